Background: an optimization exercise with open tools, aiming at small area. Do not read the settings as production practice. Only simulation tests tie the RTL to the original design; equivalence was not proved. Runs are listed by start time; runs that overlapped did not see each other's results, and the first one shown may already differ from the original design. The series may have gaps, and a smaller design here may also do less where the tests do not look. The clock port is modelled as an ideal driver, which makes a skipped or thinned clock tree look cheaper than it is; a real chip needs a root buffer or a tree. Power and IR drop assume default switching activity.

`design/flow/run.sh`:
```
#!/bin/bash
# synth_recipe.tcl (not shown) runs the flow's synth.tcl, then flattens the netlist and writes it again
# the make line also repeats each setting of config.mk as NAME=value (left out here)
make -C /OpenROAD-flow-scripts/flow DESIGN_CONFIG=/design/flow/config.mk WORK_HOME=/design/flow/orfs CLKGATE_MAP_FILE= SYNTH_SCRIPT=/design/flow/synth_recipe.tcl finish
```
`design/flow/config.mk`:
```
export PLATFORM = sky130hd
export DESIGN_NAME = rgb_fpga
export DESIGN_NICKNAME = rgb_fpga
export VERILOG_FILES = /design/flow/design.v
export SDC_FILE = /design/flow/constraint.sdc
export NUM_CORES = 4
export LEC_CHECK = 0
export CAP_MARGIN = 20
export CORE_MARGIN = 2
export CORE_UTILIZATION = 40
export SLEW_MARGIN = 20
```
`design/flow/constraint.sdc`:
```
create_clock -name core_clock -period 12.0 [get_ports {clk}]
set_input_delay 2.4000 -clock core_clock [delete_from_list [all_inputs] [get_ports {clk}]]
set_output_delay 2.4000 -clock core_clock [all_outputs]
set_load 0.01 [all_outputs]
```
`design/flow/design.v`:
```
module KeyDebounce (
    input clk,
    input rst_n,
    input key_in, 
    output reg key_pulse 
);
parameter CNT_MAX = 1_000_000;
reg [19:0] cnt_20ms ; 
always@(posedge clk or negedge rst_n)begin
    if(!rst_n)
        cnt_20ms <= 0;
    else if(key_in == 1'b1)
        cnt_20ms <= 0;
    else if(cnt_20ms == CNT_MAX && key_in == 1'b0)
        cnt_20ms <= cnt_20ms;
    else
        cnt_20ms <= cnt_20ms + 1'b1;
end
always@(posedge clk or negedge rst_n)begin
    if(!rst_n)
        key_pulse <= 0;
    else if(cnt_20ms == CNT_MAX-1 && key_in == 1'b0)
        key_pulse <= 1'b1; 
    else
        key_pulse <= 1'b0; 
end
endmodule
module LcdDriver(
    input pclk,              
    input rst_n,           
    output reg hs,          
    output reg vs,          
    output reg den,         
    output reg [23:0] rgb,   
    output pixel_request, 
    output [10:0] pixel_x,    
    output [10:0] pixel_y,     
    output [10:0] max_x,    
    output [10:0] max_y,     
    input [23:0] pixel_data 
);
    parameter H_SYNC_CYCLES     = 3;   
    parameter H_BACK_PORCH      = 3;    
    parameter H_ACTIVE_VIDEO    = 750;  
    parameter H_FRONT_PORCH     = 40;   
    parameter V_SYNC_CYCLES     = 3;    
    parameter V_BACK_PORCH      = 3;    
    parameter V_ACTIVE_VIDEO    = 1334; 
    parameter V_FRONT_PORCH     = 500;   
    reg [10:0] h_count;    
    reg [10:0] v_count;     
    wire [10:0] h_total = H_SYNC_CYCLES + H_BACK_PORCH + H_ACTIVE_VIDEO + H_FRONT_PORCH; 
    wire [10:0] v_total = V_SYNC_CYCLES + V_BACK_PORCH + V_ACTIVE_VIDEO + V_FRONT_PORCH; 
    wire [10:0] next_h_count = (h_count < (h_total - 1)) ? h_count + 1 : 0; 
    wire [10:0] next_v_count = (h_count == (h_total - 1)) ? (v_count < (v_total - 1) ? v_count + 1 : 0) : v_count; 
    always @(posedge pclk or negedge rst_n) begin
        if(!rst_n) begin
            h_count <= 0;
            v_count <= 0;
        end else begin
            h_count <= next_h_count; 
            v_count <= next_v_count; 
        end
    end
    always @(posedge pclk or negedge rst_n) begin
        if(!rst_n) begin
            hs <= 1; 
        end else begin
            if (h_count < H_SYNC_CYCLES) begin
                hs <= 0;
            end else begin
                hs <= 1;
            end
        end
    end
    always @(posedge pclk or negedge rst_n) begin
        if(!rst_n) begin
            vs <= 1; 
        end else begin
            if (v_count < V_SYNC_CYCLES) begin
                vs <= 0;
            end else begin
                vs <= 1;
            end
        end
    end
    always @(posedge pclk or negedge rst_n) begin
        if(!rst_n) begin
            den <= 0; 
        end else begin
            if (h_count >= (H_SYNC_CYCLES + H_BACK_PORCH) && h_count < (H_SYNC_CYCLES + H_BACK_PORCH + H_ACTIVE_VIDEO) && v_count >= (V_SYNC_CYCLES + V_BACK_PORCH) && v_count < (V_SYNC_CYCLES + V_BACK_PORCH + V_ACTIVE_VIDEO)) begin
                den <= 1;
            end else begin
                den <= 0;
            end
        end
    end
    wire is_next_active_video = (
        next_h_count >= (H_SYNC_CYCLES + H_BACK_PORCH) &&
        next_h_count < (H_SYNC_CYCLES + H_BACK_PORCH + H_ACTIVE_VIDEO) &&
        next_v_count >= (V_SYNC_CYCLES + V_BACK_PORCH) &&
        next_v_count < (V_SYNC_CYCLES + V_BACK_PORCH + V_ACTIVE_VIDEO)
    );
    wire [10:0] h_pos = h_count - (H_SYNC_CYCLES + H_BACK_PORCH); 
    wire [10:0] v_pos = v_count - (V_SYNC_CYCLES + V_BACK_PORCH); 
    assign pixel_request = is_next_active_video;
    assign pixel_x = next_h_count - (H_SYNC_CYCLES + H_BACK_PORCH);  
    assign pixel_y = next_v_count - (V_SYNC_CYCLES + V_BACK_PORCH);  
    assign max_x = H_ACTIVE_VIDEO;
    assign max_y = V_ACTIVE_VIDEO;
    always @(posedge pclk or negedge rst_n) begin
        if(!rst_n) begin
            rgb <= 24'b0; 
        end else begin
            rgb <= pixel_data;  
        end
    end
endmodule
module DisplaySignal(
    input pclk,              
    input rst_n,           
    input pixel_request, 
    input [10:0] pixel_x,    
    input [10:0] pixel_y,    
    input [10:0] max_x,       
    input [10:0] max_y,       
    output reg [23:0] pixel_data, 
    input btn_next_img 
);
parameter RED = 24'hFF0000;  
parameter GREEN = 24'h00FF00;  
parameter BLUE = 24'h0000FF;  
parameter WHITE = 24'hFFFFFF;  
parameter BLACK = 24'h000000;  
parameter colors = 5;
wire next_img;
KeyDebounce key_debounce (
    .clk(pclk),
    .rst_n(rst_n),
    .key_in(btn_next_img), 
    .key_pulse(next_img)
);
reg [1:0]img_id;
always @(posedge pclk or negedge rst_n)begin
    if(!rst_n)begin
        img_id <= 0;
    end else begin
        if(next_img)begin
            if(img_id == 4) begin
                img_id <= 0; 
            end else
            begin
                img_id <= img_id + 1; 
            end
        end else begin
            img_id <= img_id;
        end
    end
end
reg [23:0] grid1_color;
always @(*) begin
    if (pixel_x % 100 <= 20 || pixel_y % 100 <= 20) begin
        grid1_color = BLACK; 
    end else begin
        case( ((pixel_x / 100)+ (pixel_y / 100)) % 9)
            0: grid1_color = 24'hFF0000;
            1: grid1_color = 24'h00FF00;
            2: grid1_color = 24'h0000FF;
            3: grid1_color = 24'h00FFFF;
            4: grid1_color = 24'hFF00FF;
            5: grid1_color = 24'hFFFF00;
            6: grid1_color = 24'h7f0000;
            7: grid1_color = 24'h007f00;
            8: grid1_color = 24'h00007f;
            default: grid1_color = BLACK;  
        endcase
    end
end
always @(posedge pclk or negedge rst_n)begin
    if(!rst_n)begin
        pixel_data <= 0;
    end else begin
        if(img_id == 0)begin
            if(pixel_request)begin
                case(pixel_x / (max_x / colors))
                        0: pixel_data <= RED;
                        1: pixel_data <= GREEN;
                        2: pixel_data <= BLUE;
                        3: pixel_data <= WHITE;
                        4: pixel_data <= BLACK;
                        default: pixel_data <= BLACK;  
                endcase
            end else begin
                pixel_data <= BLACK;  
            end
        end else if(img_id == 1)begin  
            if(pixel_request)begin
                pixel_data <= RED;
            end else begin
                pixel_data <= BLACK;  
            end
        end else if(img_id == 2)begin  
            if(pixel_request)begin
                pixel_data <= GREEN;
            end else begin
                pixel_data <= BLACK;  
            end
        end else if(img_id == 3)begin  
            if(pixel_request)begin
                pixel_data <= grid1_color;
            end else begin
                pixel_data <= BLACK;  
            end
        end else if(img_id == 4)begin  
            if(pixel_request)begin
                pixel_data <= grid1_color;
            end else begin
                pixel_data <= BLACK;  
            end
        end
    end
end
endmodule
module rgb_fpga(
    input clk,               
    input rst_n,           
    output lcd_reset,     
    output lcd_bl,        
    output vs,          
    output hs,          
    output den,         
    output [23:0] rgb,   
    input btn_next_img 
);
    assign lcd_reset = 1'b0;  
    assign lcd_bl = 1'b1;  
    wire pclk = clk;
    wire pixel_request;
    wire [10:0] pixel_x;  
    wire [10:0] pixel_y;  
    wire [10:0] max_x;  
    wire [10:0] max_y;  
    wire [23:0] pixel_data; 
    LcdDriver lcd_driver(
        .pclk(pclk),
        .rst_n(rst_n),
        .hs(hs),
        .vs(vs),
        .den(den),
        .rgb(rgb),
        .pixel_request(pixel_request),
        .pixel_x(pixel_x),
        .pixel_y(pixel_y),
        .max_x(max_x),
        .max_y(max_y),
        .pixel_data(pixel_data)
    );
    DisplaySignal display_signal(
        .pclk(pclk),
        .rst_n(rst_n),
        .pixel_request(pixel_request),
        .pixel_x(pixel_x),
        .pixel_y(pixel_y),
        .max_x(max_x),
        .max_y(max_y),
        .pixel_data(pixel_data),
        .btn_next_img(btn_next_img) 
    );
endmodule
```
==> results of run 1 <==
## metal layers
layer  GRT usage, %  vias up  wire length, µm
met2          33.65      223            10380
met1          29.19     4007            10880
met5              0        -                0
met4          6.635        0              479
li1               -     4136                -
met3          2.901       27             1106
## synth_stat cells, types with 11 or more instances
cell type                  instances  area share, %
sky130_fd_sc_hd__o21ai_0          61            3.7
sky130_fd_sc_hd__nand2_1          97            4.4
sky130_fd_sc_hd__a211o_1          11            1.2
sky130_fd_sc_hd__or3_1            21            1.6
sky130_fd_sc_hd__nor3_1           29            1.8
sky130_fd_sc_hd__a21oi_1          74            4.5
sky130_fd_sc_hd__dfrtp_1          58             18
sky130_fd_sc_hd__inv_1            43            2.0
sky130_fd_sc_hd__o211ai_1         13            1.2
sky130_fd_sc_hd__nand4_1          22            1.7
sky130_fd_sc_hd__nor2_1          124            5.6
sky130_fd_sc_hd__o21a_1           15            1.4
sky130_fd_sc_hd__and2_1           13           0.99
sky130_fd_sc_hd__xor2_1           24            2.5
sky130_fd_sc_hd__nand3_1          46            2.8
sky130_fd_sc_hd__o31ai_1          16            1.5
sky130_fd_sc_hd__clkbuf_1         22            1.0
sky130_fd_sc_hd__o21ai_1          12           0.73
sky130_fd_sc_hd__buf_4            21            1.9
sky130_fd_sc_hd__ha_1             33            5.0
sky130_fd_sc_hd__a31oi_1          17            1.3
sky130_fd_sc_hd__xnor2_1          50            5.3
## sequential cells by signal, summed over array words and instances, names as in the netlist
register,cells
display_signal.img_id,2
display_signal.key_debounce.cnt_20ms,20
display_signal.key_debounce.key_pulse,1
display_signal.pixel_data,6
lcd_driver.den,1
lcd_driver.h_count,11
lcd_driver.hs,1
lcd_driver.rgb,6
lcd_driver.v_count,11
lcd_driver.vs,1
## timing repair
item	CTS	global route
gates cloned	0	0
endpoints found under the setup margin	1	6
setup buffers	0	2
resized for setup	1	34
hold buffers	0	0
pin swaps	0	3
## cell families (layout without fill, tap and decap cells)
kind of cell	count (synthesis)	in the layout	share of synthesized area [%]
xor+xnor	75	75	8.059
other cells	2	3	0.09109
fa+ha+maj	35	35	5.373
mux	16	16	2.201
buf+inv	107	133	6.496
flops	60	60	18.24
simple gates	441	441	27.56
compound gates	360	360	31.98
## final timing paths
kind                                                                        end  cells past startpoint
max reg2reg                            display_signal.pixel_data[7]$_DFFE_PN0P_                     50
max in group asynchronous             display_signal.pixel_data[14]$_DFFE_PN0P_                      2
min reg2reg                                         lcd_driver.rgb[6]$_DFF_PN0_                      0
min                                                 lcd_driver.rgb[6]$_DFF_PN0_                      0
max                                    display_signal.pixel_data[7]$_DFFE_PN0P_                     50
min in group asynchronous  display_signal.key_debounce.cnt_20ms[16]$_DFFE_PN0P_                      2
## cell type report
class / count / area [µm²] / area share (%)
Clock inverter: 7 / 55.05 / 0.5956
Tap cell: 270 / 337.8 / 3.655
Inverter: 48 / 180.2 / 1.949
Timing Repair Buffer: 69 / 585.6 / 6.335
Clock buffer: 9 / 225.2 / 2.437
Multi-Input combinational cell: 930 / 6355 / 68.76
Sequential cell: 60 / 1504 / 16.27
## per-stage QoR
| step | setup TNS (ns) | instance area (µm²) | cells | hold slack [ns] |
|---|---|---|---|---|
| 6_report | 0 | 9243 | 1393 | 0.3677 |
| 5_1_grt | -0.1016 | 9243 | 1393 | 0.3894 |
| 4_1_cts | 0 | 9087 | 1391 | 0.3725 |
| 3_5_place_dp | -0.01407 | 8807 | 1375 | 0.3653 |
| 3_3_place_gp | 0 | 8807 | 1375 | 0.3591 |
| 2_1_floorplan | 0 | 8248 | 1097 | 0.3491 |
==> run summary, run 1 <==
The setup slack after placement came out at -0.01407 ns. The setup path with the least slack is of type flip-flop to flip-flop. At the end of the flow, the number of nets in the layout was 1,155. The count of nets left with antenna violations once routing finished came out at 0.

The post-synthesis instance area is 8244 µm². The number of placed I/O pins came out at 32. The max-slew violation count was 0. The worst setup path is captured at a flip-flop. The number of distinct library cells after synthesis came out at 113.

The flow ran to the end and the layout has no timing, DRC or antenna violations. The number of antenna violations at the first check in global routing came out at 0. Measured against its own limit, the worst slew margin works out to 40.60%.

The cell type group with the largest total delay on the critical path is simple AND/OR/NAND/NOR gates. Measured along the x axis, the die boundary spans 147.6 µm. For this block, the routed nets add up to 22,850 µm of wire. The initial standard-cell utilization of the core is 40.74%.

In this run the tool buffered the top-level ports with 29 buffer cells. Across all setup checks in the final design, the least slack found is 0.8925 ns. The count of endpoints failing hold in the final timing report was 0. The full die area came out at 21,780 µm². The detail-routed via count per cell came out at 6.025. The largest fanout of any net on the critical path came out at 14. Among all flip-flop cells after synthesis, the most frequent one is sky130_fd_sc_hd__dfrtp_1. The post-synthesis sequential element count came out at 60. The number of fillers in the final layout came out at 1,999. In the final routed layout, each cell accounts on average for 16.41 µm. The floorplan row count is 52. The pin count of the biggest net entering global routing is 61.

The first global-routing pass estimated 38,140 µm of wire. The source of the worst register-to-register timing path is lcd_driver.h_count[7]$_DFF_PN0_. The measured slew at the worst slew-check pin is 0.8910 ns. The flop-to-flop setup slack is 0.89 ns. The clock buffer count from CTS came out at 9. The count of mapped cells out of synthesis came out at 1,096.

The first-pass detailed-route iteration total came out at 5. The root buffer cell is sky130_fd_sc_hd__clkbuf_16. The maximum clock insertion buffer count is 2.

Counting flops with an async set or reset pin after synthesis yields a share of 100.0%. Among all stages on the critical path, the largest delay is contributed by sky130_fd_sc_hd__or4_1. The synthesized design contains 0 enable-type register cells. The final core utilization came out at 45.68%.

The clock skew after layout is 0.01150 ns. Of the cells placed in the final design, the portion with a size suffix greater than 1 is 13.45%. The clock input transition at the sequential cells of the worst setup and hold paths came out at 0.06 ns. The CTS sink count came out at 60. The number of setup violations in the final report is 0. The detailed router placed 8,393 vias in this run. 0 antenna diodes ended up in the layout. After synthesis, flip-flops and latches occupy 18.24% of the total area. The average footprint of a synthesized cell is 7.522 µm².

The top cell types in the final layout, fill and taps aside, are sky130_fd_sc_hd__nor2_1, sky130_fd_sc_hd__nand2_1, sky130_fd_sc_hd__a21oi_1. The critical path arrival came out at 11.38 ns. The share of the clock period used by the worst path is 92.56%. The number of global-route vias before repair came out at 7,672. The placeable core region came out at 20,230 µm². For the worst-skew pair, the clock arrives at the later sink with an insertion delay of 0.34 ns. Across every metal layer, demand over resource in global routing totals 20.96%. The buffering stage count on the worst path with inverters included is 5. The delay of the slowest critical-path stage is 0.59 ns. The max-cap violation count is 0.

The violation count after the first detailed-routing iteration is 580. The global placer's final weighted congestion came out at 0.8973. The path class of the tightest hold or removal check is flip-flop to flip-flop.

The startpoint identified for the worst hold timing path is display_signal.pixel_data[6]$_DFFE_PN0P_. The maximum clock frequency is 90.03 MHz. The vertical extent of the die is 147.6 µm.

The number of synthesis warnings is 3. At the worst endpoint, the required time is 12.27 ns. TritonCTS built the clock tree. Summed over all layers, the global routing overflow is 0. The H-tree depth came out at 3. After detailed routing, the number of remaining DRC violations is 0. The clock period minus worst slack is 11.11 ns. In this run the worst setup path begins at lcd_driver.h_count[7]$_DFF_PN0_. The startpoint kind of the worst setup timing path is a flip-flop. The wire-length estimate of the detail-placed layout is 17,690 µm. The library cell used most frequently in the layout, excluding fill and tap cells, is sky130_fd_sc_hd__nor2_1.

By instance count, the cell type seen most on the critical path is sky130_fd_sc_hd__nand2_1. The layout overhead on the synthesized area came out at 12.11%.
Power of run 1 is left out: the tool's default activity adds up to more than one toggle a clock period on the data nets, which glitch-free logic cannot reach.
==> inputs of run 2 (changes only) <==
==> design/flow/design.v (replaced) <==
module KeyDebounce (
    input clk,
    input rst_n,
    input key_in,
    output key_pulse
);
localparam [19:0] S0 = 20'hC1546;   
reg [19:0] lfsr;
wire low_ones = &lfsr[18:0];
wire fb = ~(lfsr[19] ^ lfsr[16]) | low_ones;
always @(posedge clk or negedge rst_n) begin
    if (!rst_n)
        lfsr <= S0;
    else if (key_in)
        lfsr <= S0;
    else
        lfsr <= {lfsr[18:0], fb};
end
assign key_pulse = low_ones & ~lfsr[19];
endmodule
module LcdDriver(
    input pclk,
    input rst_n,
    output hs,
    output vs,
    output act,            
    output [2:0] xhi,
    output [6:0] xlo,
    output [3:0] yb,
    output [6:0] ylo
);
reg [2:0] xh;
reg [6:0] xl;
reg       yw;
reg [3:0] yh;
reg [6:0] yl;
wire blk7   = (xh == 3'd7);
wire x_wrap = blk7 ? (xl == 7'd95) : (xl == 7'd99);
wire yh_last = (yh == 4'd8);
wire y_long = yw & (yh >= 4'd4);
wire y_wrap = y_long ? (yl == 7'd107) : (yl == 7'd99);
always @(posedge pclk or negedge rst_n) begin
    if (!rst_n) begin
        xh <= 3'd7;
        xl <= 7'd89;
        yw <= 1'b1;
        yh <= 4'd8;
        yl <= 7'd101;
    end else begin
        if (x_wrap) begin
            xl <= 7'd0;
            xh <= xh + 3'd1;
            if (blk7) begin
            if (y_wrap) begin
                yl <= 7'd0;
                if (yh_last) begin
                    yh <= 4'd0;
                    yw <= ~yw;
                end else begin
                    yh <= yh + 4'd1;
                end
            end else begin
                yl <= yl + 7'd1;
            end
            end
        end else begin
            xl <= xl + 7'd1;
        end
    end
end
wire tail = blk7 & (xl >= 7'd90);
assign hs = ~(blk7 & (xl >= 7'd90) & (xl <= 7'd92));
wire last_blk = yw & yh_last;
assign vs = ~(last_blk & ((yl == 7'd102) | (yl == 7'd103) |
                          (yl == 7'd104 & ~tail) | (yl == 7'd101 & tail)));
wire x_act = ~blk7 | (xl < 7'd50);
wire y_act = ~yw | (yh < 4'd4) | (yh == 4'd4 & yl < 7'd34);
assign act = x_act & y_act;
assign xhi = xh;
assign xlo = xl;
assign yb  = yh;
assign ylo = yl;
endmodule
module DisplaySignal(
    input pclk,
    input rst_n,
    input act,
    input [2:0] xhi,
    input [6:0] xlo,
    input [3:0] yb,
    input [6:0] ylo,
    output [23:0] pixel_data,
    input btn_next_img
);
wire next_img;
KeyDebounce key_debounce (
    .clk(pclk),
    .rst_n(rst_n),
    .key_in(btn_next_img),
    .key_pulse(next_img)
);
reg d1, d2;
reg [1:0] img_id;
always @(posedge pclk or negedge rst_n) begin
    if (!rst_n) begin
        d1 <= 1'b0;
        d2 <= 1'b0;
        img_id <= 2'd0;
    end else begin
        d1 <= next_img;
        d2 <= d1;
        if (d2)
            img_id <= img_id + 2'd1;
    end
end
wire lt50 = (xlo < 7'd50);
wire bar0 = (xhi == 3'd0) | (xhi == 3'd1 & lt50);
wire bar1 = (xhi == 3'd1 & ~lt50) | (xhi == 3'd2);
wire bar2 = (xhi == 3'd3) | (xhi == 3'd4 & lt50);
wire bar3 = (xhi == 3'd4 & ~lt50) | (xhi == 3'd5);
wire line = (xlo <= 7'd20) | (ylo <= 7'd20);
wire [4:0] sum = xhi + yb;
wire [3:0] ci = (sum >= 5'd9) ? sum - 5'd9 : sum;
reg r7, rl, g7, gl, b7, bl;
always @(*) begin
    r7 = 1'b0; rl = 1'b0; g7 = 1'b0; gl = 1'b0; b7 = 1'b0; bl = 1'b0;
    case (img_id)
        2'd0: begin
            r7 = bar0 | bar3; rl = r7;
            g7 = bar1 | bar3; gl = g7;
            b7 = bar2 | bar3; bl = b7;
        end
        2'd1: begin r7 = 1'b1; rl = 1'b1; end
        2'd2: begin g7 = 1'b1; gl = 1'b1; end
        2'd3: if (!line) begin
            case (ci)
                4'd0: begin r7 = 1'b1; rl = 1'b1; end
                4'd1: begin g7 = 1'b1; gl = 1'b1; end
                4'd2: begin b7 = 1'b1; bl = 1'b1; end
                4'd3: begin g7 = 1'b1; gl = 1'b1; b7 = 1'b1; bl = 1'b1; end
                4'd4: begin r7 = 1'b1; rl = 1'b1; b7 = 1'b1; bl = 1'b1; end
                4'd5: begin r7 = 1'b1; rl = 1'b1; g7 = 1'b1; gl = 1'b1; end
                4'd6: rl = 1'b1;
                4'd7: gl = 1'b1;
                4'd8: bl = 1'b1;
                default: ;
            endcase
        end
    endcase
end
assign pixel_data = act ? {r7, {7{rl}}, g7, {7{gl}}, b7, {7{bl}}} : 24'd0;
endmodule
module rgb_fpga(
    input clk,               
    input rst_n,
    output lcd_reset,
    output lcd_bl,
    output vs,
    output hs,
    output den,
    output [23:0] rgb,
    input btn_next_img
);
    assign lcd_reset = 1'b0;  
    assign lcd_bl = 1'b1;     
    wire [2:0] xhi;
    wire [6:0] xlo;
    wire [3:0] yb;
    wire [6:0] ylo;
    LcdDriver lcd_driver(
        .pclk(clk),
        .rst_n(rst_n),
        .hs(hs),
        .vs(vs),
        .act(den),
        .xhi(xhi),
        .xlo(xlo),
        .yb(yb),
        .ylo(ylo)
    );
    DisplaySignal display_signal(
        .pclk(clk),
        .rst_n(rst_n),
        .act(den),
        .xhi(xhi),
        .xlo(xlo),
        .yb(yb),
        .ylo(ylo),
        .pixel_data(rgb),
        .btn_next_img(btn_next_img)
    );
endmodule
--- a/design/flow/config.mk
+++ b/design/flow/config.mk
@@ -6,6 +6,7 @@
 export NUM_CORES = 4
 export LEC_CHECK = 0
+export ABC_AREA = 1
 export CAP_MARGIN = 20
 export CORE_MARGIN = 2
-export CORE_UTILIZATION = 40
+export CORE_UTILIZATION = 70
 export SLEW_MARGIN = 20
==> run summary, run 2 <==
The worst setup path is launched from a flip-flop. For this run, the leading register cell type out of synthesis is sky130_fd_sc_hd__dfrtp_1. Summed over all nets, the switching power comes to 57.66 µW. The detailed placer's ending HPWL is 4220 µm. The clock input transition at the sequential cells of the worst setup and hold paths is 0.09 ns. The worst vdd rail ir drop came out at 0.09946 mV. The first-pass GRT wire length came out at 8914 µm. The routed length per placed instance came out at 12.87 µm. The pin count of the biggest net entering global routing is 47. The footprint of the multi-input gates came out at 1343 µm². The antenna diode instance count is 0. The clock latency on the worst-skew pair came out at 0.30 ns. The total setup buffers inserted after CTS is 0. The maximum clock frequency came out at 169.0 MHz. The layout overhead on the synthesized area came out at 10.24%. The number of DRC violations after detailed routing is 0. The cell with the most instances on the worst path is sky130_fd_sc_hd__nand2_1. The cell taking the most area after synthesis is sky130_fd_sc_hd__dfrtp_1. The filler cells instantiated in the layout total 280. The number of placed I/O pins came out at 32. The fraction of power consumed by sequential logic is 57.4%. The min-delay analysis places its worst path in the category flip-flop to flip-flop. The worst setup path is of the flip-flop to output port kind. The power density over the cells is 86.87 nW/µm². TritonCTS built the clock tree. Summed over all cells, the static leakage comes to 1.625 nW.

The placeable core region is 4029 µm². The run finished with no timing, DRC or antenna violations. The logic gate share of total power is 3.1%. Input and output buffers added on the ports amount to 29. The fraction of synthesis flops using an asynchronous set or reset pin came out at 100.0%. At the pin with the least slew margin, the transition time is 0.5527 ns.

STA puts the critical path data arrival time at 3.52 ns. The final routed wirelength across all metal layers came out at 5520 µm. The internal power contribution is 224.4 µW.

The signal on the critical path passes through ha_1 -> fa_1 -> inv_1 -> ha_1 -> inv_1 -> nand3_1 -> nand3_1 -> nand2_1 -> nand2_1 -> nand2_1 -> nand2_1 -> nand2_1 -> nand3_1 -> a21oi_1 -> clkdlybuf4s50_1. Timing analysis after detailed placement gives a worst setup slack of 6.368 ns. The max-cap violation count is 0. The total of hold buffers inserted after clock tree synthesis is 0.

The die covers 4742 µm². Across every metal layer, demand over resource in global routing totals 25.35%. The number of distinct library cells after synthesis is 35. The post-synthesis sequential element count is 46. Leaving out fill and tap cells, the most frequent cell in the layout is sky130_fd_sc_hd__inv_1.

The flip-flop and latch area came out at 1177 µm². CTS built an H-tree with a depth of 2. The largest fanout of any net on the critical path is 7. By area the synthesized netlist is led by sky130_fd_sc_hd__dfrtp_1, sky130_fd_sc_hd__dfstp_2, sky130_fd_sc_hd__ha_1, sky130_fd_sc_hd__inv_1, sky130_fd_sc_hd__nand2_1. The clock skew after layout is 0.005888 ns. The floorplan row count is 23. The delay of the slowest critical-path stage is 0.63 ns. At the end of routability-driven placement, the weighted congestion stood at 0.8338. The number of antenna violations at the first check in global routing came out at 0. The register with the most flip-flops is display_signal.key_debounce.lfsr. The max-slew violation count is 0. The post-synthesis instance area came out at 2945 µm². The proportion of synthesized chip area in sequential cells is 39.97%.

In the final layout, the registers with the most flip-flops are display_signal.key_debounce.lfsr (20), lcd_driver.xl (7), lcd_driver.yl (7). Measured against its own limit, the worst slew margin works out to 63.16%. The average footprint of a synthesized cell came out at 8.092 µm².

The total number of nets in the final design is 403. The clock passes through at most 2 buffers. Data on the critical path is required at its endpoint by 9.60 ns. The floorplan step set the die height to 68.87 µm. The final critical path takes up 49.32% of the cycle.

The number of setup violations in the final report came out at 0. The residual overflow from global routing is 0. The violation count after the first detailed-routing iteration came out at 119. The proportion of layout cells with a drive suffix above 1 came out at 11.87%. Setup repair after global routing left no endpoint under its margin.

The count of endpoints failing hold in the final timing report came out at 0. The number of synthesis warnings came out at 3. Detailed routing inserted a total of 2,301 vias.

The root buffer cell is sky130_fd_sc_hd__clkbuf_8. The detail-routed via count per cell is 5.364. The top cell type's share of synthesized area came out at 21.24%.

In the post-synthesis netlist, the cell with the most instances is sky130_fd_sc_hd__inv_1. The initial standard-cell utilization of the core came out at 73.11%. The flip-flop count of the largest register after layout is 20. The clock period minus worst slack is 5.918 ns. The count of mapped cells out of synthesis is 364.

The clock buffer count from CTS is 5. The count of nets left with antenna violations once routing finished came out at 0. STA classifies the critical path endpoint as an output port. The die width is 68.87 µm. The top cell types in the final layout, fill and taps aside, are sky130_fd_sc_hd__inv_1, sky130_fd_sc_hd__nand2_1, sky130_fd_sc_hd__nor2_1. The share of power burned in the clock network came out at 39.5%.

The CTS sink count came out at 46. For this run, the detailed router's first-pass iteration total came to 5. The number of enable flip-flop cells after synthesis came out at 0. The worst-case setup margin in the final layout is 6.082 ns.

The accumulated negative setup slack is 0 ns. On the critical path, the stage with the largest delay is an instance of sky130_fd_sc_hd__clkdlybuf4s50_1. Once the clock tree was built, the resizer swapped 0 gates to a different size. In the synthesized netlist, the cells that appear most often are sky130_fd_sc_hd__inv_1, sky130_fd_sc_hd__nand2_1, sky130_fd_sc_hd__nor2_1. Of the total power, the share spent switching nets is 20.44%.

The number of global-route vias before repair came out at 2,029.
==> run 2: cell types whose count changed after synthesis, moves of 27 or more <==
cell | before | now
sky130_fd_sc_hd__nor2_1 | 124 | 33
sky130_fd_sc_hd__a21oi_1 | 74 | 9
sky130_fd_sc_hd__o21ai_0 | 61 | 10
sky130_fd_sc_hd__xnor2_1 | 50 | 1
sky130_fd_sc_hd__nand2_1 | 97 | 58
sky130_fd_sc_hd__dfrtp_1 | 58 | 25
sky130_fd_sc_hd__inv_1 | 43 | 70
==> run 2: through the flow <==
stage                     total power [mW]  area [µm²]  util (%)  hold WS, ns  std cells
after global routing                0.2910        3247     80.59       0.3745        429
after detailed placement            0.1733        3134     77.80       0.3575        421
after global placement              0.1727        3134     77.80       0.3315        421
after floorplan                     0.1687        2945         -       0.3312        364
after CTS                           0.2844        3244     80.53       0.3693        429
final                               0.2821        3247     80.59       0.3750        429
==> run 2: power by group through the flow <==
stage | Sequential, mW | Clock [mW] | Combinational (mW)
finish | 0.162 | 0.111 | 0.00884
global route | 0.162 | 0.118 | 0.0106
CTS | 0.162 | 0.114 | 0.00899
detailed placement | 0.164 | 0 | 0.00894
global placement | 0.164 | 0 | 0.00856
floorplan | 0.164 | 0 | 0.00481
==> run 2: metal layers <==
layer	share of wire, %	vias to the layer above	track usage [%]	routed length (µm)
li1	-	1162	-	-
met1	48	1075	35.34	2643
met2	47	58	41.95	2619
met3	3.8	6	4.058	207
met4	0.87	0	5.882	48
met5	0	-	0	0
==> run 2: cell type report <==
cell class | count | area share, %
multi-input cells | 225 | 41.35
clock buffers | 6 | 2.235
flip-flops and latches | 46 | 36.26
inverters | 71 | 8.208
repair buffers | 29 | 8.863
clock inverters | 2 | 1.156
well taps | 50 | 1.927
==> run 2: logic make-up after synthesis <==
kind of cell / count (synthesis) / share of synthesized area [%]
simple gates: 158 / 25.53
buf+inv: 93 / 14.44
flops: 46 / 39.97
compound gates: 32 / 6.924
fa+ha+maj: 22 / 9.601
xor+xnor: 11 / 3.271
other cells: 2 / 0.2550
==> run 2: worst paths after layout <==
kind                                           endpoint                          from  slack [ns]  cells past startpoint
setup / recovery                                rgb[20]  lcd_driver.xh[0]$_DFFE_PN1N_        6.08                     15
hold / removal              display_signal.d2$_DFF_PN0_   display_signal.d1$_DFF_PN0_        0.37                      0
setup reg to reg             lcd_driver.xl[0]$_DFF_PN1_  lcd_driver.xh[1]$_DFFE_PN1N_        9.88                      7
hold reg to reg             display_signal.d2$_DFF_PN0_   display_signal.d1$_DFF_PN0_        0.37                      0
max in group asynchronous     lcd_driver.yw$_DFFE_PN1P_                         rst_n        9.52                      1
min in group asynchronous  lcd_driver.yl[3]$_DFFE_PN0P_                         rst_n        2.09                      1
==> run 2: critical path, delay by kind of cell (launching register included) <==
kind	cells	cell delay (ns)
flip-flops	1	0.56
buffers and inverters	3	0.78
AO/OA/AOI/OAI	1	0.37
AND/OR/NAND/NOR	8	0.72
adder cells (fa/ha/maj)	3	0.78
==> inputs of run 3 (changes only) <==
--- a/design/flow/design.v
+++ b/design/flow/design.v
@@ -5,17 +5,20 @@
     output key_pulse
 );
+localparam [19:0] P  = 20'h55555;
 localparam [19:0] S0 = 20'hC1546;   
-reg [19:0] lfsr;
-wire low_ones = &lfsr[18:0];
-wire fb = ~(lfsr[19] ^ lfsr[16]) | low_ones;
+localparam [19:0] T0 = S0 ^ P;
+localparam [19:0] TP = 20'h7FFFF ^ P;
+reg [19:0] t;
+wire low_ones = (t[18:0] == TP[18:0]);
+wire fb = (t[19] ^ t[16]) | low_ones;
 always @(posedge clk or negedge rst_n) begin
     if (!rst_n)
-        lfsr <= S0;
+        t <= T0;
     else if (key_in)
-        lfsr <= S0;
+        t <= T0;
     else
-        lfsr <= {lfsr[18:0], fb};
+        t <= {~t[18:0], ~fb};
 end
-assign key_pulse = low_ones & ~lfsr[19];
+assign key_pulse = low_ones & (t[19] == TP[19]);
 endmodule
 module LcdDriver(
@@ -25,31 +28,30 @@
     output vs,
     output act,            
-    output [2:0] xhi,
-    output [6:0] xlo,
+    output [3:0] xq,
+    output [5:0] xr,
     output [3:0] yb,
     output [6:0] ylo
 );
-reg [2:0] xh;
-reg [6:0] xl;
+reg [3:0] q;
+reg [5:0] r;
 reg       yw;
 reg [3:0] yh;
 reg [6:0] yl;
-wire blk7   = (xh == 3'd7);
-wire x_wrap = blk7 ? (xl == 7'd95) : (xl == 7'd99);
-wire yh_last = (yh == 4'd8);
-wire y_long = yw & (yh >= 4'd4);
-wire y_wrap = y_long ? (yl == 7'd107) : (yl == 7'd99);
+wire blk15  = &q;
+wire x_wrap = r[5] & r[0] & (blk15 ? (r[3] & r[2]) : r[4]);
+wire yh_last = yh[3];                          
+wire y_long = yw & (yh[3] | yh[2]);            
+wire y_wrap = yl[6] & yl[5] & yl[1] & yl[0] & (~y_long | yl[3]);
 always @(posedge pclk or negedge rst_n) begin
     if (!rst_n) begin
-        xh <= 3'd7;
-        xl <= 7'd89;
+        q  <= 4'd15;
+        r  <= 6'd39;
         yw <= 1'b1;
         yh <= 4'd8;
         yl <= 7'd101;
-    end else begin
-        if (x_wrap) begin
-            xl <= 7'd0;
-            xh <= xh + 3'd1;
-            if (blk7) begin
+    end else if (x_wrap) begin
+        r <= 6'd0;
+        q <= q + 4'd1;
+        if (blk15) begin
             if (y_wrap) begin
                 yl <= 7'd0;
@@ -63,20 +65,19 @@
                 yl <= yl + 7'd1;
             end
-            end
-        end else begin
-            xl <= xl + 7'd1;
         end
+    end else begin
+        r <= r + 6'd1;
     end
 end
-wire tail = blk7 & (xl >= 7'd90);
-assign hs = ~(blk7 & (xl >= 7'd90) & (xl <= 7'd92));
+wire tail = blk15 & (r >= 6'd40);
+assign hs = ~(blk15 & (r >= 6'd40) & (r <= 6'd42));
 wire last_blk = yw & yh_last;
 assign vs = ~(last_blk & ((yl == 7'd102) | (yl == 7'd103) |
                           (yl == 7'd104 & ~tail) | (yl == 7'd101 & tail)));
-wire x_act = ~blk7 | (xl < 7'd50);
-wire y_act = ~yw | (yh < 4'd4) | (yh == 4'd4 & yl < 7'd34);
+wire x_act = ~blk15;
+wire y_act = ~yw | ~(yh[3] | yh[2]) | (yh == 4'd4 & yl < 7'd34);
 assign act = x_act & y_act;
-assign xhi = xh;
-assign xlo = xl;
+assign xq  = q;
+assign xr  = r;
 assign yb  = yh;
 assign ylo = yl;
@@ -86,6 +87,6 @@
     input rst_n,
     input act,
-    input [2:0] xhi,
-    input [6:0] xlo,
+    input [3:0] xq,
+    input [5:0] xr,
     input [3:0] yb,
     input [6:0] ylo,
@@ -114,11 +115,9 @@
     end
 end
-wire lt50 = (xlo < 7'd50);
-wire bar0 = (xhi == 3'd0) | (xhi == 3'd1 & lt50);
-wire bar1 = (xhi == 3'd1 & ~lt50) | (xhi == 3'd2);
-wire bar2 = (xhi == 3'd3) | (xhi == 3'd4 & lt50);
-wire bar3 = (xhi == 3'd4 & ~lt50) | (xhi == 3'd5);
-wire line = (xlo <= 7'd20) | (ylo <= 7'd20);
-wire [4:0] sum = xhi + yb;
+wire bar_r = (xq <= 4'd2) | (xq >= 4'd9 & xq <= 4'd11);
+wire bar_g = (xq >= 4'd3 & xq <= 4'd5) | (xq >= 4'd9 & xq <= 4'd11);
+wire bar_b = (xq >= 4'd6 & xq <= 4'd11);
+wire line = (~xq[0] & (xr <= 6'd20)) | (ylo <= 7'd20);
+wire [4:0] sum = xq[3:1] + yb;
 wire [3:0] ci = (sum >= 5'd9) ? sum - 5'd9 : sum;
 reg r7, rl, g7, gl, b7, bl;
@@ -127,7 +126,7 @@
     case (img_id)
         2'd0: begin
-            r7 = bar0 | bar3; rl = r7;
-            g7 = bar1 | bar3; gl = g7;
-            b7 = bar2 | bar3; bl = b7;
+            r7 = bar_r; rl = bar_r;
+            g7 = bar_g; gl = bar_g;
+            b7 = bar_b; bl = bar_b;
         end
         2'd1: begin r7 = 1'b1; rl = 1'b1; end
@@ -164,6 +163,6 @@
     assign lcd_reset = 1'b0;  
     assign lcd_bl = 1'b1;     
-    wire [2:0] xhi;
-    wire [6:0] xlo;
+    wire [3:0] xq;
+    wire [5:0] xr;
     wire [3:0] yb;
     wire [6:0] ylo;
@@ -174,6 +173,6 @@
         .vs(vs),
         .act(den),
-        .xhi(xhi),
-        .xlo(xlo),
+        .xq(xq),
+        .xr(xr),
         .yb(yb),
         .ylo(ylo)
@@ -183,6 +182,6 @@
         .rst_n(rst_n),
         .act(den),
-        .xhi(xhi),
-        .xlo(xlo),
+        .xq(xq),
+        .xr(xr),
         .yb(yb),
         .ylo(ylo),
==> design/flow/flow/run.sh (new file) <==
#!/bin/bash
# Own layout flow: the standard ORFS flow with
#  - a stronger ABC area script for the combinational logic (registers are
#    mapped by the standard synthesis steps, unchanged),
#  - the smallest buffer on each input and output port,
#  - CTS without dummy loads and with small clock buffers.
# Each tool's output goes to the ORFS logs under orfs/logs and to the log
# files written here.
set -euo pipefail
W=$(pwd)
F=$W/flow
export MY_ABC_SCRIPT=$F/abc_area.script
make -C "$FLOW_HOME" DESIGN_CONFIG=$W/config.mk WORK_HOME=$W/orfs CLKGATE_MAP_FILE= \
  SYNTH_SCRIPT=$F/synth.tcl \
  "BUFFER_PORTS_ARGS=-buffer_cell sky130_fd_sc_hd__buf_1" \
  "CTS_ARGS=-sink_clustering_enable -repair_clock_nets -dont_use_dummy_load -buf_list sky130_fd_sc_hd__clkbuf_8" \
  finish > $W/make_finish.log 2>&1
R=$W/orfs/results/$FLOW_PLATFORM/rgb_fpga/base
: # left out here: write the final layout as DEF
==> design/flow/flow/abc_area.script (new file) <==
strash
&get -n
&fraig -x
&put
scorr
dc2
strash
&get -n
&dch -f
&nf -a -R 1000
&put
==> design/flow/flow/synth.tcl (new file) <==
# The standard synthesis script, with ABC run on a stronger area script.
proc synth {args} { yosys synth -nofsm -noshare {*}$args }
proc abc {args} {
  set i [lsearch -exact $args -script]
  if { $i >= 0 } { lset args [expr { $i + 1 }] $::env(MY_ABC_SCRIPT) }
  yosys abc {*}$args
}
source $::env(SCRIPTS_DIR)/synth.tcl
# left out here: clear keep_hierarchy, flatten, clean up, hide names made inside functions, write 1_2_yosys.v
==> design/flow/standard.sh (new file) <==
#!/bin/bash
# synth_recipe.tcl (not shown) runs the flow's synth.tcl, then flattens the netlist and writes it again
# the make line also repeats each setting of config.mk as NAME=value (left out here)
make -C /OpenROAD-flow-scripts/flow DESIGN_CONFIG=/design/flow/config.mk WORK_HOME=/design/flow/orfs CLKGATE_MAP_FILE= SYNTH_SCRIPT=/design/flow/synth_recipe.tcl "${@:-finish}"
removed: design/flow/run.sh
==> run summary, run 3 <==
The overall track demand over capacity in global routing is 23.76%. For the final routed database, the setup TNS stands at 0 ns. The worst slew margin relative to its limit is 52.07%. The setup slack after placement is 6.116 ns. In this run the top signal layer used is met4.

The leakage power came out at 1.200 nW. The proportion of synthesized chip area in sequential cells came out at 45.24%. The number of nets with antenna violations after routing is 0. display_signal.key_debounce.t holds more flip-flops than any other register.

The met3 layer wire length in the routed design is 188 µm. The synthesized netlist devotes 10.54% of its cell area to compound gates. The cell taking the most area after synthesis is sky130_fd_sc_hd__dfrtp_1. Setup repair after global routing left no endpoint under its margin. The top cell type's share of synthesized area is 25.02%. The vertical extent of the die is 64.95 µm. The number of cells after detailed placement came out at 330.

The worst vdd rail ir drop came out at 0.09685 mV. The total of hold buffers inserted after clock tree synthesis came out at 0. The required time of the critical path came out at 9.60 ns. The number of vias after detailed routing is 1,874. The number of fillers in the final layout is 277. In the final layout, the share of cells above drive strength 1 is 9.756%. The final routed wirelength across all metal layers is 4478 µm. The largest fanout of any net on the critical path is 8. The critical path class is flip-flop to output port. The worst setup path is captured at an output port. The layout overhead on the synthesized area is 3.994%. The worst-case setup margin in the final layout is 5.751 ns. Once the clock tree was built, the resizer swapped 0 gates to a different size.

After floorplanning, the core was divided into 22 placement rows. The H-tree depth is 2. The detailed placer's ending HPWL came out at 3323 µm. The non-filler instance count after layout is 335.

The routed length per placed instance is 13.37 µm. The maximum clock frequency is 160.0 MHz. Averaged over all synthesized cells, the footprint is 9.594 µm². The clock buffer count from CTS is 5. Pin placement for this block handled 32 I/O pins. The number of synthesis warnings is 3. In the layout the commonest cells are sky130_fd_sc_hd__nor2_1, sky130_fd_sc_hd__buf_1, sky130_fd_sc_hd__dfrtp_1. The cell sitting at the root of the clock tree is a sky130_fd_sc_hd__clkbuf_8. The residual overflow from global routing is 0. The adder-cell share of the synthesized area came out at 10.88%. The wire length on met1 is 2092 µm. The first-pass detailed-route iteration total is 4. The CTS tree is built.

Ranked by total cell area, the synthesized netlist is headed by sky130_fd_sc_hd__dfrtp_1, sky130_fd_sc_hd__dfstp_2, sky130_fd_sc_hd__ha_1, sky130_fd_sc_hd__buf_4, sky130_fd_sc_hd__nor2_1. The total setup buffers inserted after CTS is 0. The initial utilization of the core area, before any placement, comes to 72.10%. The post-synthesis sequential element count is 46. The worst setup path is launched from a flip-flop. The min-delay analysis places its worst path in the category flip-flop to flip-flop. The count of mapped cells out of synthesis came out at 271. Leaving out fill and tap cells, the most frequent cell in the layout is sky130_fd_sc_hd__nor2_1.

The die width came out at 64.95 µm. After synthesis, the largest family of logic cells by area is simple AND/OR/NAND/NOR gates. The count of endpoints failing hold in the final timing report came out at 0.

The share of the clock period used by the worst path came out at 52.07%. The critical path arrival is 3.85 ns. The die covers 4218 µm². The maximum clock insertion buffer count came out at 2. After synthesis, the netlist uses 39 different library cells. The clock drives 46 sinks.

The measured slew at the worst slew-check pin is 0.7190 ns. The flow ran to the end and the layout has no timing, DRC or antenna violations. The clock period minus worst slack is 6.249 ns. The fraction of synthesis flops using an asynchronous set or reset pin is 100.0%. Summing the areas of all and, or, nand and nor instances in the mapped netlist gives 19.20% of the synthesized area.

The number of DRC violations after detailed routing came out at 0. The post-synthesis instance area is 2600 µm². For this run, the leading register cell type out of synthesis is sky130_fd_sc_hd__dfrtp_1.

The global placer's final weighted congestion is 0.8355. The pin count of the biggest net entering global routing is 47. The largest registers in the layout are display_signal.key_debounce.t (20), lcd_driver.yl (7), lcd_driver.r (6).

The power density over the cells is 93.24 nW/µm². The total number of nets in the final design is 314. The placeable core region is 3606 µm².

The antenna diode instance count is 0. The routed length on met2 came out at 2103 µm. The most common cell in the synthesized netlist is sky130_fd_sc_hd__nor2_1. The max-cap violation count came out at 0. The first-pass GRT wire length is 7686 µm. The parity-gate share of the synthesized area counting xor and xnor cells is 5.390%. The clock skew after layout came out at 0.02610 ns. The violation count after the first detailed-routing iteration is 124.

After synthesis, the most frequently instantiated cells are sky130_fd_sc_hd__nor2_1, sky130_fd_sc_hd__dfrtp_1, sky130_fd_sc_hd__nand2_1. The clock reaches the later pin of the worst-skew pair after 0.30 ns. The number of setup violations in the final report came out at 0. The detail-routed via count per cell is 5.594. The max-slew violation count came out at 0. The share of synthesized area spent on multiplexers came out at 0.3850%. The number of antenna violations at the first check in global routing is 0. The number of enable flip-flop cells after synthesis is 0.

The number of global-route vias before repair came out at 1,723. The flip-flop count of the largest register after layout is 20. In this run the tool buffered the top-level ports with 29 buffer cells. The clock input transition at the sequential cells of the worst setup and hold paths came out at 0.09 ns.
## run 3: routing by layer
metal  global-route usage [%]  up-vias
met1                    31.89      890
met5                        0        -
met4                    10.11        0
li1                         -      931
met2                    37.37       41
met3                    5.208       12
## run 3: worst paths after layout
check	startpoint	endpoint	slack, ns	depth (start not counted)
max	lcd_driver.q[1]$_DFFE_PN1P_	rgb[15]	5.75	12
min	display_signal.d1$_DFF_PN0_	display_signal.d2$_DFF_PN0_	0.36	0
max reg2reg	lcd_driver.q[0]$_DFFE_PN1P_	lcd_driver.yl[6]$_DFFE_PN1P_	9.20	9
min reg2reg	display_signal.d1$_DFF_PN0_	display_signal.d2$_DFF_PN0_	0.36	0
max in group asynchronous	rst_n	lcd_driver.yh[3]$_DFFE_PN1P_	9.43	2
min in group asynchronous	rst_n	display_signal.key_debounce.t[8]$_DFF_PN0_	2.16	2
## run 3: final cells by class
type,count,area (µm²),area share (%)
clock buffer,5,68.82,2.545
timing repair buffer,31,125.1,4.627
sequential,46,1176,43.50
inverter,16,60.06,2.221
multi-input combinational,189,1214,44.89
tap,48,60.06,2.221
## run 3: power by group
part	leakage [nW]	internal [mW]	switching, mW	total, mW
Combinational	0.616	0.00209	0.00489	0.00698
Clock	0.0359	0.0376	0.0456	0.0831
Sequential	0.549	0.160	0.00226	0.162
Total	1.20	0.199	0.0527	0.252
## run 3: cell families (layout without fill, tap and decap cells)
| logic type | after synthesis | in the layout |
|---|---|---|
| other | 2 | 2 |
| multiplexers | 1 | 1 |
| XOR/XNOR | 16 | 16 |
| adder cells (fa/ha/maj) | 22 | 22 |
| buffers and inverters | 36 | 52 |
| AND/OR/NAND/NOR | 103 | 103 |
| flip-flops | 46 | 46 |
| AO/OA/AOI/OAI | 45 | 45 |
## run 3: worst max-delay path, cell delays in order, from the launching register on
cell and delay (ns):
sky130_fd_sc_hd__dfstp_2 0.58, sky130_fd_sc_hd__ha_1 0.21, sky130_fd_sc_hd__fa_1 0.45, sky130_fd_sc_hd__or3_1 0.40, sky130_fd_sc_hd__o21ai_0 0.15, sky130_fd_sc_hd__o21ai_0 0.23, sky130_fd_sc_hd__nand2_1 0.15, sky130_fd_sc_hd__xor2_1 0.23
sky130_fd_sc_hd__and2_0 0.18, sky130_fd_sc_hd__a31oi_1 0.09, sky130_fd_sc_hd__nor3_1 0.50, sky130_fd_sc_hd__o31a_1 0.24, sky130_fd_sc_hd__buf_1 0.15
## run 3: through the flow
step / power, mW / hold WS (ns) / area, µm² / util, %
detailed placement: 0.1719 / 0.3443 / 2635 / 73.07
CTS: 0.2545 / 0.3604 / 2704 / 74.98
global route: 0.2603 / 0.3631 / 2704 / 74.98
finish: 0.2521 / 0.3590 / 2704 / 74.98
floorplan: 0.1671 / 0.3312 / 2600 / -
global placement: 0.1715 / 0.3365 / 2635 / 73.07
==> inputs of run 4 (changes only) <==
--- a/design/flow/flow/run.sh
+++ b/design/flow/flow/run.sh
@@ -14,5 +14,5 @@
   SYNTH_SCRIPT=$F/synth.tcl \
   "BUFFER_PORTS_ARGS=-buffer_cell sky130_fd_sc_hd__buf_1" \
-  "CTS_ARGS=-sink_clustering_enable -repair_clock_nets -dont_use_dummy_load -buf_list sky130_fd_sc_hd__clkbuf_8" \
+  "CTS_ARGS=-sink_clustering_enable -repair_clock_nets -dont_use_dummy_load -buf_list {sky130_fd_sc_hd__clkbuf_4 sky130_fd_sc_hd__clkbuf_8}" \
   finish > $W/make_finish.log 2>&1
 R=$W/orfs/results/$FLOW_PLATFORM/rgb_fpga/base
==> run summary, run 4 <==
Yosys printed 3 warnings. The clock buffer count from CTS is 5. The tool flagged a number of max-cap violations equal to 0. The number of antenna violations at the first check in global routing is 0. The count of buffers added on input and output ports is 29.

The clock latency on the worst-skew pair came out at 0.30 ns. The setup path with the least slack is of type flip-flop to output port. The largest fanout of any net on the critical path came out at 8. The worst hold path belongs to the class flip-flop to flip-flop. The synthesized design contains 46 register bits. The share of the clock period used by the worst path is 52.07%. The worst setup path startpoint is lcd_driver.q[1]$_DFFE_PN1P_.

In the post-route analysis, the smallest setup slack over all paths is 5.751 ns. The clock skew after layout came out at 0.02610 ns. The full die area came out at 4218 µm².

STA classifies the critical path endpoint as an output port. The overall track demand over capacity in global routing came out at 23.76%. The post-synthesis instance area came out at 2600 µm². The fraction of synthesis flops using an asynchronous set or reset pin came out at 100.0%. No sink is reached through more buffers than the 2 on the longest clock path. The critical path goes through ha_1 -> fa_1 -> or3_1 -> o21ai_0 -> o21ai_0 -> nand2_1 -> xor2_1 -> and2_0 -> a31oi_1 -> nor3_1 -> o31a_1 -> buf_1.

The worst register-to-register path ends at lcd_driver.yl[6]$_DFFE_PN1P_. Dividing the detail-routed wire length by the instance count gives 13.37 µm. The number of DRC violations after detailed routing is 0. Cells with a size suffix above 1 make up 9.756% of the layout.

The antenna diode instance count is 0. The delay of the slowest critical-path stage is 0.58 ns. The number of setup violations in the final report came out at 0.

Ranked by instance count, the synthesized netlist is headed by sky130_fd_sc_hd__nor2_1, sky130_fd_sc_hd__dfrtp_1, sky130_fd_sc_hd__nand2_1. The leakage power came out at 1.200 nW. OpenSTA, run right after detailed placement, puts the worst setup slack at 6.116 ns. The slowest stage of the critical path is the sky130_fd_sc_hd__dfstp_2 cell.

More flip-flops sit in one register than any other, and that register is display_signal.key_debounce.t. Setup repair after global routing left no endpoint under its margin. Counting distinct cell types in the post-synthesis netlist gives 39. The count of endpoints failing hold in the final timing report came out at 0. The global routing met2 resource utilization came out at 37.37%. The flow ran to the end and the layout has no timing, DRC or antenna violations. The flop-to-flop setup slack came out at 9.20 ns. At the pin with the least slew margin, the transition time is 0.7190 ns. Among the stages of the critical path, the cell type that occurs most often is sky130_fd_sc_hd__o21ai_0. The vertical extent of the die came out at 64.95 µm.

The worst vdd rail ir drop is 0.09685 mV. The detail-routed via count per cell came out at 5.594. The average footprint of a synthesized cell is 9.594 µm². The floorplan row count is 22. The library cells used most frequently in the layout, excluding fill and tap cells, are sky130_fd_sc_hd__nor2_1, sky130_fd_sc_hd__buf_1, sky130_fd_sc_hd__dfrtp_1. The tree is rooted in a sky130_fd_sc_hd__clkbuf_8. The number of global-route vias before repair came out at 1,723.

The worst register-to-register path begins at lcd_driver.q[0]$_DFFE_PN1P_. The max-slew violation count came out at 0. For met3 alone, demand over resource in global routing was 5.208%.

The startpoint kind of the worst setup timing path is a flip-flop. The first-pass GRT wire length is 7686 µm. The largest total area in the synthesized netlist belongs to sky130_fd_sc_hd__dfrtp_1. The critical path arrival came out at 3.85 ns. The detailed placer's ending HPWL is 3323 µm. The initial standard-cell utilization of the core came out at 72.10%. After global routing the overflow that remains totals 0. Following the worst setup path forward leads to its endpoint at rgb[15]. The number of placed I/O pins is 32. The floorplan step defined a core boundary enclosing 3606 µm².

Among all cell types in the netlist, the one instantiated most often is sky130_fd_sc_hd__nor2_1. The post-CTS resize count came out at 0. The register with the most flip-flops in the layout has 20 of them. The layout overhead on the synthesized area is 3.994%. The largest registers in the layout are display_signal.key_debounce.t (20), lcd_driver.yl (7), lcd_driver.r (6). Summed over all failing endpoints, the final setup total negative slack is 0 ns. The H-tree depth is 2. The total number of nets in the final design is 314.

TritonCTS built the clock tree. The top cell type's share of synthesized area came out at 25.02%. The CTS sink count is 46. The predominant post-synthesis flop cell is sky130_fd_sc_hd__dfrtp_1. Derived from the worst setup path, the maximum achievable clock frequency is 160.0 MHz. After layout, the minimum clock period comes to 6.249 ns.

The leading cell type in the layout, fill and taps excluded is sky130_fd_sc_hd__nor2_1. Detailed routing inserted a total of 1,874 vias. In the global route stage, met1 resource usage came out at 31.89%. The global placer's final weighted congestion came out at 0.8355.

The detail route stage leaves a number of antenna-violating nets equal to 0. The global routing stage identified its most utilized layer as met2. The total of hold buffers inserted after clock tree synthesis came out at 0. Synthesis produced a netlist whose cell count is 271. The number of enable flip-flop cells after synthesis came out at 0. The clock input transition at the sequential cells of the worst setup and hold paths came out at 0.09 ns.

The final routed wirelength across all metal layers came out at 4478 µm. The die width came out at 64.95 µm. The proportion of synthesized chip area in sequential cells came out at 45.24%. The pin count of the biggest net entering global routing is 47.

The power density over the cells is 93.24 nW/µm². By area the synthesized netlist is led by sky130_fd_sc_hd__dfrtp_1, sky130_fd_sc_hd__dfstp_2, sky130_fd_sc_hd__ha_1, sky130_fd_sc_hd__buf_4, sky130_fd_sc_hd__nor2_1. Counting the fill cells in the layout gives 277. In this run the post-CTS setup repair buffer count came out at 0. The required time of the critical path is 9.60 ns. The worst reg-to-reg path cell count is 9.

The worst slew margin relative to its limit came out at 52.07%. The detailed router finished its first iteration with 124 violations. The first detailed-routing pass took 4 iterations.
## run 4: cell counts after synthesis
Identical to the previous run, type by type.
## run 4: layout make-up
class | instances | area, µm² | share of cell area (%)
timing repair buffer | 31 | 125.1 | 4.627
inverter | 16 | 60.06 | 2.221
tap | 48 | 60.06 | 2.221
multi-input combinational | 189 | 1214 | 44.89
sequential | 46 | 1176 | 43.50
clock buffer | 5 | 68.82 | 2.545
## run 4: worst max-delay path, delay by kind of cell (launching register included)
kind | cells | cell delay, ns
compound gates | 4 | 0.71
xor+xnor | 1 | 0.23
fa+ha+maj | 2 | 0.66
buf+inv | 1 | 0.15
flops | 1 | 0.58
simple gates | 4 | 1.23
## run 4: logic make-up after synthesis
kind of cell / count (synthesis) / synth area share, %
AO/OA/AOI/OAI: 45 / 10.54
XOR/XNOR: 16 / 5.390
adder cells (fa/ha/maj): 22 / 10.88
buffers and inverters: 36 / 8.085
flip-flops: 46 / 45.24
multiplexers: 1 / 0.3850
other: 2 / 0.2888
AND/OR/NAND/NOR: 103 / 19.20
## run 4: through the flow
stage	instances	total power, mW	utilization [%]	hold slack (ns)	instance area (µm²)
CTS	335	0.2545	74.98	0.3604	2704
global route	335	0.2603	74.98	0.3631	2704
finish	335	0.2521	74.98	0.3590	2704
detailed placement	330	0.1719	73.07	0.3443	2635
floorplan	271	0.1671	-	0.3312	2600
global placement	330	0.1715	73.07	0.3365	2635
## run 4: worst min-delay path by stage
stage / start / end / depth (start not counted)
detailed placement: display_signal.d1$_DFF_PN0_ / display_signal.d2$_DFF_PN0_ / 0
global placement: display_signal.d1$_DFF_PN0_ / display_signal.d2$_DFF_PN0_ / 0
floorplan: display_signal.d1$_DFF_PN0_ / display_signal.d2$_DFF_PN0_ / 0
finish: display_signal.d1$_DFF_PN0_ / display_signal.d2$_DFF_PN0_ / 0
global route: display_signal.d1$_DFF_PN0_ / display_signal.d2$_DFF_PN0_ / 0
CTS: display_signal.d1$_DFF_PN0_ / display_signal.d2$_DFF_PN0_ / 0
## run 4: layer usage
layer | vias to the layer above | share of wire (%) | wire, µm
met1 | 890 | 47 | 2092
li1 | 931 | - | -
met4 | 0 | 2.1 | 93
met3 | 12 | 4.2 | 188
met5 | - | 0 | 0
met2 | 41 | 47 | 2103
## run 4: report_power, final
group / internal [mW] / switching [mW]
Sequential: 0.160 / 0.00226
Combinational: 0.00209 / 0.00489
Clock: 0.0376 / 0.0456
==> inputs of run 5 (changes only) <==
--- a/design/flow/flow/run.sh
+++ b/design/flow/flow/run.sh
@@ -14,5 +14,5 @@
   SYNTH_SCRIPT=$F/synth.tcl \
   "BUFFER_PORTS_ARGS=-buffer_cell sky130_fd_sc_hd__buf_1" \
-  "CTS_ARGS=-sink_clustering_enable -repair_clock_nets -dont_use_dummy_load -buf_list {sky130_fd_sc_hd__clkbuf_4 sky130_fd_sc_hd__clkbuf_8}" \
+  "CTS_ARGS=-sink_clustering_enable -repair_clock_nets -dont_use_dummy_load -buf_list sky130_fd_sc_hd__clkbuf_16 -sink_clustering_size 50 -sink_clustering_max_diameter 1000" \
   finish > $W/make_finish.log 2>&1
 R=$W/orfs/results/$FLOW_PLATFORM/rgb_fpga/base
==> run summary, run 5 <==
The final routed wirelength across all metal layers came out at 4630 µm. More flip-flops sit in one register than any other, and that register is display_signal.key_debounce.t. In the layout the commonest cells are sky130_fd_sc_hd__nor2_1, sky130_fd_sc_hd__buf_1, sky130_fd_sc_hd__dfrtp_1.

TritonCTS built the clock tree. Clock latency on the worst-skew pair, taken at its later pin, is 0.29 ns. The worst slew margin relative to its limit came out at 52.07%. The number of distinct library cells after synthesis is 39. The overall track demand over capacity in global routing came out at 24.90%. The max-slew violation count was 0.

The number of global-route vias before repair is 1,805. The maximum clock frequency is 161.0 MHz. The post-synthesis sequential element count is 46. The number of instances on the worst hold path is 0. In the synthesized netlist the async set-or-reset flop fraction comes to 100.0%. The power density over the cells came out at 105.5 nW/µm². The share of the clock period used by the worst path came out at 51.77%. The initial utilization of the core area, before any placement, comes to 72.10%. The proportion of synthesized chip area in sequential cells is 45.24%. Setup slack on the worst reg-to-reg path comes out at 9.12 ns.

The worst register-to-register path ends at lcd_driver.yl[6]$_DFFE_PN1P_. Entering global routing, the biggest net connects 47 pins. The worst-case IR drop observed on VDD is 0.1187 mV.

The region available for standard cell placement spans 3606 µm². In the final layout, the registers with the most flip-flops are display_signal.key_debounce.t (20), lcd_driver.yl (7), lcd_driver.r (6). The proportion of layout cells with a drive suffix above 1 came out at 9.756%.

The total setup buffers inserted after CTS is 0. The flip-flop and latch area is 1176 µm². Pin placement for this block handled 32 I/O pins. The count of mapped cells out of synthesis came out at 271. Yosys printed 3 warnings. In the final timing run, aggregate negative setup slack is 0 ns.

For this design, the CTS-stage hold fixing added 0 buffers. The count of endpoints failing hold in the final timing report is 0. The routed length per placed instance is 13.82 µm. The worst reg-to-reg path cell count came out at 9. Setup repair after global routing left no endpoint under its margin. For this run, the leading register cell type out of synthesis is sky130_fd_sc_hd__dfrtp_1. The top cell type's share of synthesized area is 25.02%. The tree is rooted in a sky130_fd_sc_hd__clkbuf_16. The number of nets with antenna violations after routing is 0. The critical path in this run is classified as flip-flop to output port. The footprint of the multi-input gates is 1214 µm². The worst setup path is captured at an output port. By area the synthesized netlist is led by sky130_fd_sc_hd__dfrtp_1, sky130_fd_sc_hd__dfstp_2, sky130_fd_sc_hd__ha_1, sky130_fd_sc_hd__buf_4, sky130_fd_sc_hd__nor2_1. Counting instances in the post-synthesis netlist gives the leading cell types as sky130_fd_sc_hd__nor2_1, sky130_fd_sc_hd__dfrtp_1, sky130_fd_sc_hd__nand2_1. In this run, the number of DRC markers left after iteration 0 of detailed routing was 145.

The biggest area contributor in the post-synthesis netlist is sky130_fd_sc_hd__dfrtp_1. The clock net in this run drives a total of 46 sinks. The global placer's final weighted congestion came out at 0.8355. The average footprint of a synthesized cell came out at 9.594 µm².

The measured slew at the worst slew-check pin is 0.7190 ns. The initialized floorplan defines 22 standard-cell rows. The source of the worst register-to-register timing path is lcd_driver.q[0]$_DFFE_PN1P_. The number of antenna violations at the first check in global routing came out at 0. The clock skew after layout came out at 0.01936 ns. The clock input transition at the sequential cells of the worst setup and hold paths is 0.06 ns. Data on the critical path arrives at its endpoint at 3.81 ns. The post-synthesis instance area is 2600 µm².

The most common cell in the synthesized netlist is sky130_fd_sc_hd__nor2_1. The critical path starts at lcd_driver.q[1]$_DFFE_PN1P_. The max-cap violation count is 0.

The die width is 64.95 µm. The worst-case hold path end point is display_signal.d2$_DFF_PN0_. For this block, the via count after detailed routing is 1,882. The pre-antenna-repair detailed-routing pass consisted of 4 iterations. Once the clock tree was built, the resizer swapped 0 gates to a different size. The area growth from synthesis to layout is 6.160%. The number of antenna diodes in the final layout is 0. The register with the most flip-flops in the layout has 20 of them.

The total number of nets in the final design is 314. Detailed placement finished with a half-perimeter wire length of 3323 µm. The number of setup violations in the final report is 0. The vertical extent of the die is 64.95 µm. The count of buffers inserted at the top-level ports is 29.

STA classifies the critical path startpoint as a flip-flop. The clock buffer count from CTS is 5. The leakage power came out at 1.226 nW. The startpoint identified for the worst hold timing path is display_signal.d1$_DFF_PN0_. The design draws 291.3 µW. The number of fillers in the final layout is 270.

For this run, design rule violations remaining after detail routing come to 0. The clock period minus worst slack is 6.213 ns. The first-pass GRT wire length came out at 7990 µm. The residual overflow from global routing is 0.

The number of enable flip-flop cells after synthesis came out at 0. In this run the worst path has a maximum fanout of 8. The detail-routed via count per cell came out at 5.618. In this run the worst hold path is classified as flip-flop to flip-flop. The full die area came out at 4218 µm². The maximum clock insertion buffer count came out at 2. The required time of the critical path came out at 9.60 ns. The H-tree depth came out at 2.

The run finished with no timing, DRC or antenna violations. Leaving out fill and tap cells, the most frequent cell in the layout is sky130_fd_sc_hd__nor2_1.
run 5: cell counts after synthesis:
No cell type changed its count.
run 5: power by group:
| group | switching, mW | internal [mW] |
|---|---|---|
| Clock | 0.0488 | 0.0733 |
| Sequential | 0.00225 | 0.160 |
| Combinational | 0.00491 | 0.00209 |
run 5: worst max path at each step:
stage	endpoint	slack [ns]	cells after the start
after floorplan	rgb[15]	6.27	11
after global placement	rgb[15]	6.28	13
after detailed placement	rgb[15]	6.12	12
after CTS	rgb[15]	5.79	12
after global routing	rgb[15]	5.51	12
final	rgb[15]	5.79	12
run 5: stage by stage:
stage	area [µm²]	utilization (%)	hold slack [ns]	cells	worst slack, ns
after floorplan	2600	-	0.3312	271	6.272
after global placement	2635	73.07	0.3365	330	6.285
after global routing	2760	76.54	0.3585	335	5.511
after CTS	2760	76.54	0.3566	335	5.791
after detailed placement	2635	73.07	0.3443	330	6.116
final	2760	76.54	0.3537	335	5.787
run 5: logic make-up (layout without fill, tap and decap cells):
| kind of cell | after synthesis | after routing | synth area share (%) |
|---|---|---|---|
| AOI/OAI and AO/OA | 45 | 45 | 10.54 |
| other | 2 | 2 | 0.2888 |
| and+or+nand+nor | 103 | 103 | 19.20 |
| xor gates and xnor gates | 16 | 16 | 5.390 |
| buffers and inverters | 36 | 52 | 8.085 |
| adders and majority gates | 22 | 22 | 10.88 |
| DFF | 46 | 46 | 45.24 |
| muxes | 1 | 1 | 0.3850 |
run 5: worst max-delay path: stages, from the launching register on:
cell                      delay [ns]
sky130_fd_sc_hd__dfstp_2        0.57
sky130_fd_sc_hd__ha_1           0.20
sky130_fd_sc_hd__fa_1           0.45
sky130_fd_sc_hd__or3_1          0.40
sky130_fd_sc_hd__o21ai_0        0.15
sky130_fd_sc_hd__o21ai_0        0.22
sky130_fd_sc_hd__nand2_1        0.15
sky130_fd_sc_hd__xor2_1         0.23
sky130_fd_sc_hd__and2_0         0.18
sky130_fd_sc_hd__a31oi_1        0.09
sky130_fd_sc_hd__nor3_1         0.50
sky130_fd_sc_hd__o31a_1         0.24
sky130_fd_sc_hd__buf_1          0.15
run 5: final cells by class:
cell class,instances,area share [%]
multi-input cells,189,43.97
flip-flops and latches,46,42.61
clock buffers,5,4.533
repair buffers,31,4.533
inverters,16,2.176
well taps,48,2.176
run 5: routing by layer:
| metal | routed length [µm] | vias to the layer above | global-route usage (%) |
|---|---|---|---|
| met2 | 2198 | 52 | 38.79 |
| met4 | 131 | 0 | 11.44 |
| li1 | - | 931 | - |
| met1 | 2087 | 883 | 32.51 |
| met3 | 212 | 16 | 6.771 |
| met5 | 0 | - | 0 |
==> inputs of run 6 (changes only) <==
--- a/design/flow/flow/run.sh
+++ b/design/flow/flow/run.sh
@@ -14,5 +14,5 @@
   SYNTH_SCRIPT=$F/synth.tcl \
   "BUFFER_PORTS_ARGS=-buffer_cell sky130_fd_sc_hd__buf_1" \
-  "CTS_ARGS=-sink_clustering_enable -repair_clock_nets -dont_use_dummy_load -buf_list sky130_fd_sc_hd__clkbuf_16 -sink_clustering_size 50 -sink_clustering_max_diameter 1000" \
+  "CTS_ARGS=-sink_clustering_enable -repair_clock_nets -dont_use_dummy_load -buf_list sky130_fd_sc_hd__clkbuf_8 -sink_clustering_size 50 -sink_clustering_max_diameter 1000" \
   finish > $W/make_finish.log 2>&1
 R=$W/orfs/results/$FLOW_PLATFORM/rgb_fpga/base
==> run summary, run 6 <==
The clock latency on the worst-skew pair is 0.30 ns. The CTS sink count came out at 46. The layer flagged by global routing as most heavily used is met2. For the pin with the worst max-slew slack, the measured transition is 0.7190 ns. The cell taking the most area after synthesis is sky130_fd_sc_hd__dfrtp_1. The initial standard-cell utilization of the core is 72.10%.

The root buffer cell is sky130_fd_sc_hd__clkbuf_8. The startpoint kind of the worst setup timing path is a flip-flop. Setup repair after global routing left no endpoint under its margin. After synthesis, the cell types taking the most area are sky130_fd_sc_hd__dfrtp_1, sky130_fd_sc_hd__dfstp_2, sky130_fd_sc_hd__ha_1, sky130_fd_sc_hd__buf_4, sky130_fd_sc_hd__nor2_1.

The first-pass detailed-route iteration total is 4. Post-CTS repair changed the size of 0 cells. In the final routed layout, each cell accounts on average for 13.37 µm. Of all nets on the critical path, the largest fanout is 8. The die width is 64.95 µm.

The count of endpoints failing hold in the final timing report is 0. The number of enable flip-flop cells after synthesis came out at 0. The number of DRC violations after detailed routing came out at 0. The number of global-route vias before repair came out at 1,723. The clock period minus worst slack is 6.249 ns.

The total setup buffers inserted after CTS is 0. In this run the most critical hold path is launched from display_signal.d1$_DFF_PN0_. The worst pin sits at a relative slew slack of 52.07%. The post-synthesis instance area came out at 2600 µm².

The antenna diode instance count is 0. The detailed placer's ending HPWL is 3323 µm. The maximum clock insertion buffer count is 2. In this run the worst hold path is classified as flip-flop to flip-flop. The critical path arrival is 3.85 ns.

The floorplan row count came out at 22. The maximum clock frequency is 160.0 MHz. For met1 alone, demand over resource in global routing was 31.89%.

The register with the most flip-flops is display_signal.key_debounce.t. The violation count after the first detailed-routing iteration is 124. The final core utilization came out at 74.98%. The total number of nets in the final design is 314. For met2 alone, demand over resource in global routing was 37.37%. The most common cell in the synthesized netlist is sky130_fd_sc_hd__nor2_1. The number of vias after detailed routing came out at 1,874.

Across the run, the number of max-cap violations was 0. Setup violations remaining at the end of the flow were counted as 0. The total placed instance area is 2635 µm². In this run the worst setup path begins at lcd_driver.q[1]$_DFFE_PN1P_.

The synthesized design contains 46 register bits. The placeable core region is 3606 µm². The flip-flop count of the largest register after layout is 20. The count of buffers inserted at the top-level ports is 29. The summed area of non-filler cells in the final layout came out at 2704 µm².

The fraction of synthesis flops using an asynchronous set or reset pin came out at 100.0%. The flow ran to the end and the layout has no timing, DRC or antenna violations. The share of the clock period used by the worst path came out at 52.07%. The overall track demand over capacity in global routing is 23.76%. The full die area is 4218 µm². The vertical extent of the die came out at 64.95 µm. The clock skew after layout is 0.02610 ns. The layout overhead on the synthesized area is 3.994%. Leaving out fill and tap cells, the most frequent cells in the layout are sky130_fd_sc_hd__nor2_1, sky130_fd_sc_hd__buf_1, sky130_fd_sc_hd__dfrtp_1.

The proportion of synthesized chip area in sequential cells is 45.24%. The number of clock buffers added by TritonCTS is 5. The accumulated negative setup slack is 0 ns. The number of placed I/O pins came out at 32. Entering global routing, the biggest net connects 47 pins. The detail-routed via count per cell came out at 5.594. TritonCTS built the clock tree.

The count of mapped cells out of synthesis came out at 271. The proportion of layout cells with a drive suffix above 1 came out at 9.756%. The leakage power is 1.200 nW. The global placer's final weighted congestion came out at 0.8355. After global routing the overflow that remains totals 0. The startpoint identified for the worst register-to-register timing path is lcd_driver.q[0]$_DFFE_PN1P_. At the worst endpoint, the required time is 9.60 ns.

The first-pass GRT wire length came out at 7686 µm. The clock input transition at the sequential cells of the worst setup and hold paths came out at 0.09 ns. The number of antenna violations at the first check in global routing was 0.

Of the post-synthesis cell area, the dominant cell type holds 25.02%. In the synthesized netlist the dominant register cell turns out to be sky130_fd_sc_hd__dfrtp_1. IR analysis of the VDD net gives a maximum drop of 0.09685 mV. Across all hold checks on the routed design, the worst slack comes to 0.3590 ns.

The worst setup path is of the flip-flop to output port kind. The power density over the cells came out at 93.24 nW/µm². The max-slew violation count came to 0. The leading cell type in the layout, fill and taps excluded is sky130_fd_sc_hd__nor2_1. The largest registers in the layout are display_signal.key_debounce.t (20), lcd_driver.yl (7), lcd_driver.r (6). The global-route track usage on met3 is 5.208%. The number of synthesis warnings came out at 3. The H-tree depth came out at 2.

After synthesis, the netlist uses 39 different library cells. By count the netlist is led by sky130_fd_sc_hd__nor2_1, sky130_fd_sc_hd__dfrtp_1, sky130_fd_sc_hd__nand2_1. The number of nets with antenna violations after routing came out at 0. The final routed wirelength across all metal layers is 4478 µm. The average footprint of a synthesized cell came out at 9.594 µm².

After clock tree synthesis, the flow added hold-fix buffers numbering 0. The worst setup path is captured at an output port.
## run 6: final timing paths
kind / depth (start not counted) / slack [ns] / endpoint
max in group asynchronous: 2 / 9.43 / lcd_driver.yh[3]$_DFFE_PN1P_
min in group asynchronous: 2 / 2.16 / display_signal.key_debounce.t[8]$_DFF_PN0_
worst min register to register: 0 / 0.36 / display_signal.d2$_DFF_PN0_
worst max register to register: 9 / 9.20 / lcd_driver.yl[6]$_DFFE_PN1P_
worst max-delay path: 12 / 5.75 / rgb[15]
worst min-delay path: 0 / 0.36 / display_signal.d2$_DFF_PN0_
## run 6: where the power goes
| part | switching [mW] | internal [mW] | leakage [nW] | total, mW |
|---|---|---|---|---|
| Combinational | 0.00489 | 0.00209 | 0.616 | 0.00698 |
| Clock | 0.0456 | 0.0376 | 0.0359 | 0.0831 |
| Sequential | 0.00226 | 0.160 | 0.549 | 0.162 |
## run 6: cell families (layout without fill, tap and decap cells)
family | count (synthesis) | count (layout) | share of synthesized area [%]
flip-flops | 46 | 46 | 45.24
multiplexers | 1 | 1 | 0.3850
AND/OR/NAND/NOR | 103 | 103 | 19.20
buffers and inverters | 36 | 52 | 8.085
other | 2 | 2 | 0.2888
adder cells (fa/ha/maj) | 22 | 22 | 10.88
AO/OA/AOI/OAI | 45 | 45 | 10.54
XOR/XNOR | 16 | 16 | 5.390
## run 6: layer usage
metal | vias up | wire (µm)
li1 | 931 | -
met1 | 890 | 2092
met2 | 41 | 2103
met3 | 12 | 188
met4 | 0 | 93
met5 | - | 0
## run 6: final cells by class
| cell class | instances | area, µm² |
|---|---|---|
| clock buffer | 5 | 68.82 |
| fill | 277 | 902.1 |
| inverter | 16 | 60.06 |
| multi-input combinational | 189 | 1214 |
| sequential | 46 | 1176 |
| tap | 48 | 60.06 |
| timing repair buffer | 31 | 125.1 |
## run 6: critical path, cell delays in order, from the launching register on
cell	delay (ns)
sky130_fd_sc_hd__dfstp_2	0.58
sky130_fd_sc_hd__ha_1	0.21
sky130_fd_sc_hd__fa_1	0.45
sky130_fd_sc_hd__or3_1	0.40
sky130_fd_sc_hd__o21ai_0	0.15
sky130_fd_sc_hd__o21ai_0	0.23
sky130_fd_sc_hd__nand2_1	0.15
sky130_fd_sc_hd__xor2_1	0.23
sky130_fd_sc_hd__and2_0	0.18
sky130_fd_sc_hd__a31oi_1	0.09
sky130_fd_sc_hd__nor3_1	0.50
sky130_fd_sc_hd__o31a_1	0.24
sky130_fd_sc_hd__buf_1	0.15
## run 6: per-stage QoR
stage / total power, mW / cells / worst slack, ns
finish: 0.2521 / 335 / 5.751
global route: 0.2603 / 335 / 5.484
CTS: 0.2545 / 335 / 5.760
detailed placement: 0.1719 / 330 / 6.116
global placement: 0.1715 / 330 / 6.285
floorplan: 0.1671 / 271 / 6.272
==> inputs of run 7 (changes only) <==
--- a/design/flow/flow/run.sh
+++ b/design/flow/flow/run.sh
@@ -14,5 +14,5 @@
   SYNTH_SCRIPT=$F/synth.tcl \
   "BUFFER_PORTS_ARGS=-buffer_cell sky130_fd_sc_hd__buf_1" \
-  "CTS_ARGS=-sink_clustering_enable -repair_clock_nets -dont_use_dummy_load -buf_list sky130_fd_sc_hd__clkbuf_8 -sink_clustering_size 50 -sink_clustering_max_diameter 1000" \
+  "CTS_ARGS=-sink_clustering_enable -repair_clock_nets -dont_use_dummy_load -buf_list sky130_fd_sc_hd__clkbuf_8" \
   finish > $W/make_finish.log 2>&1
 R=$W/orfs/results/$FLOW_PLATFORM/rgb_fpga/base
==> design/flow/flow/abc_area.script (replaced) <==
strash
dc2
balance -l
resub -K 6 -l
rewrite -l
resub -K 6 -N 2 -l
refactor -l
resub -K 8 -l
balance -l
resub -K 8 -N 2 -l
rewrite -l
resub -K 10 -l
rewrite -z -l
resub -K 10 -N 2 -l
balance -l
resub -K 12 -l
refactor -z -l
resub -K 12 -N 2 -l
rewrite -z -l
balance -l
dch -f
amap
==> run summary, run 7 <==
The detail-routed via count per cell came out at 5.533. The post-CTS resize count came out at 0. Prior to clock tree synthesis, the placed netlist has a worst setup slack of 6.050 ns. The cell taking the most area after synthesis is sky130_fd_sc_hd__dfrtp_1. In this run, synthesis inferred 0 flip-flops with an integrated enable.

Leaving out filler cells and counting taps, the final layout contains 353. For this design the total switching power over the nets is 53.02 µW. The accumulated negative setup slack came out at 0 ns. The routed length per placed instance is 13.13 µm. Traced cell by cell, the critical path runs through ha_1 -> fa_1 -> clkinv_1 -> nor2_1 -> a21oi_1 -> nor3_1 -> clkinv_1 -> nor2_1 -> o21ai_0 -> clkinv_1 -> nor2_1 -> a21oi_1 -> nor2_1 -> clkinv_1 -> a2111oi_0 -> nor2_1 -> nor2_1 -> a41o_1 -> buf_1.

The maximum clock frequency is 157.6 MHz. In this run the cell area of the synthesized design comes to 2592 µm². The register with the most flip-flops is display_signal.key_debounce.t. The total of hold buffers inserted after clock tree synthesis is 0. The CTS tree is built.

Setup repair after global routing left no endpoint under its margin. The number of global-route vias before repair came to 1,871. In the post-synthesis netlist, the biggest area contributors are sky130_fd_sc_hd__dfrtp_1, sky130_fd_sc_hd__dfstp_2, sky130_fd_sc_hd__ha_1, sky130_fd_sc_hd__nor2_1, sky130_fd_sc_hd__buf_4. The placeable core region came out at 3606 µm². The root buffer cell chosen for the clock tree is sky130_fd_sc_hd__clkbuf_8. The flow ran to the end and the layout has no timing, DRC or antenna violations. After global routing the overflow that remains totals 0. The H-tree depth came out at 2.

The met3 layer wire length in the routed design came out at 173 µm. On the critical path, the stage with the largest delay is an instance of sky130_fd_sc_hd__a2111oi_0. The worst vdd rail ir drop is 0.09497 mV. In the post-synthesis netlist, the cell with the most instances is sky130_fd_sc_hd__nor2_1. The top cell type's share of synthesized area is 25.10%. The pin count of the biggest net entering global routing came out at 47. The number of antenna violations at the first check in global routing came out at 0. Max-cap violations in this run came to 0. The flip-flop count of the largest register after layout came out at 20. Counting stages on the worst path, the most repeated cell is sky130_fd_sc_hd__nor2_1. In this run the static leakage power is 1.099 nW. The number of distinct library cells after synthesis is 34. The proportion of layout cells with a drive suffix above 1 is 8.852%. The violation count after the first detailed-routing iteration came out at 86.

The first-pass detailed-route iteration total is 4. The total setup buffers inserted after CTS is 0. The proportion of synthesized chip area in sequential cells is 45.37%. The post-synthesis sequential element count is 46. After legalization and detailed placement, the total HPWL measured 3573 µm. The clock skew after layout is 0.01731 ns.

The number of nets with antenna violations after routing is 0. The total number of nets in the final design came out at 332. The initial standard-cell utilization of the core is 71.89%. The number of cells after detailed placement is 348. The number of synthesis warnings came out at 3.

The path class of the tightest hold or removal check is flip-flop to flip-flop. The antenna diode instance count came out at 0. The routed length on met2 came out at 2324 µm. The worst setup path is captured at an output port. CTS saw 46 sinks. The flop-to-flop setup slack came out at 8.75 ns. The first-pass GRT wire length is 8162 µm. The count of endpoints failing hold in the final timing report came out at 0. The max-slew violation count is 0. The largest fanout of any net on the critical path came out at 7. The number of DRC violations after detailed routing is 0. The floorplan step defined a die boundary enclosing 4206 µm². The fraction of synthesis flops using an asynchronous set or reset pin is 100.0%. The internal power contribution is 199.0 µW. Counting instances in the post-synthesis netlist gives the leading cell types as sky130_fd_sc_hd__nor2_1, sky130_fd_sc_hd__clkinv_1, sky130_fd_sc_hd__dfrtp_1.

The global placer's final weighted congestion came out at 0.8246. The predominant post-synthesis flop cell is sky130_fd_sc_hd__dfrtp_1. The largest registers in the layout are display_signal.key_debounce.t (20), lcd_driver.yl (7), lcd_driver.r (6).

The worst setup path is launched from a flip-flop. The critical path class is flip-flop to output port. The worst hold slack across all endpoints came out at 0.3892 ns.

The required time of the critical path came out at 9.60 ns. The measured slew at the worst slew-check pin came out at 0.6349 ns. The clock period minus worst slack is 6.343 ns. The count of buffers inserted at the top-level ports is 29.

Once routing completed, OpenROAD measured the worst setup slack at 5.657 ns. Summing internal, switching and leakage power gives 252.0 µW. The clock network burns 33.2% of the power. The power density over the cells is 93.85 nW/µm². The count of mapped cells out of synthesis came out at 291. The critical path arrival came out at 3.94 ns. The clock buffer count from CTS is 5. The fraction of power consumed by sequential logic came out at 64.2%.

The final routed wirelength across all metal layers came out at 4634 µm. Clock-pin slew was measured on the worst setup and hold paths at 0.08 ns. The share of the clock period used by the worst path is 52.86%.

The vertical extent of the die came out at 64.86 µm. The average footprint of a synthesized cell is 8.909 µm². The number of placed I/O pins is 32. The die is 64.86 µm wide.

The overall track demand over capacity in global routing came out at 25.27%. The floorplan row count is 22. The maximum clock insertion buffer count came out at 2. In the layout the commonest cells are sky130_fd_sc_hd__nor2_1, sky130_fd_sc_hd__clkinv_1, sky130_fd_sc_hd__buf_1.

On the worst path, the slowest cell contributes a delay of 0.45 ns. The net switching share of the total power is 21.04%. The number of setup violations in the final report is 0. The worst slew margin relative to its limit came out at 57.54%. The clock latency on the worst-skew pair is 0.30 ns. The detailed router used layers up to and including met4.

The logic gate share of total power is 2.7%. From synthesis to final layout, the design area changed by 3.572%. The number of vias after detailed routing is 1,953.

Leaving out fill and tap cells, the most frequent cell in the layout is sky130_fd_sc_hd__nor2_1. After detailed routing, the wire length on met1 is 2087 µm.
run 7: changes by cell type after synthesis, moves of 5 or more:
cell,before,now
sky130_fd_sc_hd__a211oi_1,1,7
sky130_fd_sc_hd__nand4_1,5,0
sky130_fd_sc_hd__xor2_1,7,1
sky130_fd_sc_hd__clkinv_1,16,37
sky130_fd_sc_hd__nor2_1,39,64
sky130_fd_sc_hd__xnor2_1,9,0
sky130_fd_sc_hd__a21oi_1,10,16
sky130_fd_sc_hd__nand2b_1,7,0
run 7: logic make-up (layout without fill, tap and decap cells):
family	Yosys count	after routing	share of synthesized area, %
AO/OA/AOI/OAI	58	58	14.38
adder cells (fa/ha/maj)	22	22	10.91
XOR/XNOR	1	1	0.3379
buffers and inverters	58	72	11.29
flip-flops	46	46	45.37
AND/OR/NAND/NOR	104	104	17.42
other	2	2	0.2897
run 7: final timing paths:
path / from / cells past startpoint / endpoint
worst max-delay path: lcd_driver.yh[0]$_DFFE_PN0P_ / 19 / rgb[3]
worst min-delay path: display_signal.key_debounce.t[15]$_DFF_PN0_ / 1 / display_signal.key_debounce.t[16]$_DFF_PN1_
worst max register to register: lcd_driver.q[0]$_DFFE_PN1P_ / 15 / lcd_driver.yl[5]$_DFFE_PN1P_
worst min register to register: display_signal.key_debounce.t[15]$_DFF_PN0_ / 1 / display_signal.key_debounce.t[16]$_DFF_PN1_
max in group asynchronous: rst_n / 2 / lcd_driver.q[3]$_DFFE_PN1P_
min in group asynchronous: rst_n / 2 / lcd_driver.yl[3]$_DFFE_PN0P_
run 7: worst max-delay path: cells and delay by family, from the launching register on:
kind / cells / cell delay [ns]
adders and majority gates: 2 / 0.61
DFF: 1 / 0.42
buffers and inverters: 5 / 0.62
and+or+nand+nor: 7 / 0.66
AOI/OAI and AO/OA: 5 / 1.34
run 7: cell type report:
class                           count  area, µm²
Clock buffer                        5      68.82
Fill cell                         277      920.9
Inverter                           37      138.9
Multi-Input combinational cell    187       1124
Sequential cell                    46       1176
Tap cell                           48      60.06
Timing Repair Buffer               30      117.6
run 7: power by group through the flow:
stage,clock network [mW],logic (mW),registers [mW]
5_1_grt,0.0909,0.00809,0.162
3_5_place_dp,0,0.00711,0.164
6_report,0.0836,0.00677,0.162
4_1_cts,0.0859,0.00707,0.162
3_3_place_gp,0,0.00689,0.164
2_1_floorplan,0,0.00301,0.164
run 7: routing by layer:
layer / vias to the layer above / GRT usage, %
li1: 997 / -
met1: 912 / 31.73
met2: 39 / 44.59
met3: 5 / 5.208
met4: 0 / 6.383
met5: - / 0
run 7: per-stage QoR:
| step | utilization (%) | instance area (µm²) |
|---|---|---|
| 3_3_place_gp | 72.55 | 2616 |
| 3_5_place_dp | 72.55 | 2616 |
| 2_1_floorplan | - | 2592 |
| 6_report | 74.46 | 2685 |
| 5_1_grt | 74.46 | 2685 |
| 4_1_cts | 74.46 | 2685 |
==> inputs of run 8 (changes only) <==
--- a/design/flow/flow/run.sh
+++ b/design/flow/flow/run.sh
@@ -11,4 +11,5 @@
 F=$W/flow
 export MY_ABC_SCRIPT=$F/abc_area.script
+export MY_CLK_ROOT_BUF=sky130_fd_sc_hd__clkbuf_16
 make -C "$FLOW_HOME" DESIGN_CONFIG=$W/config.mk WORK_HOME=$W/orfs CLKGATE_MAP_FILE= \
   SYNTH_SCRIPT=$F/synth.tcl \
--- a/design/flow/flow/abc_area.script
+++ b/design/flow/flow/abc_area.script
@@ -20,3 +20,3 @@
 balance -l
 dch -f
-amap
+amap -m
==> design/flow/flow/post_cts.tcl (new file) <==
# Replace the clock tree CTS built (a root buffer and a level of leaf
# buffers) by a single buffer that drives every register clock pin.
set block [ord::get_db_block]
set clk_net [$block findNet clk]
set root ""
foreach it [$clk_net getITerms] {
  if { [$it getIoType] == "INPUT" } { set root [$it getInst] }
}
if { $root == "" } { error "no clock root buffer found" }
set root_net [[$root findITerm X] getNet]
set leaves {}
foreach it [$root_net getITerms] {
  if { [$it getIoType] == "INPUT" } {
    set inst [$it getInst]
    if { [string match "*clkbuf*" [[$inst getMaster] getName]] } { lappend leaves $inst }
  }
}
puts "post_cts: root [$root getName], [llength $leaves] leaf buffers"
foreach leaf $leaves {
  set lnet [[$leaf findITerm X] getNet]
  set sinks {}
  foreach sit [$lnet getITerms] {
    if { [$sit getInst] != $leaf } { lappend sinks $sit }
  }
  foreach sit $sinks {
    $sit disconnect
    $sit connect $root_net
  }
  odb::dbInst_destroy $leaf
  odb::dbNet_destroy $lnet
}
set m [[ord::get_db] findMaster $::env(MY_CLK_ROOT_BUF)]
$root swapMaster $m
puts "post_cts: root is now [[$root getMaster] getName] driving [llength [$root_net getITerms]] pins"
detailed_placement
check_placement -verbose
estimate_parasitics -placement
report_clock_skew
--- a/design/flow/flow/synth.tcl
+++ b/design/flow/flow/synth.tcl
@@ -6,4 +6,6 @@
   yosys abc {*}$args
 }
+# Leave adders to ABC rather than mapping them to half and full adder cells.
+set ::env(ADDER_MAP_FILE) ""
 source $::env(SCRIPTS_DIR)/synth.tcl
 # left out here: clear keep_hierarchy, flatten, clean up, hide names made inside functions, write 1_2_yosys.v
--- a/design/flow/config.mk
+++ b/design/flow/config.mk
@@ -9,4 +9,4 @@
 export CAP_MARGIN = 20
 export CORE_MARGIN = 2
-export CORE_UTILIZATION = 70
+export CORE_UTILIZATION = 50
 export SLEW_MARGIN = 20
==> run summary, run 8 <==
The finished layout holds 324 standard cells, fillers aside. Global routing consumed, over all layers together, 18.09% of the routing resources. By area the synthesized netlist is led by sky130_fd_sc_hd__dfrtp_1, sky130_fd_sc_hd__dfstp_2, sky130_fd_sc_hd__nor2_1, sky130_fd_sc_hd__buf_4, sky130_fd_sc_hd__clkinv_1. The number of placed instances, taps included, is 319.

The number of vias after detailed routing is 1,695. The detail-routed via count per cell came out at 5.231. Detailed placement ended at an HPWL of 3009 µm. The wire length on met1 is 2102 µm. The count of mapped cells out of synthesis is 257.

The die is 70.87 µm tall. OpenSTA, run right after detailed placement, puts the worst setup slack at 6.301 ns. The clock skew after layout is 0.01085 ns. The number of antenna violations at the first check in global routing came out at 0. Leaving out fill and tap cells, the most frequent cell in the layout is sky130_fd_sc_hd__nor2_1. TritonCTS built the clock tree. Pin placement for this block handled 32 I/O pins.

The flop-to-flop setup slack is 8.67 ns. In the layout the commonest cells are sky130_fd_sc_hd__nor2_1, sky130_fd_sc_hd__clkinv_1, sky130_fd_sc_hd__buf_1. The worst setup path is launched from a flip-flop. Among all flip-flop cells after synthesis, the most frequent one is sky130_fd_sc_hd__dfrtp_1. The first-pass detailed-route iteration total is 4. For this run, design rule violations remaining after detail routing come to 0. The flip-flop count of the largest register after layout is 20. The tool flagged a number of max-cap violations equal to 0. The pin count of the biggest net entering global routing is 47.

The clock latency on the worst-skew pair is 0.29 ns. The proportion of synthesized chip area in sequential cells is 52.60%. The number of global-route vias before repair is 1,607. The class of the tightest hold or removal check is flip-flop to flip-flop.

The element type at the critical path end is an output port. In this run the clock root is driven by a sky130_fd_sc_hd__clkbuf_8. The full die area is 5023 µm². In the final layout, the share of cells above drive strength 1 is 9.926%. The floorplan row count is 24.

The first global-routing pass estimated 7182 µm of wire. The post-synthesis sequential element count is 46. The total number of nets in the final design is 277. In this run the deepest clock path goes through 2 buffers.

The number of setup violations in the final report came out at 0. The number of synthesis warnings is 3. The required time of the critical path is 9.60 ns.

The critical path arrival is 3.64 ns. 0 antenna diodes ended up in the layout. The placeable core region is 4324 µm². The measured slew at the worst slew-check pin is 0.7621 ns. The violation count after the first detailed-routing iteration is 86. The number of nets with antenna violations after routing is 0. The most common cell in the synthesized netlist is sky130_fd_sc_hd__nor2_1. The number of enable flip-flop cells after synthesis is 0. The flow ran to the end and the layout has no timing, DRC or antenna violations.

The total setup buffers inserted after CTS came out at 0. The clock period minus worst slack came out at 6.043 ns. The initial utilization of the core area, before any placement, comes to 51.71%. The max-slew violation count came to 0. The layout overhead on the synthesized area is 4.533%.

Routability-driven placement finished with a final weighted congestion of 0.7772. The largest registers in the layout are display_signal.key_debounce.t (20), lcd_driver.yl (7), lcd_driver.r (6). The post-CTS resize count is 0. Along the worst path, the maximum fanout reaches 8. Power spread over the standard cell area amounts to 107.6 nW/µm². The clock buffer count from CTS is 5. In the synthesized netlist, the cells that appear most often are sky130_fd_sc_hd__nor2_1, sky130_fd_sc_hd__clkinv_1, sky130_fd_sc_hd__dfrtp_1. The worst path meets setup with 5.957 ns of slack. The count of endpoints failing hold in the final timing report is 0. The die width came out at 70.87 µm.

The CTS sink count came out at 46. The top cell type's share of synthesized area is 29.10%. The H-tree depth is 2. Clock-pin slew was measured on the worst setup and hold paths at 0.08 ns. For this design, the slowest cell found on the critical path is sky130_fd_sc_hd__dfstp_2. The final routed wirelength across all metal layers is 4029 µm. The residual overflow from global routing is 0.

The worst vdd rail ir drop came out at 0.07573 mV. The maximum clock frequency came out at 165.5 MHz. After layout, the design draws a total of 251.6 µW. Wire segments on met3 add up to 155 µm in the final route. The worst slew margin relative to its limit came out at 48.89%. The critical path in this run is classified as flip-flop to output port. The leakage power came out at 0.9224 nW.

The cell with the most instances on the worst path is sky130_fd_sc_hd__nor2_1. The routed length on met2 is 1708 µm. The accumulated negative setup slack came out at 0 ns. The total of hold buffers inserted after clock tree synthesis is 0.

The register with the most flip-flops is display_signal.key_debounce.t. The highest metal layer carrying signal wires in the routed design is met4. After layout, the worst path uses 50.36% of the clock period.

The count of buffers inserted at the top-level ports came out at 29. The cell area that synthesis handed to floorplanning was 2236 µm². The average footprint of a synthesized cell is 8.700 µm². The delay of the slowest critical-path stage is 0.56 ns. Setup repair after global routing left no endpoint under its margin. The biggest area contributor in the post-synthesis netlist is sky130_fd_sc_hd__dfrtp_1. The routed length per placed instance came out at 12.44 µm. The number of distinct library cells after synthesis is 31.

Walking the worst path, the cells encountered are clkinv_1 -> a22oi_1 -> nand2_1 -> o21a_1 -> o21ai_0 -> nor3_1 -> nor3_1 -> o21ai_0 -> nor2_1 -> clkinv_1 -> a21oi_1 -> nor2_1 -> a21oi_1 -> nor2_1 -> nor2_1 -> o21a_1 -> buf_1. The fraction of synthesis flops using an asynchronous set or reset pin came out at 100.0%.
-- run 8: changes by cell type after synthesis, moves of 3 or more --
cell / previous run / this run
sky130_fd_sc_hd__ha_1: 21 / 0
sky130_fd_sc_hd__nor3_1: 5 / 14
sky130_fd_sc_hd__clkinv_1: 37 / 30
sky130_fd_sc_hd__nor2_1: 64 / 59
sky130_fd_sc_hd__a21oi_1: 16 / 12
sky130_fd_sc_hd__o21a_1: 2 / 6
sky130_fd_sc_hd__o21ai_0: 11 / 14
sky130_fd_sc_hd__o22ai_1: 4 / 1
sky130_fd_sc_hd__or4_1: 4 / 1
-- run 8: logic make-up after synthesis --
group,after synthesis,share of synthesized area (%)
other,2,0.3359
XOR/XNOR,1,0.3918
flip-flops,46,52.60
AO/OA/AOI/OAI,51,14.44
buffers and inverters,50,11.75
AND/OR/NAND/NOR,107,20.48
-- run 8: metrics by stage --
stage	utilization, %	hold slack (ns)	instance area (µm²)
3_3_place_gp	52.46	0.3326	2268
6_report	54.05	0.3593	2337
2_1_floorplan	-	0.3312	2236
3_5_place_dp	52.46	0.3458	2268
4_1_cts	54.05	0.3649	2337
5_1_grt	54.05	0.3684	2337
-- run 8: report_power, final --
part | internal [mW] | switching (mW) | total, mW | leakage (nW)
Sequential | 0.160 | 0.00195 | 0.162 | 0.549
Clock | 0.0376 | 0.0457 | 0.0832 | 0.0359
Combinational | 0.00157 | 0.00515 | 0.00672 | 0.338
Total | 0.199 | 0.0528 | 0.252 | 0.922
-- run 8: worst max-delay path: cells and delay by family, from the launching register on --
family / cells / cell delay (ns)
compound gates: 7 / 1.43
simple gates: 7 / 1.02
flops: 1 / 0.56
buf+inv: 3 / 0.38
-- run 8: final timing paths --
path / end / cells past startpoint / from
min: display_signal.d2$_DFF_PN0_ / 0 / display_signal.d1$_DFF_PN0_
min in group asynchronous: display_signal.key_debounce.t[15]$_DFF_PN0_ / 2 / rst_n
max: rgb[23] / 17 / lcd_driver.q[2]$_DFFE_PN1P_
min reg2reg: display_signal.d2$_DFF_PN0_ / 0 / display_signal.d1$_DFF_PN0_
max reg2reg: lcd_driver.yh[3]$_DFFE_PN1P_ / 14 / lcd_driver.q[1]$_DFFE_PN1P_
max in group asynchronous: lcd_driver.yh[1]$_DFFE_PN0P_ / 2 / rst_n
-- run 8: layout make-up --
type                    count  area [µm²]
clock buffers               5       68.82
fillers                   434        1987
repair buffers             30       117.6
multi-input cells         161       797.0
flip-flops and latches     46        1176
well taps                  52       65.06
inverters                  30       112.6
-- run 8: routing by layer --
metal / up-vias / GRT usage, %
met2: 41 / 27.41
li1: 870 / -
met3: 7 / 4.274
met5: - / 0
met4: 0 / 6.918
met1: 777 / 25.47
==> inputs of run 9 (changes only) <==
--- a/design/flow/flow/run.sh
+++ b/design/flow/flow/run.sh
@@ -11,5 +11,4 @@
 F=$W/flow
 export MY_ABC_SCRIPT=$F/abc_area.script
-export MY_CLK_ROOT_BUF=sky130_fd_sc_hd__clkbuf_16
 make -C "$FLOW_HOME" DESIGN_CONFIG=$W/config.mk WORK_HOME=$W/orfs CLKGATE_MAP_FILE= \
   SYNTH_SCRIPT=$F/synth.tcl \
removed: design/flow/flow/post_cts.tcl
==> run summary, run 9 <==
Once the clock tree was built, the resizer swapped 0 gates to a different size. The synthesized netlist devotes 0% of its cell area to adder and majority cells. The portion of synthesized area spent on multiplexers is 0%. At the end of the flow, the number of nets in the layout was 277. After detailed routing, the number of remaining DRC violations is 0. The non-filler instance count after layout came out at 324.

The violation count after the first detailed-routing iteration is 86. The biggest area contributor in the post-synthesis netlist is sky130_fd_sc_hd__dfrtp_1. Fill cells in the final layout number 434. From bottom edge to top edge, the die measures 70.87 µm. The first-pass detailed-route iteration total is 4. The clock latency on the worst-skew pair is 0.29 ns. By area the synthesized netlist is led by sky130_fd_sc_hd__dfrtp_1, sky130_fd_sc_hd__dfstp_2, sky130_fd_sc_hd__nor2_1, sky130_fd_sc_hd__buf_4, sky130_fd_sc_hd__clkinv_1. Clock tree synthesis selected as its root buffer the cell sky130_fd_sc_hd__clkbuf_8.

The number of global-route vias before repair came out at 1,607. The max-slew violation count came out at 0. The number of vias after detailed routing came out at 1,695.

In the layout the commonest cells are sky130_fd_sc_hd__nor2_1, sky130_fd_sc_hd__clkinv_1, sky130_fd_sc_hd__buf_1. The worst slew margin relative to its limit came out at 48.89%. The detail-routed via count per cell is 5.231.

The number of placed I/O pins came out at 32. The max-cap violation count is 0. The cell with the most instances on the worst path is sky130_fd_sc_hd__nor2_1.

In the final layout, the registers with the most flip-flops are display_signal.key_debounce.t (20), lcd_driver.yl (7), lcd_driver.r (6). The pin count of the biggest net entering global routing came out at 47. The count of buffers inserted at the top-level ports is 29. The most common cell in the synthesized netlist is sky130_fd_sc_hd__nor2_1.

The flip-flop count of the largest register after layout is 20. The power density over the cells is 107.6 nW/µm². The startpoint kind of the worst setup timing path is a flip-flop. TritonCTS built the clock tree. The total setup buffers inserted after CTS came out at 0. The worst vdd rail ir drop is 0.07573 mV. The floorplan row count came out at 24. The first-pass GRT wire length is 7182 µm. The die width came out at 70.87 µm. In the final layout, the multi-input gates occupy 797.0 µm².

Setup repair after global routing left no endpoint under its margin. The worst setup path is captured at an output port. The run finished with no timing, DRC or antenna violations. After technology mapping, the gate count stands at 257. The proportion of synthesized chip area in sequential cells came out at 52.60%.

The antenna diode instance count came out at 0. The clock period minus worst slack is 6.043 ns. The clock buffer count from CTS is 5.

After global routing the overflow that remains totals 0. The CTS sink count came out at 46. The proportion of layout cells with a drive suffix above 1 is 9.926%.

For the worst setup path, the data required time is 9.60 ns. The clock input transition at the sequential cells of the worst setup and hold paths came out at 0.08 ns. The flop-to-flop setup slack came out at 8.67 ns.

The final routed wirelength across all metal layers came out at 4029 µm. The number of antenna violations at the first check in global routing came out at 0. The simple-gate area share of the yosys netlist came out at 20.48%. The count of endpoints failing hold in the final timing report is 0.

Walking the worst path, the cells encountered are clkinv_1 -> a22oi_1 -> nand2_1 -> o21a_1 -> o21ai_0 -> nor3_1 -> nor3_1 -> o21ai_0 -> nor2_1 -> clkinv_1 -> a21oi_1 -> nor2_1 -> a21oi_1 -> nor2_1 -> nor2_1 -> o21a_1 -> buf_1. In this run the worst path has a maximum fanout of 8. Once the floorplan was initialized, standard cells occupied 51.71% of the core.

Leaving out fill and tap cells, the most frequent cell in the layout is sky130_fd_sc_hd__nor2_1. The flip-flop and latch area came out at 1176 µm². After synthesis the cells add up to 2236 µm².

The share of the clock period used by the worst path came out at 50.36%. The layout overhead on the synthesized area is 4.533%. The accumulated negative setup slack came out at 0 ns.

The global placer's final weighted congestion is 0.7772. The class of the tightest hold or removal check is flip-flop to flip-flop. The critical path arrival came out at 3.64 ns. The critical path is of the flip-flop to output port type. In this run the remaining antenna-violating nets after routing total 0. Each instance of the synthesized netlist takes up on average 8.700 µm². The total of hold buffers inserted after clock tree synthesis came out at 0. Yosys printed 3 warnings. The maximum clock frequency came out at 165.5 MHz. The leakage power is 0.9224 nW. By area, the combinational part of the netlist is dominated by simple AND/OR/NAND/NOR gates. The number of enable flip-flop cells after synthesis is 0. The floorplan step defined a die boundary enclosing 5023 µm². The core region is 4324 µm². The synthesized netlist devotes 14.44% of its cell area to compound gates. The post-synthesis sequential element count came out at 46. The fraction of synthesis flops using an asynchronous set or reset pin is 100.0%. The parity-gate share of the synthesized area counting xor and xnor cells is 0.3917%.

The delay of the slowest critical-path stage came out at 0.56 ns. The detailed placer's ending HPWL is 3009 µm. The measured slew at the worst slew-check pin came out at 0.7621 ns. The cell with the biggest individual delay on the critical path is sky130_fd_sc_hd__dfstp_2. The synthesized design devotes to its leading area cell type 29.10% of total area. The H-tree depth is 2.

For this run, the total global-route usage over all layers was measured as 18.09%. The routed length per placed instance is 12.44 µm. The number of setup violations in the final report is 0. Synthesis instantiated 31 different standard cells from the library. In this run the deepest clock path goes through 2 buffers. The most used flip-flop cell after synthesis is sky130_fd_sc_hd__dfrtp_1. The number of cells after detailed placement came out at 319.

Counting flops per register, the top entry is display_signal.key_debounce.t. Sorting the synthesized cells by how often they occur yields sky130_fd_sc_hd__nor2_1, sky130_fd_sc_hd__clkinv_1, sky130_fd_sc_hd__dfrtp_1. The clock skew after layout is 0.01085 ns.
[run 9: cell counts after synthesis]
No cell type changed its count.
[run 9: path summary, 6_finish.rpt]
kind / startpoint / end / cells after the start
worst max-delay path: lcd_driver.q[2]$_DFFE_PN1P_ / rgb[23] / 17
min in group asynchronous: rst_n / display_signal.key_debounce.t[15]$_DFF_PN0_ / 2
worst min register to register: display_signal.d1$_DFF_PN0_ / display_signal.d2$_DFF_PN0_ / 0
worst min-delay path: display_signal.d1$_DFF_PN0_ / display_signal.d2$_DFF_PN0_ / 0
max in group asynchronous: rst_n / lcd_driver.yh[1]$_DFFE_PN0P_ / 2
worst max register to register: lcd_driver.q[1]$_DFFE_PN1P_ / lcd_driver.yh[3]$_DFFE_PN1P_ / 14
[run 9: cells by family after synthesis]
group / after synthesis
compound gates: 51
flops: 46
buf+inv: 50
xor+xnor: 1
simple gates: 107
other cells: 2
[run 9: per-stage QoR]
step	hold slack [ns]	power (mW)	area, µm²	setup slack (ns)	utilization (%)
final	0.3593	0.2516	2337	5.957	54.05
after CTS	0.3649	0.2563	2337	5.964	54.05
after global placement	0.3326	0.1715	2268	6.433	52.46
after global routing	0.3684	0.2637	2337	5.382	54.05
after floorplan	0.3312	0.1668	2236	6.475	-
after detailed placement	0.3458	0.1715	2268	6.301	52.46
[run 9: area by class of cell]
type	instances	share of cell area [%]
clock buffers	5	2.944
repair buffers	30	5.032
well taps	52	2.784
multi-input cells	161	34.10
inverters	30	4.818
flip-flops and latches	46	50.32
[run 9: power by group]
part	total [mW]	internal, mW	leakage, nW	switching (mW)
Combinational	0.00672	0.00157	0.338	0.00515
Clock	0.0832	0.0376	0.0359	0.0457
Sequential	0.162	0.160	0.549	0.00195
Total	0.252	0.199	0.922	0.0528
[run 9: routing by layer]
metal,vias up,track usage [%],share of wire (%)
met4,0,6.918,1.6
met2,41,27.41,42
li1,870,-,-
met5,-,0,0
met1,777,25.47,52
met3,7,4.274,3.8
[run 9: worst max-delay path: cells and delay by family, from the launching register on]
kind	cells	cell delay [ns]
and+or+nand+nor	7	1.02
DFF	1	0.56
AOI/OAI and AO/OA	7	1.43
buffers and inverters	3	0.38
==> inputs of run 10 (changes only) <==
--- a/design/flow/flow/run.sh
+++ b/design/flow/flow/run.sh
@@ -12,5 +12,5 @@
 export MY_ABC_SCRIPT=$F/abc_area.script
 make -C "$FLOW_HOME" DESIGN_CONFIG=$W/config.mk WORK_HOME=$W/orfs CLKGATE_MAP_FILE= \
-  SYNTH_SCRIPT=$F/synth.tcl \
+  SYNTH_SCRIPT=$F/synth.tcl POST_CTS_TCL=$F/post_cts.tcl \
   "BUFFER_PORTS_ARGS=-buffer_cell sky130_fd_sc_hd__buf_1" \
   "CTS_ARGS=-sink_clustering_enable -repair_clock_nets -dont_use_dummy_load -buf_list sky130_fd_sc_hd__clkbuf_8" \
==> design/flow/flow/post_cts.tcl (new file) <==
set block [ord::get_db_block]
set clk_net [$block findNet clk]
set root ""
foreach it [$clk_net getITerms] {
  if { [$it getIoType] == "INPUT" } { set root [$it getInst] }
}
if { $root == "" } { error "no clock root buffer found" }
set root_net [[$root findITerm X] getNet]
set leaves {}
foreach it [$root_net getITerms] {
  if { [$it getIoType] == "INPUT" } { lappend leaves $it }
}
if { [llength $leaves] > 4 } { error "root drives [llength $leaves] pins" }
foreach it $leaves {
  $it disconnect
  $it connect $clk_net
}
puts "post_cts: removed root [$root getName]; clock port drives [llength $leaves] leaf buffers"
odb::dbInst_destroy $root
odb::dbNet_destroy $root_net
detailed_placement
check_placement -verbose
estimate_parasitics -placement
report_clock_skew
==> run summary, run 10 <==
The number of distinct library cells after synthesis came out at 31. During synthesis, Yosys emitted a total of 3 warnings. The analysis attributes to net switching a power of 45.47 µW. The first-pass detailed-route iteration total came out at 4. Summing the sequential cell areas from Yosys gives 52.60% of the chip area.

The congestion estimate from routability-driven global placement came to 0.7772. Yosys attributes the largest share of cell area to sky130_fd_sc_hd__dfrtp_1, sky130_fd_sc_hd__dfstp_2, sky130_fd_sc_hd__nor2_1, sky130_fd_sc_hd__buf_4, sky130_fd_sc_hd__clkinv_1. The leading cell type in the layout, fill and taps excluded is sky130_fd_sc_hd__nor2_1.

The overall track demand over capacity in global routing came out at 17.55%. The full die area came out at 5023 µm². The register with the most flip-flops is display_signal.key_debounce.t. The fraction of power consumed by sequential logic is 68.1%. The top cell type's share of synthesized area came out at 29.10%. After detailed routing, the number of remaining DRC violations is 0. For this run, the share of the core covered by cells in the final layout is 53.73%. The number of global-route vias before repair is 1,597. The proportion of layout cells with a drive suffix above 1 came out at 9.594%. Leaving out fill and tap cells, the most frequent cells in the layout are sky130_fd_sc_hd__nor2_1, sky130_fd_sc_hd__clkinv_1, sky130_fd_sc_hd__buf_1. The final total power came out at 237.2 µW. The clock skew after layout came out at 0.01070 ns.

The post-synthesis instance area came out at 2236 µm². The count of buffers inserted at the top-level ports came out at 29. The initial standard-cell utilization of the core is 51.71%. By instance count, the leading cell after synthesis is sky130_fd_sc_hd__nor2_1. The number of nets with antenna violations after routing came out at 0. The count of mapped cells out of synthesis is 257. Dividing the detail-routed via count by the number of cells gives 5.180. The startpoint kind of the worst setup timing path is a flip-flop. The detailed placer's ending HPWL came out at 3009 µm. In this run switching power makes up 19.17% of total power. The flip-flop count of the largest register after layout came out at 20. The antenna diode instance count is 0. The worst-case IR drop observed on VDD is 0.07608 mV.

The total number of nets in the final design came out at 276. The element type at the critical path end is an output port. The class of the tightest hold or removal check is flip-flop to flip-flop.

By count the netlist is led by sky130_fd_sc_hd__nor2_1, sky130_fd_sc_hd__clkinv_1, sky130_fd_sc_hd__dfrtp_1. The placeable core region is 4324 µm². The post-synthesis sequential element count came out at 46. The cell with the biggest individual delay on the critical path is sky130_fd_sc_hd__dfstp_2. The vertical extent of the die came out at 70.87 µm. The clock reaches the later pin of the worst-skew pair after 0.14 ns. The internal portion of the total power is 191.7 µW. The floorplan row count is 24. The final routed wirelength across all metal layers is 4004 µm.

The largest registers in the layout are display_signal.key_debounce.t (20), lcd_driver.yl (7), lcd_driver.r (6). For this run, asynchronously set or reset flops after synthesis account for 100.0%. In the final timing run, aggregate negative setup slack is 0 ns.

Yosys mapped a number of flops with a built-in enable equal to 0. The largest fanout of any net on the critical path came out at 8. The layout overhead on the synthesized area came out at 3.917%. The count of endpoints failing hold in the final timing report came out at 0. The CTS sink count came out at 46. The leakage power is 0.9152 nW.

Setup violations remaining at the end of the flow were counted as 0. The number of vias after detailed routing came out at 1,673. The clock period minus worst slack came out at 5.898 ns. The flow ran to the end and the layout has no timing, DRC or antenna violations. The first-pass GRT wire length is 7120 µm. The routed length per placed instance came out at 12.40 µm. For this design the ratio of total power to cell area is 102.1 nW/µm². The average footprint of a synthesized cell came out at 8.700 µm².

Max-cap violations in this run came to 0. The measured slew at the worst slew-check pin is 0.7634 ns. Of the total power, combinational logic draws 2.9%. The critical path class is flip-flop to output port.

The maximum clock frequency came out at 169.5 MHz. The worst slew margin relative to its limit came out at 48.80%. Among all flip-flop cells after synthesis, the most frequent one is sky130_fd_sc_hd__dfrtp_1. In this run, the number of DRC markers left after iteration 0 of detailed routing was 78. Walking the worst path, the cells encountered are clkinv_1 -> a22oi_1 -> nand2_1 -> o21a_1 -> o21ai_0 -> nor3_1 -> nor3_1 -> o21ai_0 -> nor2_1 -> clkinv_1 -> a21oi_1 -> nor2_1 -> a21oi_1 -> nor2_1 -> nor2_1 -> o21a_1 -> buf_1. The number of placed I/O pins is 32.

In this run the horizontal extent of the chip is 70.87 µm. The max-slew violation count is 0. Of the available clock period, the critical path in the final layout requires 49.15%. The clock network is responsible for 29.0% of the overall power. The residual overflow from global routing is 0. The required time of the critical path came out at 9.60 ns.

The number of antenna violations at the first check in global routing came out at 0. The delay of the slowest critical-path stage is 0.56 ns. The cell taking the most area after synthesis is sky130_fd_sc_hd__dfrtp_1.

The clock input transition at the sequential cells of the worst setup and hold paths is 0.08 ns. Setup repair after global routing left no endpoint under its margin. In this design, the critical path's most frequently occurring cell is sky130_fd_sc_hd__nor2_1. Entering global routing, the biggest net connects 47 pins. The critical path arrival came out at 3.50 ns.
run 10: cells by family (layout without fill, tap and decap cells):
| group | after synthesis | in the layout | share of synthesized area (%) |
|---|---|---|---|
| and+or+nand+nor | 107 | 107 | 20.48 |
| buffers and inverters | 50 | 64 | 11.75 |
| AOI/OAI and AO/OA | 51 | 51 | 14.44 |
| other | 2 | 2 | 0.3359 |
| xor gates and xnor gates | 1 | 1 | 0.3918 |
| DFF | 46 | 46 | 52.60 |
run 10: through the flow:
stage	std cells	setup slack (ns)	cell area, µm²	hold slack [ns]
final	323	6.102	2323	0.3605
after global routing	323	5.544	2323	0.3684
after detailed placement	319	6.301	2268	0.3458
after global placement	319	6.433	2268	0.3326
after floorplan	257	6.475	2236	0.3312
run 10: final timing paths:
path                                        startpoint                                     endpoint  slack (ns)  depth (start not counted)
setup / recovery           lcd_driver.q[2]$_DFFE_PN1P_                                      rgb[23]        6.10                         17
hold / removal             display_signal.d1$_DFF_PN0_                  display_signal.d2$_DFF_PN0_        0.36                          0
setup reg to reg           lcd_driver.q[1]$_DFFE_PN1P_                 lcd_driver.yh[3]$_DFFE_PN1P_        8.67                         14
hold reg to reg            display_signal.d1$_DFF_PN0_                  display_signal.d2$_DFF_PN0_        0.36                          0
max in group asynchronous                        rst_n                 lcd_driver.yh[1]$_DFFE_PN0P_        9.28                          2
min in group asynchronous                        rst_n  display_signal.key_debounce.t[15]$_DFF_PN0_        2.34                          2
run 10: layout make-up:
type,count,area [µm²]
sequential,46,1176
clock buffer,4,55.05
fill,434,2001
timing repair buffer,30,117.6
tap,52,65.06
inverter,30,112.6
multi-input combinational,161,797.0
run 10: critical path, delay by kind of cell (launching register included):
kind                   cells  cell delay [ns]
AOI/OAI and AO/OA          7             1.42
buffers and inverters      3             0.38
DFF                        1             0.56
and+or+nand+nor            7             1.02
run 10: per-layer routing:
metal / share of wire, % / track usage, % / up-vias
met5: 0 / 0 / -
met2: 42 / 27.41 / 38
met1: 53 / 25.47 / 762
li1: - / - / 869
met4: 1.0 / 4.403 / 0
met3: 3.9 / 3.419 / 4
run 10: power groups by stage:
stage / clock network [mW] / logic (mW) / registers [mW]
2_1_floorplan: 0 / 0.00292 / 0.164
3_3_place_gp: 0 / 0.00699 / 0.164
3_5_place_dp: 0 / 0.00709 / 0.164
5_1_grt: 0.0767 / 0.00821 / 0.162
6_report: 0.0688 / 0.00677 / 0.162
==> inputs of run 11 (changes only) <==
--- a/design/flow/flow/post_cts.tcl
+++ b/design/flow/flow/post_cts.tcl
@@ -19,4 +19,24 @@
 odb::dbInst_destroy $root
 odb::dbNet_destroy $root_net
+# One tie cell drives both constant outputs (conb_1 has a HI and a LO pin).
+set ties {}
+foreach inst [$block getInsts] {
+  if { [[$inst getMaster] getName] == "sky130_fd_sc_hd__conb_1" } { lappend ties $inst }
+}
+if { [llength $ties] == 2 } {
+  set keep [lindex $ties 0]
+  set drop [lindex $ties 1]
+  foreach pin {HI LO} {
+    set dn [[$drop findITerm $pin] getNet]
+    if { $dn != "NULL" } {
+      set kn [[$keep findITerm $pin] getNet]
+      if { $kn != "NULL" } { error "tie cells: both drive $pin" }
+      [$drop findITerm $pin] disconnect
+      [$keep findITerm $pin] connect $dn
+    }
+  }
+  puts "post_cts: merged tie cell [$drop getName] into [$keep getName]"
+  odb::dbInst_destroy $drop
+}
 detailed_placement
 check_placement -verbose
==> run summary, run 11 <==
The routed length per placed instance came out at 12.61 µm. The analysis attributes to cell leakage a power of 0.9120 nW. The proportion of synthesized chip area in sequential cells came out at 52.60%.

The synthesized design spends more area on one cell type than any other, namely sky130_fd_sc_hd__dfrtp_1. The worst hold slack across all endpoints came out at 0.3605 ns. The share of synthesized area in the top cell type comes to 29.10%. The post-synthesis instance area is 2236 µm². Measured along the x axis, the die boundary spans 70.87 µm. The first-pass GRT wire length came out at 7189 µm. The design draws 237.3 µW. The count of buffers inserted at the top-level ports came out at 29. Counting I/O delays and the setup requirement, the final critical path takes 5.900 ns.

The register with the most flip-flops in the final layout is display_signal.key_debounce.t. In this run the tightest slew margin relative to its limit is 48.80%. The max-slew violation count is 0. The detail-routed via count per cell is 5.196. The average footprint of a synthesized cell came out at 8.700 µm². The fraction of power consumed by sequential logic is 68.1%. The number of global-route vias before repair came to 1,596. The number of antenna violations at the first check in global routing is 0. The tree built by TritonCTS fans out to 46 sinks. The floorplan row count came out at 24. The leading cell type in the layout, fill and taps excluded is sky130_fd_sc_hd__nor2_1. Counting instances in the post-synthesis netlist gives the leading cell types as sky130_fd_sc_hd__nor2_1, sky130_fd_sc_hd__clkinv_1, sky130_fd_sc_hd__dfrtp_1. The logic gate share of total power is 2.9%. The placeable core region came out at 4324 µm².

The area growth from synthesis to layout is 3.749%. The detailed placer's ending HPWL is 3009 µm. The critical path is of the flip-flop to output port type. The initial standard-cell utilization of the core is 51.71%. The net switching share of the total power came out at 19.20%. Internal power comes to 191.7 µW. The share of power burned in the clock network came out at 29.0%.

The total number of nets in the final design came out at 276. The max-cap violation count came out at 0. The most used flip-flop cell after synthesis is sky130_fd_sc_hd__dfrtp_1. The residual overflow from global routing is 0. The run finished with no timing, DRC or antenna violations. For this run, the number of Yosys warnings is 3. The number of enable flip-flop cells after synthesis is 0. The worst setup path is launched from a flip-flop.

The share of the clock period used by the worst path is 49.17%. Based on the critical path, the design can be clocked at up to 169.5 MHz. After clock tree synthesis, the clock-pin slew on the worst setup and hold paths is 0.08 ns. The number of setup violations in the final report is 0.

After routing, the total negative slack on setup checks comes to 0 ns. Of the cells placed in the final design, the portion with a size suffix greater than 1 is 9.630%. The vertical extent of the die is 70.87 µm. The number of DRC violations after detailed routing is 0.

The post-synthesis sequential element count came out at 46. The largest fanout of any net on the critical path came out at 8. Setup repair after global routing left no endpoint under its margin. The number of fillers in the final layout is 433.

The number of cells after detailed placement is 319. The number of vias after detailed routing is 1,673. The final routed wirelength across all metal layers came out at 4060 µm. In the synthesized netlist the async set-or-reset flop fraction comes to 100.0%. The global placer's final weighted congestion is 0.7772.

By area the synthesized netlist is led by sky130_fd_sc_hd__dfrtp_1, sky130_fd_sc_hd__dfstp_2, sky130_fd_sc_hd__nor2_1, sky130_fd_sc_hd__buf_4, sky130_fd_sc_hd__clkinv_1. On the final layout, the worst clock skew is 0.01070 ns. The flip-flop count of the largest register after layout came out at 20. Entering global routing, the biggest net connects 47 pins. The required time of the critical path came out at 9.60 ns.

In the final layout, the registers with the most flip-flops are display_signal.key_debounce.t (20), lcd_driver.yl (7), lcd_driver.r (6). The flop-to-flop setup slack came out at 8.67 ns. STA classifies the critical path endpoint as an output port. The clock latency on the worst-skew pair came out at 0.14 ns. The total placed instance area came out at 2268 µm². The measured slew at the worst slew-check pin came out at 0.7634 ns. The count of endpoints failing hold in the final timing report was 0. In this run, distinct cell masters in the synthesized netlist total 31.

The library cells used most frequently in the layout, excluding fill and tap cells, are sky130_fd_sc_hd__nor2_1, sky130_fd_sc_hd__clkinv_1, sky130_fd_sc_hd__buf_1. The setup slack after placement came out at 6.301 ns. The first detailed-routing pass ran for 4 iterations. The first routing iteration left 67 violations. Yosys instantiated no cell more often than sky130_fd_sc_hd__nor2_1. The number of nets with antenna violations after routing came out at 0.

The power density over the cells came out at 102.3 nW/µm². Global routing used 17.82% of the available tracks across all layers. STA puts the critical path data arrival time at 3.50 ns. The summed area of non-filler cells in the final layout is 2320 µm². The worst vdd rail ir drop came out at 0.07605 mV. The final core utilization came out at 53.65%.

The worst-case setup margin in the final layout is 6.100 ns. The number of placed I/O pins is 32. The non-filler instance count after layout came out at 322. In this run the worst hold path is classified as flip-flop to flip-flop. The power spent charging and discharging nets came out at 45.56 µW.

The full die area came out at 5023 µm². The antenna diode instance count is 0. The count of mapped cells out of synthesis came out at 257.
run 11: final cells by class:
class | count | area, µm² | area share (%)
sequential | 46 | 1176 | 50.70
multi-input combinational | 160 | 793.3 | 34.20
inverter | 30 | 112.6 | 4.854
timing repair buffer | 30 | 117.6 | 5.070
clock buffer | 4 | 55.05 | 2.373
tap | 52 | 65.06 | 2.805
run 11: path summary, 6_finish.rpt:
| check | startpoint | to | depth (start not counted) |
|---|---|---|---|
| setup / recovery | lcd_driver.q[2]$_DFFE_PN1P_ | rgb[23] | 17 |
| hold / removal | display_signal.d1$_DFF_PN0_ | display_signal.d2$_DFF_PN0_ | 0 |
| setup reg to reg | lcd_driver.q[1]$_DFFE_PN1P_ | lcd_driver.yh[3]$_DFFE_PN1P_ | 14 |
| hold reg to reg | display_signal.d1$_DFF_PN0_ | display_signal.d2$_DFF_PN0_ | 0 |
| max in group asynchronous | rst_n | lcd_driver.yh[1]$_DFFE_PN0P_ | 2 |
| min in group asynchronous | rst_n | display_signal.key_debounce.t[15]$_DFF_PN0_ | 2 |
run 11: power by group through the flow:
| stage | Clock, mW | Combinational, mW | Sequential (mW) |
|---|---|---|---|
| after floorplan | 0 | 0.00292 | 0.164 |
| after global placement | 0 | 0.00699 | 0.164 |
| after detailed placement | 0 | 0.00709 | 0.164 |
| after global routing | 0.0767 | 0.00834 | 0.162 |
| final | 0.0688 | 0.00686 | 0.162 |
run 11: critical path: stages (launching register included):
cell,delay [ns]
sky130_fd_sc_hd__dfstp_2,0.56
sky130_fd_sc_hd__clkinv_1,0.16
sky130_fd_sc_hd__a22oi_1,0.23
sky130_fd_sc_hd__nand2_1,0.10
sky130_fd_sc_hd__o21a_1,0.12
sky130_fd_sc_hd__o21ai_0,0.25
sky130_fd_sc_hd__nor3_1,0.12
sky130_fd_sc_hd__nor3_1,0.20
sky130_fd_sc_hd__o21ai_0,0.16
sky130_fd_sc_hd__nor2_1,0.15
sky130_fd_sc_hd__clkinv_1,0.07
sky130_fd_sc_hd__a21oi_1,0.34
sky130_fd_sc_hd__nor2_1,0.09
sky130_fd_sc_hd__a21oi_1,0.15
sky130_fd_sc_hd__nor2_1,0.05
sky130_fd_sc_hd__nor2_1,0.31
sky130_fd_sc_hd__o21a_1,0.17
sky130_fd_sc_hd__buf_1,0.15
run 11: layer usage:
metal	GRT usage [%]	part of all wire, %	routed length, µm	vias to the layer above
met5	0	0	0	-
met2	28.35	43	1733	38
met4	4.403	1.0	42	0
met3	3.419	3.8	156	4
li1	-	-	-	869
met1	25.47	52	2128	762
run 11: kinds of logic after synthesis:
| group | Yosys count | share of synthesized area [%] |
|---|---|---|
| other | 2 | 0.3359 |
| AND/OR/NAND/NOR | 107 | 20.48 |
| XOR/XNOR | 1 | 0.3918 |
| AO/OA/AOI/OAI | 51 | 14.44 |
| flip-flops | 46 | 52.60 |
| buffers and inverters | 50 | 11.75 |
==> inputs of run 12 (changes only) <==
--- a/design/flow/flow/run.sh
+++ b/design/flow/flow/run.sh
@@ -14,5 +14,5 @@
   SYNTH_SCRIPT=$F/synth.tcl POST_CTS_TCL=$F/post_cts.tcl \
   "BUFFER_PORTS_ARGS=-buffer_cell sky130_fd_sc_hd__buf_1" \
-  "CTS_ARGS=-sink_clustering_enable -repair_clock_nets -dont_use_dummy_load -buf_list sky130_fd_sc_hd__clkbuf_8" \
+  "CTS_ARGS=-sink_clustering_enable -repair_clock_nets -dont_use_dummy_load -buf_list sky130_fd_sc_hd__clkbuf_4" \
   finish > $W/make_finish.log 2>&1
 R=$W/orfs/results/$FLOW_PLATFORM/rgb_fpga/base
--- a/design/flow/flow/post_cts.tcl
+++ b/design/flow/flow/post_cts.tcl
@@ -40,4 +40,24 @@
 }
 detailed_placement
+estimate_parasitics -placement
+set slew_target 0.115
+set up_master [[ord::get_db] findMaster sky130_fd_sc_hd__clkbuf_8]
+foreach it $leaves {
+  set leaf [$it getInst]
+  set out [[$leaf findITerm X] getNet]
+  set worst 0.0
+  foreach sit [$out getITerms] {
+    if { [$sit getIoType] != "INPUT" } { continue }
+    set pin [get_pins "[[$sit getInst] getName]/[[$sit getMTerm] getName]"]
+    set s [get_property $pin slew_max]
+    if { $s > $worst } { set worst $s }
+  }
+  puts "post_cts: leaf [$leaf getName] ([[$leaf getMaster] getName]) worst sink slew $worst"
+  if { $worst > $slew_target } {
+    $leaf swapMaster $up_master
+    puts "post_cts: upsized [$leaf getName] to [$up_master getName]"
+  }
+}
+detailed_placement
 check_placement -verbose
 estimate_parasitics -placement
==> run summary, run 12 <==
The run finished with no timing, DRC or antenna violations. Setup slack on the critical path of the routed design comes to 6.046 ns. In this design, the critical path's most frequently occurring cell is sky130_fd_sc_hd__nor2_1.

The number of global-route vias before repair came to 1,583. The number of nets with antenna violations after routing came out at 0. The fraction of synthesis flops using an asynchronous set or reset pin came out at 100.0%.

The element type at the critical path end is an output port. The number of antenna violations at the first check in global routing came out at 0. The total number of nets in the final design is 276. The required time of the critical path is 9.60 ns.

The average footprint of a synthesized cell is 8.700 µm². After clock tree synthesis, the clock-pin slew on the worst setup and hold paths is 0.10 ns. The detailed placer's ending HPWL came out at 3009 µm. The leakage power came out at 0.9068 nW. The summed area of non-filler cells in the final layout came out at 2307 µm². The measured slew at the worst slew-check pin is 0.7854 ns. The count of mapped cells out of synthesis came out at 257.

From left edge to right edge, the die measures 70.87 µm. The routed length per placed instance is 12.53 µm. The worst setup path is launched from a flip-flop. For this run the aggregate overflow at the end of global routing stands at 0. The worst slew margin relative to its limit came out at 47.32%. The pin count of the biggest net entering global routing is 47. The path class of the tightest hold or removal check is flip-flop to flip-flop.

The placeable core region is 4324 µm². The violation count after the first detailed-routing iteration came out at 73. Leaving out fill and tap cells, the most frequent cell in the layout is sky130_fd_sc_hd__nor2_1. The congestion estimate from routability-driven global placement came to 0.7772. The number of distinct library cells after synthesis came out at 31. The top cell type's share of synthesized area came out at 29.10%.

The max-slew violation count was 0. Pin placement for this block handled 32 I/O pins. The number of enable flip-flop cells after synthesis came out at 0. The setup slack after placement came out at 6.301 ns. The number of fillers in the final layout is 430. The critical path arrival is 3.55 ns. The post-synthesis instance area came out at 2236 µm². The floorplan row count is 24. The full die area came out at 5023 µm².

The predominant post-synthesis flop cell is sky130_fd_sc_hd__dfrtp_1. The accumulated negative setup slack is 0 ns. The post-synthesis sequential element count is 46.

The non-filler instance count after layout is 322. The CTS sink count came out at 46. The top cell types in the final layout, fill and taps aside, are sky130_fd_sc_hd__nor2_1, sky130_fd_sc_hd__clkinv_1, sky130_fd_sc_hd__buf_1.

The layout overhead on the synthesized area is 3.190%. In the final layout, the registers with the most flip-flops are display_signal.key_debounce.t (20), lcd_driver.yl (7), lcd_driver.r (6). The clock period minus worst slack is 5.954 ns. Broken down by cell family, the worst path's largest delay share belongs to compound AO/OA/AOI/OAI gates. The placed instances occupy a cell area of 2268 µm². The number of vias after detailed routing is 1,698. The clock reaches the later pin of the worst-skew pair after 0.16 ns.

The critical path contains buffers and inverters numbering 3 combined. The count of endpoints failing hold in the final timing report came to 0. The largest individual stage delay along the critical path comes from the cell sky130_fd_sc_hd__dfstp_2. VDD sags by at most 0.05978 mV. The register with the most flip-flops in the layout has 20 of them.

The number of cells after detailed placement came out at 319. The number of setup violations in the final report is 0. The proportion of layout cells with a drive suffix above 1 is 9.630%.

The first-pass GRT wire length is 7148 µm. The worst hold slack across all endpoints is 0.3594 ns. The count of buffers inserted at the top-level ports is 29. The maximum clock frequency is 168.0 MHz. The register with the most flip-flops is display_signal.key_debounce.t. 0 antenna diodes ended up in the layout. Once the floorplan was initialized, standard cells occupied 51.71% of the core.

Setup repair after global routing left no endpoint under its margin. For this run, the total global-route usage over all layers was measured as 17.67%. The vertical extent of the die came out at 70.87 µm. The share of the clock period used by the worst path is 49.61%.

Of all nets on the critical path, the largest fanout is 8. Before antenna repair, the detailed router went through 4 iterations. Of the synthesized area, sequential elements account for 52.60%. The delay of the slowest critical-path stage came out at 0.57 ns. The biggest area contributor in the post-synthesis netlist is sky130_fd_sc_hd__dfrtp_1.

Among all cell types in the netlist, the one instantiated most often is sky130_fd_sc_hd__nor2_1. On the final layout, the worst clock skew is 0.02193 ns. The number of DRC violations after detailed routing is 0. The signal on the critical path passes through clkinv_1 -> a22oi_1 -> nand2_1 -> o21a_1 -> o21ai_0 -> nor3_1 -> nor3_1 -> o21ai_0 -> nor2_1 -> clkinv_1 -> a21oi_1 -> nor2_1 -> a21oi_1 -> nor2_1 -> nor2_1 -> o21a_1 -> buf_1. Yosys attributes the largest share of cell area to sky130_fd_sc_hd__dfrtp_1, sky130_fd_sc_hd__dfstp_2, sky130_fd_sc_hd__nor2_1, sky130_fd_sc_hd__buf_4, sky130_fd_sc_hd__clkinv_1. The detail-routed via count per cell is 5.273.

For this run, the number of Yosys warnings is 3. By startpoint and endpoint, the worst setup path is classified as flip-flop to output port. The power density over the cells came out at 99.49 nW/µm². The max-cap violation count came out at 0. The final layout contains routed wiring with a total length of 4034 µm.

The commonest cells after synthesis are sky130_fd_sc_hd__nor2_1, sky130_fd_sc_hd__clkinv_1, sky130_fd_sc_hd__dfrtp_1.
==> run 12: final timing paths <==
check	startpoint	to	slack, ns	cells after the start
worst max register to register	lcd_driver.q[1]$_DFFE_PN1P_	lcd_driver.yh[3]$_DFFE_PN1P_	8.65	14
min in group asynchronous	rst_n	lcd_driver.yl[1]$_DFFE_PN0P_	2.30	2
worst min-delay path	display_signal.d1$_DFF_PN0_	display_signal.d2$_DFF_PN0_	0.36	0
max in group asynchronous	rst_n	display_signal.key_debounce.t[4]$_DFF_PN1_	9.29	2
worst max-delay path	lcd_driver.q[2]$_DFFE_PN1P_	rgb[23]	6.05	17
worst min register to register	display_signal.d1$_DFF_PN0_	display_signal.d2$_DFF_PN0_	0.36	0
==> run 12: layout make-up <==
cell class | instances | area [µm²] | area share [%]
Multi-Input combinational cell | 160 | 793.3 | 34.38
Inverter | 30 | 112.6 | 4.881
Clock buffer | 4 | 42.54 | 1.844
Tap cell | 52 | 65.06 | 2.820
Sequential cell | 46 | 1176 | 50.98
Timing Repair Buffer | 30 | 117.6 | 5.098
==> run 12: cells by family (layout without fill, tap and decap cells) <==
group / count (synthesis) / count (layout) / share of synthesized area (%)
and+or+nand+nor: 107 / 107 / 20.48
AOI/OAI and AO/OA: 51 / 51 / 14.44
buffers and inverters: 50 / 64 / 11.75
DFF: 46 / 46 / 52.60
other: 2 / 1 / 0.3359
xor gates and xnor gates: 1 / 1 / 0.3918
==> run 12: power by group <==
part | leakage [nW] | internal [mW] | switching, mW
Combinational | 0.335 | 0.00157 | 0.00528
Sequential | 0.549 | 0.160 | 0.00196
Clock | 0.0236 | 0.0233 | 0.0378
==> run 12: metrics by stage <==
step / power [mW] / utilization [%]
2_1_floorplan: 0.1668 / -
3_3_place_gp: 0.1715 / 52.46
3_5_place_dp: 0.1715 / 52.46
5_1_grt: 0.2400 / 53.36
6_report: 0.2296 / 53.36
==> run 12: layer usage <==
layer  GRT usage [%]  vias up  wire (µm)
met2           27.93       40       1751
met3           3.419        4        145
met1           25.38      783       2097
met4           4.403        0         40
met5               0        -          0
li1                -      871          -
==> run 12: worst reg2reg max path, delay by kind of cell (launching register included) <==
| family | cells | cell delay, ns |
|---|---|---|
| DFF | 1 | 0.57 |
| buffers and inverters | 3 | 0.56 |
| and+or+nand+nor | 11 | 2.13 |
==> inputs of run 13 (changes only) <==
--- a/design/flow/config.mk
+++ b/design/flow/config.mk
@@ -10,3 +10,4 @@
 export CORE_MARGIN = 2
 export CORE_UTILIZATION = 50
+export PLACE_DENSITY = 0.85
 export SLEW_MARGIN = 20
==> run summary, run 13 <==
The run finished with no timing, DRC or antenna violations. Final hold analysis gives a worst-case slack of 0.3542 ns. For this run, the slowest stage of the critical path takes 0.57 ns. The power density over the cells is 99.05 nW/µm². The routed length per placed instance came out at 12.09 µm.

The number of synthesis warnings is 3. More flip-flops sit in one register than any other, and that register is display_signal.key_debounce.t. The number of nets with antenna violations after routing is 0. The violation count after the first detailed-routing iteration came out at 90. The routing usage on met1 came out at 21.25%.

The number of antenna violations at the first check in global routing came to 0. The total number of nets in the final design is 275. The global-route track usage on met3 is 3.561%. The flop-to-flop setup slack came out at 8.78 ns. The initial standard-cell utilization of the core came out at 51.71%. The number of distinct library cells after synthesis is 31. After floorplanning, the core was sized to cover 4324 µm².

For this design, the sink count on the clock tree is 46. By startpoint and endpoint, the worst setup path is classified as flip-flop to output port. Compared with the post-synthesis result, the final layout area differs by 2.854%. The residual overflow from global routing is 0.

The die covers 5023 µm². For this run, the leading register cell type out of synthesis is sky130_fd_sc_hd__dfrtp_1. The library cells used most frequently in the layout, excluding fill and tap cells, are sky130_fd_sc_hd__nor2_1, sky130_fd_sc_hd__clkinv_1, sky130_fd_sc_hd__buf_1.

For this design the top-level I/O count stands at 32. Row generation in the floorplan step produced 24 rows. The largest registers in the layout are display_signal.key_debounce.t (20), lcd_driver.yl (7), lcd_driver.r (6). Leaving out fill and tap cells, the most frequent cell in the layout is sky130_fd_sc_hd__nor2_1. After technology mapping, the gate count stands at 257. Counting stages on the worst path, the most repeated cell is sky130_fd_sc_hd__nor2_1. The count of buffers inserted at the top-level ports is 29.

The commonest cells after synthesis are sky130_fd_sc_hd__nor2_1, sky130_fd_sc_hd__clkinv_1, sky130_fd_sc_hd__dfrtp_1. The measured slew at the worst slew-check pin is 0.9714 ns. Summed over all instances, the cell type with the most area after synthesis is sky130_fd_sc_hd__dfrtp_1.

The post-synthesis instance area came out at 2236 µm². sky130_fd_sc_hd__nor2_1 is the most common cell in the netlist. The die width is 70.87 µm. For met2 alone, demand over resource in global routing was 28.56%.

STA classifies the critical path endpoint as an output port. The max-slew violation count is 0. For this design the static power due to leakage is 0.9018 nW. The average footprint of a synthesized cell is 8.700 µm². The number of enable flip-flop cells after synthesis came out at 0. The flip-flop count of the largest register after layout is 20. The routed layout has 1,743 vias. The detail-routed via count per cell came out at 5.430. The overall track demand over capacity in global routing came out at 16.64%. For the worst-skew pair, the clock arrives at the later sink with an insertion delay of 0.16 ns. Setup repair after global routing left no endpoint under its margin. STA classifies the critical path startpoint as a flip-flop. By area the synthesized netlist is led by sky130_fd_sc_hd__dfrtp_1, sky130_fd_sc_hd__dfstp_2, sky130_fd_sc_hd__nor2_1, sky130_fd_sc_hd__buf_4, sky130_fd_sc_hd__clkinv_1.

The routing layer with the top usage in global route is met2. Summed over all failing endpoints, the final setup total negative slack is 0 ns. The number of DRC violations after detailed routing is 0. The tightest min-delay check is of the flip-flop to flip-flop type.

The first-pass detailed-route iteration total is 4. The largest fanout of any net on the critical path is 8. The clock period minus worst slack is 6.068 ns. The final core utilization came out at 53.18%.

After clock tree synthesis, the clock-pin slew on the worst setup and hold paths is 0.10 ns. The share of the clock period used by the worst path came out at 50.57%. The detailed placer's ending HPWL came out at 2883 µm.

The max-cap violation count came out at 0. The critical path arrival is 3.67 ns. The non-filler instance count after layout came out at 321.

The number of cells after detailed placement is 318. The top cell type's share of synthesized area came out at 29.10%. For the final database, setup skew stands at 0.02368 ns. The count of endpoints failing hold in the final timing report is 0.

The fraction of synthesis flops using an asynchronous set or reset pin is 100.0%. Of the cells placed in the final design, the portion with a size suffix greater than 1 is 9.294%. The pin count of the biggest net entering global routing is 47.

The final routed wirelength across all metal layers is 3880 µm. The first-pass GRT wire length came out at 6727 µm. Timing would allow up to 164.8 MHz. The number of global-route vias before repair was 1,586. The global placer's final weighted congestion is 0.9256. The worst slew margin relative to its limit came out at 35.24%.

The die is 70.87 µm tall. Traced cell by cell, the critical path runs through clkinv_1 -> a22oi_1 -> nand2_1 -> o21a_1 -> o21ai_0 -> nor3_1 -> nor3_1 -> o21ai_0 -> nor2_1 -> clkinv_1 -> a21oi_1 -> nor2_1 -> a21oi_1 -> nor2_1 -> nor2_1 -> o21a_1 -> buf_1. On the critical path, the stage with the largest delay is an instance of sky130_fd_sc_hd__dfstp_2. The number of setup violations in the final report is 0. The post-synthesis sequential element count came out at 46.

The worst vdd rail ir drop came out at 0.1137 mV. The antenna diode instance count is 0. STA puts the critical path data required time at 9.60 ns.

The proportion of synthesized chip area in sequential cells is 52.60%.
[run 13: cell types whose count changed in the layout (fill, tap and decap cells not counted), sizes merged]
cell / delta
clkbuf: -1
[run 13: cells by family (layout without fill, tap and decap cells)]
group	Yosys count	after routing	share of synthesized area, %
AOI/OAI and AO/OA	51	51	14.44
xor gates and xnor gates	1	1	0.3918
buffers and inverters	50	63	11.75
DFF	46	46	52.60
other	2	1	0.3359
and+or+nand+nor	107	107	20.48
[run 13: layout make-up]
| type | count | area, µm² |
|---|---|---|
| clock buffer | 4 | 42.54 |
| timing repair buffer | 29 | 110.1 |
| fill | 403 | 2024 |
| tap | 52 | 65.06 |
| inverter | 30 | 112.6 |
| sequential | 46 | 1176 |
| multi-input combinational | 160 | 793.3 |
[run 13: critical path, delay by kind of cell (launching register included)]
kind	cells	cell delay [ns]
flip-flops	1	0.57
buffers and inverters	3	0.39
AO/OA/AOI/OAI	7	1.47
AND/OR/NAND/NOR	7	1.09
[run 13: per-stage QoR]
| step | area [µm²] | worst slack [ns] | total power [mW] |
|---|---|---|---|
| final | 2300 | 5.932 | 0.2278 |
| after global routing | 2300 | 5.632 | 0.2370 |
| after detailed placement | 2261 | 6.277 | 0.1711 |
| after global placement | 2261 | 6.459 | 0.1707 |
| after floorplan | 2236 | 6.475 | 0.1668 |
[run 13: path summary, 6_finish.rpt]
check / startpoint / end / cells after the start
min in group asynchronous: rst_n / display_signal.key_debounce.t[15]$_DFF_PN0_ / 1
worst max register to register: lcd_driver.q[1]$_DFFE_PN1P_ / lcd_driver.yh[2]$_DFFE_PN0P_ / 12
worst min register to register: display_signal.d1$_DFF_PN0_ / display_signal.d2$_DFF_PN0_ / 0
max in group asynchronous: rst_n / display_signal.img_id[0]$_DFFE_PN0P_ / 1
worst max-delay path: lcd_driver.q[2]$_DFFE_PN1P_ / rgb[23] / 17
worst min-delay path: display_signal.d1$_DFF_PN0_ / display_signal.d2$_DFF_PN0_ / 0
[run 13: power breakdown]
part / switching, mW / leakage [nW] / internal [mW]
registers: 0.00200 / 0.549 / 0.160
logic: 0.00514 / 0.330 / 0.00136
clock network: 0.0363 / 0.0236 / 0.0233
total: 0.0435 / 0.902 / 0.184
[run 13: routing by layer]
metal / vias to the layer above / routed length, µm
met2: 45 / 1825
met5: - / 0
met3: 4 / 181
met1: 821 / 1825
li1: 873 / -
met4: 0 / 47
==> inputs of run 14 (changes only) <==
--- a/design/flow/flow/run.sh
+++ b/design/flow/flow/run.sh
@@ -1,10 +1,8 @@
 #!/bin/bash
-# Own layout flow: the standard ORFS flow with
-#  - a stronger ABC area script for the combinational logic (registers are
-#    mapped by the standard synthesis steps, unchanged),
-#  - the smallest buffer on each input and output port,
-#  - CTS without dummy loads and with small clock buffers.
-# Each tool's output goes to the ORFS logs under orfs/logs and to the log
-# files written here.
+# Own layout flow: the standard ORFS flow (the standard flow's config.mk) with
+#  - synthesis as the standard script, except that adders are left to ABC
+#    and ABC maps the combinational logic with an area script
+#    (flow/abc_area.script); registers are mapped by the standard steps,
+#  - the smallest buffer (buf_1) on each input and output port,
 set -euo pipefail
 W=$(pwd)
--- a/design/flow/flow/post_cts.tcl
+++ b/design/flow/flow/post_cts.tcl
@@ -41,5 +41,5 @@
 detailed_placement
 estimate_parasitics -placement
-set slew_target 0.115
+set slew_target 0.122
 set up_master [[ord::get_db] findMaster sky130_fd_sc_hd__clkbuf_8]
 foreach it $leaves {
--- a/design/flow/config.mk
+++ b/design/flow/config.mk
@@ -10,4 +10,3 @@
 export CORE_MARGIN = 2
 export CORE_UTILIZATION = 50
-export PLACE_DENSITY = 0.85
 export SLEW_MARGIN = 20
==> run summary, run 14 <==
The post-synthesis sequential element count came out at 46. Global routing consumed, over all layers together, 17.67% of the routing resources. The final routed wirelength across all metal layers is 4034 µm. Dividing the detail-routed wire length by the instance count gives 12.53 µm. Signal routing reaches up to met4. Data on the critical path arrives at its endpoint at 3.55 ns. Leaving out fill and tap cells, the most frequent cell in the layout is sky130_fd_sc_hd__nor2_1. In this run the worst hold path is classified as flip-flop to flip-flop. The largest fanout of any net on the critical path came out at 8. The share of power burned in the clock network is 26.6%. The share of the clock period used by the worst path is 49.61%. Port buffering added 29 buffers. The number of distinct library cells after synthesis came out at 31.

The placeable core region came out at 4324 µm². The pre-antenna-repair detailed-routing pass consisted of 4 iterations. The accumulated negative setup slack came out at 0 ns. The top cell type's share of synthesized area is 29.10%. Across all layers, the routed design uses 1,698 vias.

The proportion of layout cells with a drive suffix above 1 is 9.630%. The antenna diode instance count came out at 0. Summed over all nets, the switching power comes to 45.02 µW. The routed length on met2 came out at 1751 µm. The die covers 5023 µm². The post-synthesis instance area is 2236 µm².

The number of instances on the worst hold path came out at 0. The max-slew violation count is 0. The fraction of synthesis flops using an asynchronous set or reset pin is 100.0%. During I/O placement, the number of pins put on the boundary was 32. The path with the worst hold slack has its endpoint at display_signal.d2$_DFF_PN0_. The setup path with the least slack is of type flip-flop to output port. The net switching share of the total power came out at 19.61%. The die width is 70.87 µm. On the final layout, the worst clock skew is 0.02193 ns. Leaving out fill and tap cells, the most frequent cells in the layout are sky130_fd_sc_hd__nor2_1, sky130_fd_sc_hd__clkinv_1, sky130_fd_sc_hd__buf_1. The share of total power dissipated in sequential elements is 70.4%. The detail-routed via count per cell is 5.273.

The number of synthesis warnings is 3. The met3 layer wire length in the routed design is 145 µm. The pin count of the biggest net entering global routing is 47. The register with the most flip-flops in the layout has 20 of them. The most used flip-flop cell after synthesis is sky130_fd_sc_hd__dfrtp_1. The total number of nets in the final design is 276. The number of global-route vias before repair came out at 1,583. The flop-to-flop setup slack is 8.65 ns. The violation count after the first detailed-routing iteration is 73. For this run the aggregate overflow at the end of global routing stands at 0. The commonest cells after synthesis are sky130_fd_sc_hd__nor2_1, sky130_fd_sc_hd__clkinv_1, sky130_fd_sc_hd__dfrtp_1.

The vertical extent of the die is 70.87 µm. STA classifies the critical path startpoint as a flip-flop. Setup violations remaining at the end of the flow were counted as 0. Headroom to the max-slew limit came out at 47.32%. Summing internal, switching and leakage power gives 229.6 µW. Sorting the synthesized cells by area gives the leading types as sky130_fd_sc_hd__dfrtp_1, sky130_fd_sc_hd__dfstp_2, sky130_fd_sc_hd__nor2_1, sky130_fd_sc_hd__buf_4, sky130_fd_sc_hd__clkinv_1. The average footprint of a synthesized cell is 8.700 µm².

The analysis attributes to cell leakage a power of 0.9068 nW. Once placement completed, the tool counted placed cells totaling 319. For the worst setup path, the data required time is 9.60 ns. Once placement finished, the instance area stood at 2268 µm². The number of antenna violations at the first check in global routing came to 0. The worst vdd rail ir drop is 0.05978 mV. Yosys mapped a number of flops with a built-in enable equal to 0. The CTS sink count came out at 46.

The count of endpoints failing hold in the final timing report is 0. Setup repair after global routing left no endpoint under its margin. The largest registers in the layout are display_signal.key_debounce.t (20), lcd_driver.yl (7), lcd_driver.r (6). The global placer's final weighted congestion came out at 0.7772. The clock period minus worst slack came out at 5.954 ns. The number of nets with antenna violations after routing is 0. Of the synthesized area, sequential elements account for 52.60%.

The finished cells cover 2307 µm². The number of DRC violations after detailed routing came out at 0. The layout overhead on the synthesized area came out at 3.190%. The measured slew at the worst slew-check pin is 0.7854 ns. The flow ran to the end and the layout has no timing, DRC or antenna violations. The non-filler instance count after layout came out at 322. The worst register-to-register path ends at lcd_driver.yh[3]$_DFFE_PN1P_. The floorplan row count came out at 24. The max-cap violation count came out at 0. The worst reg-to-reg path cell count is 14. The internal power contribution came out at 184.5 µW. The clock input transition at the sequential cells of the worst setup and hold paths came out at 0.10 ns. The first-pass GRT wire length came out at 7148 µm. More flip-flops sit in one register than any other, and that register is display_signal.key_debounce.t.

STA classifies the critical path endpoint as an output port. The cell taking the most area after synthesis is sky130_fd_sc_hd__dfrtp_1. The initial standard-cell utilization of the core came out at 51.71%.

The startpoint identified for the worst register-to-register timing path is lcd_driver.q[1]$_DFFE_PN1P_. The startpoint identified for the worst hold timing path is display_signal.d1$_DFF_PN0_. The logic gate share of total power came out at 3.0%. The clock latency on the worst-skew pair is 0.16 ns. The most common cell in the synthesized netlist is sky130_fd_sc_hd__nor2_1. The maximum clock frequency is 168.0 MHz. The count of mapped cells out of synthesis came out at 257. The wire length on met1 came out at 2097 µm. The detailed placer's ending HPWL came out at 3009 µm. Dividing total power by cell area gives a power density of 99.49 nW/µm². The final core utilization came out at 53.36%.
## run 14: cell counts after synthesis
Identical to the previous run, type by type.
## run 14: worst max-delay path by stage
| stage | startpoint | endpoint |
|---|---|---|
| 3_5_place_dp | lcd_driver.q[2]$_DFFE_PN1P_ | rgb[23] |
| 3_3_place_gp | lcd_driver.q[2]$_DFFE_PN1P_ | rgb[23] |
| 6_report | lcd_driver.q[2]$_DFFE_PN1P_ | rgb[23] |
| 5_1_grt | lcd_driver.q[2]$_DFFE_PN1P_ | rgb[23] |
| 2_1_floorplan | lcd_driver.q[2]$_DFFE_PN1P_ | rgb[1] |
## run 14: metal layers
metal	up-vias	GRT usage, %
met1	783	25.38
met5	-	0
met3	4	3.419
met4	0	4.403
met2	40	27.93
li1	871	-
## run 14: cell families (layout without fill, tap and decap cells)
family          count (synthesis)  in the layout  share of synthesized area, %
simple gates                  107            107                         20.48
flops                          46             46                         52.60
xor+xnor                        1              1                        0.3918
other cells                     2              1                        0.3359
compound gates                 51             51                         14.44
buf+inv                        50             64                         11.75
## run 14: metrics by stage
step / hold WS (ns) / worst slack [ns]
floorplan: 0.3312 / 6.475
global placement: 0.3326 / 6.433
detailed placement: 0.3458 / 6.301
global route: 0.3684 / 5.490
finish: 0.3594 / 6.046
## run 14: area by class of cell
class,count,area [µm²]
inverter,30,112.6
sequential,46,1176
clock buffer,4,42.54
timing repair buffer,30,117.6
multi-input combinational,160,793.3
tap,52,65.06
fill,430,2017
## run 14: critical path: stages (launching register included)
cell and delay, ns:
sky130_fd_sc_hd__dfstp_2 0.57, sky130_fd_sc_hd__clkinv_1 0.16, sky130_fd_sc_hd__a22oi_1 0.23, sky130_fd_sc_hd__nand2_1 0.10
sky130_fd_sc_hd__o21a_1 0.12, sky130_fd_sc_hd__o21ai_0 0.25, sky130_fd_sc_hd__nor3_1 0.12, sky130_fd_sc_hd__nor3_1 0.20
sky130_fd_sc_hd__o21ai_0 0.16, sky130_fd_sc_hd__nor2_1 0.15, sky130_fd_sc_hd__clkinv_1 0.07, sky130_fd_sc_hd__a21oi_1 0.34
sky130_fd_sc_hd__nor2_1 0.09, sky130_fd_sc_hd__a21oi_1 0.15, sky130_fd_sc_hd__nor2_1 0.05, sky130_fd_sc_hd__nor2_1 0.31
sky130_fd_sc_hd__o21a_1 0.17, sky130_fd_sc_hd__buf_1 0.15
## run 14: power groups by stage
stage	registers, mW	clock network [mW]	logic [mW]
finish	0.162	0.0611	0.00685
global route	0.162	0.0694	0.00833
detailed placement	0.164	0	0.00709
global placement	0.164	0	0.00699
floorplan	0.164	0	0.00292
==> inputs of run 15 (changes only) <==
--- a/design/flow/design.v
+++ b/design/flow/design.v
@@ -43,4 +43,5 @@
 wire y_long = yw & (yh[3] | yh[2]);            
 wire y_wrap = yl[6] & yl[5] & yl[1] & yl[0] & (~y_long | yl[3]);
+wire line_end = blk15 & r[5] & r[2] & r[1] & r[0];
 always @(posedge pclk or negedge rst_n) begin
     if (!rst_n) begin
@@ -50,8 +51,12 @@
         yh <= 4'd8;
         yl <= 7'd101;
-    end else if (x_wrap) begin
-        r <= 6'd0;
-        q <= q + 4'd1;
-        if (blk15) begin
+    end else begin
+        if (x_wrap) begin
+            r <= 6'd0;
+            q <= q + 4'd1;
+        end else begin
+            r <= r + 6'd1;
+        end
+        if (line_end) begin
             if (y_wrap) begin
                 yl <= 7'd0;
@@ -66,13 +71,9 @@
             end
         end
-    end else begin
-        r <= r + 6'd1;
     end
 end
-wire tail = blk15 & (r >= 6'd40);
 assign hs = ~(blk15 & (r >= 6'd40) & (r <= 6'd42));
 wire last_blk = yw & yh_last;
-assign vs = ~(last_blk & ((yl == 7'd102) | (yl == 7'd103) |
-                          (yl == 7'd104 & ~tail) | (yl == 7'd101 & tail)));
+assign vs = ~(last_blk & (yl >= 7'd102) & (yl <= 7'd104));
 wire x_act = ~blk15;
 wire y_act = ~yw | ~(yh[3] | yh[2]) | (yh == 4'd4 & yl < 7'd34);
--- a/design/flow/flow/run.sh
+++ b/design/flow/flow/run.sh
@@ -2,11 +2,12 @@
 # Own layout flow: the standard ORFS flow (the standard flow's config.mk) with
 #  - synthesis as the standard script, except that adders are left to ABC
-#    and ABC maps the combinational logic with an area script
-#    (flow/abc_area.script); registers are mapped by the standard steps,
+#    and ABC maps the combinational logic with several area scripts
+#    (flow/abc*.script), keeping the smallest result; registers are mapped by
+#    the standard steps before ABC,
 #  - the smallest buffer (buf_1) on each input and output port,
 set -euo pipefail
 W=$(pwd)
 F=$W/flow
-export MY_ABC_SCRIPT=$F/abc_area.script
+export MY_FLOW_DIR=$F
 make -C "$FLOW_HOME" DESIGN_CONFIG=$W/config.mk WORK_HOME=$W/orfs CLKGATE_MAP_FILE= \
   SYNTH_SCRIPT=$F/synth.tcl POST_CTS_TCL=$F/post_cts.tcl \
==> design/flow/flow/abc1.script (new file) <==
strash
dc2
balance -l
resub -K 6 -l
rewrite -l
resub -K 6 -N 2 -l
refactor -l
resub -K 8 -l
balance -l
resub -K 8 -N 2 -l
rewrite -l
resub -K 10 -l
rewrite -z -l
resub -K 10 -N 2 -l
balance -l
resub -K 12 -l
refactor -z -l
resub -K 12 -N 2 -l
rewrite -z -l
balance -l
dch -f
amap -m
==> design/flow/flow/abc2.script (new file) <==
strash
dc2
balance -l
resub -K 6 -l
rewrite -l
resub -K 6 -N 2 -l
refactor -l
resub -K 8 -l
balance -l
resub -K 8 -N 2 -l
rewrite -l
resub -K 10 -l
rewrite -z -l
resub -K 10 -N 2 -l
balance -l
resub -K 12 -l
refactor -z -l
resub -K 12 -N 2 -l
rewrite -z -l
balance -l
balance -l
resub -K 6 -l
rewrite -l
resub -K 6 -N 2 -l
refactor -l
resub -K 8 -l
balance -l
resub -K 8 -N 2 -l
rewrite -l
resub -K 10 -l
rewrite -z -l
resub -K 10 -N 2 -l
balance -l
resub -K 12 -l
refactor -z -l
resub -K 12 -N 2 -l
rewrite -z -l
balance -l
dch -f
amap
==> design/flow/flow/abc3.script (new file) <==
strash
&get -n
&deepsyn -I 1 -J 20 -T 100
&put
balance -l
resub -K 6 -l
rewrite -l
resub -K 6 -N 2 -l
refactor -l
resub -K 8 -l
balance -l
resub -K 8 -N 2 -l
rewrite -l
resub -K 10 -l
rewrite -z -l
resub -K 10 -N 2 -l
balance -l
resub -K 12 -l
refactor -z -l
resub -K 12 -N 2 -l
rewrite -z -l
balance -l
dch -f
amap -m
==> design/flow/flow/abc4.script (new file) <==
strash
&get -n
&deepsyn -I 1 -J 20 -T 100
&put
dch -f
amap -m
==> design/flow/flow/abc5.script (new file) <==
strash
&get -n
&deepsyn -I 1 -J 20 -S 7 -T 100
&put
balance -l
resub -K 6 -l
rewrite -l
resub -K 6 -N 2 -l
refactor -l
resub -K 8 -l
balance -l
resub -K 8 -N 2 -l
rewrite -l
resub -K 10 -l
rewrite -z -l
resub -K 10 -N 2 -l
balance -l
resub -K 12 -l
refactor -z -l
resub -K 12 -N 2 -l
rewrite -z -l
balance -l
dch -f
amap -m
==> design/flow/flow/abc6.script (new file) <==
strash
&get -n
&deepsyn -I 1 -J 20 -S 3 -T 100
&put
dch -f
amap -m
==> design/flow/flow/synth.tcl (replaced) <==
# The standard synthesis script, with the final ABC mapping of the
# combinational logic tried with several area scripts (flow/abc*.script),
# keeping the smallest result. Registers are mapped before ABC by the
# standard steps and are not touched by it.
proc synth {args} { yosys synth -nofsm -noshare {*}$args }
proc abc {args} {
  set i [lsearch -exact $args -script]
  set l [lsearch -exact $args -liberty]
  set lib [lindex $args [expr { $l + 1 }]]
  set scripts [lsort [glob $::env(MY_FLOW_DIR)/abc*.script]]
  set stat_file $::env(RESULTS_DIR)/abc_try_stat.txt
  yosys design -save pre_abc
  set best_area ""
  set best_k -1
  set k 0
  foreach s $scripts {
    yosys design -load pre_abc
    lset args [expr { $i + 1 }] $s
    yosys abc {*}$args
    yosys tee -q -o $stat_file stat -liberty $lib
    set fh [open $stat_file r]
    set txt [read $fh]
    close $fh
    regexp {Chip area for module '[^']*': ([0-9.]+)} $txt -> area
    puts "ABC script [file tail $s]: area $area"
    yosys design -save abc_try_$k
    if { $best_area eq "" || $area < $best_area } {
      set best_area $area
      set best_k $k
    }
    incr k
  }
  puts "ABC: keeping [file tail [lindex $scripts $best_k]] (area $best_area)"
  yosys design -load abc_try_$best_k
}
# Leave adders to ABC rather than mapping them to half and full adder cells.
set ::env(ADDER_MAP_FILE) ""
source $::env(SCRIPTS_DIR)/synth.tcl
# left out here: clear keep_hierarchy, flatten, clean up, hide names made inside functions, write 1_2_yosys.v
removed: design/flow/flow/abc_area.script
==> run summary, run 15 <==
The flow ran to the end and the layout has no timing, DRC or antenna violations. The proportion of layout cells with a drive suffix above 1 came out at 10.15%. The leakage power came out at 0.9099 nW. In this run, the number of DRC markers left after iteration 0 of detailed routing was 63. For this block, wires on met1 add up to 1934 µm.

The leading cell type in the layout, fill and taps excluded is sky130_fd_sc_hd__nor2_1. The commonest cells after synthesis are sky130_fd_sc_hd__nor2_1, sky130_fd_sc_hd__clkinv_1, sky130_fd_sc_hd__dfrtp_1. In this run the vertical extent of the chip is 70.63 µm. After synthesis, flip-flops and latches occupy 52.99% of the total area. The flip-flop count of the largest register after layout is 20. The max-cap violation count is 0. The post-synthesis sequential element count came out at 46. Across the VDD grid, the largest voltage drop is 0.06526 mV. The region available for standard cell placement spans 4324 µm². The multi-input combinational cells in the finished layout cover a total of 788.3 µm². The count of endpoints failing hold in the final timing report is 0. During synthesis, Yosys emitted a total of 3 warnings. The number of global-route vias before repair is 1,551. The number of placed I/O pins is 32. The number of setup violations in the final report came out at 0. STA classifies the critical path startpoint as a flip-flop. The top cell type's share of synthesized area is 29.31%. Wire segments on met3 add up to 162 µm in the final route. The number of fillers in the final layout came out at 422. The accumulated negative setup slack came out at 0 ns. In the post-synthesis netlist, the cell with the most instances is sky130_fd_sc_hd__nor2_1. The initial standard-cell utilization of the core is 51.33%. The critical path class is flip-flop to output port. Summed over all nets, the half-perimeter wirelength after detailed placement is 2830 µm. The tightest hold path in the finished design has a slack of 0.3553 ns. The CTS sink count is 46. The largest fanout of any net on the critical path came out at 8. The register with the most flip-flops is display_signal.key_debounce.t. After synthesis, the netlist uses 35 different library cells. The number of vias after detailed routing is 1,606. The share of the clock period used by the worst path came out at 45.31%.

The post-synthesis instance area came out at 2220 µm². The final layout contains routed wiring with a total length of 3703 µm. The routed length per placed instance is 11.64 µm. The clock latency on the worst-skew pair came out at 0.17 ns. By area the synthesized netlist is led by sky130_fd_sc_hd__dfrtp_1, sky130_fd_sc_hd__dfstp_2, sky130_fd_sc_hd__nor2_1, sky130_fd_sc_hd__buf_4, sky130_fd_sc_hd__clkinv_1. The total number of nets in the final design came out at 272. The power density over the cells is 99.92 nW/µm². For the finished layout, the period the worst path requires is 5.437 ns.

The flip-flop and latch area is 1176 µm². The max-slew violation count came to 0. In the routed layout, each cell is associated on average with a via count of 5.050.

The first-pass detailed-route iteration total is 4. The largest total area in the synthesized netlist belongs to sky130_fd_sc_hd__dfrtp_1. STA puts the critical path data arrival time at 3.04 ns.

The measured slew at the worst slew-check pin is 0.7984 ns. The routed length on met2 is 1561 µm. The congestion estimate from routability-driven global placement came to 0.8590.

The floorplan step set the die width to 70.63 µm. The antenna diode instance count came out at 0. The first-pass GRT wire length came out at 6803 µm. The initialized floorplan defines 24 standard-cell rows.

Averaged over all synthesized cells, the footprint is 8.808 µm². The overall track demand over capacity in global routing came out at 16.92%. The full die area is 4988 µm². Routed signal wires occupy layers up through met4. The clock input transition at the sequential cells of the worst setup and hold paths came out at 0.10 ns. The required time of the critical path is 9.60 ns. The layout overhead on the synthesized area came out at 3.551%.

Entering global routing, the biggest net connects 47 pins. The number of nets with antenna violations after routing is 0. The worst slew margin relative to its limit came out at 45.40%. The maximum clock frequency is 183.9 MHz. The number of enable flip-flop cells after synthesis is 0. The largest registers in the layout are display_signal.key_debounce.t (20), lcd_driver.yl (7), lcd_driver.r (6). The residual overflow from global routing is 0.

The clock skew after layout came out at 0.03446 ns. The count of buffers inserted at the top-level ports came out at 29. The count of mapped cells out of synthesis is 252. Among all flip-flop cells after synthesis, the most frequent one is sky130_fd_sc_hd__dfrtp_1.

STA classifies the critical path endpoint as an output port. The fraction of synthesis flops using an asynchronous set or reset pin came out at 100.0%. Setup repair after global routing left no endpoint under its margin. After detailed routing, the number of remaining DRC violations is 0. In the layout the commonest cells are sky130_fd_sc_hd__nor2_1, sky130_fd_sc_hd__buf_1, sky130_fd_sc_hd__clkinv_1.

The min-delay analysis places its worst path in the category flip-flop to flip-flop. The number of antenna violations at the first check in global routing came out at 0.
==> run 15: cell types whose count changed after synthesis, moves of 2 or more <==
cell,before,now
sky130_fd_sc_hd__a211oi_1,7,2
sky130_fd_sc_hd__nor2_1,59,63
sky130_fd_sc_hd__nor3_1,14,10
sky130_fd_sc_hd__clkinv_1,30,27
sky130_fd_sc_hd__o21ai_0,14,11
sky130_fd_sc_hd__or2_0,0,3
sky130_fd_sc_hd__a21oi_1,12,10
sky130_fd_sc_hd__nand3_1,4,2
sky130_fd_sc_hd__nor2b_1,1,3
==> run 15: cell type report <==
type | instances | area share [%]
clock buffer | 4 | 1.851
inverter | 27 | 4.409
multi-input combinational | 158 | 34.30
sequential | 46 | 51.17
tap | 52 | 2.831
timing repair buffer | 31 | 5.444
==> run 15: cell families after synthesis <==
group / Yosys count / synth area share, %
simple gates: 111 / 21.82
flops: 46 / 52.99
compound gates: 45 / 13.13
other cells: 2 / 0.3383
buf+inv: 47 / 11.33
xor+xnor: 1 / 0.3947
==> run 15: path summary, 6_finish.rpt <==
check                                             from                                     endpoint  slack [ns]  cells after the start
max in group asynchronous                        rst_n  display_signal.key_debounce.t[14]$_DFF_PN1_        9.29                      2
min reg2reg                display_signal.d1$_DFF_PN0_                  display_signal.d2$_DFF_PN0_        0.36                      0
min in group asynchronous                        rst_n         display_signal.img_id[1]$_DFFE_PN0P_        2.29                      2
min                        display_signal.d1$_DFF_PN0_                  display_signal.d2$_DFF_PN0_        0.36                      0
max                        lcd_driver.q[2]$_DFFE_PN1P_                                      rgb[15]        6.56                     14
max reg2reg                lcd_driver.q[0]$_DFFE_PN1P_                 lcd_driver.yh[3]$_DFFE_PN1P_        9.04                     12
==> run 15: through the flow <==
step,power [mW],util [%],std cells,setup WS (ns),cell area (µm²)
global placement,0.1714,52.26,315,6.883,2260
floorplan,0.1668,-,252,6.893,2220
global route,0.2405,53.15,318,6.055,2298
finish,0.2297,53.15,318,6.563,2298
detailed placement,0.1714,52.26,315,6.779,2260
==> run 15: layer usage <==
layer / vias up / global-route usage (%)
met3: 5 / 3.419
met5: - / 0
met2: 35 / 25.89
met4: 0 / 4.822
met1: 718 / 24.74
li1: 848 / -
==> run 15: where the power goes <==
part / switching, mW / total, mW / internal, mW
clock: 0.0380 / 0.0613 / 0.0233
combinational: 0.00502 / 0.00669 / 0.00167
sequential: 0.00195 / 0.162 / 0.160
==> run 15: critical path, stage by stage, from the launching register on <==
cell and delay (ns):
sky130_fd_sc_hd__dfstp_2 0.60, sky130_fd_sc_hd__clkinv_1 0.11, sky130_fd_sc_hd__a22oi_1 0.22, sky130_fd_sc_hd__nand2_1 0.09, sky130_fd_sc_hd__o21ai_0 0.09, sky130_fd_sc_hd__nand2_1 0.11
sky130_fd_sc_hd__o21ai_0 0.11, sky130_fd_sc_hd__nand2_1 0.10, sky130_fd_sc_hd__nand2_1 0.08, sky130_fd_sc_hd__nor2_1 0.08, sky130_fd_sc_hd__a21oi_1 0.20, sky130_fd_sc_hd__nor2_1 0.09
sky130_fd_sc_hd__o31ai_1 0.64, sky130_fd_sc_hd__o21a_1 0.21, sky130_fd_sc_hd__buf_1 0.15
==> inputs of run 16 (changes only) <==
--- a/design/flow/flow/run.sh
+++ b/design/flow/flow/run.sh
@@ -13,5 +13,5 @@
   SYNTH_SCRIPT=$F/synth.tcl POST_CTS_TCL=$F/post_cts.tcl \
   "BUFFER_PORTS_ARGS=-buffer_cell sky130_fd_sc_hd__buf_1" \
-  "CTS_ARGS=-sink_clustering_enable -repair_clock_nets -dont_use_dummy_load -buf_list sky130_fd_sc_hd__clkbuf_4" \
+  "CTS_ARGS=-sink_clustering_enable -repair_clock_nets -dont_use_dummy_load -buf_list sky130_fd_sc_hd__clkbuf_4 -sink_clustering_size 12 -sink_clustering_max_diameter 60" \
   finish > $W/make_finish.log 2>&1
 R=$W/orfs/results/$FLOW_PLATFORM/rgb_fpga/base
==> run summary, run 16 <==
For this design the ratio of total power to cell area is 99.92 nW/µm². Wires add up to 3703 µm. The number of fillers in the final layout came out at 422.

In the synthesized netlist the dominant register cell turns out to be sky130_fd_sc_hd__dfrtp_1. The count of mapped cells out of synthesis is 252. The max-slew violation count came out at 0. Setup violations remaining at the end of the flow were counted as 0. The largest total area in the synthesized netlist belongs to sky130_fd_sc_hd__dfrtp_1.

Data arrives at the worst endpoint at 3.04 ns. The critical path class is flip-flop to output port. The flow ran to the end and the layout has no timing, DRC or antenna violations. The clock input transition at the sequential cells of the worst setup and hold paths is 0.10 ns. In this design, the critical path's most frequently occurring cell is sky130_fd_sc_hd__nand2_1. From synthesis to final layout, the design area changed by 3.551%. The parity-gate share of the synthesized area counting xor and xnor cells came out at 0.3946%. The count of endpoints failing hold in the final timing report is 0. Counting tap cells, the placed design contains a total of 315 instances. The global placer's final weighted congestion came out at 0.8590. The routed layout has 1,606 vias. The worst setup path is launched from a flip-flop. The leading cell type in the layout, fill and taps excluded is sky130_fd_sc_hd__nor2_1. The delay of the slowest critical-path stage came out at 0.64 ns. The total number of nets in the final design is 272. The number of global-route vias before repair is 1,551. The measured slew at the worst slew-check pin is 0.7984 ns.

The start point of the worst hold path is display_signal.d1$_DFF_PN0_. The startpoint identified for the worst register-to-register timing path is lcd_driver.q[0]$_DFFE_PN1P_. By area the synthesized netlist is led by sky130_fd_sc_hd__dfrtp_1, sky130_fd_sc_hd__dfstp_2, sky130_fd_sc_hd__nor2_1, sky130_fd_sc_hd__buf_4, sky130_fd_sc_hd__clkinv_1.

The largest fanout of any net on the critical path came out at 8. In this run the cell area measured after placement is 2260 µm². The flip-flop count of the largest register after layout is 20. The full die area came out at 4988 µm².

The tightest hold path in the finished design has a slack of 0.3553 ns. The first-pass detailed-route iteration total came out at 4. The floorplan row count came out at 24. The most common cell in the synthesized netlist is sky130_fd_sc_hd__nor2_1. The vertical extent of the die is 70.63 µm.

display_signal.key_debounce.t holds more flip-flops than any other register. Dividing the detail-routed via count by the number of cells gives 5.050. The antenna diode instance count is 0. The post-synthesis sequential element count is 46. The overall track demand over capacity in global routing is 16.92%. The worst slew margin relative to its limit came out at 45.40%. The flip-flop and latch area is 1176 µm².

The number of antenna violations at the first check in global routing came out at 0. Static timing analysis puts the maximum clock frequency at 183.9 MHz. The cell with the biggest individual delay on the critical path is sky130_fd_sc_hd__o31ai_1. The residual overflow from global routing came out at 0. For this run, the share of the core covered by cells in the final layout is 53.15%.

The largest registers in the layout are display_signal.key_debounce.t (20), lcd_driver.yl (7), lcd_driver.r (6). The violation count after the first detailed-routing iteration came out at 63. The number of enable flip-flop cells after synthesis is 0.

The initial utilization of the core area, before any placement, comes to 51.33%. The library cells used most frequently in the layout, excluding fill and tap cells, are sky130_fd_sc_hd__nor2_1, sky130_fd_sc_hd__buf_1, sky130_fd_sc_hd__clkinv_1. The post-synthesis instance area is 2220 µm². Setup total negative slack on the finished layout was measured at 0 ns. The share of the clock period used by the worst path is 45.31%. The non-filler instance count after layout came out at 318. The total area inside the core boundary comes to 4324 µm². The count of buffers inserted at the top-level ports came out at 29. The worst-case setup margin in the final layout is 6.563 ns. The proportion of synthesized chip area in sequential cells came out at 52.99%. The analysis attributes to cell leakage a power of 0.9099 nW. The detailed placer's ending HPWL is 2830 µm. The routed length per placed instance came out at 11.64 µm.

The synthesized-area fraction occupied by ao, oa, aoi and oai cells came out at 13.13%. The worst vdd rail ir drop is 0.06526 mV. For the worst setup path, the data required time is 9.60 ns. In this run the worst setup path begins at lcd_driver.q[2]$_DFFE_PN1P_.

The footprint of the multi-input gates came out at 788.3 µm². The average footprint of a synthesized cell is 8.808 µm². After Yosys synthesis, and, or, nand and nor cells account for 21.82% of the synthesized area. Walking the worst path, the cells encountered are clkinv_1 -> a22oi_1 -> nand2_1 -> o21ai_0 -> nand2_1 -> o21ai_0 -> nand2_1 -> nand2_1 -> nor2_1 -> a21oi_1 -> nor2_1 -> o31ai_1 -> o21a_1 -> buf_1. After synthesis, the largest family of logic cells by area is simple AND/OR/NAND/NOR gates. The summed area of non-filler cells in the final layout came out at 2298 µm². The die width came out at 70.63 µm. After Yosys synthesis, full adders, half adders and majority gates account for 0% of the synthesized area. The worst setup path is captured at an output port. The CTS sink count is 46. After synthesis, the share of cell area in mux cells is 0%. The tool flagged a number of max-cap violations equal to 0. The number of DRC violations after detailed routing is 0. The Yosys step of the flow raised 3 warnings. The first-pass GRT wire length came out at 6803 µm. The critical path contains buffers and inverters numbering 2 combined. The number of distinct library cells after synthesis came out at 35. The fraction of synthesis flops using an asynchronous set or reset pin came out at 100.0%. Of the cells placed in the final design, the portion with a size suffix greater than 1 is 10.15%. The share of synthesized area in the top cell type comes to 29.31%.

The number of placed I/O pins is 32. The final total power is 229.7 µW. Among cell families on the critical path, the largest total delay comes from compound AO/OA/AOI/OAI gates. Before CTS, the worst setup slack after placement is 6.779 ns. The count of nets left with antenna violations once routing finished came out at 0. For the finished layout, the period the worst path requires is 5.437 ns. By count the netlist is led by sky130_fd_sc_hd__nor2_1, sky130_fd_sc_hd__clkinv_1, sky130_fd_sc_hd__dfrtp_1. The clock skew after layout came out at 0.03446 ns. Clock latency on the worst-skew pair, taken at its later pin, is 0.17 ns. The class of the tightest hold or removal check is flip-flop to flip-flop. The pin count of the biggest net entering global routing came out at 47.

Setup repair after global routing left no endpoint under its margin.
## run 16: area by class of cell
type                       count  area share [%]
inverter                      27           4.409
multi-input combinational    158           34.30
timing repair buffer          31           5.444
tap                           52           2.831
clock buffer                   4           1.851
sequential                    46           51.17
## run 16: cells by family (layout without fill, tap and decap cells)
| group | Yosys count | after routing |
|---|---|---|
| buffers and inverters | 47 | 62 |
| AO/OA/AOI/OAI | 45 | 45 |
| AND/OR/NAND/NOR | 111 | 111 |
| other | 2 | 1 |
| flip-flops | 46 | 46 |
| XOR/XNOR | 1 | 1 |
## run 16: path summary, 6_finish.rpt
kind | end | slack (ns) | depth (start not counted)
hold / removal | display_signal.d2$_DFF_PN0_ | 0.36 | 0
hold reg to reg | display_signal.d2$_DFF_PN0_ | 0.36 | 0
setup reg to reg | lcd_driver.yh[3]$_DFFE_PN1P_ | 9.04 | 12
min in group asynchronous | display_signal.img_id[1]$_DFFE_PN0P_ | 2.29 | 2
setup / recovery | rgb[15] | 6.56 | 14
max in group asynchronous | display_signal.key_debounce.t[14]$_DFF_PN1_ | 9.29 | 2
## run 16: layer usage
layer  vias up  global-route usage, %  part of all wire (%)
met5         -                      0                     0
met4         0                  4.822                   1.2
met3         5                  3.419                   4.4
met2        35                  25.89                    42
met1       718                  24.74                    52
li1        848                      -                     -
## run 16: power by group
part / leakage (nW) / internal (mW) / switching (mW)
combinational: 0.338 / 0.00167 / 0.00502
sequential: 0.549 / 0.160 / 0.00195
clock: 0.0236 / 0.0233 / 0.0380
total: 0.910 / 0.185 / 0.0450
==> inputs of run 17 (changes only) <==
--- a/design/flow/flow/run.sh
+++ b/design/flow/flow/run.sh
@@ -10,8 +10,11 @@
 F=$W/flow
 export MY_FLOW_DIR=$F
+export MY_CLK_LEAVES=2
+export MY_CLK_LEAF_BUF=sky130_fd_sc_hd__clkbuf_8
+export MY_CLK_LEAF_UP=sky130_fd_sc_hd__clkbuf_16
 make -C "$FLOW_HOME" DESIGN_CONFIG=$W/config.mk WORK_HOME=$W/orfs CLKGATE_MAP_FILE= \
   SYNTH_SCRIPT=$F/synth.tcl POST_CTS_TCL=$F/post_cts.tcl \
   "BUFFER_PORTS_ARGS=-buffer_cell sky130_fd_sc_hd__buf_1" \
-  "CTS_ARGS=-sink_clustering_enable -repair_clock_nets -dont_use_dummy_load -buf_list sky130_fd_sc_hd__clkbuf_4 -sink_clustering_size 12 -sink_clustering_max_diameter 60" \
+  "CTS_ARGS=-sink_clustering_enable -repair_clock_nets -dont_use_dummy_load -buf_list sky130_fd_sc_hd__clkbuf_4" \
   finish > $W/make_finish.log 2>&1
 R=$W/orfs/results/$FLOW_PLATFORM/rgb_fpga/base
==> design/flow/flow/post_cts.tcl (replaced) <==
set block [ord::get_db_block]
set db [ord::get_db]
set clk_net [$block findNet clk]
set root ""
foreach it [$clk_net getITerms] {
  if { [$it getIoType] == "INPUT" } { set root [$it getInst] }
}
if { $root == "" } { error "no clock root buffer found" }
set root_net [[$root findITerm X] getNet]
set leaves {}
foreach it [$root_net getITerms] {
  if { [$it getIoType] == "INPUT" } { lappend leaves [$it getInst] }
}
# register clock pins, with their positions
set sinks {}
foreach leaf $leaves {
  foreach sit [[[$leaf findITerm X] getNet] getITerms] {
    if { [$sit getIoType] != "INPUT" } { continue }
    set box [[$sit getInst] getBBox]
    lappend sinks [list $sit [expr { ([$box xMin] + [$box xMax]) / 2 }] [expr { ([$box yMin] + [$box yMax]) / 2 }]]
  }
}
set n_leaves $::env(MY_CLK_LEAVES)
if { $n_leaves > [llength $leaves] || $n_leaves > 4 } { error "cannot make $n_leaves leaves" }
# split the sinks into n_leaves groups of equal size along the longer side
set xs [lmap s $sinks { lindex $s 1 }]
set ys [lmap s $sinks { lindex $s 2 }]
set dx [expr { [tcl::mathfunc::max {*}$xs] - [tcl::mathfunc::min {*}$xs] }]
set dy [expr { [tcl::mathfunc::max {*}$ys] - [tcl::mathfunc::min {*}$ys] }]
set key [expr { $dx >= $dy ? 1 : 2 }]
set sorted [lsort -integer -index $key $sinks]
set n [llength $sorted]
set groups {}
for { set g 0 } { $g < $n_leaves } { incr g } {
  set lo [expr { ($g * $n) / $n_leaves }]
  set hi [expr { (($g + 1) * $n) / $n_leaves - 1 }]
  lappend groups [lrange $sorted $lo $hi]
}
# disconnect every sink, drop the root and the spare leaves
foreach s $sinks { [lindex $s 0] disconnect }
foreach leaf $leaves { [$leaf findITerm A] disconnect }
odb::dbInst_destroy $root
odb::dbNet_destroy $root_net
set keep [lrange $leaves 0 [expr { $n_leaves - 1 }]]
foreach leaf [lrange $leaves $n_leaves end] {
  set lnet [[$leaf findITerm X] getNet]
  [$leaf findITerm X] disconnect
  odb::dbInst_destroy $leaf
  odb::dbNet_destroy $lnet
}
set leaf_master [$db findMaster $::env(MY_CLK_LEAF_BUF)]
set up_master [$db findMaster $::env(MY_CLK_LEAF_UP)]
foreach leaf $keep group $groups {
  $leaf swapMaster $leaf_master
  [$leaf findITerm A] connect $clk_net
  set lnet [[$leaf findITerm X] getNet]
  set sx 0
  set sy 0
  foreach s $group {
    [lindex $s 0] connect $lnet
    incr sx [lindex $s 1]
    incr sy [lindex $s 2]
  }
  set cx [expr { $sx / [llength $group] }]
  set cy [expr { $sy / [llength $group] }]
  $leaf setLocation $cx $cy
  puts "post_cts: leaf [$leaf getName] drives [llength $group] clock pins"
}
# One tie cell drives both constant outputs (conb_1 has a HI and a LO pin).
set ties {}
foreach inst [$block getInsts] {
  if { [[$inst getMaster] getName] == "sky130_fd_sc_hd__conb_1" } { lappend ties $inst }
}
if { [llength $ties] == 2 } {
  set keept [lindex $ties 0]
  set drop [lindex $ties 1]
  foreach pin {HI LO} {
    set dn [[$drop findITerm $pin] getNet]
    if { $dn != "NULL" } {
      set kn [[$keept findITerm $pin] getNet]
      if { $kn != "NULL" } { error "tie cells: both drive $pin" }
      [$drop findITerm $pin] disconnect
      [$keept findITerm $pin] connect $dn
    }
  }
  puts "post_cts: merged tie cell [$drop getName] into [$keept getName]"
  odb::dbInst_destroy $drop
}
detailed_placement
estimate_parasitics -placement
set slew_target 0.125
foreach leaf $keep {
  set worst 0.0
  foreach sit [[[$leaf findITerm X] getNet] getITerms] {
    if { [$sit getIoType] != "INPUT" } { continue }
    set pin [get_pins "[[$sit getInst] getName]/[[$sit getMTerm] getName]"]
    set s [get_property $pin slew_max]
    if { $s > $worst } { set worst $s }
  }
  puts "post_cts: leaf [$leaf getName] ([[$leaf getMaster] getName]) worst sink slew $worst"
  if { $worst > $slew_target } {
    $leaf swapMaster $up_master
    puts "post_cts: upsized [$leaf getName] to [$up_master getName]"
  }
}
detailed_placement
check_placement -verbose
estimate_parasitics -placement
report_clock_skew
==> run summary, run 17 <==
After clock tree synthesis, the clock-pin slew on the worst setup and hold paths is 0.09 ns. The logic gate share of total power came out at 2.8%. The power density over the cells came out at 102.3 nW/µm². The synthesized-area fraction occupied by ao, oa, aoi and oai cells came out at 13.13%. The number of synthesis warnings is 3.

The clock network is responsible for 28.7% of the overall power. Of the total synthesized cell area, the portion taken by AND, OR, NAND and NOR gates is 21.82%. The number of DRC violations after detailed routing came out at 0. After synthesis, the cell types taking the most area are sky130_fd_sc_hd__dfrtp_1, sky130_fd_sc_hd__dfstp_2, sky130_fd_sc_hd__nor2_1, sky130_fd_sc_hd__buf_4, sky130_fd_sc_hd__clkinv_1. The number of fillers in the final layout came out at 422. The class of the tightest hold or removal check is flip-flop to flip-flop. The total number of nets in the final design came out at 270.

The clock latency on the worst-skew pair came out at 0.15 ns. The synthesized design contains 46 register bits. Data arrives at the worst endpoint at 3.03 ns. STA classifies the critical path startpoint as a flip-flop. The detail route stage leaves a number of antenna-violating nets equal to 0.

The internal power of the cells totals 191.8 µW. The placeable core region came out at 4324 µm². In this run the mean area of a mapped cell was 8.808 µm².

The fraction of synthesis flops using an asynchronous set or reset pin is 100.0%. The detailed placer's ending HPWL came out at 2830 µm. Of the cells placed in the final design, the portion with a size suffix greater than 1 is 9.470%. The leakage power is 0.9110 nW.

The worst-case setup margin in the final layout is 6.574 ns. The clock skew after layout came out at 0.006194 ns. The count of endpoints failing hold in the final timing report is 0.

The max-slew violation count was 0. sky130_fd_sc_hd__dfrtp_1 takes more of the synthesized area than any other cell. The power spent charging and discharging nets came out at 44.09 µW. The layout overhead on the synthesized area came out at 3.889%. The largest registers in the layout are display_signal.key_debounce.t (20), lcd_driver.yl (7), lcd_driver.r (6). The synthesized design devotes to its leading area cell type 29.31% of total area. The net switching share of the total power is 18.69%. The leading cell type in the layout, fill and taps excluded is sky130_fd_sc_hd__nor2_1.

The final route contains 1,608 vias. The number of global-route vias before repair is 1,513. After detailed routing, the number of vias per cell comes to 5.089.

The share of the clock period used by the worst path came out at 45.21%. The die covers 4988 µm². From left edge to right edge, the die measures 70.63 µm. Setup repair after global routing left no endpoint under its margin. The count of buffers inserted at the top-level ports is 29. The fraction of power consumed by sequential logic is 68.5%. STA classifies the critical path endpoint as an output port. The global placer's final weighted congestion is 0.8590. For this run, the top clock speed supported by timing is 184.3 MHz. The overall track demand over capacity in global routing is 16.29%.

The pin count of the biggest net entering global routing came out at 47. At the pin with the least slew margin, the transition time is 0.7996 ns. The post-synthesis instance area is 2220 µm². The residual overflow from global routing is 0. The number of antenna violations at the first check in global routing came out at 0. The proportion of synthesized chip area in sequential cells is 52.99%.

The accumulated negative setup slack came out at 0 ns. The number of placed I/O pins came out at 32. The count of mapped cells out of synthesis is 252. More flip-flops sit in one register than any other, and that register is display_signal.key_debounce.t. The first-pass GRT wire length is 6672 µm. In this run the tightest slew margin relative to its limit is 45.32%. The number of enable flip-flop cells after synthesis came out at 0.

The vertical extent of the die came out at 70.63 µm. The adder-cell share of the synthesized area is 0%. Summing the areas of all xor and xnor instances in the mapped netlist gives 0.3946% of the synthesized area. For this configuration, the core starts out at a cell density of 51.33%. The flow ran to the end and the layout has no timing, DRC or antenna violations.

The max-cap violation count is 0. The antenna diode instance count came out at 0. In this run the worst path has a maximum fanout of 8. The violation count after the first detailed-routing iteration is 84.

The clock period minus worst slack is 5.426 ns. The worst hold slack across all endpoints came out at 0.3533 ns. Ranked by instance count, the synthesized netlist is headed by sky130_fd_sc_hd__nor2_1, sky130_fd_sc_hd__clkinv_1, sky130_fd_sc_hd__dfrtp_1. The flip-flop count of the largest register after layout came out at 20. The combinational family with the most area after synthesis is simple AND/OR/NAND/NOR gates. STA puts the critical path data required time at 9.60 ns. Wires add up to 3632 µm. The routed length per placed instance came out at 11.49 µm. After synthesis, the share of cell area in mux cells is 0%. The number of distinct library cells after synthesis is 35. The number of setup violations in the final report came out at 0. Row generation in the floorplan step produced 24 rows. The worst setup path is of the flip-flop to output port kind. Clock tree synthesis found a total of 46 sinks. sky130_fd_sc_hd__nor2_1 is the most common cell in the netlist. At the placement stage, the worst setup path has a slack of 6.779 ns. The completed layout was analyzed and its total power is 235.9 µW. The predominant post-synthesis flop cell is sky130_fd_sc_hd__dfrtp_1. IR analysis of the VDD net gives a maximum drop of 0.06073 mV. Leaving out fill and tap cells, the most frequent cells in the layout are sky130_fd_sc_hd__nor2_1, sky130_fd_sc_hd__buf_1, sky130_fd_sc_hd__clkinv_1. The first detailed-routing pass took 4 iterations.
## run 17: power groups by stage
stage	Sequential, mW	Clock, mW	Combinational, mW
3_3_place_gp	0.164	0	0.00699
6_report	0.162	0.0676	0.00664
3_5_place_dp	0.164	0	0.00710
2_1_floorplan	0.164	0	0.00299
5_1_grt	0.162	0.0748	0.00813
## run 17: cells by family (layout without fill, tap and decap cells)
family,after synthesis,count (layout)
flip-flops,46,46
buffers and inverters,47,60
AO/OA/AOI/OAI,45,45
other,2,1
AND/OR/NAND/NOR,111,111
XOR/XNOR,1,1
## run 17: layout make-up
cell class | instances | area, µm² | area share (%)
flip-flops and latches | 46 | 1176 | 51.00
multi-input cells | 158 | 788.3 | 34.18
repair buffers | 31 | 125.1 | 5.426
inverters | 27 | 101.3 | 4.395
well taps | 52 | 65.06 | 2.821
clock buffers | 2 | 50.05 | 2.170
## run 17: metal layers
layer | global-route usage (%) | vias up | share of wire [%]
met5 | 0 | - | 0
li1 | - | 850 | -
met1 | 24.37 | 728 | 53
met4 | 3.774 | 0 | 0.69
met2 | 25.58 | 28 | 43
met3 | 2.137 | 2 | 3.0
## run 17: critical path: stages, from the launching register on
cell and delay [ns]:
sky130_fd_sc_hd__dfstp_2 0.59, sky130_fd_sc_hd__clkinv_1 0.11, sky130_fd_sc_hd__a22oi_1 0.22, sky130_fd_sc_hd__nand2_1 0.09, sky130_fd_sc_hd__o21ai_0 0.09, sky130_fd_sc_hd__nand2_1 0.11, sky130_fd_sc_hd__o21ai_0 0.11, sky130_fd_sc_hd__nand2_1 0.10
sky130_fd_sc_hd__nand2_1 0.08, sky130_fd_sc_hd__nor2_1 0.08, sky130_fd_sc_hd__a21oi_1 0.20, sky130_fd_sc_hd__nor2_1 0.09, sky130_fd_sc_hd__o31ai_1 0.64, sky130_fd_sc_hd__o21a_1 0.21, sky130_fd_sc_hd__buf_1 0.15
## run 17: final timing paths
check	start	endpoint	slack, ns	depth (start not counted)
worst max-delay path	lcd_driver.q[2]$_DFFE_PN1P_	rgb[15]	6.57	14
worst min-delay path	display_signal.d1$_DFF_PN0_	display_signal.d2$_DFF_PN0_	0.35	0
worst max register to register	lcd_driver.q[0]$_DFFE_PN1P_	lcd_driver.yh[3]$_DFFE_PN1P_	9.01	12
worst min register to register	display_signal.d1$_DFF_PN0_	display_signal.d2$_DFF_PN0_	0.35	0
max in group asynchronous	rst_n	lcd_driver.yl[5]$_DFFE_PN1P_	9.31	2
min in group asynchronous	rst_n	lcd_driver.r[3]$_DFF_PN0_	2.30	2
## run 17: per-stage QoR
step / instances / cell area [µm²] / utilization [%]
finish: 316 / 2306 / 53.33
global route: 316 / 2306 / 53.33
detailed placement: 315 / 2260 / 52.26
global placement: 315 / 2260 / 52.26
floorplan: 252 / 2220 / -
==> inputs of run 18 (changes only) <==
--- a/design/flow/flow/run.sh
+++ b/design/flow/flow/run.sh
@@ -10,7 +10,7 @@
 F=$W/flow
 export MY_FLOW_DIR=$F
-export MY_CLK_LEAVES=2
-export MY_CLK_LEAF_BUF=sky130_fd_sc_hd__clkbuf_8
-export MY_CLK_LEAF_UP=sky130_fd_sc_hd__clkbuf_16
+export MY_CLK_LEAVES=4
+export MY_CLK_LEAF_BUF=sky130_fd_sc_hd__clkbuf_4
+export MY_CLK_LEAF_UP=sky130_fd_sc_hd__clkbuf_8
 make -C "$FLOW_HOME" DESIGN_CONFIG=$W/config.mk WORK_HOME=$W/orfs CLKGATE_MAP_FILE= \
   SYNTH_SCRIPT=$F/synth.tcl POST_CTS_TCL=$F/post_cts.tcl \
--- a/design/flow/flow/post_cts.tcl
+++ b/design/flow/flow/post_cts.tcl
@@ -23,18 +23,23 @@
 set n_leaves $::env(MY_CLK_LEAVES)
 if { $n_leaves > [llength $leaves] || $n_leaves > 4 } { error "cannot make $n_leaves leaves" }
-# split the sinks into n_leaves groups of equal size along the longer side
-set xs [lmap s $sinks { lindex $s 1 }]
-set ys [lmap s $sinks { lindex $s 2 }]
-set dx [expr { [tcl::mathfunc::max {*}$xs] - [tcl::mathfunc::min {*}$xs] }]
-set dy [expr { [tcl::mathfunc::max {*}$ys] - [tcl::mathfunc::min {*}$ys] }]
-set key [expr { $dx >= $dy ? 1 : 2 }]
-set sorted [lsort -integer -index $key $sinks]
-set n [llength $sorted]
-set groups {}
-for { set g 0 } { $g < $n_leaves } { incr g } {
-  set lo [expr { ($g * $n) / $n_leaves }]
-  set hi [expr { (($g + 1) * $n) / $n_leaves - 1 }]
-  lappend groups [lrange $sorted $lo $hi]
+# split the sinks into n_leaves (1, 2 or 4) groups of equal size by
+# recursive bisection, each time across the longer side of the bounding box
+proc bisect { sinks } {
+  set xs [lmap s $sinks { lindex $s 1 }]
+  set ys [lmap s $sinks { lindex $s 2 }]
+  set dx [expr { [tcl::mathfunc::max {*}$xs] - [tcl::mathfunc::min {*}$xs] }]
+  set dy [expr { [tcl::mathfunc::max {*}$ys] - [tcl::mathfunc::min {*}$ys] }]
+  set key [expr { $dx >= $dy ? 1 : 2 }]
+  set sorted [lsort -integer -index $key $sinks]
+  set h [expr { [llength $sorted] / 2 }]
+  return [list [lrange $sorted 0 [expr { $h - 1 }]] [lrange $sorted $h end]]
 }
+set groups [list $sinks]
+while { [llength $groups] < $n_leaves } {
+  set next {}
+  foreach g $groups { lappend next {*}[bisect $g] }
+  set groups $next
+}
+if { [llength $groups] != $n_leaves } { error "MY_CLK_LEAVES must be 1, 2 or 4" }
 # disconnect every sink, drop the root and the spare leaves
 foreach s $sinks { [lindex $s 0] disconnect }
==> run summary, run 18 <==
The number of fillers in the final layout came out at 419. Ranked by flip-flop count, first place goes to display_signal.key_debounce.t. In this run the worst hold path is classified as flip-flop to flip-flop. The final total power is 225.0 µW. The number of synthesis warnings is 3.

The proportion of synthesized chip area in sequential cells is 52.99%. The number of setup violations in the final report came out at 0. The maximum clock frequency is 185.1 MHz.

The clock input transition at the sequential cells of the worst setup and hold paths came out at 0.08 ns. The critical path in this run is classified as flip-flop to output port. The CTS sink count came out at 46. After legalization and detailed placement, the total HPWL measured 2830 µm.

The number of DRC violations after detailed routing is 0. Measured along the x axis, the die boundary spans 70.63 µm. The initial utilization of the core area, before any placement, comes to 51.33%. During placement, the flow inserted port buffers numbering 29.

The overall track demand over capacity in global routing came out at 16.86%. The largest registers in the layout are display_signal.key_debounce.t (20), lcd_driver.yl (7), lcd_driver.r (6). The layout overhead on the synthesized area is 3.270%. The element type at the critical path end is an output port. The largest fanout of any net on the critical path came out at 8. The antenna diode instance count came out at 0. The congestion estimate from routability-driven global placement came to 0.8590.

The most common cell in the synthesized netlist is sky130_fd_sc_hd__nor2_1. STA puts the critical path data arrival time at 3.00 ns. The total overflow left after global routing is 0. In this run the power density over the cells is 98.16 nW/µm². After detailed routing, the average wire length per cell comes to 11.67 µm. The clock skew after layout came out at 0.03120 ns. The flip-flop and latch area is 1176 µm². The number of antenna violations at the first check in global routing came out at 0. The predominant post-synthesis flop cell is sky130_fd_sc_hd__dfrtp_1. By count the netlist is led by sky130_fd_sc_hd__nor2_1, sky130_fd_sc_hd__clkinv_1, sky130_fd_sc_hd__dfrtp_1.

The delay of the slowest critical-path stage is 0.63 ns. The violation count after the first detailed-routing iteration came out at 72. The power spent charging and discharging nets is 44.00 µW. Sorting the synthesized cells by area gives the leading types as sky130_fd_sc_hd__dfrtp_1, sky130_fd_sc_hd__dfstp_2, sky130_fd_sc_hd__nor2_1, sky130_fd_sc_hd__buf_4, sky130_fd_sc_hd__clkinv_1. The leading cell type in the layout, fill and taps excluded is sky130_fd_sc_hd__nor2_1. The max-slew violation count was 0. The net switching share of the total power came out at 19.55%. After detailed routing, the number of vias per cell comes to 5.047. The proportion of layout cells with a drive suffix above 1 came out at 10.15%.

The required time of the critical path is 9.60 ns. The internal portion of the total power is 181.0 µW. The worst hold slack across all endpoints came out at 0.3512 ns. For this design the top-level I/O count stands at 32. The pin count of the biggest net entering global routing is 47. The share of power burned in the clock network came out at 25.2%. STA classifies the critical path startpoint as a flip-flop. The worst slew margin relative to its limit is 45.27%. The accumulated negative setup slack came out at 0 ns.

The number of enable flip-flop cells after synthesis came out at 0. After synthesis, the mean cell area works out to 8.808 µm². The worst vdd rail ir drop came out at 0.07387 mV. The die is 70.63 µm tall. The measured slew at the worst slew-check pin is 0.8003 ns. The fraction of power consumed by sequential logic came out at 71.8%. Of the total power, combinational logic draws 3.0%. The final routed wirelength across all metal layers is 3712 µm.

The post-synthesis instance area came out at 2220 µm². The number of global-route vias before repair came out at 1,529. The first-pass detailed-route iteration total came out at 4. The flow ran to the end and the layout has no timing, DRC or antenna violations.

The share of the clock period used by the worst path came out at 45.01%. The placeable core region came out at 4324 µm². The count of mapped cells out of synthesis is 252.

The count of endpoints failing hold in the final timing report is 0. The fraction of synthesis flops using an asynchronous set or reset pin is 100.0%. The cell taking the most area after synthesis is sky130_fd_sc_hd__dfrtp_1.

The top cell type's share of synthesized area came out at 29.31%. In the layout the commonest cells are sky130_fd_sc_hd__nor2_1, sky130_fd_sc_hd__buf_1, sky130_fd_sc_hd__clkinv_1. The flip-flop count of the largest register after layout is 20. For the finished layout, the period the worst path requires is 5.402 ns.

The max-cap violation count is 0. The total number of nets in the final design came out at 272. Counting flops and latches in the post-synthesis netlist gives 46. Setup repair after global routing left no endpoint under its margin. The number of nets with antenna violations after routing is 0. Once layout is complete, the utilization of the core stands at 53.01%. The leakage power came out at 0.9073 nW. The first-pass GRT wire length is 6741 µm. The floorplan row count came out at 24. The detailed router placed 1,605 vias in this run. The footprint of the multi-input gates is 788.3 µm². The slowest stage of the critical path belongs to the cell sky130_fd_sc_hd__o31ai_1. Traced cell by cell, the critical path runs through clkinv_1 -> a22oi_1 -> nand2_1 -> o21ai_0 -> nand2_1 -> o21ai_0 -> nand2_1 -> nand2_1 -> nor2_1 -> a21oi_1 -> nor2_1 -> o31ai_1 -> o21a_1 -> buf_1. The full die area is 4988 µm². The number of distinct library cells after synthesis is 35. By instance count, the cell type seen most on the critical path is sky130_fd_sc_hd__nand2_1. At the later pin of the worst-skew pair, clock insertion delay measures 0.17 ns.
-- run 18: final timing paths --
kind | from | end | slack [ns] | cells past startpoint
worst max-delay path | lcd_driver.q[2]$_DFFE_PN1P_ | rgb[15] | 6.60 | 14
worst min-delay path | display_signal.d1$_DFF_PN0_ | display_signal.d2$_DFF_PN0_ | 0.35 | 0
worst max register to register | lcd_driver.q[0]$_DFFE_PN1P_ | lcd_driver.yh[3]$_DFFE_PN1P_ | 9.03 | 12
worst min register to register | display_signal.d1$_DFF_PN0_ | display_signal.d2$_DFF_PN0_ | 0.35 | 0
max in group asynchronous | rst_n | lcd_driver.q[2]$_DFFE_PN1P_ | 9.29 | 2
min in group asynchronous | rst_n | lcd_driver.r[4]$_DFF_PN0_ | 2.28 | 2
-- run 18: final cells by class --
cell class / count / area share, %
timing repair buffer: 31 / 5.459
tap: 52 / 2.838
inverter: 27 / 4.421
sequential: 46 / 51.31
multi-input combinational: 158 / 34.39
clock buffer: 4 / 1.583
-- run 18: cells by family (layout without fill, tap and decap cells) --
family,after synthesis,after routing,synth area share (%)
buf+inv,47,62,11.33
other cells,2,1,0.3383
simple gates,111,111,21.82
xor+xnor,1,1,0.3947
compound gates,45,45,13.13
flops,46,46,52.99
-- run 18: power by group through the flow --
| stage | clock, mW | sequential [mW] | combinational [mW] |
|---|---|---|---|
| 2_1_floorplan | 0 | 0.164 | 0.00299 |
| 3_3_place_gp | 0 | 0.164 | 0.00699 |
| 3_5_place_dp | 0 | 0.164 | 0.00710 |
| 5_1_grt | 0.0651 | 0.162 | 0.00814 |
| 6_report | 0.0567 | 0.162 | 0.00669 |
-- run 18: critical path: cells and delay by family, from the launching register on --
family                 cells  cell delay [ns]
flip-flops                 1             0.59
buffers and inverters      2             0.26
AO/OA/AOI/OAI              6             1.45
AND/OR/NAND/NOR            6             0.55
-- run 18: metal layers --
| metal | global-route usage (%) | part of all wire, % | vias up |
|---|---|---|---|
| li1 | - | - | 850 |
| met1 | 24.46 | 52 | 723 |
| met2 | 25.89 | 43 | 29 |
| met3 | 3.846 | 3.9 | 3 |
| met4 | 4.403 | 1.2 | 0 |
| met5 | 0 | 0 | - |
-- run 18: metrics by stage --
stage | instance area [µm²] | std cells | worst slack [ns]
floorplan | 2220 | 252 | 6.893
global placement | 2260 | 315 | 6.883
detailed placement | 2260 | 315 | 6.779
global route | 2292 | 318 | 6.082
finish | 2292 | 318 | 6.598
==> inputs of run 19 (changes only) <==
--- a/design/flow/config.mk
+++ b/design/flow/config.mk
@@ -7,6 +7,7 @@
 export LEC_CHECK = 0
 export ABC_AREA = 1
-export CAP_MARGIN = 20
+export CAP_MARGIN = 0
 export CORE_MARGIN = 2
 export CORE_UTILIZATION = 50
-export SLEW_MARGIN = 20
+export PLACE_DENSITY = 0.85
+export SLEW_MARGIN = 0
==> run summary, run 19 <==
Sorting the synthesized cells by area gives the leading types as sky130_fd_sc_hd__dfrtp_1, sky130_fd_sc_hd__dfstp_2, sky130_fd_sc_hd__nor2_1, sky130_fd_sc_hd__buf_4, sky130_fd_sc_hd__clkinv_1. In this run the number of cells on the critical path is 14. The flop-to-flop setup slack is 9.11 ns. The non-filler instance count after layout is 317. The first-pass GRT wire length came out at 6465 µm.

The share of the Yosys chip area taken by registers is 52.99%. The first-pass detailed-route iteration total came out at 4. The total number of nets in the final design came out at 271. The floorplan step set the die height to 70.63 µm. The number of placed I/O pins came out at 32. Summed over all instances, the cell type with the most area after synthesis is sky130_fd_sc_hd__dfrtp_1.

The pin count of the biggest net entering global routing is 47. For this run, the leading register cell type out of synthesis is sky130_fd_sc_hd__dfrtp_1. By count the netlist is led by sky130_fd_sc_hd__nor2_1, sky130_fd_sc_hd__clkinv_1, sky130_fd_sc_hd__dfrtp_1. At the placement stage, the worst setup path has a slack of 6.777 ns. After layout, the minimum clock period comes to 5.417 ns. The average footprint of a synthesized cell is 8.808 µm². The library cell used most frequently in the layout, excluding fill and tap cells, is sky130_fd_sc_hd__nor2_1. The number of global-route vias before repair came out at 1,532.

In the layout the commonest cells are sky130_fd_sc_hd__nor2_1, sky130_fd_sc_hd__buf_1, sky130_fd_sc_hd__clkinv_1. The max-cap violation count is 0. The register with the most flip-flops in the layout has 20 of them. The critical path arrival came out at 3.02 ns. During synthesis, Yosys emitted a total of 3 warnings.

The violation count after the first detailed-routing iteration came out at 110. The most critical setup path has its startpoint at lcd_driver.q[2]$_DFFE_PN1P_. The initial standard-cell utilization of the core is 51.33%. The detail-routed via count per cell came out at 5.227.

The post-synthesis instance area came out at 2220 µm². The synthesized-area fraction occupied by ao, oa, aoi and oai cells is 13.13%. The CTS sink count came out at 46.

The required time of the critical path is 9.60 ns. The leakage power is 0.8999 nW. The residual overflow from global routing came out at 0. The most common cell in the synthesized netlist is sky130_fd_sc_hd__nor2_1. Once layout is complete, the utilization of the core stands at 52.69%. The critical path goes through clkinv_1 -> a22oi_1 -> nand2_1 -> o21ai_0 -> nand2_1 -> o21ai_0 -> nand2_1 -> nand2_1 -> nor2_1 -> a21oi_1 -> nor2_1 -> o31ai_1 -> o21a_1 -> buf_1.

The floorplan has 24 rows. The path class of the tightest hold or removal check is flip-flop to flip-flop. The number of nets with antenna violations after routing came out at 0.

The count of mapped cells out of synthesis is 252. In the routed design, unresolved DRC markers number 0. The worst setup path is captured at an output port. The delay of the slowest critical-path stage is 0.61 ns. The final total power is 219.2 µW. The number of cells after detailed placement came out at 314.

The largest registers in the layout are display_signal.key_debounce.t (20), lcd_driver.yl (7), lcd_driver.r (6). The worst slew margin relative to its limit came out at 29.45%. Of all nets on the critical path, the largest fanout is 8.

For the worst flop-to-flop path, the logic depth is 12. The worst register-to-register path begins at lcd_driver.q[0]$_DFFE_PN1P_. The run finished with no timing, DRC or antenna violations. The floorplan step defined a die boundary enclosing 4988 µm².

VDD sags by at most 0.04928 mV. The accumulated negative setup slack came out at 0 ns. After clock tree synthesis, the clock-pin slew on the worst setup and hold paths is 0.11 ns. The number of instances on the worst hold path came out at 0. The detailed placer's ending HPWL came out at 2715 µm. The most critical setup path has its endpoint at rgb[15]. Setup repair after global routing left no endpoint under its margin. In this run the standard cell core region covers 4324 µm². display_signal.key_debounce.t holds more flip-flops than any other register. The number of antenna violations at the first check in global routing came out at 0. The fraction of synthesis flops using an asynchronous set or reset pin is 100.0%. The overall track demand over capacity in global routing is 15.96%. In this run the tool buffered the top-level ports with 29 buffer cells. The critical path class is flip-flop to output port. The die is 70.63 µm wide.

Counting distinct cell types in the post-synthesis netlist gives 35. By area, the combinational part of the netlist is dominated by simple AND/OR/NAND/NOR gates. The maximum clock frequency came out at 184.6 MHz.

At the pin with the least slew margin, the transition time is 1.058 ns. The adder-cell share of the synthesized area came out at 0%. After detailed routing, the average wire length per cell comes to 11.43 µm.

The number of vias after detailed routing came out at 1,657. The share of synthesized area spent on multiplexers came out at 0%. The cell type group with the largest total delay on the critical path is compound AO/OA/AOI/OAI gates.

The max-slew violation count came out at 0. The cell with the biggest individual delay on the critical path is sky130_fd_sc_hd__o31ai_1. The congestion estimate from routability-driven global placement came to 0.9523. The share of the clock period used by the worst path came out at 45.14%. The parity-gate share of the synthesized area counting xor and xnor cells is 0.3946%. The area growth from synthesis to layout is 2.650%. The final routed wirelength across all metal layers is 3624 µm. The buffering stage count on the worst path with inverters included came out at 2. Setup violations remaining at the end of the flow were counted as 0. Between clock sinks in the finished design, the worst skew comes to 0.01104 ns. The power density over the cells came out at 96.23 nW/µm². The cell with the most instances on the worst path is sky130_fd_sc_hd__nand2_1.

Cells with a size suffix above 1 make up 9.811% of the layout. The startpoint kind of the worst setup timing path is a flip-flop. The simple-gate area share of the yosys netlist is 21.82%. The number of enable flip-flop cells after synthesis is 0. The antenna diode instance count came out at 0. The count of endpoints failing hold in the final timing report is 0. The endpoint identified for the worst register-to-register timing path is lcd_driver.yh[3]$_DFFE_PN1P_.

The post-synthesis sequential element count is 46. The worst-case setup margin in the final layout is 6.583 ns. The top cell type's share of synthesized area is 29.31%.

The clock latency on the worst-skew pair came out at 0.17 ns.
[run 19: cell types whose count changed in the layout (fill, tap and decap cells not counted)]
cell	before	now
sky130_fd_sc_hd__buf_4	2	1
sky130_fd_sc_hd__clkbuf_4	3	4
sky130_fd_sc_hd__clkbuf_8	1	0
[run 19: how the worst min path moves through the flow]
stage	endpoint	slack (ns)	from
2_1_floorplan	display_signal.d2$_DFF_PN0_	0.33	display_signal.d1$_DFF_PN0_
3_5_place_dp	display_signal.d2$_DFF_PN0_	0.35	display_signal.d1$_DFF_PN0_
3_3_place_gp	display_signal.d2$_DFF_PN0_	0.33	display_signal.d1$_DFF_PN0_
6_report	display_signal.d2$_DFF_PN0_	0.38	display_signal.d1$_DFF_PN0_
5_1_grt	display_signal.d2$_DFF_PN0_	0.38	display_signal.d1$_DFF_PN0_
[run 19: final cells by class]
| cell class | count | area (µm²) |
|---|---|---|
| Tap cell | 52 | 65.06 |
| Multi-Input combinational cell | 158 | 788.3 |
| Timing Repair Buffer | 30 | 117.6 |
| Sequential cell | 46 | 1176 |
| Inverter | 27 | 101.3 |
| Fill cell | 415 | 2046 |
| Clock buffer | 4 | 30.03 |
[run 19: logic make-up after synthesis]
group / count (synthesis)
AO/OA/AOI/OAI: 45
XOR/XNOR: 1
buffers and inverters: 47
flip-flops: 46
other: 2
AND/OR/NAND/NOR: 111
[run 19: routing by layer]
metal	GRT usage, %	up-vias	wire [µm]
met2	25.37	43	1608
li1	-	845	-
met1	21.17	762	1699
met5	0	-	0
met3	4.131	7	210
met4	6.289	0	106
[run 19: power breakdown]
| part | internal (mW) | switching (mW) | leakage [nW] |
|---|---|---|---|
| Clock | 0.0160 | 0.0351 | 0.0184 |
| Sequential | 0.160 | 0.00189 | 0.549 |
| Combinational | 0.00145 | 0.00510 | 0.333 |
[run 19: metrics by stage]
step	hold WS, ns	instance area [µm²]
after floorplan	0.3312	2220
after global placement	0.3344	2252
after detailed placement	0.3510	2252
after global routing	0.3757	2278
final	0.3761	2278
==> inputs of run 20 (changes only) <==
--- a/design/flow/flow/run.sh
+++ b/design/flow/flow/run.sh
@@ -6,4 +6,10 @@
 #    the standard steps before ABC,
 #  - the smallest buffer (buf_1) on each input and output port,
+#  - CTS with clkbuf_4 and no dummy loads, then (flow/post_cts.tcl) the tree
+#    reworked: the root buffer removed and the clock port driving 4 leaf
+#    buffers directly, each at the centre of a quarter of the register clock
+#    pins (recursive bisection); a leaf whose clock pins see too high a slew
+#    is upsized. The two tie cells are merged into one.
+# make's output goes to make_finish.log here, each ORFS step's to orfs/logs.
 set -euo pipefail
 W=$(pwd)
==> run summary, run 20 <==
The largest registers in the layout are display_signal.key_debounce.t (20), lcd_driver.yl (7), lcd_driver.r (6). The worst reg-to-reg path cell count is 12. The clock input transition at the sequential cells of the worst setup and hold paths is 0.11 ns. The worst register-to-register path begins at lcd_driver.q[0]$_DFFE_PN1P_. The synthesized design contains 46 register bits. The top cell type's share of synthesized area came out at 29.31%.

The number of distinct library cells after synthesis is 35. The number of setup violations in the final report came out at 0. The power spent charging and discharging nets is 42.07 µW. The first-pass detailed-route iteration total is 4. For the final routed database, the setup TNS stands at 0 ns.

Of the total power, combinational logic draws 3.0%. The footprint of the multi-input gates came out at 788.3 µm². The startpoint identified for the worst hold timing path is display_signal.d1$_DFF_PN0_.

Summing every instance area after synthesis gives 2220 µm². The largest fanout of any net on the critical path came out at 8. The number of enable flip-flop cells after synthesis is 0.

32 I/O pins were placed. Using the TritonRoute via totals, the vias-per-cell ratio works out to 5.227. The max-cap violation count is 0.

The clock skew after layout came out at 0.01104 ns. The total number of nets in the final design is 271. The flip-flop count of the largest register after layout is 20.

The leakage power came out at 0.8999 nW. The total placed instance area came out at 2252 µm². The routed length per placed instance came out at 11.43 µm. The count of endpoints failing hold in the final timing report is 0. The count of mapped cells out of synthesis came out at 252.

The library cell used most frequently in the layout, excluding fill and tap cells, is sky130_fd_sc_hd__nor2_1. The global placer's final weighted congestion is 0.9523. The summed area of non-filler cells in the final layout came out at 2278 µm². The number of fillers in the final layout came out at 415.

Setup repair after global routing left no endpoint under its margin. After the first detailed-routing iteration, the DRC count stood at 110. The placeable core region is 4324 µm². The number of instances on the worst hold path came out at 0.

sky130_fd_sc_hd__dfrtp_1 takes more of the synthesized area than any other cell. The count of buffers inserted at the top-level ports is 29. Row generation in the floorplan step produced 24 rows. The commonest cells after synthesis are sky130_fd_sc_hd__nor2_1, sky130_fd_sc_hd__clkinv_1, sky130_fd_sc_hd__dfrtp_1. The most used flip-flop cell after synthesis is sky130_fd_sc_hd__dfrtp_1. The die width came out at 70.63 µm.

Summed over all layers, the routed wires come to 3624 µm. The tree built by TritonCTS fans out to 46 sinks. The share of power burned in the clock network is 23.3%.

The number of DRC violations after detailed routing came out at 0. The first global-routing pass estimated 6465 µm of wire. The proportion of layout cells with a drive suffix above 1 came out at 9.811%. The detailed placer's ending HPWL came out at 2715 µm. The clock latency on the worst-skew pair is 0.17 ns.

For the finished layout, the period the worst path requires is 5.417 ns. Data on the critical path arrives at its endpoint at 3.02 ns. The worst register-to-register path ends at lcd_driver.yh[3]$_DFFE_PN1P_. Entering global routing, the biggest net connects 47 pins. The worst setup path is launched from a flip-flop. The initial standard-cell utilization of the core came out at 51.33%. The overall track demand over capacity in global routing is 15.96%.

STA classifies the critical path endpoint as an output port. 0 antenna diodes ended up in the layout. The net switching share of the total power is 19.19%. The maximum clock frequency came out at 184.6 MHz. The average footprint of a synthesized cell came out at 8.808 µm². For this design the ratio of total power to cell area is 96.23 nW/µm². The count of nets left with antenna violations once routing finished came out at 0. The number of antenna violations at the first check in global routing came out at 0. The share of the clock period used by the worst path is 45.14%. The class of the tightest hold or removal check is flip-flop to flip-flop. For hold timing, the worst endpoint is display_signal.d2$_DFF_PN0_. The required time of the critical path came out at 9.60 ns. Across the whole layout, storage elements account for 1176 µm². Counting flops per register, the top entry is display_signal.key_debounce.t. The critical path class is flip-flop to output port. The library cells used most frequently in the layout, excluding fill and tap cells, are sky130_fd_sc_hd__nor2_1, sky130_fd_sc_hd__buf_1, sky130_fd_sc_hd__clkinv_1.

The vertical extent of the die came out at 70.63 µm. The fraction of power consumed by sequential logic came out at 73.7%. The fraction of synthesis flops using an asynchronous set or reset pin is 100.0%. The total overflow left after global routing is 0. The number of global-route vias before repair came out at 1,532. The max-slew violation count is 0.

By area the synthesized netlist is led by sky130_fd_sc_hd__dfrtp_1, sky130_fd_sc_hd__dfstp_2, sky130_fd_sc_hd__nor2_1, sky130_fd_sc_hd__buf_4, sky130_fd_sc_hd__clkinv_1. The flop-to-flop setup slack is 9.11 ns. The measured slew at the worst slew-check pin is 1.058 ns. The run finished with no timing, DRC or antenna violations.

The final total power came out at 219.2 µW. The worst-case setup margin in the final layout is 6.583 ns. The floorplan step defined a die boundary enclosing 4988 µm². Among all cell types in the netlist, the one instantiated most often is sky130_fd_sc_hd__nor2_1. After synthesis, flip-flops and latches occupy 52.99% of the total area.

The worst vdd rail ir drop is 0.04928 mV. The number of vias after detailed routing came out at 1,657. The worst slew margin relative to its limit is 29.45%. The setup slack after placement is 6.777 ns. Relative to the synthesized area, the layout overhead comes to 2.650%. The number of synthesis warnings is 3.

The internal power contribution is 177.2 µW.
## run 20: cell counts after synthesis
No cell type changed its count.
## run 20: power by group through the flow
stage          logic (mW)  clock network [mW]  registers [mW]
2_1_floorplan     0.00299                   0           0.164
3_3_place_gp      0.00660                   0           0.164
3_5_place_dp      0.00671                   0           0.164
5_1_grt           0.00793              0.0599           0.162
6_report          0.00655              0.0511           0.162
## run 20: kinds of logic after synthesis
logic type | after synthesis | share of synthesized area [%]
DFF | 46 | 52.99
other | 2 | 0.3383
and+or+nand+nor | 111 | 21.82
buffers and inverters | 47 | 11.33
xor gates and xnor gates | 1 | 0.3947
AOI/OAI and AO/OA | 45 | 13.13
## run 20: cell type report
cell class	count	area share [%]
inverter	27	4.448
sequential	46	51.62
timing repair buffer	30	5.162
clock buffer	4	1.318
multi-input combinational	158	34.60
tap	52	2.856
## run 20: worst max-delay path by stage
stage          cells past startpoint  slack [ns]  endpoint                         from
2_1_floorplan                     14        6.89   rgb[17]  lcd_driver.q[2]$_DFFE_PN1P_
3_3_place_gp                      14        6.91   rgb[15]  lcd_driver.q[2]$_DFFE_PN1P_
3_5_place_dp                      14        6.78   rgb[15]  lcd_driver.q[2]$_DFFE_PN1P_
5_1_grt                           14        6.20   rgb[15]  lcd_driver.q[2]$_DFFE_PN1P_
6_report                          14        6.58   rgb[15]  lcd_driver.q[2]$_DFFE_PN1P_
## run 20: metal layers
metal,vias up,GRT usage [%],part of all wire [%]
li1,845,-,-
met1,762,21.17,47
met2,43,25.37,44
met3,7,4.131,5.8
met4,0,6.289,2.9
met5,-,0,0
## run 20: through the flow
step	cells	utilization [%]	hold slack (ns)
after detailed placement	314	52.08	0.3510
after floorplan	252	-	0.3312
after global routing	317	52.69	0.3757
final	317	52.69	0.3761
after global placement	314	52.08	0.3344
## run 20: critical path, cell delays in order, from the launching register on
cell                       delay [ns]
sky130_fd_sc_hd__dfstp_2         0.60
sky130_fd_sc_hd__clkinv_1        0.11
sky130_fd_sc_hd__a22oi_1         0.22
sky130_fd_sc_hd__nand2_1         0.09
sky130_fd_sc_hd__o21ai_0         0.09
sky130_fd_sc_hd__nand2_1         0.11
sky130_fd_sc_hd__o21ai_0         0.11
sky130_fd_sc_hd__nand2_1         0.10
sky130_fd_sc_hd__nand2_1         0.09
sky130_fd_sc_hd__nor2_1          0.08
sky130_fd_sc_hd__a21oi_1         0.20
sky130_fd_sc_hd__nor2_1          0.09
sky130_fd_sc_hd__o31ai_1         0.61
sky130_fd_sc_hd__o21a_1          0.21
sky130_fd_sc_hd__buf_1           0.14
==> inputs of run 21 (changes only) <==
--- a/design/flow/config.mk
+++ b/design/flow/config.mk
@@ -10,4 +10,5 @@
 export CORE_MARGIN = 2
 export CORE_UTILIZATION = 50
+export GPL_TIMING_DRIVEN = 0
 export PLACE_DENSITY = 0.85
 export SLEW_MARGIN = 0
==> run summary, run 21 <==
The flow ran to the end and the layout has no timing, DRC or antenna violations. The worst setup path is launched from a flip-flop. The critical path arrival came out at 3.21 ns. The first global-routing pass estimated 6955 µm of wire. Ranked by instance count, the synthesized netlist is headed by sky130_fd_sc_hd__nor2_1, sky130_fd_sc_hd__clkinv_1, sky130_fd_sc_hd__dfrtp_1.

The cell taking the most area after synthesis is sky130_fd_sc_hd__dfrtp_1. The worst hold path passes through 0 cells. The pin count of the biggest net entering global routing is 40.

The final core utilization came out at 56.63%. The number of fillers in the final layout came out at 388. The initial utilization of the core area, before any placement, comes to 51.33%. The vertical extent of the die is 70.63 µm. In this run the most critical hold path is launched from display_signal.d1$_DFF_PN0_.

In this run, synthesis inferred 0 flip-flops with an integrated enable. In the layout the commonest cells are sky130_fd_sc_hd__nor2_1, sky130_fd_sc_hd__buf_1, sky130_fd_sc_hd__clkinv_1. The number of placed instances, taps included, is 334. The number of global-route vias before repair came to 1,621. In this run the core area contains 24 standard-cell rows. Averaged over all synthesized cells, the footprint is 8.808 µm². For this design the static power due to leakage is 1.008 nW.

The worst reg-to-reg path cell count is 9. The kind of cell with the highest combined delay along the critical path is compound AO/OA/AOI/OAI gates. The placed instances occupy a cell area of 2416 µm². The worst hold slack across all endpoints is 0.3614 ns. The top cell type's share of synthesized area came out at 29.31%.

The layout overhead on the synthesized area came out at 10.32%. For this design the ratio of total power to cell area is 92.18 nW/µm². For met1 alone, demand over resource in global routing was 22.12%. The number of placed I/O pins came out at 32. The summed area of non-filler cells in the final layout is 2449 µm².

The routed length per placed instance came out at 11.58 µm. The count of mapped cells out of synthesis is 252. The critical path class is flip-flop to output port. The finished layout holds 337 standard cells, fillers aside. The routing layer with the top usage in global route is met2.

At the later pin of the worst-skew pair, clock insertion delay measures 0.18 ns. The placeable core region came out at 4324 µm². The post-synthesis instance area is 2220 µm². The worst vdd rail ir drop is 0.07674 mV. The worst slew margin relative to its limit came out at 25.21%. Adding up every negative setup slack in the final design gives 0 ns. The number of DRC violations after detailed routing came out at 0. The measured slew at the worst slew-check pin came out at 1.119 ns. The full die area came out at 4988 µm². Of all flip-flops after synthesis, the portion carrying an async set or reset was 100.0%.

Setup repair after global routing left no endpoint under its margin. The count of buffers inserted at the top-level ports came out at 29. The first TritonRoute pass finished after 4 iterations. The count of endpoints failing hold in the final timing report is 0.

The violation count after the first detailed-routing iteration came out at 59. The max-slew violation count is 0. The clock input transition at the sequential cells of the worst setup and hold paths came out at 0.12 ns. The clock skew after layout is 0.03691 ns. The overall track demand over capacity in global routing is 17.17%. For this design, the slowest cell found on the critical path is sky130_fd_sc_hd__dfstp_2. STA classifies the critical path endpoint as an output port. The post-synthesis sequential element count came out at 46.

The largest fanout of any net on the critical path is 7. In this run the critical register-to-register path is launched from lcd_driver.q[0]$_DFFE_PN1P_. Sequential elements use 52.99% of the synthesized area. Global routing consumed, on the met3 layer, 4.131% of the routing resources.

The CTS sink count came out at 46. The register with the most flip-flops in the final layout is display_signal.key_debounce.t. The max-cap violation count is 0. The largest registers in the layout are display_signal.key_debounce.t (20), lcd_driver.yl (7), lcd_driver.r (6). The antenna diode instance count came out at 0. The register with the most flip-flops in the layout has 20 of them.

The delay of the slowest critical-path stage is 0.59 ns. Among the stages of the critical path, the cell type that occurs most often is sky130_fd_sc_hd__nand2_1. The total number of nets in the final design is 291. The library cell used most frequently in the layout, excluding fill and tap cells, is sky130_fd_sc_hd__nor2_1. The number of nets with antenna violations after routing is 0. In the final layout, the share of cells above drive strength 1 is 16.14%. The number of setup violations in the final report is 0. The clock period minus worst slack is 5.611 ns. The path with the worst hold slack has its endpoint at display_signal.d2$_DFF_PN0_. The maximum clock frequency came out at 178.2 MHz. Detailed placement ended at an HPWL of 2880 µm. The residual overflow from global routing is 0. The die width is 70.63 µm. Ranked by total cell area, the synthesized netlist is headed by sky130_fd_sc_hd__dfrtp_1, sky130_fd_sc_hd__dfstp_2, sky130_fd_sc_hd__nor2_1, sky130_fd_sc_hd__buf_4, sky130_fd_sc_hd__clkinv_1. The class of the tightest hold or removal check is flip-flop to flip-flop. Using the TritonRoute via totals, the vias-per-cell ratio works out to 5.092. The destination of the worst register-to-register timing path is lcd_driver.q[3]$_DFFE_PN1P_. The most common cell in the synthesized netlist is sky130_fd_sc_hd__nor2_1. The number of vias after detailed routing came out at 1,716. Traced cell by cell, the critical path runs through clkinv_1 -> a22oi_1 -> nand2_1 -> o21ai_0 -> nand2_1 -> o21ai_0 -> nand2_1 -> nand2_1 -> nor2_1 -> a21oi_1 -> o211ai_1 -> o32a_1 -> o22ai_1 -> buf_4 -> buf_1.

In the synthesized netlist the dominant register cell turns out to be sky130_fd_sc_hd__dfrtp_1. The number of distinct library cells after synthesis came out at 35. For this run, the number of Yosys warnings is 3. The flop-to-flop setup slack came out at 8.85 ns. Global routing used 29.25% of the available met2 tracks. The final layout contains routed wiring with a total length of 3904 µm. The required time of the critical path is 9.60 ns. The global placer's final weighted congestion is 0.8223.

The number of antenna violations at the first check in global routing came out at 0. Counting both buffers and inverters, the worst setup path holds a total of 3. In the finished design, the share of the clock period the worst path needs comes to 46.76%.
-- run 21: cells by family after synthesis --
| logic type | Yosys count | synth area share, % |
|---|---|---|
| XOR/XNOR | 1 | 0.3947 |
| flip-flops | 46 | 52.99 |
| buffers and inverters | 47 | 11.33 |
| AO/OA/AOI/OAI | 45 | 13.13 |
| other | 2 | 0.3383 |
| AND/OR/NAND/NOR | 111 | 21.82 |
-- run 21: how the worst max path moves through the flow --
stage	startpoint	end	slack (ns)	cells past startpoint
floorplan	lcd_driver.q[2]$_DFFE_PN1P_	rgb[17]	6.89	14
global placement	lcd_driver.q[2]$_DFFE_PN1P_	rgb[21]	6.65	15
detailed placement	lcd_driver.q[2]$_DFFE_PN1P_	rgb[19]	6.57	15
global route	lcd_driver.q[2]$_DFFE_PN1P_	rgb[21]	5.91	15
finish	lcd_driver.q[2]$_DFFE_PN1P_	rgb[19]	6.39	15
-- run 21: layout make-up --
cell class	count	area (µm²)	share of cell area, %
well taps	52	65.06	2.657
clock buffers	4	36.28	1.482
flip-flops and latches	46	1176	48.03
inverters	27	101.3	4.139
multi-input cells	158	789.5	32.24
repair buffers	30	130.1	5.314
plain buffers	20	150.1	6.132
-- run 21: metal layers --
layer  part of all wire (%)  wire length, µm  vias up
met5                      0                0        -
met4                    1.3               50        0
met3                    5.6              220        5
met2                     48             1861       53
met1                     45             1772      769
li1                       -                -      889
-- run 21: report_power, final --
part	switching, mW	total, mW	internal (mW)
registers	0.00196	0.162	0.160
logic	0.00536	0.00790	0.00254
clock network	0.0365	0.0562	0.0197
-- run 21: metrics by stage --
stage	total power, mW	setup slack (ns)
floorplan	0.1668	6.893
global placement	0.1713	6.647
detailed placement	0.1724	6.569
global route	0.2353	5.912
finish	0.2257	6.389

re-timing with driven ports:
The results above use ideal ports. As a check the final layouts listed here were re-extracted and re-timed, cells and wires unchanged. Step 1: set_driving_cell puts a clkbuf_16 on clk and a buf_2 on each other input, an assumption about the parent block. Step 2 moves the port delays by t, midway between the first and last clock arrival at a register: inputs arrive t later, outputs are due t later. That takes back most of the time a late clock gives input paths. a / b / c = no drivers / after step 1 / after step 2; a / b = the first two.
run	t (ns)	slack for setup (ns)	cell pins on the clock port's net
run 1	0.379	0.893 / 0.893 / 0.893	1
run 2	0.317	6.082 / 6.057 / 6.374	1
run 3	0.318	5.751 / 5.723 / 6.040	1
run 4	0.318	5.751 / 5.723 / 6.040	1
run 5	0.308	5.787 / 5.756 / 6.064	1
run 6	0.318	5.751 / 5.723 / 6.040	1
run 7	0.316	5.657 / 5.634 / 5.950	1
run 8	0.314	5.957 / 5.931 / 6.245	1
run 9	0.314	5.957 / 5.931 / 6.245	1
run 10	0.186	6.102 / 6.051 / 6.237	4
run 11	0.186	6.100 / 6.049 / 6.236	4
run 12	0.198	6.046 / 5.999 / 6.197	4
run 13	0.200	5.932 / 5.883 / 6.083	4
run 14	0.198	6.046 / 5.999 / 6.197	4
run 15	0.199	6.563 / 6.516 / 6.714	4
run 16	0.199	6.563 / 6.516 / 6.714	4
run 17	0.192	6.574 / 6.532 / 6.724	2
run 18	0.204	6.598 / 6.550 / 6.754	4
run 19	0.208	6.583 / 6.542 / 6.749	4
run 20	0.208	6.583 / 6.542 / 6.749	4
run 21	0.203	6.389 / 6.344 / 6.547	4
After both steps setup and hold are still met in every run listed.
